Background: an optimization exercise with open tools, aiming at small area. Do not read the settings as production practice. Where RTL was checked, it was by simulation tests only, not by an equivalence proof against the original. The runs stand in the order in which they began. Some may have run side by side, so a run need not build on the results above it, and the first need not be the original design. Not every run is shown, and edits may drop behaviour that the tests do not exercise. The RTL of runs 2, 4 and 5 was laid out without a check of its function. The flow treats the clock pin as an ideal source, which a real chip does not have.

`flow/design.v`:
```
`timescale 1ns / 1ps
module segDisplay(
	input wire [3:0] number,
	output wire [7:0] segment
    );
reg[7:0] segment_reg;
always @ (*) begin
	segment_reg[7] = 1'b1; 
	segment_reg[6] = (number[3] & number[2]) | 
						  (number[3] & number[1]) | 
						  (number[2] & number[1] & number[0]) |
						  (~number[3] & (~number[2]) & (~number[1]));
	segment_reg[5] = (number[3] & number[2]) | 
						  (number[1] & number[0]) |
						  (~number[2] & number[1]) |
						  (~number[3] & (~number[2]) & number[0]);
	segment_reg[4] = number[0] |
						 (number[3] & number[1]) |
						 (number[2] & ~number[1]);
	segment_reg[3] = (number[3] & number[2]) | 
						  (number[3] & number[1]) | 
						  (number[2] & number[1] & number[0]) |
						  (number[2] & (~number[1]) & (~number[0])) |
						  (~number[3] & (~number[2]) & (~number[1]) & number[0]);
	segment_reg[2] = (number[3] & number[2]) | 
						  (number[3] & number[1]) | 
						  (~number[2] & number[1] & ~number[0]);
	segment_reg[1] = (number[3] & number[2]) | 
						  (number[3] & number[1]) |
						  (number[2] & number[1] & ~number[0]) |
						  (number[2] & (~number[1]) & number[0]);
	segment_reg[0] = (number[3] & number[2]) | 
						  (number[3] & number[1]) |
						  (number[2] & (~number[1]) & ~number[0]) |
						  (~number[3] & (~number[2]) & (~number[1]) & number[0]);
end
assign segment = segment_reg;
endmodule
`timescale 1ns / 1ps
module segSignDisplay(
    input sign,
    output reg [7:0] segment
    );
	 always @(*) begin
		if(sign)  
		begin
			segment <= 8'b10111111;
		end
		else
		begin
			segment <= 8'b11111111;
		end
	 end
endmodule
`timescale 1ns / 1ps
module twoc_to_sm(
    input [10:0] T,
    output [10:0] SM,
	 output signbit
    );
	 reg [10:0] D;
	 reg sign;
	 always @(*)
	 begin
		D = T;
		if (D == 11'b10000000000)
			begin
				D = 11'b01111111111;
			end
		sign = D[10];
		if (sign)
		begin
			D = ~D + 1;
		end
	end
	assign SM = D;
	assign signbit = sign;
endmodule
`timescale 1ns / 1ps
module extract_digits(
    input [10:0] number,  
    output [3:0] digit_1,
    output [3:0] digit_2,
    output [3:0] digit_3
    );
	 reg [10:0] temp;
	 reg [3:0] digit_1_reg;
	 reg [3:0] digit_2_reg;
	 reg [3:0] digit_3_reg;
	 always @(*)
	 begin
		temp = number;
		digit_1_reg = temp % 10;
		temp = temp / 10;
		digit_2_reg = temp % 10;
		temp = temp / 10;
		digit_3_reg = temp % 10;
	 end
	 assign digit_1 = digit_1_reg;
	 assign digit_2 = digit_2_reg;
	 assign digit_3 = digit_3_reg;
endmodule
`timescale 1ns / 1ps
module display_number(
	 input clk,
	 input rst,
	 input en,  
    input [10:0] number,
    output reg [3:0] n_cnt,
    output reg [7:0] seg
    );
	 wire [10:0] sm_wire;
	 wire sign_wire;
	 wire [3:0] digit_1_wire, digit_2_wire, digit_3_wire;
	 wire [7:0] seg_sign, seg_digit1, seg_digit2, seg_digit3;
	 twoc_to_sm task1 (
		.T(number), 
		.SM(sm_wire),
		.signbit(sign_wire)
	);
	extract_digits task2(
		.number(sm_wire),
		.digit_1(digit_1_wire),
		.digit_2(digit_2_wire),
		.digit_3(digit_3_wire)
	);
	segDisplay digit_1(
		.number(digit_1_wire),
		.segment(seg_digit1)
		);
	segDisplay digit_2 (
		.number(digit_2_wire),
		.segment(seg_digit2)
		);
	segDisplay digit_3 (
		.number(digit_3_wire),
		.segment(seg_digit3)
		);
	segSignDisplay digit_sign (
		.sign(sign_wire),
		.segment(seg_sign)
	);
	reg [1:0] count;
	always @ (posedge clk) begin
		if (rst) begin
		  count <= 0;
		  n_cnt <= 4'b1111;
		  seg <= 8'b11111111;
		end
		else if (en) begin
		if (count == 0) begin  
		  n_cnt <= 4'b0111;
		  seg <= seg_sign;
		  count <= count + 1;
		end
		if (count == 1) begin
		  n_cnt <= 4'b1011;
		  seg <= seg_digit3;
		  count <= count + 1;
		end
		if (count == 2) begin
		  n_cnt <= 4'b1101;
		  seg <= seg_digit2;
		  count <= count + 1;
		end
		if (count == 3) begin
		  n_cnt <= 4'b1110;
		  seg <= seg_digit1;  
		  count <= count + 1;
		end
		end
	 end
endmodule
`timescale 1ns / 1ps
module choose_display(
	 input gameClk,
	 input rst,
    input status_btn,
    input [10:0] current_money_invested,
    input [10:0] current_balance,
    output reg [10:0] number_to_display
    );
	 always @(posedge gameClk)
	 begin
		if(rst)
		begin
			number_to_display <= 0;
		end
		else if(status_btn)
		begin
			number_to_display <= current_balance - current_money_invested;
		end
		else
		begin
			number_to_display <= current_balance;
		end
	 end
endmodule
`timescale 1ns / 1ps
module displayNum(
	num,
	array
    );
input wire [2:0]num;
output reg [63:0]array;
always @ (num)
	case(num)
		0:begin
				array = 64'b0000000001111110100000011000000110000001100000011000000101111110;
		  end
		1:begin
				array = 64'b0000000001111110000110000001100000011000000110110001111000011100;
			end
		2:begin
				array = 64'b0000000011111111000000010000000111111111100000001000000011111111;
			end
		3:begin
				array = 64'b0000000011111111100000001000000011111111100000001000000011111111;
			end
		4:begin
				array = 64'b0000000010000000100000001000000011111111100000011000000110000001;
			end
		5:begin
				array = 64'b0000000011111111100000001000000011111111000000010000000111111111;
			end
		6:begin
				array = 64'b0000000011111111100000011000000111111111000000010000000111111111;
			end
		7:begin
				array = 64'b0000000010000000100000001000000010000000100000001000000011111111;
			end
	endcase
endmodule
`timescale 1ns / 1ps
module calculate_result(
    input [2:0] card_1,
    input [2:0] card_2,
    input [2:0] card_3,
    output reg [2:0] multiplier
    );
	 always@(*)
	 begin
		multiplier = 0;
		if((card_1 == card_2) ||
			(card_2 == card_3) ||
			(card_3 == card_1))
		begin
			multiplier = 1;
		end
		if((card_1 == card_2) && (card_2 == card_3))
		begin
			multiplier = 2;
			if (card_1 == 3'b111)
			begin
				multiplier = 3;
			end
		end
	 end
endmodule
`timescale 1ns / 1ps
module random    (
	output [2:0] out             ,   
	input enable          ,   
	input clk             ,   
	input rst             ,   
	input tick            ,   
	input reset,             
	input [2:0] seed
);
reg [2:0] out_reg;
wire linear_feedback;
assign linear_feedback = !(out[2] ^ out[0] ^ seed[2] ^ seed[1] ^ seed[0]);
always @(posedge clk)
if (rst) begin
  out_reg <= 3'b0 ;
end else if (tick) begin
  if (reset) begin  
    out_reg <= 3'b0 ;
  end else if (enable) begin
    out_reg <= {out[2] ^ seed[1], out[1] ^ seed[0], out[0], linear_feedback};
  end
end
assign out = out_reg;
endmodule  
`timescale 1ns / 1ps
module generate_seed(
    input clk,
    input rst,
	 input [2:0] initial_seed,
	 input run_game,
    output [2:0] seed
    );
	 reg [2:0] counter;
	 reg [2:0] seed_reg;
	 always @(posedge clk)
	 begin
		if(rst)
		begin
			counter <= initial_seed;
			seed_reg <= initial_seed;
		end
		else
		begin
			counter <= counter + initial_seed;
			if(run_game == 1)
				seed_reg <= counter + initial_seed;
		end
	 end
	 assign seed = seed_reg;
endmodule
`timescale 1ns / 1ps
module balance_buttons(
	 input gameClk,
	 input rst,
	 input changeEn,  
	 input hold,
	 input compute,
    input cash_out_btn,  
    input add_btn,  
    input gamble_btn,  
	 input buffer_5,  
	 input buffer_10,  
	 input buffer_20,  
	 output [10:0] current_money_invested,  
    output [10:0] current_balance,  
	 output run_game,
	 output [2:0] digit_1,
	 output [2:0] digit_2,
	 output [2:0] digit_3
    );
	 reg [10:0] total_buffer;
	 reg [10:0] buffer_5_reg;
	 reg [10:0] buffer_10_reg;
	 reg [10:0] buffer_20_reg;
	 reg [10:0] money_invested_reg;
	 reg [10:0] balance_reg;
	 reg run_game_reg;
	 reg [2:0] multiplier_reg;
	 wire [2:0] out1;
	 wire [2:0] out2;
	 wire [2:0] out3;
	 wire [2:0] multiplier_wire;
	 wire [2:0] seed1_wire;
	 wire [2:0] seed2_wire;
	 wire [2:0] seed3_wire;
	 reg [10:0] money_invested_nxt;
	 reg [10:0] balance_nxt;
	 reg run_game_nxt;
	 always @(posedge gameClk)
	 if(rst)
	 begin
		total_buffer = 0;
		buffer_5_reg = 0;
		buffer_10_reg = 0;
		buffer_20_reg = 0;
		money_invested_reg <= 0;
		balance_reg <= 0;
		run_game_reg <= 0;
		multiplier_reg = 0;
	 end
	 else
	 begin
		money_invested_nxt = money_invested_reg;
		balance_nxt = balance_reg;
		run_game_nxt = run_game_reg;
		if(hold == 1)
		begin
			if(compute == 1)
			begin
				multiplier_reg = multiplier_wire;
				balance_nxt = balance_nxt + (total_buffer * multiplier_reg);
				total_buffer = 0;
				run_game_nxt = 0;
			end
		end
		else
		begin
			if(buffer_5)
				buffer_5_reg = 11'b0000000101;
			else
				buffer_5_reg = 0;
			if(buffer_10)
				buffer_10_reg = 11'b0000001010;
			else
				buffer_10_reg = 0;
			if(buffer_20)
				buffer_20_reg = 11'b0000010100;
			else
				buffer_20_reg = 0;
			total_buffer = buffer_5_reg + buffer_10_reg + buffer_20_reg;
			if(add_btn)
			begin
				money_invested_nxt = money_invested_nxt + total_buffer;
				if(money_invested_nxt > 11'b01111100111)
				begin
					money_invested_nxt = 11'b01111100111;
				end
				balance_nxt = balance_nxt + total_buffer;
				if(balance_nxt > 11'b01111100111)
				begin
					balance_nxt = 11'b01111100111;
				end
			end
			else if(gamble_btn)
			begin
				if(balance_nxt >= total_buffer) 
				begin
					balance_nxt = balance_nxt - total_buffer;
					run_game_nxt = 1;  
				end
			end
			if(cash_out_btn)
			begin
				money_invested_nxt = 0;
				balance_nxt = 0;
			end
		end
		money_invested_reg <= money_invested_nxt;
		balance_reg <= balance_nxt;
		run_game_reg <= run_game_nxt;
	end
	generate_seed gs1 (
		.clk(gameClk),
		.rst(rst),
		.initial_seed(3'b001),
		.run_game(run_game_reg),
		.seed(seed1_wire)
	);
	generate_seed gs2 (
		.clk(gameClk),
		.rst(rst),
		.initial_seed(3'b011),
		.run_game(run_game_reg),
		.seed(seed2_wire)
	);
	generate_seed gs3 (
		.clk(gameClk),
		.rst(rst),
		.initial_seed(3'b110),
		.run_game(run_game_reg),
		.seed(seed3_wire)
	);
	random digit_1_mod (
		.clk(gameClk),
		.rst(rst),
		.tick(changeEn),
		.seed(seed1_wire),
		.reset(cash_out_btn),
		.enable(run_game_reg),
		.out(out1)
	);
	random digit_2_mod (
		.clk(gameClk),
		.rst(rst),
		.tick(changeEn),
		.seed(seed2_wire),
		.reset(cash_out_btn),
		.enable(run_game_reg),
		.out(out2)
	);
	random digit_3_mod (
		.clk(gameClk),
		.rst(rst),
		.tick(changeEn),
		.seed(seed3_wire),
		.reset(cash_out_btn),
		.enable(run_game_reg),
		.out(out3)
	);
	 calculate_result calculate (
		.card_1(out1),
		.card_2(out2),
		.card_3(out3),
		.multiplier(multiplier_wire)
    );
	 assign current_money_invested = money_invested_reg;
	 assign current_balance = balance_reg;
	 assign run_game = run_game_reg;
	 assign digit_1 = out1;
	 assign digit_2 = out2;
	 assign digit_3 = out3;
endmodule
`timescale 1ns / 1ps
module counter(
    input clk,
    input rst,
    input en,
    input run_game,
    output compute,
	 output hold
    );
	 reg compute_reg;
	 reg [2:0] counter;
	 reg hold_reg;
	 always @(posedge clk)
	 if(rst)
	 begin
		compute_reg <= 0;
		counter <= 0;
		hold_reg <= 0;
	 end
	 else if(en)
	 begin
		if(run_game == 1)
		begin
			hold_reg <= 1;
			if(counter + 3'd1 == 3'b101)
			begin
				compute_reg <= 1;
				counter <= 0;
			end
			else
				counter <= counter + 1;
		end
		else
		begin
			compute_reg <= 0;
			counter <= 0;
			hold_reg <= 0;
		end
	 end
	 assign compute = compute_reg;
	 assign hold = hold_reg;
endmodule
`timescale 1ns / 1ps
module debouncer(
    input clk,
    input rst,
    input btn,
    output btnState
    );
		reg button_reg;
		localparam [15:0] DEB_COUNT = 16'd255;
		reg [15:0] count;
		always @ (posedge clk)
		begin
			if(rst)
			begin
				count <= 0;
				button_reg <= 0;
			end
			else if(btn > 0 || btn < 0)
			begin
				count <= count +1;
				if(count == DEB_COUNT)
				begin
					button_reg <= 1;
					count <= 0;
				end
			end
			else
			begin
				count <= 0;
				button_reg <= 0;
			end
		end
		assign btnState = button_reg;
endmodule
`timescale 1ns / 1ps
module edge_detect (input async_sig,
                    input clk,
                    input rst,
                    output reg rise,
                    output reg fall);
  reg [1:3] resync;
  always @(posedge clk)
  if (rst)
  begin
    rise <= 1'b0;
    fall <= 1'b0;
    resync <= 3'b000;
  end
  else
  begin
    rise <= resync[2] & !resync[3];
    fall <= resync[3] & !resync[2];
    resync <= {async_sig , resync[1:2]};
  end
endmodule
`timescale 1ns / 1ps
module clock(
	input wire clk,
	input wire rst,
	output wire hzSegClk,
	output wire gameClk,
	output wire clk1hz,
	output wire pix_en,
	output wire changeClk,
	output wire clk1hz_tick,	 
	output wire changeClk_tick,	 
	output wire hzSegClk_tick	 
    );
	localparam [31:0] TERM_1HZ    = 32'd5000;
	localparam [31:0] TERM_GAME   = 32'd500;
	localparam [31:0] TERM_CHANGE = 32'd100;
	localparam [31:0] TERM_SEG    = 32'd500;
	reg hzSegClkReg;
	reg gameClkReg;
	reg clk1hzReg;
	reg changeClkReg;
	reg [31:0] cnt_seg;
	reg [31:0] cnt_game;
	reg [31:0] cnt_1hz;
	reg [31:0] cnt_change;
	reg [1:0] q;
	always @ (posedge clk)
	begin
		if(rst)
		begin
			cnt_1hz <= 32'b0;
			clk1hzReg <= 1'b0;
		end
		else if(cnt_1hz == TERM_1HZ)
		begin
			cnt_1hz <= 32'b0;
			clk1hzReg <= ~clk1hz;
		end
		else
		begin
			cnt_1hz <= cnt_1hz + 32'b1;
			clk1hzReg <= clk1hz;
		end
	end
	always @ (posedge clk)
	begin
		if(rst)
		begin
			cnt_game <= 32'b0;
			gameClkReg <= 1'b0;
		end
		else if(cnt_game == TERM_GAME)
		begin
			cnt_game <= 32'b0;
			gameClkReg <= ~gameClk;
		end
		else
		begin
			cnt_game <= cnt_game + 32'b1;
			gameClkReg <= gameClk;
		end
	end
	always @ (posedge clk)
	begin
		if(rst)
		begin
			cnt_change <= 32'b0;
			changeClkReg <= 1'b0;
		end
		else if(cnt_change == TERM_CHANGE)
		begin
			cnt_change <= 32'b0;
			changeClkReg <= ~changeClk;
		end
		else
		begin
			cnt_change <= cnt_change + 32'b1;
			changeClkReg <= changeClk;
		end
	end
	always @ (posedge clk)
	begin
		if(rst)
		begin
			cnt_seg <= 32'b0;
			hzSegClkReg <= 1'b0;
		end
		else if(cnt_seg == TERM_SEG)
		begin
			cnt_seg <= 32'b0;
			hzSegClkReg <= ~hzSegClk;
		end
		else
		begin
			cnt_seg <= cnt_seg + 32'b1;
			hzSegClkReg <= hzSegClk;
		end
	end
	always @(posedge clk)
	begin
		if (rst == 1)
			q <= 0;
		else
			q <= q+1;
	end
	assign changeClk = changeClkReg;
	assign clk1hz = clk1hzReg;
	assign gameClk = gameClkReg;
	assign hzSegClk = hzSegClkReg;
	assign pix_en = ~q[1] & ~q[0];
	assign clk1hz_tick = (cnt_1hz == TERM_1HZ) & ~clk1hzReg & ~rst;
	assign changeClk_tick = (cnt_change == TERM_CHANGE) & ~changeClkReg & ~rst;
	assign hzSegClk_tick = (cnt_seg == TERM_SEG) & ~hzSegClkReg & ~rst;
endmodule
`timescale 1ns / 1ps
module vga640x480(
	input wire pix_en,		 
	input wire clk,			 
	input wire rst,			 
	input wire [63:0]array1,  
	input wire [63:0]array2,  
	input wire [63:0]array3,  
	output wire hsync,		 
	output wire vsync,		 
	output reg [2:0] red,	 
	output reg [2:0] green,  
	output reg [1:0] blue	 
	);
parameter hpixels = 800; 
parameter vlines = 521;  
parameter hpulse = 96; 	 
parameter vpulse = 2; 	 
parameter hbp = 144; 	 
parameter hfp = 784; 	 
parameter vbp = 31; 		 
parameter vfp = 511; 	 
reg [9:0] hc;
reg [9:0] vc;
always @(posedge clk)
begin
	if (rst == 1)
	begin
		hc <= 0;
		vc <= 0;
	end
	else if (pix_en == 1)
	begin
		if (hc < hpixels - 1)
			hc <= hc + 1;
		else
		begin
			hc <= 0;
			if (vc < vlines - 1)
				vc <= vc + 1;
			else
				vc <= 0;
		end
	end
end
assign hsync = (hc < hpulse) ? 0:1;
assign vsync = (vc < vpulse) ? 0:1;
always @(*)
begin
	if (vc >= vbp && vc < vfp)
	begin
		if (hc >= hbp && hc < (hbp+640) && vc >= vbp && vc < (vbp+160))
		begin
			red = 3'b111;
			green = 3'b111;
			blue = 2'b11;
		end
		else if (hc >= hbp && hc < (hbp+640) && vc >= (vbp+320) && vc < (vbp+480))
		begin
			red = 3'b111;
			green = 3'b111;
			blue = 2'b11;
		end
		else if (hc >= hbp && hc < (hbp+40) && vc >= (vbp+160) && vc < (vbp+320))
		begin
			red = 3'b111;
			green = 3'b111;
			blue = 2'b11;
		end
		else if (hc >= (hbp+40) && hc < (hbp+200) && vc >= (vbp+160) && vc < (vbp+320))
		begin
			if(array1[(hc - (hbp+40))/20 + 8*((vc - (vbp+160))/20)] == 1 && hc >= (hbp+50) && hc < (hbp+190) && vc >= (vbp+170) && vc < (vbp+310))
			begin
				red = 3'b000;
				green = 3'b000;
				blue = 2'b11;
			end
			else begin
				red = 3'b111;
				green = 3'b111;
				blue = 2'b00;
			end
		end
		else if (hc >= (hbp+200) && hc < (hbp+240) && vc >= (vbp+160) && vc < (vbp+320))
		begin
			red = 3'b111;
			green = 3'b111;
			blue = 2'b11;
		end
		else if (hc >= (hbp+240) && hc < (hbp+400) && vc >= (vbp+160) && vc < (vbp+320))
		begin
			if(array2[(hc - (hbp+240))/20 + 8*((vc - (vbp+160))/20)] == 1 && hc >= (hbp+250) && hc < (hbp+390) && vc >= (vbp+170) && vc < (vbp+310))
			begin
				red = 3'b000;
				green = 3'b000;
				blue = 2'b11;
			end
			else begin
				red = 3'b111;
				green = 3'b111;
				blue = 2'b00;
			end
		end
		else if (hc >= (hbp+400) && hc < (hbp+440) && vc >= (vbp+160) && vc < (vbp+320))
		begin
			red = 3'b111;
			green = 3'b111;
			blue = 2'b11;
		end
		else if (hc >= (hbp+440) && hc < (hbp+600) && vc >= (vbp+160) && vc < (vbp+320))
		begin
			if(array3[(hc - (hbp+440))/20 + 8*((vc - (vbp+160))/20)] == 1 && hc >= (hbp+450) && hc < (hbp+590) && vc >= (vbp+170) && vc < (vbp+310))
			begin
				red = 3'b000;
				green = 3'b000;
				blue = 2'b11;
			end
			else begin
				red = 3'b111;
				green = 3'b111;
				blue = 2'b00;
			end
		end
		else if (hc >= (hbp+600) && hc < (hbp+640) && vc >= (vbp+160) && vc < (vbp+320))
		begin
			red = 3'b111;
			green = 3'b111;
			blue = 2'b11;
		end
		else
		begin
			red = 0;
			green = 0;
			blue = 0;
		end
	end
	else
	begin
		red = 0;
		green = 0;
		blue = 0;
	end
end
endmodule
`timescale 1ns / 1ps
module controller(
    input clk,
    input rst,
    input cash_out_btn,
    input add_btn,
    input gamble_btn,
    input status_btn,
    input buffer_5,
    input buffer_10,
    input buffer_20,
	 output wire [3:0] n_cnt,
    output wire [7:0] seg,
	 output wire [2:0] red,	 
	 output wire [2:0] green, 
	 output wire [1:0] blue,	 
	 output wire hsync,		 
	 output wire vsync			 
    );
	 wire [10:0] current_money_wire;
	 wire [10:0] current_balance_wire;
	 wire [10:0] number_to_display_wire;
	 wire run_game_wire;
	 wire hzSegClk_wire;
	 wire gameClk_wire;
	 wire clk1hz_wire;
	 wire pix_en_wire;
	 wire changeClk_wire;
	 wire clk1hz_tick_wire;
	 wire changeClk_tick_wire;
	 wire hzSegClk_tick_wire;
	 wire reset_state_wire;
	 wire add_state_wire;
	 wire gamble_state_wire;
	 wire status_state_wire;
	 wire add_signal_on;
	 wire add_signal_off;
	 wire gamble_signal_on;
	 wire gamble_signal_off;
	 wire reset_signal_on;
	 wire reset_signal_off;
	 wire compute_wire;
	 wire hold_wire;
	 wire [2:0] out1_wire;
	 wire [2:0] out2_wire;
	 wire [2:0] out3_wire;
	 wire [63:0] array_1_wire;
	 wire [63:0] array_2_wire;
	 wire [63:0] array_3_wire;
	 debouncer add_deb(
		.clk(clk),
		.rst(rst),
		.btn(add_btn),
		.btnState(add_state_wire)
    );
	 debouncer gamble_deb(
		.clk(clk),
		.rst(rst),
		.btn(gamble_btn),
		.btnState(gamble_state_wire)
    );
	 debouncer status_deb(
		.clk(clk),
		.rst(rst),
		.btn(status_btn),
		.btnState(status_state_wire)
    );
    debouncer reset_deb(
		.clk(clk),
		.rst(rst),
		.btn(cash_out_btn),
		.btnState(reset_state_wire)
    );
    edge_detect ed_add(
        .async_sig(add_state_wire),
        .clk(clk),
        .rst(rst),
        .rise(add_signal_on),
        .fall(add_signal_off)
        );
	 edge_detect ed_gamble(
        .async_sig(gamble_state_wire),
        .clk(clk),
        .rst(rst),
        .rise(gamble_signal_on),
        .fall(gamble_signal_off)
        );
	 edge_detect ed_reset(
        .async_sig(reset_state_wire),
        .clk(clk),
        .rst(rst),
        .rise(reset_signal_on),
        .fall(reset_signal_off)
        );
	  clock m_clk(
		.clk(clk),
		.rst(rst),
		.clk1hz(clk1hz_wire),
		.hzSegClk(hzSegClk_wire),
		.gameClk(gameClk_wire),
		.pix_en(pix_en_wire),
		.changeClk(changeClk_wire),
		.clk1hz_tick(clk1hz_tick_wire),
		.changeClk_tick(changeClk_tick_wire),
		.hzSegClk_tick(hzSegClk_tick_wire)
		);
	 counter count (
		.clk(clk),
		.rst(rst),
		.en(clk1hz_tick_wire),
		.run_game(run_game_wire),
		.compute(compute_wire),
		.hold(hold_wire)
	 );
	 balance_buttons brain (
		.gameClk(clk),
		.rst(rst),
		.changeEn(changeClk_tick_wire),
		.hold(hold_wire),
		.compute(compute_wire),
		.cash_out_btn(reset_signal_on), 
		.add_btn(add_signal_on), 
		.gamble_btn(gamble_signal_on), 
		.buffer_5(buffer_5), 
		.buffer_10(buffer_10), 
		.buffer_20(buffer_20), 
		.current_money_invested(current_money_wire), 
		.current_balance(current_balance_wire), 
		.run_game(run_game_wire),
		.digit_1(out1_wire),
		.digit_2(out2_wire),
		.digit_3(out3_wire)
	 );
	 choose_display choose_disp (
		.gameClk(clk),
		.rst(rst),
		.status_btn(status_state_wire),
		.current_money_invested(current_money_wire),
		.current_balance(current_balance_wire),
		.number_to_display(number_to_display_wire)
	 );
	 display_number display (
		.clk(clk),
		.rst(rst),
		.en(hzSegClk_tick_wire),
		.number(number_to_display_wire), 
		.n_cnt(n_cnt), 
		.seg(seg)
	 );
	displayNum dnum1 (
		.num(out1_wire),
		.array(array_1_wire)
	);
	displayNum dnum2 (
		.num(out2_wire),
		.array(array_2_wire)
	);
	displayNum dnum3 (
		.num(out3_wire),
		.array(array_3_wire)
	);
	vga640x480 U3(
		.pix_en(pix_en_wire),
		.clk(clk),
		.rst(rst | reset_signal_on),
		.hsync(hsync),
		.vsync(vsync),
		.red(red),
		.green(green),
		.blue(blue),
		.array1(array_1_wire),
		.array2(array_2_wire),
		.array3(array_3_wire)
	);
endmodule
```
`flow/run.sh`:
```
#!/bin/bash
# synth_recipe.tcl (not shown) runs the flow's synth.tcl, then flattens the netlist and writes it again
# the make line also repeats each setting of config.mk as NAME=value (left out here)
make -C /OpenROAD-flow-scripts/flow DESIGN_CONFIG=/design/flow/config.mk WORK_HOME=/design/flow/orfs CLKGATE_MAP_FILE= SYNTH_SCRIPT=/design/flow/synth_recipe.tcl finish
```
`flow/config.mk`:
```
export PLATFORM = sky130hd
export DESIGN_NAME = controller
export DESIGN_NICKNAME = controller
export VERILOG_FILES = /design/flow/design.v
export SDC_FILE = /design/flow/constraint.sdc
export NUM_CORES = 4
export LEC_CHECK = 0
export CAP_MARGIN = 20
export CORE_MARGIN = 2
export CORE_UTILIZATION = 40
export SLEW_MARGIN = 20
```
`flow/constraint.sdc`:
```
create_clock -name core_clock -period 15.0 [get_ports {clk}]
set_input_delay 3.0000 -clock core_clock [delete_from_list [all_inputs] [get_ports {clk}]]
set_output_delay 3.0000 -clock core_clock [all_outputs]
set_load 0.01 [all_outputs]
```
==> results of run 1 <==
==> worst max-delay path by stage <==
stage,to,slack [ps],depth (start not counted)
after floorplan,green[1],4280,35
after global placement,blue[1],2560,34
after detailed placement,blue[0],2250,34
after CTS,blue[0],1620,36
after global routing,blue[0],1220,33
final,blue[0],1960,34
==> metal layers <==
layer,GRT usage (%),up-vias
met5,0,-
met4,5.55,0
met3,2.53,109
met2,31.6,537
met1,26.8,10300
li1,-,11000
==> worst max-delay path, delay by kind of cell, from the launching register on <==
family	cells	cell delay (ps)
compound gates	15	3820
simple gates	10	1910
fa+ha+maj	4	1370
xor+xnor	3	1050
buf+inv	1	650
flops	1	360
mux	1	310
==> Yosys cell counts, types with 19 or more instances <==
library cell and count:
o31ai_1 30, o22ai_1 19, buf_2 23, nand4_1 48, a211oi_1 43, or2_2 25
clkbuf_1 112, and2_1 33, or3_1 30, nand3_1 139, a21o_1 39, nor3_1 87
nor2_1 389, and3_1 58, xor2_1 140, nand2b_1 30, ha_1 123, o21ai_0 137
a21oi_1 157, inv_1 138, nor4_1 46, o211ai_1 26, xnor2_1 123, a22oi_1 19
nand2_1 269, dfxtp_1 329, mux2i_1 36, a31oi_1 43, nor2b_1 50
==> cell usage in the layout, fill, tap and decap left out, drive strengths merged, types with 30 or more instances in the layout <==
cell type,instances
o31ai,33
nand2b,30
a31oi,43
nor3,88
inv,142
o21ai,150
ha,123
nor2,390
nand3,140
nand4,48
nor2b,50
xnor2,123
xor2,140
a211oi,46
or3,31
a21o,40
a21oi,159
and2,36
dfxtp,329
clkbuf,54
nand2,269
and3,58
nor4,50
mux2i,36
==> logic make-up (layout without fill, tap and decap cells) <==
logic type,after synthesis,in the layout,synth area share (%)
other cells,1,5,0.0158
fa+ha+maj,139,139,7.69
compound gates,738,738,21.6
xor+xnor,263,263,9.68
buf+inv,304,257,5.06
flops,329,329,27.7
simple gates,1282,1282,26.4
mux,43,43,1.85
==> through the flow <==
step,hold slack (ps),utilization [%]
global placement,372,41.6
global route,411,43.9
floorplan,367,-
finish,380,43.9
detailed placement,376,41.7
CTS,385,43.9
==> layout make-up <==
class / count / area (um^2) / share of cell area (%)
clock inverters: 13 / 249 / 0.963
flip-flops and latches: 329 / 6590 / 25.5
well taps: 773 / 967 / 3.74
repair buffers: 44 / 400 / 1.55
clock buffers: 54 / 1070 / 4.14
inverters: 146 / 548 / 2.12
multi-input cells: 2470 / 16000 / 62.0
==> run summary, run 1 <==
Status = timing/DRC/antenna clean
Synth unique cells = 116
Min cycle time layout = 13040 ps
Synthesized cell area = 0.0238 mm^2
Skew final = 18.1 ps
Rel. slew slack = 20.6%
Pin count of the biggest net entering global routing = 71
Final period util = 86.9%
Post-CTS sizing = 0
Die X = 248 um
Final worst slack = 1960 ps
Mapped Avg Cell Area = 7.68 um^2
Final Hold Viols = 0
Total gr overflow = 0
Worst min-delay path class = reg2reg
CTS tree = done
Critical Path AT = 10040 ps
NumNets Final = 3174
Core Box Area = 0.0589 mm^2
Final Setup Violations = 0
Hold endpoint = ed_reset.rise
Vias after detailed routing = 21.9k
Clk Tree Root Cell = clkbuf_16
First-pass GRT wire length = 101000 um
R2R depth = 24
Max Transition Viols Final = 0
Worst r2r dst = display.seg[3]
Num CTS Buffers = 38
Post-synth EDFFs = 0
Cell count after synthesis = 3099
Layout Cells excl Fill = 3829
YS warnings = 16
Seq cells post-synth = 329
Via count of the first global-routing pass = 20.5k
Crit path largest cell delay = 650 ps
Metal-1 WL = 28900 um
Die area = 0.0615 mm^2
Setup bufs post-CTS = 0
RePlAce Congestion = 0.946
Register area share after synthesis = 27.7%
CP endpoint kind = output pin
Primary FF master, synth = dfxtp_1
Final ANT Viol Nets = 0
WP data required = 12000 ps
Clk pin slew, worst setup/hold paths = 60 ps
Synth-to-Final Area Change = 8.70%
Min-delay src = ed_reset.resync[3]
Crit-path max FO = 11
Worst hold path depth = 1
Avg WL per Cell = 15.9 um
CTS Sinks = 329
Final Instance Area = 0.0259 mm^2
DP Area = 0.0245 mm^2
H-tree levels = 2
Hpwl dp = 44400 um
Die Span Y = 248 um
DR pass1 iterations = 6
Iter 0 DRT Violations = 1620
Synth top area share = 27.7%
Critical path startpoint category = flop
Clock buffer depth = 3
Placed cells = 3762
Final WL = 60800 um
Critical path type = reg2out
Largest cells by area after synthesis = dfxtp_1 28%, ha_1 6.5%, nor2_1 6.1%
Worst reg2reg setup slack = 7380 ps
Maxcap violations = 0
Crit-path slowest cell = xnor2_1
RSZ-0062 raised after global routing = no
GR Util All Layers = 19.4%
Met3 WL = 3050 um
Largest regs = m_clk.cnt_1hz x32, m_clk.cnt_change x32, m_clk.cnt_seg x32
Async S/R FF share, synth = 0%
Hold-fix buffers, CTS = 0
Initial antenna violation count = 0
Residual DRC = 0
Slew @ Worst Pin = 1190 ps
Fmax = 76.7 MHz
Dpl ws = 2250 ps
Synth area leader = dfxtp_1
Top Metal Used = met4
Met2 WL = 27600 um
Final setup TNS = 0 ps
Initial core utilization = 40.4%
Worst skew pair latency = 550 ps
# rows = 89
Layout cells sized above 1 = 5.43%
Antenna cells = 0
# fillers = 5830
PortBufs = 29
Worst setup path start = U3.vc[0]
Vias per cell = 5.72
RR Startpoint = choose_disp.number_to_display[10]
I/O pins = 31
Power of run 1 is not shown: the default activity estimate is doubtful for this run.
==> inputs of run 2 (changes only) <==
==> flow/design.v (replaced) <==
`timescale 1ns / 1ps
module controller(
    input clk,
    input rst,
    input cash_out_btn,
    input add_btn,
    input gamble_btn,
    input status_btn,
    input buffer_5,
    input buffer_10,
    input buffer_20,
    output wire [3:0] n_cnt,
    output wire [7:0] seg,
    output wire [2:0] red,
    output wire [2:0] green,
    output wire [1:0] blue,
    output wire hsync,
    output wire vsync
    );
    reg [2:0]  q8;
    reg [6:0]  c101;
    reg [8:0]  c501;
    reg [12:0] c5001;
    wire c101_end  = c101[6] & c101[5] & c101[2];                           
    wire c501_end  = c501[8] & c501[7] & c501[6] & c501[5] & c501[4] & c501[2];  
    wire c5001_end = c5001[12] & c5001[9] & c5001[8] & c5001[7] & c5001[3];      
    always @(posedge clk) begin
        q8    <= rst ? 3'd0 : q8 + 3'd1;
        c101  <= (rst | c101_end)  ? 7'd0  : c101 + 7'd1;
        c501  <= (rst | c501_end)  ? 9'd0  : c501 + 9'd1;
        c5001 <= (rst | c5001_end) ? 13'd0 : c5001 + 13'd1;
    end
    wire pix_en      = (q8[1:0] == 2'd0);
    wire change_tick = c101_end  & ~q8[0];
    wire seg_tick    = c501_end  & ~q8[0];
    wire game_tick   = c5001_end & ~q8[0];
    wire add_b, gamble_b, cash_b, status_b;
    wire add_p, gamble_p, cash_p;
    sm_deb deb_add   (.clk(clk), .rst(rst), .btn(add_btn),      .b(add_b));
    sm_deb deb_gam   (.clk(clk), .rst(rst), .btn(gamble_btn),   .b(gamble_b));
    sm_deb deb_cash  (.clk(clk), .rst(rst), .btn(cash_out_btn), .b(cash_b));
    sm_deb deb_stat  (.clk(clk), .rst(rst), .btn(status_btn),   .b(status_b));
    sm_rise rise_add (.clk(clk), .rst(rst), .b(add_b),    .rise(add_p));
    sm_rise rise_gam (.clk(clk), .rst(rst), .b(gamble_b), .rise(gamble_p));
    sm_rise rise_cash(.clk(clk), .rst(rst), .b(cash_b),   .rise(cash_p));
    reg [2:0] g;
    reg run;
    always @(posedge clk)
        if (rst) g <= 3'd0;
        else if (game_tick) g <= run ? g + 3'd1 : 3'd0;
    wire hold    = |g;
    wire compute = g[2] & g[0];
    reg [2:0] s;
    reg [2:0] o1, o2, o3;
    wire [2:0] sd1 = s;
    wire [2:0] sd2 = s * 3'd3;
    wire [2:0] sd3 = s * 3'd6;
    always @(posedge clk)
        if (rst) s <= 3'd1;
        else if (run) s <= q8 + 3'd2;
    always @(posedge clk)
        if (rst) begin
            o1 <= 3'd0; o2 <= 3'd0; o3 <= 3'd0;
        end else if (change_tick) begin
            if (cash_p) begin
                o1 <= 3'd0; o2 <= 3'd0; o3 <= 3'd0;
            end else if (run) begin
                o1 <= {o1[1] ^ sd1[0], o1[0], ~(o1[2] ^ o1[0] ^ sd1[2] ^ sd1[1] ^ sd1[0])};
                o2 <= {o2[1] ^ sd2[0], o2[0], ~(o2[2] ^ o2[0] ^ sd2[2] ^ sd2[1] ^ sd2[0])};
                o3 <= {o3[1] ^ sd3[0], o3[0], ~(o3[2] ^ o3[0] ^ sd3[2] ^ sd3[1] ^ sd3[0])};
            end
        end
    wire e12 = (o1 == o2);
    wire e23 = (o2 == o3);
    wire e13 = (o1 == o3);
    wire [1:0] mult = (e12 & e23) ? ((&o1) ? 2'd3 : 2'd2) : ((e12 | e23 | e13) ? 2'd1 : 2'd0);
    reg [10:0] bal;
    reg [9:0]  inv;
    reg [2:0]  k;
    wire [2:0]  sw  = {buffer_20, buffer_10, buffer_5};
    wire [5:0]  tot = {1'b0, sw, 2'b00} + {3'b000, sw};
    wire [5:0]  ktot = {1'b0, k, 2'b00} + {3'b000, k};
    wire [10:0] win = ktot * mult;
    wire [10:0] bal_add = bal + {5'd0, tot};
    wire [10:0] inv_add = {1'b0, inv} + {5'd0, tot};
    wire        can_gamble = (bal >= {5'd0, tot});
    always @(posedge clk)
        if (rst) begin
            bal <= 11'd0; inv <= 10'd0; k <= 3'd0; run <= 1'b0;
        end else if (hold) begin
            if (compute) begin
                bal <= bal + win;
                k   <= 3'd0;
                run <= 1'b0;
            end
        end else begin
            k <= sw;
            if (cash_p) begin
                bal <= 11'd0;
                inv <= 10'd0;
            end else if (add_p) begin
                bal <= (bal_add > 11'd999) ? 11'd999 : bal_add;
                inv <= (inv_add > 11'd999) ? 10'd999 : inv_add[9:0];
            end else if (gamble_p & can_gamble) begin
                bal <= bal - {5'd0, tot};
            end
            if (~add_p & gamble_p & can_gamble) run <= 1'b1;
        end
    wire [10:0] num = status_b ? (bal - {1'b0, inv}) : bal;
    wire is_min = num[10] & (num[9:0] == 10'd0);
    wire sign   = num[10] & ~is_min;
    wire [9:0] mag = is_min ? 10'd1023 : (num[10] ? (~num[9:0] + 10'd1) : num[9:0]);
    reg [15:0] bcd;
    integer i;
    always @(*) begin
        bcd = 16'd0;
        for (i = 9; i >= 0; i = i - 1) begin
            if (bcd[3:0]  >= 4'd5) bcd[3:0]  = bcd[3:0]  + 4'd3;
            if (bcd[7:4]  >= 4'd5) bcd[7:4]  = bcd[7:4]  + 4'd3;
            if (bcd[11:8] >= 4'd5) bcd[11:8] = bcd[11:8] + 4'd3;
            bcd = {bcd[14:0], mag[i]};
        end
    end
    reg [1:0] cnt;
    reg [3:0] P, H;
    always @(posedge clk) begin
        case (cnt)
            2'd0: P <= {3'b101, ~sign};
            2'd1: P <= bcd[11:8];
            2'd2: P <= bcd[7:4];
            default: P <= bcd[3:0];
        endcase
        if (rst) begin
            cnt <= 2'd0;
            H <= 4'b1111;
        end else if (seg_tick) begin
            cnt <= cnt + 2'd1;
            H <= P;
        end
    end
    reg [6:0] sg;
    always @(*) begin
        case (H)
            4'd0: sg = 7'b1000000;
            4'd1: sg = 7'b1111001;
            4'd2: sg = 7'b0100100;
            4'd3: sg = 7'b0110000;
            4'd4: sg = 7'b0011001;
            4'd5: sg = 7'b0010010;
            4'd6: sg = 7'b0000010;
            4'd7: sg = 7'b1111000;
            4'd8: sg = 7'b0000000;
            4'd9: sg = 7'b0010000;
            4'd10: sg = 7'b0111111;
            default: sg = 7'b1111111;
        endcase
    end
    assign seg = {1'b1, sg};
    wire started = ~(H[3] & H[2]);
    assign n_cnt = ~started    ? 4'b1111 :
                   (cnt == 2'd1) ? 4'b0111 :
                   (cnt == 2'd2) ? 4'b1011 :
                   (cnt == 2'd3) ? 4'b1101 : 4'b1110;
    reg [3:0] hs;
    reg [4:0] hh;
    reg [1:0] hB;
    reg [3:0] vs;
    reg [5:0] vh;
    wire vrst     = rst | cash_p;
    wire hs_end   = hs[3] & hs[0];
    wire hh_end   = hh[4] & hh[1] & hh[0];
    wire vs_end   = vs[3] & vs[0];
    wire v_end    = vh[5] & vh[4] & vh[2];
    wire line_end = (hB == 2'd3) & (hh == 5'd1) & (hs == 4'd5);
    always @(posedge clk)
        if (vrst) begin
            hs <= 4'd6; hh <= 5'd1; hB <= 2'd3;
            vs <= 4'd0; vh <= 6'd49;
        end else if (pix_en) begin
            hs <= hs_end ? 4'd0 : hs + 4'd1;
            if (hs_end) begin
                hh <= hh_end ? 5'd0 : hh + 5'd1;
                if (hh_end) hB <= hB + 2'd1;
            end
            if (line_end) begin
                if (v_end) begin
                    vs <= 4'd0; vh <= 6'd0;
                end else begin
                    vs <= vs_end ? 4'd0 : vs + 4'd1;
                    if (vs_end) vh <= vh + 6'd1;
                end
            end
        end
    wire vact    = ~(vh[5] & vh[4]);
    wire midband = ~vh[5] & vh[4];
    wire black_h = (hB == 2'd3) & ~hh[4];
    wire box     = midband & ~hh[4] & ~(hB == 2'd3);
    wire drow    = (vh[3:0] != 4'd0) & (vh[3:0] != 4'd15);
    wire dcol    = (hh[3:0] != 4'd0) & (hh[3:0] != 4'd15);
    wire [2:0] reel = (hB == 2'd0) ? o1 : (hB == 2'd1) ? o2 : o3;
    reg [63:0] arr;
    always @(*)
        case (reel)
            3'd0: arr = 64'b0000000001111110100000011000000110000001100000011000000101111110;
            3'd1: arr = 64'b0000000001111110000110000001100000011000000110110001111000011100;
            3'd2: arr = 64'b0000000011111111000000010000000111111111100000001000000011111111;
            3'd3: arr = 64'b0000000011111111100000001000000011111111100000001000000011111111;
            3'd4: arr = 64'b0000000010000000100000001000000011111111100000011000000110000001;
            3'd5: arr = 64'b0000000011111111100000001000000011111111000000010000000111111111;
            3'd6: arr = 64'b0000000011111111100000011000000111111111000000010000000111111111;
            default: arr = 64'b0000000010000000100000001000000010000000100000001000000011111111;
        endcase
    wire pbit = arr[{vh[3:1], hh[3:1]}];
    wire dp   = box & drow & dcol & pbit;
    wire R    = vact & ~black_h & ~dp;
    wire B    = vact & ~black_h & (~box | dp);
    assign red   = {3{R}};
    assign green = {3{R}};
    assign blue  = {2{B}};
    assign hsync = ~((hB == 2'd3) & (((hh == 5'd1) & (hs >= 4'd6)) |
                                     ((hh >= 5'd2) & (hh <= 5'd10)) |
                                     ((hh == 5'd11) & (hs < 4'd2))));
    assign vsync = ~((vh == 6'd49) & (vs <= 4'd1));
endmodule
module sm_deb(
    input clk,
    input rst,
    input btn,
    output reg b
    );
    reg [7:0] cnt;
    always @(posedge clk)
        if (rst | ~btn) begin
            cnt <= 8'd0;
            b <= 1'b0;
        end else begin
            cnt <= cnt + 8'd1;
            if (&cnt) b <= 1'b1;
        end
endmodule
module sm_rise(
    input clk,
    input rst,
    input b,
    output reg rise
    );
    reg [2:0] r;
    always @(posedge clk)
        if (rst) begin
            r <= 3'd0;
            rise <= 1'b0;
        end else begin
            r <= {r[1:0], b};
            rise <= r[1] & ~r[2];
        end
endmodule
--- a/flow/config.mk
+++ b/flow/config.mk
@@ -7,2 +7,3 @@
 export LEC_CHECK = 0
+export ABC_AREA = 1
 export CAP_MARGIN = 20
==> run summary, run 2 <==
Pin count of the biggest net entering global routing = 59 (-17%)
I/O pins = 31 (unchanged)
XOR/XNOR Fraction of Synth Area = 4.66% (-5.0 points)
Commonest non-fill, non-tap cell in the layout = nand2_1
WP data required = 15310 ps (+3310 ps)
DP Area = 0.0119 mm^2 (-52%)
Cell count after synthesis = 1683 (-46%)
Hpwl dp = 19300 um (-57%)
Synth top area share = 28.0% (+0.34 points)
DR pass1 iterations = 5 (-1)
Top Metal Used = met4
Clk pin slew, worst setup/hold paths = 60 ps (about the same)
Die area = 0.0296 mm^2 (-52%)
Synth unique cells = 57 (-51%)
Placed cells = 2058 (-45%)
Crit path largest cell delay = 560 ps (-90 ps)
Num CTS Buffers = 17 (-55%)
Mux cell area share after synthesis = 0% (-1.8 points)
Skew final = 9.88 ps (-8.20 ps)
Setup bufs post-CTS = 0 (unchanged)
Synth area leader = dfxtp_1
Final WL = 25100 um (-59%)
Seq cells post-synth = 158 (-52%)
Biggest register = c5001
Worst setup path start = bal[1]
Clk Tree Root Cell = clkbuf_16
Crit-path slowest cell = fa_1
Footprint of the multi-input gates = 0.00688 mm^2 (-57%)
R2R depth = 60 (+150%)
Critical path startpoint category = flop
Min cycle time layout = 7800 ps (-5240 ps)
Clock buffer depth = 2 (-1)
RePlAce Congestion = 0.861 (-9.0%)
Rel. slew slack = 43.3% (+23 points)
Primary FF master, synth = dfxtp_1
CTS tree = done
PortBufs = 29 (unchanged)
Layout cells sized above 1 = 5.02% (-0.41 points)
GR Util All Layers = 17.8% (-1.6 points)
Mapped Avg Cell Area = 6.71 um^2 (-13%)
Total gr overflow = 0 (unchanged)
Initial core utilization = 40.6% (+0.24 points)
Maxcap violations = 0 (unchanged)
Max reg flops = 13
Via count of the first global-routing pass = 9835 (-52%)
Antenna cells = 0 (unchanged)
Post-synth EDFFs = 0 (unchanged)
Worst reg2reg setup slack = 7200 ps (-180 ps)
Final Setup Violations = 0 (unchanged)
Vias per cell = 4.94 (-14%)
Avg WL per Cell = 12.0 um (-25%)
Fin Hold WS = 389 ps (+8.27 ps)
Critical path type = reg2reg
Worst r2r dst = P[2]
Final Hold Viols = 0 (unchanged)
Met2 WL = 11700 um (-57%)
Async S/R FF share, synth = 0% (unchanged)
Worst Setup EP = P[2]
Register area share after synthesis = 28.0% (+0.34 points)
Iter 0 DRT Violations = 474 (-71%)
Most frequent cells after synthesis = 352 x nand2_1, 276 x inv_1, 191 x nor2_1
Largest regs = c5001 x13, bal x11, inv x10
Status = timing/DRC/antenna clean
Hold-fix buffers, CTS = 0 (unchanged)
First-pass GRT wire length = 43900 um (-57%)
Largest cells by area after synthesis = dfxtp_1 28%, nand2_1 12%, ha_1 11%
NumNets Final = 1817 (-43%)
Die Span Y = 172 um (-31%)
Vias after detailed routing = 10.3k (-53%)
RR Startpoint = bal[1]
Layout Cells excl Fill = 2090 (-45%)
# rows = 61 (-31%)
Most frequent cells in the layout = 352 x nand2_1, 276 x inv_1, 191 x nor2_1
Synth-to-Final Area Change = 10.8%
Most common cell in the synthesized netlist = nand2_1
Slew @ Worst Pin = 848 ps (-343 ps)
Final setup TNS = 0 ps (unchanged)
CTS Sinks = 158 (-52%)
Final period util = 52.0% (-35 points)
Synthesized cell area = 0.0113 mm^2 (-53%)
Simple-Gate Fraction of Synth Area = 29.7% (+3.3 points)
RSZ-0062 raised after global routing = no
Residual DRC = 0 (unchanged)
Final Instance Area = 0.0125 mm^2 (-52%)
Fmax = 128 MHz (+67%)
Worst min-delay path class = reg2reg
# fillers = 2932 (-50%)
H-tree levels = 4 (+2)
Initial antenna violation count = 0 (unchanged)
Die X = 172 um (-31%)
Crit-path max FO = 7 (-4)
Worst skew pair latency = 420 ps (-130 ps)
Post-CTS sizing = 0 (unchanged)
CP endpoint kind = flop
Critical Path AT = 8110 ps (-1930 ps)
Max Transition Viols Final = 0 (unchanged)
Post-synthesis adder-cell area fraction = 12.7% (+5.1 points)
Largest family of logic cells by synthesized area = simple AND/OR/NAND/NOR gates
Final ANT Viol Nets = 0 (unchanged)
YS warnings = 3 (-13)
Core Box Area = 0.0278 mm^2 (-53%)
Metal-1 WL = 12200 um (-58%)
Post-synthesis compound-gate area fraction = 13.7% (-7.9 points)
Met3 WL = 639 um (-79%)
Crit-path most repeated cell = nand2_1
FF/Latch Area = 0.00316 mm^2 (-52%)
run 2: changes by cell type after synthesis, sizes merged, moves of 57 or more:
| cell | before | now |
|---|---|---|
| xor2 | 140 | 36 |
| nor2 | 390 | 195 |
| clkbuf | 112 | 20 |
| inv | 141 | 279 |
| xnor2 | 123 | 24 |
| nor3 | 88 | 24 |
| o21ai | 150 | 79 |
| nand2 | 269 | 372 |
| and3 | 58 | 1 |
| dfxtp | 329 | 158 |
run 2: worst max-delay path, delay by kind of cell, from the launching register on:
| kind | cells | cell delay [ps] |
|---|---|---|
| DFF | 1 | 510 |
| adders and majority gates | 10 | 2200 |
| and+or+nand+nor | 36 | 3730 |
| buffers and inverters | 11 | 810 |
| AOI/OAI and AO/OA | 3 | 420 |
run 2: cells by family after synthesis:
group | count (synthesis)
AOI/OAI and AO/OA | 265
xor gates and xnor gates | 60
adders and majority gates | 109
buffers and inverters | 322
DFF | 158
other | 1
and+or+nand+nor | 768
run 2: cell type report:
type / instances / share of cell area, %
timing repair buffer: 32 / 2.46
clock inverter: 12 / 1.21
tap: 378 / 3.78
multi-input combinational: 1203 / 55.0
clock buffer: 20 / 3.65
sequential: 158 / 25.3
inverter: 287 / 8.65
run 2: how the worst min path moves through the flow:
| stage | start | endpoint | cells after the start | slack [ps] |
|---|---|---|---|---|
| 6_report | rise_add.r[2] | rise_add.rise | 1 | 390 |
| 5_1_grt | rise_cash.r[2] | rise_cash.rise | 1 | 400 |
| 4_1_cts | rise_add.r[2] | rise_add.rise | 1 | 390 |
| 3_5_place_dp | rise_add.r[2] | rise_add.rise | 1 | 380 |
| 3_3_place_gp | rise_add.r[2] | rise_add.rise | 1 | 380 |
| 2_1_floorplan | rise_add.r[2] | rise_add.rise | 1 | 370 |
run 2: per-stage QoR:
step           util [%]  setup WS, ps
6_report           45.0          7200
5_1_grt            45.0          6270
4_1_cts            45.0          7210
3_5_place_dp       42.8          7260
3_3_place_gp       42.8          7630
2_1_floorplan         -          8150
run 2: layer usage:
metal,vias to the layer above,GRT usage [%]
met4,0,5.92
met3,33,1.99
met2,150,30.9
met1,4685,23.0
met5,-,0
li1,5452,-
Power of run 2 is not shown: the default activity estimate is doubtful for this run.
==> inputs of run 3 (changes only) <==
--- a/flow/design.v
+++ b/flow/design.v
@@ -23,10 +23,10 @@
     reg [12:0] c5001;
-    wire c101_end  = c101[6] & c101[5] & c101[2];                           
-    wire c501_end  = c501[8] & c501[7] & c501[6] & c501[5] & c501[4] & c501[2];  
-    wire c5001_end = c5001[12] & c5001[9] & c5001[8] & c5001[7] & c5001[3];      
+    wire c101_end  = c101[6] & ~c101[3] & ~c101[2] & ~c101[1] & ~c101[0];
+    wire c501_end  = ~c501[8] & c501[7] & ~c501[6] & ~c501[5] & ~c501[4] & ~c501[3] & c501[2] & c501[1] & c501[0];
+    wire c5001_end = ~c5001[12] & c5001[11] & c5001[10] & ~c5001[9] & ~c5001[7] & c5001[4] & ~c5001[3] & ~c5001[2] & ~c5001[1] & ~c5001[0];
     always @(posedge clk) begin
         q8    <= rst ? 3'd0 : q8 + 3'd1;
-        c101  <= (rst | c101_end)  ? 7'd0  : c101 + 7'd1;
-        c501  <= (rst | c501_end)  ? 9'd0  : c501 + 9'd1;
-        c5001 <= (rst | c5001_end) ? 13'd0 : c5001 + 13'd1;
+        c101  <= (rst | c101_end)  ? 7'd0  : {c101[5:0],   ~(c101[6] ^ c101[3])};
+        c501  <= (rst | c501_end)  ? 9'd0  : {c501[7:0],   ~(c501[8] ^ c501[3])};
+        c5001 <= (rst | c5001_end) ? 13'd0 : {c5001[11:0], ~(c5001[12] ^ c5001[5])};
     end
@@ -80,8 +80,11 @@
     wire [2:0]  sw  = {buffer_20, buffer_10, buffer_5};
-    wire [5:0]  tot = {1'b0, sw, 2'b00} + {3'b000, sw};
-    wire [5:0]  ktot = {1'b0, k, 2'b00} + {3'b000, k};
-    wire [10:0] win = ktot * mult;
-    wire [10:0] bal_add = bal + {5'd0, tot};
-    wire [10:0] inv_add = {1'b0, inv} + {5'd0, tot};
-    wire        can_gamble = (bal >= {5'd0, tot});
+    wire [2:0]  z   = hold ? k : sw;
+    wire [5:0]  t5  = {1'b0, z, 2'b00} + {3'b000, z};
+    wire [1:0]  m   = hold ? mult : 2'd1;
+    wire [6:0]  Y   = ({7{m[0]}} & {1'b0, t5}) + ({7{m[1]}} & {t5, 1'b0});
+    wire        sub = ~hold & ~add_p;
+    wire [10:0] Yx  = sub ? ~{4'd0, Y} : {4'd0, Y};
+    wire [11:0] sum = {1'b0, bal} + {1'b0, Yx} + {11'd0, sub};
+    wire        ge  = sum[11];
+    wire [10:0] inv_add = {1'b0, inv} + {5'd0, t5};
     always @(posedge clk)
@@ -91,3 +94,3 @@
             if (compute) begin
-                bal <= bal + win;
+                bal <= sum[10:0];
                 k   <= 3'd0;
@@ -101,8 +104,8 @@
             end else if (add_p) begin
-                bal <= (bal_add > 11'd999) ? 11'd999 : bal_add;
+                bal <= (sum[10:0] > 11'd999) ? 11'd999 : sum[10:0];
                 inv <= (inv_add > 11'd999) ? 10'd999 : inv_add[9:0];
-            end else if (gamble_p & can_gamble) begin
-                bal <= bal - {5'd0, tot};
-            end
-            if (~add_p & gamble_p & can_gamble) run <= 1'b1;
+            end else if (gamble_p & ge) begin
+                bal <= sum[10:0];
+            end
+            if (~add_p & gamble_p & ge) run <= 1'b1;
         end
@@ -231,2 +234,3 @@
     reg [7:0] cnt;
+    wire fb = ~(cnt[7] ^ cnt[5] ^ cnt[4] ^ cnt[3]) ^ (&cnt[6:0]);
     always @(posedge clk)
@@ -236,4 +240,4 @@
         end else begin
-            cnt <= cnt + 8'd1;
-            if (&cnt) b <= 1'b1;
+            cnt <= {cnt[6:0], fb};
+            if (cnt == 8'b10000000) b <= 1'b1;
         end
==> flow/flow/run.sh (new file) <==
#!/bin/bash
# Layout flow: the standard synthesis, then the combinational logic between
# the (unchanged) registers is re-mapped with an area-oriented ABC script, then
# the standard layout (floorplan to finish) on that netlist.
set -euo pipefail
W=$PWD
R=$W/orfs/results/$FLOW_PLATFORM/controller/base
YOSYS=$(command -v yosys || echo "$FLOW_HOME/../tools/install/yosys/bin/yosys")

bash standard.sh synth > $W/log_1_standard_synth.log 2>&1
cp $R/1_2_yosys.v $W/std_1_2_yosys.v

# 2. re-map the logic between the registers
export RESYN_LIB=$FLOW_HOME/platforms/$FLOW_PLATFORM/lib/sky130_fd_sc_hd__tt_025C_1v80.lib
export RESYN_IN=$W/std_1_2_yosys.v
export RESYN_OUT=$W/resyn_1_2_yosys.v
export RESYN_ABC=$W/flow/resyn.abc
export RESYN_DONT_USE="$(sed -n '/DONT_USE_CELLS +=/,/^$/p' $FLOW_HOME/platforms/$FLOW_PLATFORM/config.mk | grep -o 'sky130_fd_sc_hd__[a-z0-9_]*' | tr '\n' ' ')"
$YOSYS -c $W/flow/resyn.tcl > $W/log_2_resyn.log 2>&1
cp $RESYN_OUT $R/1_2_yosys.v
rm -f $R/1_synth.odb $R/1_synth.sdc

# 3. standard layout from the new netlist
bash standard.sh > $W/log_3_standard_layout.log 2>&1
==> flow/flow/resyn.abc (new file) <==
strash; &get -n; &deepsyn -T 30; &dch -f; &nf -a; &put
==> flow/flow/resyn.tcl (new file) <==
# Re-map the combinational logic of the standard synthesis netlist.
# Registers stay as they are (same instances, names and cell types).
set lib $::env(RESYN_LIB)
set du {}
foreach c $::env(RESYN_DONT_USE) { lappend du -dont_use $c }
# 1. flatten the mapped cells into plain logic, keeping the flip-flops as cells
yosys read_liberty -ignore_miss_func -ignore_miss_data_latch $lib
yosys read_verilog $::env(RESYN_IN)
yosys hierarchy -top controller
yosys tee -o resyn_stat_before.txt stat -liberty $lib
yosys blackbox sky130_fd_sc_hd__df* sky130_fd_sc_hd__edf* sky130_fd_sc_hd__sdf* sky130_fd_sc_hd__dl*
yosys flatten
yosys opt_clean -purge
yosys select controller
yosys write_verilog -selected -noattr resyn_flat.v
yosys design -reset
# 2. map the logic again
yosys read_liberty -lib $lib
yosys read_verilog resyn_flat.v
yosys hierarchy -top controller
yosys techmap
yosys opt -purge
yosys abc -liberty $lib {*}$du -script $::env(RESYN_ABC)
yosys opt_clean -purge
yosys splitnets
yosys opt_clean -purge
yosys hilomap -singleton -hicell sky130_fd_sc_hd__conb_1 HI -locell sky130_fd_sc_hd__conb_1 LO
yosys insbuf -buf sky130_fd_sc_hd__buf_1 A X
yosys check -assert -mapped
yosys tee -o resyn_stat_after.txt stat -liberty $lib
yosys write_verilog -noattr -nohex -nodec $::env(RESYN_OUT)
==> flow/standard.sh (new file) <==
#!/bin/bash
# synth_recipe.tcl (not shown) runs the flow's synth.tcl, then flattens the netlist and writes it again
# the make line also repeats each setting of config.mk as NAME=value (left out here)
make -C /OpenROAD-flow-scripts/flow DESIGN_CONFIG=/design/flow/config.mk WORK_HOME=/design/flow/orfs CLKGATE_MAP_FILE= SYNTH_SCRIPT=/design/flow/synth_recipe.tcl "${@:-finish}"
removed: flow/run.sh
==> run summary, run 3 <==
Rel. slew slack = 46.4% (+3.1 points)
First-pass GRT wire length = 28800 um (-34%)
Layout cells sized above 1 = 3.68% (-1.3 points)
Initial antenna violation count = 0 (unchanged)
Die area = 0.0208 mm^2 (-30%)
Critical path type = reg2reg
DP Area = 0.00849 mm^2 (-29%)
Largest regs = c5001 x13, bal x11, inv x10
Critical path startpoint category = flop
Initial core utilization = 40.6% (about the same)
Layout Cells excl Fill = 1270 (-39%)
Maxcap violations = 0 (unchanged)
Core Box Area = 0.0194 mm^2 (-30%)
# fillers = 1953 (-33%)
# rows = 51 (-16%)
Min cycle time layout = 7820 ps (+22.6 ps)
I/O pins = 31 (unchanged)
Dpl ws = 7040 ps (-222 ps)
Final period util = 52.1% (+0.15 points)
CTS tree = done
Status = timing/DRC/antenna clean
PortBufs = 29 (unchanged)
Final ANT Viol Nets = 0 (unchanged)
Worst min-delay path class = reg2reg
Hold-fix buffers, CTS = 0 (unchanged)
RSZ-0062 raised after global routing = no
Avg WL per Cell = 13.2 um (+10%)
Clk Tree Root Cell = clkbuf_16
Crit-path max FO = 7 (unchanged)
DR pass1 iterations = 5 (unchanged)
Vias per cell = 5.28 (+6.9%)
Clk pin slew, worst setup/hold paths = 70 ps (about the same)
CTS Sinks = 158 (unchanged)
Via count of the first global-routing pass = 6261 (-36%)
YS warnings = 3 (unchanged)
Slew @ Worst Pin = 797 ps (-50.6 ps)
Fmax = 128 MHz (-0.29%)
Post-CTS sizing = 0 (unchanged)
Commonest non-fill, non-tap cell in the layout = dfxtp_1
Synthesized cell area = 0.00788 mm^2 (-30%)
Max reg flops = 13 (unchanged)
H-tree levels = 4 (unchanged)
NumNets Final = 1001 (-45%)
Skew final = 13.4 ps (+3.49 ps)
Most frequent cells in the layout = 158 x dfxtp_1, 98 x nand2_1, 88 x nor2_1
GR Util All Layers = 17.0% (-0.82 points)
Die Span Y = 144 um (-16%)
Final setup TNS = 0 ps (unchanged)
Cell count after synthesis = 953 (-43%)
Final Hold Viols = 0 (unchanged)
Setup bufs post-CTS = 0 (unchanged)
Num CTS Buffers = 17 (unchanged)
Synth-to-Final Area Change = 15.3%
Critical Path AT = 8130 ps (+20 ps)
Antenna cells = 0 (unchanged)
Worst skew pair latency = 420 ps (about the same)
Total gr overflow = 0 (unchanged)
Final Setup Violations = 0 (unchanged)
Biggest register = c5001
Mapped Avg Cell Area = 8.27 um^2 (+23%)
Pin count of the biggest net entering global routing = 57 (-3.4%)
Final worst slack = 7180 ps (-22.6 ps)
Final WL = 16800 um (-33%)
Hpwl dp = 12000 um (-38%)
Final Instance Area = 0.00909 mm^2 (-27%)
RePlAce Congestion = 0.867 (+0.71%)
Max Transition Viols Final = 0 (unchanged)
Clock buffer depth = 2 (unchanged)
Residual DRC = 0 (unchanged)
CP endpoint kind = flop
Die X = 144 um (-16%)
Vias after detailed routing = 6702 (-35%)
Placed cells = 1238 (-40%)
Iter 0 DRT Violations = 324 (-32%)
WP data required = 15310 ps (about the same)
run 3: final cells by class:
cell class              instances  area (um^2)  share of cell area, %
well taps                     265          332                   3.65
clock inverters                14          175                   1.93
multi-input cells             758         4590                   50.5
flip-flops and latches        158         3160                   34.8
inverters                      24         90.1                  0.991
clock buffers                  18          429                   4.72
repair buffers                 33          315                   3.47
run 3: worst paths after layout:
| kind | start | end | slack [ps] | cells after the start |
|---|---|---|---|---|
| worst max-delay path | bal[0] | P[2] | 7180 | 25 |
| worst min register to register | rise_add.r[2] | rise_add.rise | 380 | 1 |
| worst max register to register | bal[0] | P[2] | 7180 | 25 |
| worst min-delay path | rise_add.r[2] | rise_add.rise | 380 | 1 |
run 3: critical path, stage by stage, from the launching register on:
cell and delay, ps:
dfxtp_1 380, nand2b_1 190, o211ai_1 200, a31oi_1 150, maj3_1 410, o211ai_1 350
a21o_1 210, nand3_1 90, a31oi_1 300, a21oi_1 240, nor4b_1 660, a31oi_1 200
xnor2_1 490, a22oi_1 220, o21ai_0 450, xnor2_1 230, a211oi_1 420, nor2_1 180
o32ai_1 650, a21boi_0 230, o22ai_1 280, a21oi_1 170, o22a_1 200, o21ai_0 330
a2bb2oi_1 130, o32a_1 340
run 3: stage by stage:
step | utilization, % | hold WS (ps)
CTS | 46.9 | 382
finish | 46.9 | 380
global route | 46.9 | 407
detailed placement | 43.8 | 372
global placement | 43.8 | 373
floorplan | - | 367
run 3: per-layer routing:
metal	global-route usage [%]	share of wire, %
met5	0	0
met4	6.29	1.7
met3	3.31	3.0
met2	27.5	45
met1	22.6	50
Power of run 3 is not shown: the default activity estimate is doubtful for this run.
==> inputs of run 4 (changes only) <==
--- a/flow/design.v
+++ b/flow/design.v
@@ -130,3 +130,3 @@
         case (cnt)
-            2'd0: P <= {3'b101, ~sign};
+            2'd0: P <= {1'b1, sign, ~sign, 1'b0};
             2'd1: P <= bcd[11:8];
@@ -137,3 +137,3 @@
             cnt <= 2'd0;
-            H <= 4'b1111;
+            H <= 4'b1110;
         end else if (seg_tick) begin
@@ -143,21 +143,13 @@
     end
-    reg [6:0] sg;
-    always @(*) begin
-        case (H)
-            4'd0: sg = 7'b1000000;
-            4'd1: sg = 7'b1111001;
-            4'd2: sg = 7'b0100100;
-            4'd3: sg = 7'b0110000;
-            4'd4: sg = 7'b0011001;
-            4'd5: sg = 7'b0010010;
-            4'd6: sg = 7'b0000010;
-            4'd7: sg = 7'b1111000;
-            4'd8: sg = 7'b0000000;
-            4'd9: sg = 7'b0010000;
-            4'd10: sg = 7'b0111111;
-            default: sg = 7'b1111111;
-        endcase
-    end
+    wire [6:0] sg;
+    wire is_minus = H[3] & H[2] & ~H[1];
+    assign sg[6] = ((H[3] & H[2]) | (H[3] & H[1]) | (H[2] & H[1] & H[0]) | (~H[3] & ~H[2] & ~H[1])) & ~is_minus;
+    assign sg[5] = (H[3] & H[2]) | (H[1] & H[0]) | (~H[2] & H[1]) | (~H[3] & ~H[2] & H[0]);
+    assign sg[4] = H[0] | (H[3] & H[1]) | (H[2] & ~H[1]);
+    assign sg[3] = (H[3] & H[2]) | (H[3] & H[1]) | (H[2] & H[1] & H[0]) | (H[2] & ~H[1] & ~H[0]) | (~H[3] & ~H[2] & ~H[1] & H[0]);
+    assign sg[2] = (H[3] & H[2]) | (H[3] & H[1]) | (~H[2] & H[1] & ~H[0]);
+    assign sg[1] = (H[3] & H[2]) | (H[3] & H[1]) | (H[2] & H[1] & ~H[0]) | (H[2] & ~H[1] & H[0]);
+    assign sg[0] = (H[3] & H[2]) | (H[3] & H[1]) | (H[2] & ~H[1] & ~H[0]) | (~H[3] & ~H[2] & ~H[1] & H[0]);
     assign seg = {1'b1, sg};
-    wire started = ~(H[3] & H[2]);
+    wire started = ~(H[3] & H[2] & H[1]);
     assign n_cnt = ~started    ? 4'b1111 :
--- a/flow/flow/run.sh
+++ b/flow/flow/run.sh
@@ -23,2 +23,2 @@
 # 3. standard layout from the new netlist
-bash standard.sh > $W/log_3_standard_layout.log 2>&1
+bash standard.sh "CTS_ARGS=-sink_clustering_enable -repair_clock_nets -dont_use_dummy_load" "BUFFER_PORTS_ARGS=-buffer_cell sky130_fd_sc_hd__buf_1" finish > $W/log_3_standard_layout.log 2>&1
--- a/flow/config.mk
+++ b/flow/config.mk
@@ -7,3 +7,2 @@
 export LEC_CHECK = 0
-export ABC_AREA = 1
 export CAP_MARGIN = 20
==> run summary, run 4 <==
Final ANT Viol Nets = 0 (unchanged)
Setup bufs post-CTS = 0 (unchanged)
Slew @ Worst Pin = 1040 ps (+247 ps)
YS warnings = 3 (unchanged)
Critical Path AT = 7970 ps (-160 ps)
Most frequent cells in the layout = 151 x dfxtp_1, 92 x nor2_1, 81 x nand2_1
CTS Sinks = 151 (-4.4%)
DR pass1 iterations = 4 (-1)
Worst setup path start = inv[1]
Status = timing/DRC/antenna clean
Vias per cell = 5.39 (+2.2%)
Worst skew pair latency = 420 ps (about the same)
Iter 0 DRT Violations = 277 (-15%)
First-pass GRT wire length = 27000 um (-6.4%)
Cell count after synthesis = 933 (-2.1%)
CP endpoint kind = flop
Final Setup Violations = 0 (unchanged)
Worst reg2reg setup slack = 7320 ps (+140 ps)
NumNets Final = 976 (-2.5%)
WP data required = 15290 ps (-20 ps)
Worst r2r dst = P[1]
Clk pin slew, worst setup/hold paths = 50 ps (-20 ps)
I/O pins = 31 (unchanged)
Final WL = 15700 um (-6.7%)
# rows = 50 (-2.0%)
Core Box Area = 0.0188 mm^2 (-3.3%)
Commonest non-fill, non-tap cell in the layout = dfxtp_1
Pin count of the biggest net entering global routing = 47 (-18%)
Worst min-delay path class = reg2reg
Worst Setup EP = P[1]
Vias after detailed routing = 6466 (-3.5%)
Final setup TNS = 0 ps (unchanged)
RSZ-0062 raised after global routing = no
Total gr overflow = 0 (unchanged)
GR Util All Layers = 16.2% (-0.79 points)
Skew final = 20.2 ps (+6.83 ps)
Hold-fix buffers, CTS = 0 (unchanged)
Via count of the first global-routing pass = 5810 (-7.2%)
Largest regs = c5001 x13, bal x11, inv x10
Post-CTS sizing = 0 (unchanged)
Min cycle time layout = 7680 ps (-144 ps)
H-tree levels = 4 (unchanged)
Final Hold Viols = 0 (unchanged)
Layout Cells excl Fill = 1199 (-5.6%)
Initial core utilization = 41.0% (+0.34 points)
# fillers = 1880 (-3.7%)
Rel. slew slack = 29.5% (-17 points)
Crit-path max FO = 7 (unchanged)
Avg WL per Cell = 13.1 um (-1.2%)
Layout cells sized above 1 = 2.49% (-1.2 points)
Max Transition Viols Final = 0 (unchanged)
Critical path type = reg2reg
Residual DRC = 0 (unchanged)
Max reg flops = 13 (unchanged)
PortBufs = 29 (unchanged)
CTS tree = done
Clk Tree Root Cell = clkbuf_16
Fmax = 130 MHz (+1.9%)
Initial antenna violation count = 0 (unchanged)
Antenna cells = 0 (unchanged)
R2R depth = 26 (+4.0%)
Fin util = 45.2% (-1.6 points)
Die Span Y = 143 um (-1.2%)
RR Startpoint = inv[1]
RePlAce Congestion = 0.860 (-0.86%)
Synthesized cell area = 0.00769 mm^2 (-2.4%)
Biggest register = c5001
Mapped Avg Cell Area = 8.24 um^2 (-0.35%)
Critical path startpoint category = flop
Placed cells = 1182 (-4.5%)
Final period util = 51.2% (-0.96 points)
Num CTS Buffers = 17 (unchanged)
Die X = 143 um (-1.2%)
Hpwl dp = 11500 um (-4.0%)
Clock buffer depth = 2 (unchanged)
Die area = 0.0204 mm^2 (-2.4%)
Synth-to-Final Area Change = 10.4%
Maxcap violations = 0 (unchanged)
run 4: metrics by stage:
step | setup slack (ps) | area, um^2 | hold WS (ps)
2_1_floorplan | 8110 | 7690 | 367
3_3_place_gp | 7530 | 8060 | 374
3_5_place_dp | 7410 | 8060 | 372
4_1_cts | 7360 | 8490 | 390
5_1_grt | 6720 | 8490 | 403
6_report | 7320 | 8490 | 384
run 4: how the worst min path moves through the flow:
stage                    end  cells after the start          start  slack [ps]
2_1_floorplan  rise_add.rise                      1  rise_add.r[2]         370
3_3_place_gp   rise_add.rise                      1  rise_add.r[2]         370
3_5_place_dp   rise_add.rise                      1  rise_add.r[2]         370
4_1_cts        rise_gam.rise                      1  rise_gam.r[2]         390
5_1_grt        rise_add.rise                      1  rise_add.r[2]         400
6_report       rise_add.rise                      1  rise_add.r[2]         380
run 4: routing by layer:
| metal | global-route usage [%] | part of all wire [%] | vias to the layer above |
|---|---|---|---|
| met2 | 26.2 | 45 | 86 |
| met5 | 0 | 0 | - |
| met1 | 21.8 | 51 | 2993 |
| met3 | 3.42 | 3.6 | 13 |
| met4 | 4.90 | 1.2 | 0 |
| li1 | - | - | 3374 |
run 4: layout make-up:
class | count | area (um^2) | area share, %
Timing Repair Buffer | 35 | 155 | 1.83
Clock buffer | 17 | 425 | 5.01
Multi-Input combinational cell | 738 | 4500 | 53.0
Sequential cell | 151 | 3020 | 35.6
Inverter | 24 | 90.1 | 1.06
Tap cell | 234 | 293 | 3.45
run 4: worst max-delay path: stages, from the launching register on:
cell       delay [ps]
dfxtp_1           450
nor2b_1           210
a21oi_1            60
maj3_1            360
maj3_1            390
maj3_1            400
o211a_1           250
o311ai_0          490
nand3_1           210
o32a_1            400
a21boi_0          220
xor2_1            430
o211a_1           320
and2_0            280
o221ai_1          240
a221o_1           350
a21o_1            240
xnor2_1           160
a221o_1           350
a21oi_1           240
a2bb2oi_1         280
o21bai_1          190
xnor2_1           210
o22ai_1           310
a21o_1            180
nand2_1            50
a211o_1           270
Power of run 4 is not shown: the default activity estimate is doubtful for this run.
==> inputs of run 5 (changes only) <==
--- a/flow/flow/run.sh
+++ b/flow/flow/run.sh
@@ -23,2 +23,2 @@
 # 3. standard layout from the new netlist
-bash standard.sh "CTS_ARGS=-sink_clustering_enable -repair_clock_nets -dont_use_dummy_load" "BUFFER_PORTS_ARGS=-buffer_cell sky130_fd_sc_hd__buf_1" finish > $W/log_3_standard_layout.log 2>&1
+bash standard.sh "CTS_ARGS=-sink_clustering_enable -repair_clock_nets -dont_use_dummy_load -buf_list sky130_fd_sc_hd__clkbuf_8" "BUFFER_PORTS_ARGS=-buffer_cell sky130_fd_sc_hd__buf_1" finish > $W/log_3_standard_layout.log 2>&1
==> run summary, run 5 <==
Clk pin slew, worst setup/hold paths = 70 ps (+20 ps)
Pin count of the biggest net entering global routing = 47 (unchanged)
Maxcap violations = 0 (unchanged)
Crit-path most repeated cell = maj3_1
NumNets Final = 976 (unchanged)
Crit-path slowest cell = o311ai_0
YS warnings = 3 (unchanged)
Critical path type = reg2reg
Crit-path leading delay family = compound AO/OA/AOI/OAI gates
Max Transition Viols Final = 0 (unchanged)
Avg WL per Cell = 12.9 um (-1.0%)
Footprint of the multi-input gates = 0.00450 mm^2 (unchanged)
Post-CTS sizing = 0 (unchanged)
WP data required = 15310 ps (+20 ps)
Commonest non-fill, non-tap cell in the layout = dfxtp_1
Total gr overflow = 0 (unchanged)
Initial antenna violation count = 0 (unchanged)
Mapped Avg Cell Area = 8.24 um^2 (unchanged)
Worst min-delay path class = reg2reg
CTS tree = done
First-pass GRT wire length = 26800 um (-0.56%)
CTS Sinks = 151 (unchanged)
DR pass1 iterations = 5 (+1)
RePlAce Congestion = 0.860 (unchanged)
Via count of the first global-routing pass = 5772 (-0.65%)
Setup bufs post-CTS = 0 (unchanged)
Slew @ Worst Pin = 1050 ps (+8.43 ps)
Final ANT Viol Nets = 0 (unchanged)
Hpwl dp = 11500 um (unchanged)
# fillers = 1900 (+1.1%)
Fmax = 130 MHz (-0.45%)
Layout cells sized above 1 = 2.49% (unchanged)
Skew final = 29.3 ps (+9.14 ps)
Biggest register = c5001
Final WL = 15500 um (-1.0%)
# rows = 50 (unchanged)
Largest regs = c5001 x13, bal x11, inv x10
Final Setup Violations = 0 (unchanged)
Worst path bufs/invs = 0 (unchanged)
Die area = 0.0204 mm^2 (unchanged)
Min cycle time layout = 7710 ps (+34.7 ps)
Cell count after synthesis = 933 (unchanged)
Antenna cells = 0 (unchanged)
Fin Hold WS = 392 ps (+8.02 ps)
Crit path largest cell delay = 510 ps (+20 ps)
Die Span Y = 143 um (unchanged)
Synth-to-Final Area Change = 7.89%
CP endpoint kind = flop
Most frequent cells in the layout = 151 x dfxtp_1, 92 x nor2_1, 81 x nand2_1
Core Box Area = 0.0188 mm^2 (unchanged)
FF/Latch Area = 0.00302 mm^2 (unchanged)
Residual DRC = 0 (unchanged)
I/O pins = 31 (unchanged)
Initial core utilization = 41.0% (unchanged)
Critical path startpoint category = flop
Final setup TNS = 0 ps (unchanged)
Status = timing/DRC/antenna clean
RSZ-0062 raised after global routing = no
Final period util = 51.4% (+0.23 points)
Clock buffer depth = 2 (unchanged)
H-tree levels = 4 (unchanged)
Final Hold Viols = 0 (unchanged)
Vias after detailed routing = 6418 (-0.74%)
WP depth = 26 (unchanged)
R2R depth = 26 (unchanged)
Crit-path max FO = 7 (unchanged)
Die X = 143 um (unchanged)
Iter 0 DRT Violations = 298 (+7.6%)
Critical Path AT = 8020 ps (+50 ps)
GR Util All Layers = 16.2% (-0.042 points)
Max reg flops = 13 (unchanged)
Vias per cell = 5.35 (-0.74%)
Rel. slew slack = 28.9% (-0.57 points)
Synthesized cell area = 0.00769 mm^2 (unchanged)
Worst skew pair latency = 440 ps (+20 ps)
Hold-fix buffers, CTS = 0 (unchanged)
Num CTS Buffers = 17 (unchanged)
PortBufs = 29 (unchanged)
Worst hold path depth = 1 (unchanged)
Clk Tree Root Cell = clkbuf_8
-- run 5: layout make-up --
| class | count | share of cell area, % |
|---|---|---|
| inverters | 24 | 1.09 |
| well taps | 234 | 3.53 |
| flip-flops and latches | 151 | 36.4 |
| clock buffers | 17 | 2.82 |
| multi-input cells | 738 | 54.3 |
| repair buffers | 35 | 1.87 |
-- run 5: metrics by stage --
step	utilization [%]	cells	worst slack, ps	cell area (um^2)
finish	44.2	1199	7290	8300
floorplan	-	933	8110	7690
CTS	44.2	1199	7360	8300
global route	44.2	1199	6710	8300
global placement	43.0	1182	7530	8060
detailed placement	43.0	1182	7410	8060
-- run 5: path summary, 6_finish.rpt --
path,startpoint,to,slack (ps)
setup / recovery,inv[1],P[1],7290
hold / removal,rise_gam.r[2],rise_gam.rise,390
setup reg to reg,inv[1],P[1],7290
hold reg to reg,rise_gam.r[2],rise_gam.rise,390
-- run 5: layer usage --
layer / up-vias / global-route usage [%] / wire length [um]
met5: - / 0 / 0
met2: 89 / 25.9 / 6880
met1: 2948 / 21.8 / 7900
li1: 3368 / - / -
met3: 13 / 3.92 / 578
met4: 0 / 4.43 / 154
Power of run 5 is not shown: the default activity estimate is doubtful for this run.
==> inputs of run 6 (changes only) <==
--- a/flow/design.v
+++ b/flow/design.v
@@ -36,11 +36,8 @@
     wire game_tick   = c5001_end & ~q8[0];
-    wire add_b, gamble_b, cash_b, status_b;
+    wire status_b;
     wire add_p, gamble_p, cash_p;
-    sm_deb deb_add   (.clk(clk), .rst(rst), .btn(add_btn),      .b(add_b));
-    sm_deb deb_gam   (.clk(clk), .rst(rst), .btn(gamble_btn),   .b(gamble_b));
-    sm_deb deb_cash  (.clk(clk), .rst(rst), .btn(cash_out_btn), .b(cash_b));
-    sm_deb deb_stat  (.clk(clk), .rst(rst), .btn(status_btn),   .b(status_b));
-    sm_rise rise_add (.clk(clk), .rst(rst), .b(add_b),    .rise(add_p));
-    sm_rise rise_gam (.clk(clk), .rst(rst), .b(gamble_b), .rise(gamble_p));
-    sm_rise rise_cash(.clk(clk), .rst(rst), .b(cash_b),   .rise(cash_p));
+    sm_deb_rise deb_add (.clk(clk), .rst(rst), .btn(add_btn),      .rise(add_p));
+    sm_deb_rise deb_gam (.clk(clk), .rst(rst), .btn(gamble_btn),   .rise(gamble_p));
+    sm_deb_rise deb_cash(.clk(clk), .rst(rst), .btn(cash_out_btn), .rise(cash_p));
+    sm_deb      deb_stat(.clk(clk), .rst(rst), .btn(status_btn),   .b(status_b), .set());
     reg [2:0] g;
@@ -82,4 +79,5 @@
     wire [5:0]  t5  = {1'b0, z, 2'b00} + {3'b000, z};
-    wire [1:0]  m   = hold ? mult : 2'd1;
-    wire [6:0]  Y   = ({7{m[0]}} & {1'b0, t5}) + ({7{m[1]}} & {t5, 1'b0});
+    wire        dbl = hold & ~run;
+    wire        yen = ~hold | ~run | mult[0];
+    wire [6:0]  Y   = {7{yen}} & (dbl ? {t5, 1'b0} : {1'b0, t5});
     wire        sub = ~hold & ~add_p;
@@ -90,4 +88,7 @@
     always @(posedge clk)
-        if (rst) begin
-            bal <= 11'd0; inv <= 10'd0; k <= 3'd0; run <= 1'b0;
+        if (~hold) k <= sw;
+        else if (compute) k <= (run & mult[1]) ? k : 3'd0;
+    always @(posedge clk)
+        if (rst) begin
+            bal <= 11'd0; inv <= 10'd0; run <= 1'b0;
         end else if (hold) begin
@@ -95,3 +96,2 @@
                 bal <= sum[10:0];
-                k   <= 3'd0;
                 run <= 1'b0;
@@ -99,3 +99,2 @@
         end else begin
-            k <= sw;
             if (cash_p) begin
@@ -223,3 +222,4 @@
     input btn,
-    output reg b
+    output reg b,
+    output set
     );
@@ -227,2 +227,4 @@
     wire fb = ~(cnt[7] ^ cnt[5] ^ cnt[4] ^ cnt[3]) ^ (&cnt[6:0]);
+    wire top = (cnt == 8'b10000000);
+    assign set = btn & top & ~b;
     always @(posedge clk)
@@ -233,19 +235,21 @@
             cnt <= {cnt[6:0], fb};
-            if (cnt == 8'b10000000) b <= 1'b1;
+            if (top) b <= 1'b1;
         end
 endmodule
-module sm_rise(
+module sm_deb_rise(
     input clk,
     input rst,
-    input b,
+    input btn,
     output reg rise
     );
-    reg [2:0] r;
-    always @(posedge clk)
-        if (rst) begin
-            r <= 3'd0;
+    wire b, set;
+    reg [1:0] p;
+    sm_deb deb(.clk(clk), .rst(rst), .btn(btn), .b(b), .set(set));
+    always @(posedge clk)
+        if (rst) begin
+            p <= 2'd0;
             rise <= 1'b0;
         end else begin
-            r <= {r[1:0], b};
-            rise <= r[1] & ~r[2];
+            p <= set ? 2'd1 : p + {1'b0, |p};
+            rise <= &p;
         end
==> flow/flow/resyn.abc (replaced) <==
strash; &get -n; &deepsyn -T 60; &dch -f; &nf -a; &put
==> run summary, run 6 <==
Final Hold Viols = 0 (unchanged)
Hpwl dp = 11900 um (+3.0%)
Total gr overflow = 0 (unchanged)
First-pass GRT wire length = 27100 um (+1.3%)
Biggest register = c5001
Status = timing/DRC/antenna clean
Crit-path max FO = 9 (+2)
GR Util All Layers = 16.3% (+0.082 points)
Final period util = 55.5% (+4.1 points)
Min cycle time layout = 8330 ps (+614 ps)
Worst min-delay path class = reg2reg
NumNets Final = 976 (unchanged)
Skew final = 24.9 ps (-4.43 ps)
Die area = 0.0203 mm^2 (-0.40%)
Layout cells sized above 1 = 2.49% (unchanged)
Cell count after synthesis = 933 (unchanged)
Final setup TNS = 0 ps (unchanged)
CTS tree = done
Fin util = 44.0% (-0.18 points)
Worst setup path start = inv[0]
Worst hold path depth = 1 (unchanged)
CTS Sinks = 148 (-2.0%)
# rows = 50 (unchanged)
Worst reg2reg setup slack = 6670 ps (-610 ps)
I/O pins = 31 (unchanged)
DR pass1 iterations = 5 (unchanged)
Max reg flops = 13 (unchanged)
R2R depth = 26 (unchanged)
Dpl ws = 6820 ps (-584 ps)
Final Setup Violations = 0 (unchanged)
Vias per cell = 5.47 (+2.1%)
Die X = 142 um (-0.20%)
Max Transition Viols Final = 0 (unchanged)
Initial antenna violation count = 0 (unchanged)
Critical path type = reg2reg
Worst skew pair latency = 440 ps (about the same)
Critical path startpoint category = flop
H-tree levels = 4 (unchanged)
Antenna cells = 0 (unchanged)
Maxcap violations = 0 (unchanged)
Post-CTS sizing = 0 (unchanged)
Setup bufs post-CTS = 0 (unchanged)
Fmax = 120 MHz (-7.4%)
Avg WL per Cell = 13.4 um (+3.3%)
Pin count of the biggest net entering global routing = 39 (-17%)
Min-delay src = c101[4]
Residual DRC = 0 (unchanged)
Via count of the first global-routing pass = 5841 (+1.2%)
YS warnings = 3 (unchanged)
Final WL = 16000 um (+3.3%)
Fin Hold WS = 435 ps (+42.9 ps)
Iter 0 DRT Violations = 366 (+23%)
RSZ-0062 raised after global routing = no
Core Box Area = 0.0188 mm^2 (unchanged)
Synth-to-Final Area Change = 7.89% (about the same)
Initial core utilization = 40.8% (-0.17 points)
Mapped Avg Cell Area = 8.21 um^2 (-0.41%)
Clk Tree Root Cell = clkbuf_8
CP endpoint kind = flop
Rel. slew slack = 27.3% (-1.7 points)
RR Startpoint = inv[0]
Final ANT Viol Nets = 0 (unchanged)
Hold-fix buffers, CTS = 0 (unchanged)
Most frequent cells in the layout = 145 x dfxtp_1, 84 x nor2_1, 83 x nand2_1
Slew @ Worst Pin = 1080 ps (+26.7 ps)
Die Span Y = 142 um (-0.20%)
Synthesized cell area = 0.00766 mm^2 (-0.41%)
Critical Path AT = 8660 ps (+640 ps)
Vias after detailed routing = 6554 (+2.1%)
Clock buffer depth = 2 (unchanged)
Clk pin slew, worst setup/hold paths = 60 ps (about the same)
WP data required = 15330 ps (+20 ps)
RePlAce Congestion = 0.885 (+2.9%)
PortBufs = 29 (unchanged)
Num CTS Buffers = 17 (unchanged)
Final worst slack = 6670 ps (-614 ps)
Largest regs = c5001 x13, bal x11, inv x10
Commonest non-fill, non-tap cell in the layout = dfxtp_1
run 6: layout make-up:
class	instances	area (um^2)
timing repair buffer	35	153
inverter	27	101
clock buffer	17	234
tap	234	293
fill	1904	10500
multi-input combinational	738	4490
sequential	148	2990
run 6: per-stage QoR:
step	std cells	instance area (um^2)
after CTS	1198	8260
after global placement	1181	8030
after floorplan	933	7660
after detailed placement	1181	8030
final	1199	8260
after global routing	1199	8260
run 6: worst max-delay path: stages (launching register included):
cell       delay [ps]
dfxtp_1           350
nor2b_1           160
maj3_1            390
maj3_1            400
maj3_1            400
maj3_1            400
maj3_1            410
o211ai_1          280
a21oi_1           150
o31ai_1           480
a21oi_1           170
xnor2_1           520
or3_1             270
a31oi_1           160
xnor2_1           510
nand2_1           180
a2111oi_0         600
o21ai_0           340
o21a_1            270
o31ai_1           330
xnor2_1           200
a211oi_1          330
o21bai_1          100
a31oi_1           340
o21a_1            160
o32ai_1            80
a211oi_1          260
run 6: path summary, 6_finish.rpt:
path                                end
worst max register to register     P[2]
worst min register to register  c101[5]
worst min-delay path            c101[5]
worst max-delay path               P[2]
run 6: metal layers:
layer  part of all wire [%]  GRT usage [%]  vias up  routed length [um]
met4                   0.94           3.96        0                 151
met2                     43           24.8      115                6820
met5                      0              0        -                   0
met3                    3.7           3.77       13                 589
li1                       -              -     3418                   -
met1                     53           23.2     3008                8460
Power of run 6 is not shown: the default activity estimate is doubtful for this run.
==> inputs of run 7 (changes only) <==
--- a/flow/flow/run.sh
+++ b/flow/flow/run.sh
@@ -23,2 +23,2 @@
 # 3. standard layout from the new netlist
-bash standard.sh "CTS_ARGS=-sink_clustering_enable -repair_clock_nets -dont_use_dummy_load -buf_list sky130_fd_sc_hd__clkbuf_8" "BUFFER_PORTS_ARGS=-buffer_cell sky130_fd_sc_hd__buf_1" finish > $W/log_3_standard_layout.log 2>&1
+bash standard.sh "CTS_ARGS=-sink_clustering_enable -repair_clock_nets -dont_use_dummy_load -buf_list sky130_fd_sc_hd__clkbuf_8 -sink_clustering_size 25" "BUFFER_PORTS_ARGS=-buffer_cell sky130_fd_sc_hd__buf_1" finish > $W/log_3_standard_layout.log 2>&1
==> run summary, run 7 <==
Status = timing/DRC/antenna clean
Worst min-delay path class = reg2reg
Final setup TNS = 0 ps (unchanged)
I/O pins = 31 (unchanged)
H-tree levels = 4 (unchanged)
Metal-1 WL = 8460 um (unchanged)
Post-CTS sizing = 0 (unchanged)
Clk Tree Root Cell = clkbuf_8
Final WL = 16000 um (unchanged)
# fillers = 1904 (unchanged)
Vias after detailed routing = 6554 (unchanged)
Worst reg2reg setup slack = 6670 ps (about the same)
First-pass GRT wire length = 27100 um (unchanged)
Rel. slew slack = 27.3% (unchanged)
Pin count of the biggest net entering global routing = 39 (unchanged)
Worst path bufs/invs = 0 (unchanged)
Hold-fix buffers, CTS = 0 (unchanged)
Max reg flops = 13 (unchanged)
Final Hold Viols = 0 (unchanged)
Mapped Avg Cell Area = 8.21 um^2 (unchanged)
RSZ-0062 raised after global routing = no
Crit-path most repeated cell = maj3_1
# rows = 50 (unchanged)
Met2 WL = 6820 um (unchanged)
RePlAce Congestion = 0.885 (unchanged)
Skew final = 24.9 ps (unchanged)
Hold endpoint = c101[5]
Final Setup Violations = 0 (unchanged)
Fmax = 120 MHz (unchanged)
DR pass1 iterations = 5 (unchanged)
Avg WL per Cell = 13.4 um (unchanged)
Worst skew pair latency = 440 ps (about the same)
Clock buffer depth = 2 (unchanged)
R2R depth = 26 (unchanged)
Final period util = 55.5% (unchanged)
CTS tree = done
Layout cells sized above 1 = 2.49% (unchanged)
Die X = 142 um (unchanged)
Hpwl dp = 11900 um (unchanged)
Crit-path leading delay family = compound AO/OA/AOI/OAI gates
Fin util = 44.0% (unchanged)
Setup bufs post-CTS = 0 (unchanged)
Num CTS Buffers = 17 (unchanged)
Initial core utilization = 40.8% (unchanged)
NumNets Final = 976 (unchanged)
Final ANT Viol Nets = 0 (unchanged)
Worst r2r dst = P[2]
Die Span Y = 142 um (unchanged)
Total gr overflow = 0 (unchanged)
Iter 0 DRT Violations = 366 (unchanged)
Vias per cell = 5.47 (unchanged)
Min cycle time layout = 8330 ps (unchanged)
Cell count after synthesis = 933 (unchanged)
Maxcap violations = 0 (unchanged)
Commonest non-fill, non-tap cell in the layout = dfxtp_1
Synth-to-Final Area Change = 7.89% (unchanged)
CTS Sinks = 148 (unchanged)
PortBufs = 29 (unchanged)
Die area = 0.0203 mm^2 (unchanged)
GR Util All Layers = 16.3% (unchanged)
Core Box Area = 0.0188 mm^2 (unchanged)
Slew @ Worst Pin = 1080 ps (unchanged)
Via count of the first global-routing pass = 5841 (unchanged)
Crit-path slowest cell = a2111oi_0
Initial antenna violation count = 0 (unchanged)
Crit path largest cell delay = 600 ps (about the same)
Met3 WL = 589 um (unchanged)
Clk pin slew, worst setup/hold paths = 60 ps (about the same)
Antenna cells = 0 (unchanged)
Residual DRC = 0 (unchanged)
YS warnings = 3 (unchanged)
CP endpoint kind = flop
Min-delay src = c101[4]
RR Startpoint = inv[0]
Critical Path AT = 8660 ps (about the same)
Synthesized cell area = 0.00766 mm^2 (unchanged)
Crit-path max FO = 9 (unchanged)
Largest regs = c5001 x13, bal x11, inv x10
Most frequent cells in the layout = 145 x dfxtp_1, 84 x nor2_1, 83 x nand2_1
Critical path type = reg2reg
WP data required = 15330 ps (about the same)
Worst hold path depth = 1 (unchanged)
Top Metal Used = met4
Critical path startpoint category = flop
Biggest register = c5001
Max Transition Viols Final = 0 (unchanged)
run 7: final cells by class:
| type | count | area, um^2 | area share, % |
|---|---|---|---|
| tap | 234 | 293 | 3.54 |
| clock buffer | 17 | 234 | 2.83 |
| timing repair buffer | 35 | 153 | 1.85 |
| inverter | 27 | 101 | 1.23 |
| multi-input combinational | 738 | 4490 | 54.3 |
| sequential | 148 | 2990 | 36.2 |
run 7: metal layers:
layer	GRT usage [%]	up-vias
li1	-	3418
met1	23.2	3008
met2	24.8	115
met3	3.77	13
met4	3.96	0
met5	0	-
run 7: through the flow:
step / setup slack, ps / hold WS [ps] / cells / area, um^2
3_3_place_gp: 7100 / 412 / 1181 / 8030
4_1_cts: 6780 / 438 / 1198 / 8260
5_1_grt: 5800 / 465 / 1199 / 8260
3_5_place_dp: 6820 / 418 / 1181 / 8030
6_report: 6670 / 435 / 1199 / 8260
2_1_floorplan: 7650 / 407 / 933 / 7660
run 7: worst max-delay path by stage:
stage | startpoint | to | slack [ps] | depth (start not counted)
final | inv[0] | P[2] | 6670 | 26
after global routing | inv[0] | P[2] | 5800 | 26
after CTS | inv[0] | P[2] | 6780 | 26
after detailed placement | inv[0] | P[2] | 6820 | 26
after global placement | buffer_5 | bal[10] | 7100 | 21
after floorplan | buffer_10 | bal[10] | 7650 | 21
Power of run 7 is not shown: the default activity estimate is doubtful for this run.
==> inputs of run 8 (changes only) <==
--- a/flow/flow/run.sh
+++ b/flow/flow/run.sh
@@ -23,2 +23,2 @@
 # 3. standard layout from the new netlist
-bash standard.sh "CTS_ARGS=-sink_clustering_enable -repair_clock_nets -dont_use_dummy_load -buf_list sky130_fd_sc_hd__clkbuf_8 -sink_clustering_size 25" "BUFFER_PORTS_ARGS=-buffer_cell sky130_fd_sc_hd__buf_1" finish > $W/log_3_standard_layout.log 2>&1
+bash standard.sh "CTS_ARGS=-sink_clustering_enable -repair_clock_nets -dont_use_dummy_load -buf_list sky130_fd_sc_hd__clkbuf_8" "BUFFER_PORTS_ARGS=-buffer_cell sky130_fd_sc_hd__buf_1" finish > $W/log_3_standard_layout.log 2>&1
==> flow/flow/resyn.abc (replaced) <==
strash; &get -n; &deepsyn -T 60; &put; dch -f; amap; strash; dch -f; amap; topo
--- a/flow/config.mk
+++ b/flow/config.mk
@@ -9,3 +9,3 @@
 export CORE_MARGIN = 2
-export CORE_UTILIZATION = 40
+export CORE_UTILIZATION = 70
 export SLEW_MARGIN = 20
==> run summary, run 8 <==
Critical path type = reg2reg
PortBufs = 29 (unchanged)
I/O pins = 31 (unchanged)
Die area = 0.0114 mm^2 (-44%)
Maxcap violations = 0 (unchanged)
Most frequent cells in the layout = 202 x nor2_1, 161 x clkinv_1, 145 x dfxtp_1
DR pass1 iterations = 5 (unchanged)
Final ANT Viol Nets = 0 (unchanged)
Crit-path slowest cell = o21ai_0
Clock buffer depth = 2 (unchanged)
Crit path largest cell delay = 580 ps (-20 ps)
Critical Path AT = 9010 ps (+350 ps)
CTS Sinks = 148 (unchanged)
Core Box Area = 0.0103 mm^2 (-45%)
Min cycle time layout = 8640 ps (+312 ps)
Final setup TNS = 0 ps (unchanged)
Post-CTS sizing = 0 (unchanged)
Mapped Avg Cell Area = 6.97 um^2 (-15%)
R2R depth = 50 (+92%)
Worst hold path depth = 2 (+1)
Worst r2r dst = P[2]
Worst min-delay path class = reg2reg
Max reg flops = 13 (unchanged)
Clk pin slew, worst setup/hold paths = 80 ps (+20 ps)
Max Transition Viols Final = 0 (unchanged)
# rows = 37 (-26%)
GR Util All Layers = 29.6% (+13 points)
Crit-path max FO = 8 (-1)
Fin util = 76.4% (+32 points)
Via count of the first global-routing pass = 6342 (+8.6%)
Die X = 107 um (-25%)
Critical path startpoint category = flop
Vias after detailed routing = 7229 (+10%)
Final period util = 57.6% (+2.1 points)
Die Span Y = 107 um (-25%)
Hold endpoint = c5001[3]
Layout Cells excl Fill = 1226 (+2.3%)
Initial core utilization = 72.0% (+31 points)
Synthesized cell area = 0.00740 mm^2 (-3.4%)
Residual DRC = 0 (unchanged)
Final WL = 16400 um (+2.1%)
Cell count after synthesis = 1062 (+14%)
H-tree levels = 4 (unchanged)
Avg WL per Cell = 13.3 um (-0.13%)
Hpwl dp = 12300 um (+4.0%)
Slew @ Worst Pin = 890 ps (-190 ps)
Vias per cell = 5.90 (+7.9%)
RSZ-0062 raised after global routing = no
Largest regs = c5001 x13, bal x11, inv x10
YS warnings = 3 (unchanged)
Min-delay src = c5001[2]
Status = timing/DRC/antenna clean
Initial antenna violation count = 0 (unchanged)
Pin count of the biggest net entering global routing = 32 (-18%)
Worst skew pair latency = 460 ps (+20 ps)
Placed cells = 1209 (+2.4%)
Skew final = 27.1 ps (+2.19 ps)
Total gr overflow = 0 (unchanged)
NumNets Final = 1101 (+13%)
Setup bufs post-CTS = 0 (unchanged)
First-pass GRT wire length = 27700 um (+2.1%)
Synth-to-Final Area Change = 6.12%
Layout cells sized above 1 = 1.74% (-0.74 points)
Worst reg2reg setup slack = 6360 ps (-310 ps)
Final Setup Violations = 0 (unchanged)
CTS tree = done
WP data required = 15370 ps (+40 ps)
Biggest register = c5001
CP endpoint kind = flop
RR Startpoint = bal[1]
Hold-fix buffers, CTS = 0 (unchanged)
Num CTS Buffers = 17 (unchanged)
Fmax = 116 MHz (-3.6%)
Clk Tree Root Cell = clkbuf_8
Commonest non-fill, non-tap cell in the layout = nor2_1
Antenna cells = 0 (unchanged)
RePlAce Congestion = 0.922 (+4.1%)
Rel. slew slack = 40.7% (+13 points)
Final Hold Viols = 0 (unchanged)
Iter 0 DRT Violations = 549 (+50%)
[run 8: changes by cell type in the layout (fill, tap and decap cells not counted), moves of 12 or more]
| cell | delta |
|---|---|
| clkinv_1 | +134 |
| nor2_1 | +118 |
| xnor2_1 | -51 |
| and2_0 | -50 |
| o22ai_1 | +40 |
| o21ai_0 | +28 |
| nand2_1 | +24 |
| xor2_1 | -18 |
| nand2b_1 | -16 |
| a21o_1 | -15 |
| nor2b_1 | -12 |
[run 8: final cells by class]
| cell class | instances | area, um^2 |
|---|---|---|
| clock buffers | 17 | 234 |
| fillers | 836 | 2420 |
| inverters | 161 | 604 |
| multi-input cells | 733 | 3730 |
| flip-flops and latches | 148 | 2990 |
| well taps | 136 | 170 |
| repair buffers | 31 | 124 |
[run 8: stage by stage]
stage               hold slack, ps  instance area (um^2)  setup slack, ps
detailed placement             406                  7620             6550
global route                   428                  7860             4940
finish                         400                  7860             6360
CTS                            404                  7860             6500
floorplan                      397                  7400             7630
global placement               404                  7620             6870
[run 8: worst max-delay path: cells and delay by family, from the launching register on]
kind                   cells  cell delay (ps)
and+or+nand+nor           21             2540
AOI/OAI and AO/OA         24             4900
DFF                        1              340
buffers and inverters      5              800
[run 8: per-layer routing]
metal	up-vias	wire, um	track usage, %
li1	3735	-	-
met1	3275	7810	39.2
met2	190	7490	48.6
met3	29	817	6.14
met4	0	235	9.46
met5	-	0	0
[run 8: how the worst max path moves through the flow]
stage          startpoint  endpoint  slack (ps)  cells after the start
2_1_floorplan      bal[1]      P[2]        7630                     50
5_1_grt            bal[1]      P[2]        4940                     48
3_5_place_dp       bal[1]      P[2]        6550                     48
6_report           bal[1]      P[2]        6360                     50
4_1_cts            bal[1]      P[2]        6500                     48
3_3_place_gp       bal[1]      P[2]        6870                     50
Power of run 8 is not shown: the default activity estimate is doubtful for this run.
==> inputs of run 9 (changes only) <==
--- a/flow/design.v
+++ b/flow/design.v
@@ -42,9 +42,12 @@
     sm_deb      deb_stat(.clk(clk), .rst(rst), .btn(status_btn),   .b(status_b), .set());
-    reg [2:0] g;
-    reg run;
-    always @(posedge clk)
-        if (rst) g <= 3'd0;
-        else if (game_tick) g <= run ? g + 3'd1 : 3'd0;
-    wire hold    = |g;
-    wire compute = g[2] & g[0];
+    reg [2:0] e;
+    wire hold    = e[2] | e[1];
+    wire compute = e[2] & e[1];
+    wire run     = (e != 3'd0) & (e != 3'd7);
+    wire start;
+    always @(posedge clk)
+        if (rst) e <= 3'd0;
+        else if (e == 3'd6) e <= 3'd7;
+        else if (game_tick) e <= (e == 3'd7) ? 3'd0 : (e == 3'd0) ? {2'b00, start} : e + 3'd1;
+        else if ((e == 3'd0) & start) e <= 3'd1;
     reg [2:0] s;
@@ -87,2 +90,3 @@
     wire [10:0] inv_add = {1'b0, inv} + {5'd0, t5};
+    assign start = ~hold & ~add_p & gamble_p & ge;
     always @(posedge clk)
@@ -92,8 +96,5 @@
         if (rst) begin
-            bal <= 11'd0; inv <= 10'd0; run <= 1'b0;
+            bal <= 11'd0; inv <= 10'd0;
         end else if (hold) begin
-            if (compute) begin
-                bal <= sum[10:0];
-                run <= 1'b0;
-            end
+            if (compute) bal <= sum[10:0];
         end else begin
@@ -108,3 +109,2 @@
             end
-            if (~add_p & gamble_p & ge) run <= 1'b1;
         end
==> run summary, run 9 <==
Layout cells sized above 1 = 1.71% (-0.033 points)
Biggest register = c5001
Iter 0 DRT Violations = 471 (-14%)
Die area = 0.0114 mm^2 (-0.16%)
Crit-path max FO = 9 (+1)
Hold-fix buffers, CTS = 0 (unchanged)
R2R depth = 50 (unchanged)
Crit-path most repeated cell = nor2_1
# rows = 37 (unchanged)
Mapped Avg Cell Area = 6.82 um^2 (-2.1%)
YS warnings = 3 (unchanged)
Worst reg2reg setup slack = 5950 ps (-410 ps)
Final Instance Area = 0.00784 mm^2 (-0.16%)
Initial core utilization = 71.9% (-0.12 points)
Clk pin slew, worst setup/hold paths = 70 ps (about the same)
Num CTS Buffers = 17 (unchanged)
Cell count after synthesis = 1083 (+2.0%)
Worst r2r dst = P[1]
Synth-to-Final Area Change = 6.13% (about the same)
Vias per cell = 5.79 (-1.9%)
Skew final = 33.9 ps (+6.79 ps)
GR Util All Layers = 30.1% (+0.50 points)
Slew @ Worst Pin = 840 ps (-49.7 ps)
Crit path largest cell delay = 650 ps (+70 ps)
Worst min-delay path class = reg2reg
Final period util = 60.4% (+2.8 points)
Worst hold path depth = 2 (unchanged)
Vias after detailed routing = 7215 (-0.19%)
CP endpoint kind = flop
Metal-1 WL = 7640 um (-2.3%)
I/O pins = 31 (unchanged)
RePlAce Congestion = 0.952 (+3.3%)
First-pass GRT wire length = 28100 um (+1.5%)
Synthesized cell area = 0.00739 mm^2 (-0.17%)
Max Transition Viols Final = 0 (unchanged)
Via count of the first global-routing pass = 6418 (+1.2%)
Largest regs = c5001 x13, bal x11, inv x10
Initial antenna violation count = 0 (unchanged)
Pin count of the biggest net entering global routing = 33 (+3.1%)
CTS Sinks = 147 (-0.68%)
Final setup TNS = 0 ps (unchanged)
Final Setup Violations = 0 (unchanged)
PortBufs = 29 (unchanged)
Antenna cells = 0 (unchanged)
Rel. slew slack = 43.6% (+2.9 points)
Die Span Y = 107 um (about the same)
Most frequent cells in the layout = 242 x nor2_1, 158 x clkinv_1, 144 x dfxtp_1
Top Metal Used = met4
Critical Path AT = 9360 ps (+350 ps)
NumNets Final = 1122 (+1.9%)
Total gr overflow = 0 (unchanged)
Hpwl dp = 12100 um (-1.7%)
Fmax = 110 MHz (-4.6%)
Final Hold Viols = 0 (unchanged)
WP depth = 50 (unchanged)
Avg WL per Cell = 12.8 um (-3.8%)
Worst skew pair latency = 460 ps (about the same)
Status = timing/DRC/antenna clean
Met2 WL = 7220 um (-3.6%)
Setup bufs post-CTS = 0 (unchanged)
Crit-path slowest cell = o21ai_0
Final WL = 16000 um (-2.2%)
Final ANT Viol Nets = 0 (unchanged)
Die X = 107 um (about the same)
Post-CTS sizing = 0 (unchanged)
Critical path type = reg2reg
Crit-path leading delay family = compound AO/OA/AOI/OAI gates
Max reg flops = 13 (unchanged)
Residual DRC = 0 (unchanged)
DP Area = 0.00761 mm^2 (-0.16%)
Critical path startpoint category = flop
DR pass1 iterations = 7 (+2)
RSZ-0062 raised after global routing = no
H-tree levels = 4 (unchanged)
WP data required = 15310 ps (-60 ps)
Clk Tree Root Cell = clkbuf_8
Clock buffer depth = 2 (unchanged)
Worst path bufs/invs = 8 (+3)
Worst Setup EP = P[1]
Met3 WL = 907 um (+11%)
CTS tree = done
Maxcap violations = 0 (unchanged)
Commonest non-fill, non-tap cell in the layout = nor2_1
Min cycle time layout = 9050 ps (+414 ps)
Worst setup path start = inv[0]
RR Startpoint = inv[0]
Core Box Area = 0.0103 mm^2 (unchanged)
==> run 9: changes by cell type in the layout (fill, tap and decap cells not counted), sizes merged, moves of 5 or more <==
cell    delta
nor2b      -7
nor2      +40
and3       +6
o221ai     -7
o32ai      +5
==> run 9: worst reg2reg max path, delay by kind of cell, from the launching register on <==
kind            cells  cell delay (ps)
flops               1              380
compound gates     23             5240
simple gates       19             2110
buf+inv             8             1180
==> run 9: area by class of cell <==
cell class                      count  area (um^2)
Inverter                          158          593
Multi-Input combinational cell    758         3750
Fill cell                         839         2430
Tap cell                          136          170
Clock buffer                       17          234
Timing Repair Buffer               31          124
Sequential cell                   147         2970
==> run 9: per-layer routing <==
| metal | GRT usage (%) | vias to the layer above |
|---|---|---|
| li1 | - | 3765 |
| met1 | 41.2 | 3203 |
| met2 | 48.3 | 219 |
| met3 | 6.08 | 28 |
| met4 | 9.09 | 0 |
| met5 | 0 | - |
==> run 9: stage by stage <==
| stage | hold slack [ps] | setup slack (ps) | std cells | utilization (%) |
|---|---|---|---|---|
| finish | 418 | 5950 | 1247 | 76.3 |
| global route | 440 | 4620 | 1247 | 76.3 |
| CTS | 420 | 6120 | 1247 | 76.3 |
| detailed placement | 411 | 6130 | 1230 | 74.0 |
| global placement | 402 | 6290 | 1230 | 74.0 |
| floorplan | 397 | 7400 | 1083 | - |
==> run 9: worst min path at each step <==
stage / from / endpoint / slack, ps
finish: deb_gam.deb.cnt[1] / deb_gam.deb.cnt[2] / 420
global route: c501[4] / c501[5] / 440
CTS: c501[0] / c501[1] / 420
detailed placement: c501[0] / c501[1] / 410
global placement: c501[4] / c501[5] / 400
floorplan: c101[0] / c101[1] / 400
Power of run 9 is not shown: the default activity estimate is doubtful for this run.
==> inputs of run 10 (changes only) <==
--- a/flow/design.v
+++ b/flow/design.v
@@ -20,18 +20,21 @@
     reg [2:0]  q8;
+    reg [1:0]  c3;
     reg [6:0]  c101;
-    reg [8:0]  c501;
-    reg [12:0] c5001;
+    reg [7:0]  c167;
+    reg [10:0] c1667;
+    wire c3_end    = c3[1];
     wire c101_end  = c101[6] & ~c101[3] & ~c101[2] & ~c101[1] & ~c101[0];
-    wire c501_end  = ~c501[8] & c501[7] & ~c501[6] & ~c501[5] & ~c501[4] & ~c501[3] & c501[2] & c501[1] & c501[0];
-    wire c5001_end = ~c5001[12] & c5001[11] & c5001[10] & ~c5001[9] & ~c5001[7] & c5001[4] & ~c5001[3] & ~c5001[2] & ~c5001[1] & ~c5001[0];
+    wire c167_end  = c167[6] & c167[4] & ~c167[3] & c167[2] & c167[1] & c167[0];
+    wire c1667_end = c1667[9] & ~c1667[8] & c1667[7] & c1667[6] & ~c1667[5] & ~c1667[4] & c1667[3] & c1667[2] & c1667[1] & ~c1667[0];
     always @(posedge clk) begin
         q8    <= rst ? 3'd0 : q8 + 3'd1;
-        c101  <= (rst | c101_end)  ? 7'd0  : {c101[5:0],   ~(c101[6] ^ c101[3])};
-        c501  <= (rst | c501_end)  ? 9'd0  : {c501[7:0],   ~(c501[8] ^ c501[3])};
-        c5001 <= (rst | c5001_end) ? 13'd0 : {c5001[11:0], ~(c5001[12] ^ c5001[5])};
+        c3    <= (rst | c3_end)    ? 2'd0  : {c3[0], ~c3[0]};
+        c101  <= (rst | c101_end)  ? 7'd0  : {c101[5:0],  ~(c101[6] ^ c101[3])};
+        c167  <= (rst | c167_end)  ? 8'd0  : {c167[6:0],  ~(c167[7] ^ c167[4] ^ c167[2] ^ c167[0])};
+        c1667 <= (rst | c1667_end) ? 11'd0 : {c1667[9:0], ~(c1667[10] ^ c1667[1])};
     end
     wire pix_en      = (q8[1:0] == 2'd0);
-    wire change_tick = c101_end  & ~q8[0];
-    wire seg_tick    = c501_end  & ~q8[0];
-    wire game_tick   = c5001_end & ~q8[0];
+    wire change_tick = c101_end & ~q8[0];
+    wire seg_tick    = c167_end & c3_end & ~q8[0];
+    wire game_tick   = c1667_end & c3_end & ~q8[0];
     wire status_b;
@@ -52,10 +55,10 @@
         else if ((e == 3'd0) & start) e <= 3'd1;
-    reg [2:0] s;
+    reg [1:0] sh;
+    wire [2:0] sd1 = {sh, 1'b1};
+    wire [2:0] sd2 = sd1 * 3'd3;
+    wire [2:0] sd3 = sd1 * 3'd6;
     reg [2:0] o1, o2, o3;
-    wire [2:0] sd1 = s;
-    wire [2:0] sd2 = s * 3'd3;
-    wire [2:0] sd3 = s * 3'd6;
-    always @(posedge clk)
-        if (rst) s <= 3'd1;
-        else if (run) s <= q8 + 3'd2;
+    always @(posedge clk)
+        if (rst) sh <= 2'd0;
+        else if (run) sh <= q8[2:1] + 2'd1;
     always @(posedge clk)
==> flow/flow/run.sh (replaced) <==
#!/bin/bash
# Layout flow: the standard synthesis, then the combinational logic between
# the (unchanged) registers is re-mapped with an area-oriented ABC script (a few
# random seeds, keeping the smallest result), then the standard layout
# (floorplan to finish) on that netlist, with a smaller clock-tree buffer, no
# CTS dummy loads and the smallest buffer on the ports.
set -euo pipefail
W=$PWD
R=$W/orfs/results/$FLOW_PLATFORM/controller/base
YOSYS=$(command -v yosys || echo "$FLOW_HOME/../tools/install/yosys/bin/yosys")

bash standard.sh synth > $W/log_1_standard_synth.log 2>&1
cp $R/1_2_yosys.v $W/std_1_2_yosys.v

# 2. re-map the logic between the registers
export RESYN_LIB=$FLOW_HOME/platforms/$FLOW_PLATFORM/lib/sky130_fd_sc_hd__tt_025C_1v80.lib
export RESYN_IN=$W/std_1_2_yosys.v
export RESYN_DONT_USE="$(sed -n '/DONT_USE_CELLS +=/,/^$/p' $FLOW_HOME/platforms/$FLOW_PLATFORM/config.mk | grep -o 'sky130_fd_sc_hd__[a-z0-9_]*' | tr '\n' ' ')"
for S in 1 2 3 4; do
  mkdir -p $W/resyn_$S
  sed "s/@SEED@/$S/" $W/flow/resyn.abc > $W/resyn_$S/resyn.abc
  ( cd $W/resyn_$S && RESYN_ABC=$W/resyn_$S/resyn.abc RESYN_OUT=$W/resyn_$S/resyn_1_2_yosys.v \
      $YOSYS -c $W/flow/resyn.tcl > $W/log_2_resyn_$S.log 2>&1 ) &
done
wait
BEST=""; BESTA=""
for S in 1 2 3 4; do
  F=$W/resyn_$S/resyn_stat_after.txt
  [[ -f $F && -f $W/resyn_$S/resyn_1_2_yosys.v ]] || continue
  A=$(grep "Chip area" $F | tail -1 | awk '{print $NF}')
  echo "seed $S area $A" >> $W/log_2_resyn_pick.log
  if [[ -z $BEST ]] || awk "BEGIN{exit !($A < $BESTA)}"; then BEST=$S; BESTA=$A; fi
done
echo "picked seed $BEST area $BESTA" >> $W/log_2_resyn_pick.log
cp $W/resyn_$BEST/resyn_1_2_yosys.v $R/1_2_yosys.v
rm -f $R/1_synth.odb $R/1_synth.sdc

# 3. standard layout from the new netlist
bash standard.sh \
  "CTS_ARGS=-sink_clustering_enable -repair_clock_nets -dont_use_dummy_load -buf_list sky130_fd_sc_hd__clkbuf_8" \
  "BUFFER_PORTS_ARGS=-buffer_cell sky130_fd_sc_hd__buf_1" \
  finish > $W/log_3_standard_layout.log 2>&1
==> flow/flow/resyn.abc (replaced) <==
strash; &get -n; &deepsyn -S @SEED@ -T 60; &put; dch -f; amap; strash; dch -f; amap; topo
==> run summary, run 10 <==
Final period util = 55.6% (-4.7 points)
Final Setup Violations = 0 (unchanged)
Synth-to-Final Area Change = 6.41%
Worst skew pair latency = 440 ps (-20 ps)
Pin count of the biggest net entering global routing = 34 (+3.0%)
Footprint of the multi-input gates = 0.00363 mm^2 (-3.2%)
Fin Hold WS = 411 ps (-7.18 ps)
Status = timing/DRC/antenna clean
Skew final = 29.4 ps (-4.44 ps)
Cell count after synthesis = 1021 (-5.7%)
Clock buffer depth = 2 (unchanged)
Synthesized cell area = 0.00721 mm^2 (-2.5%)
NumNets Final = 1061 (-5.4%)
Fin util = 75.7% (-0.66 points)
Num CTS Buffers = 17 (unchanged)
Worst min-delay path class = reg2reg
Critical Path AT = 8650 ps (-710 ps)
Clk Tree Root Cell = clkbuf_8
Clk pin slew, worst setup/hold paths = 80 ps (about the same)
Vias after detailed routing = 6909 (-4.2%)
PortBufs = 29 (unchanged)
Final Hold Viols = 0 (unchanged)
Min cycle time layout = 8350 ps (-707 ps)
Crit-path most repeated cell = nor2_1
Rel. slew slack = 38.8% (-4.7 points)
Total gr overflow = 0 (unchanged)
RePlAce Congestion = 0.974 (+2.4%)
DR pass1 iterations = 5 (-2)
Hold-fix buffers, CTS = 0 (unchanged)
Most frequent cells in the layout = 205 x nor2_1, 153 x clkinv_1, 142 x dfxtp_1
Largest regs = bal x11, c1667 x11, inv x10
YS warnings = 3 (unchanged)
GR Util met2 = 48.5% (+0.21 points)
Via count of the first global-routing pass = 6278 (-2.2%)
Max Transition Viols Final = 0 (unchanged)
WP data required = 15310 ps (about the same)
H-tree levels = 4 (unchanged)
Die X = 105 um (-1.2%)
Setup bufs post-CTS = 0 (unchanged)
Fmax = 120 MHz (+8.5%)
Mapped Avg Cell Area = 7.06 um^2 (+3.5%)
CTS tree = done
Hpwl dp = 11400 um (-5.8%)
Final WL = 15500 um (-3.1%)
GR Util All Layers = 28.8% (-1.3 points)
Slew @ Worst Pin = 908 ps (+68.0 ps)
CTS Sinks = 145 (-1.4%)
# rows = 37 (unchanged)
Grt peak-use layer = met2
Initial antenna violation count = 0 (unchanged)
Die Span Y = 105 um (-1.2%)
Die area = 0.0111 mm^2 (-2.4%)
Initial core utilization = 71.1% (-0.80 points)
FF/Latch Area = 0.00293 mm^2 (-1.3%)
Post-CTS sizing = 0 (unchanged)
Crit path largest cell delay = 390 ps (-260 ps)
RSZ-0062 raised after global routing = no
Layout cells sized above 1 = 1.90% (+0.19 points)
Critical path startpoint category = flop
Antenna cells = 0 (unchanged)
I/O pins = 31 (unchanged)
M3 GR Usage = 5.94% (-0.14 points)
Final ANT Viol Nets = 0 (unchanged)
First-pass GRT wire length = 26700 um (-5.2%)
Iter 0 DRT Violations = 507 (+7.6%)
Avg WL per Cell = 13.1 um (+1.9%)
# fillers = 788 (-6.1%)
Final setup TNS = 0 ps (unchanged)
Commonest non-fill, non-tap cell in the layout = nor2_1
Crit-path max FO = 9 (unchanged)
GR Layer Usage met1 = 36.7% (-4.4 points)
Core Box Area = 0.0101 mm^2 (-1.4%)
Critical path type = reg2reg
CP endpoint kind = flop
Maxcap violations = 0 (unchanged)
Crit-path slowest cell = a21oi_1
Residual DRC = 0 (unchanged)
Vias per cell = 5.83 (+0.68%)
## run 10: cell types whose count changed in the layout (fill, tap and decap cells not counted), sizes merged, moves of 5 or more
cell and change:
nor2 -37, nand2 -20, and3 -13, o21ai -13
a21oi -11, nor2b +9, a22oi +5, clkinv -5
o32ai -5
## run 10: area by class of cell
class	instances	area share (%)
clock buffers	17	3.05
well taps	136	2.22
repair buffers	32	1.71
flip-flops and latches	145	38.2
multi-input cells	703	47.3
inverters	153	7.49
## run 10: through the flow
step	instance area (um^2)	setup slack [ps]	std cells
final	7670	6650	1186
after floorplan	7210	7110	1021
after detailed placement	7440	6820	1169
after CTS	7670	6840	1186
after global routing	7670	5460	1186
after global placement	7440	7170	1169
## run 10: layer usage
metal  wire length (um)  part of all wire [%]
met3                765                   4.9
met1               7200                    46
met4                290                   1.9
met5                  0                     0
met2               7260                    47
## run 10: worst paths after layout
check        startpoint     to  slack (ps)  cells past startpoint
min               c3[0]  c3[0]         410                      1
max reg2reg      bal[1]   P[2]        6650                     50
max              bal[1]   P[2]        6650                     50
min reg2reg       c3[0]  c3[0]         410                      1
## run 10: worst max-delay path, delay by kind of cell, from the launching register on
| kind | cells | cell delay [ps] |
|---|---|---|
| and+or+nand+nor | 20 | 2560 |
| xor gates and xnor gates | 1 | 170 |
| AOI/OAI and AO/OA | 21 | 3990 |
| buffers and inverters | 8 | 1150 |
| DFF | 1 | 380 |
Power of run 10 is not shown: the default activity estimate is doubtful for this run.
==> inputs of run 11 (changes only) <==
--- a/flow/flow/run.sh
+++ b/flow/flow/run.sh
@@ -18,18 +18,21 @@
 export RESYN_DONT_USE="$(sed -n '/DONT_USE_CELLS +=/,/^$/p' $FLOW_HOME/platforms/$FLOW_PLATFORM/config.mk | grep -o 'sky130_fd_sc_hd__[a-z0-9_]*' | tr '\n' ' ')"
-for S in 1 2 3 4; do
-  mkdir -p $W/resyn_$S
-  sed "s/@SEED@/$S/" $W/flow/resyn.abc > $W/resyn_$S/resyn.abc
-  ( cd $W/resyn_$S && RESYN_ABC=$W/resyn_$S/resyn.abc RESYN_OUT=$W/resyn_$S/resyn_1_2_yosys.v \
-      $YOSYS -c $W/flow/resyn.tcl > $W/log_2_resyn_$S.log 2>&1 ) &
+# six runs: two ABC recipes, three random seeds each; keep the smallest
+RUNS="a1 a2 a3 b1 b2 b3"
+for RS in $RUNS; do
+  K=${RS:0:1}; S=${RS:1}
+  mkdir -p $W/resyn_$RS
+  sed "s/@SEED@/$S/" $W/flow/resyn_$K.abc > $W/resyn_$RS/resyn.abc
+  ( cd $W/resyn_$RS && RESYN_ABC=$W/resyn_$RS/resyn.abc RESYN_OUT=$W/resyn_$RS/resyn_1_2_yosys.v \
+      timeout 1200 $YOSYS -c $W/flow/resyn.tcl > $W/log_2_resyn_$RS.log 2>&1 ) &
 done
-wait
+wait || true
 BEST=""; BESTA=""
-for S in 1 2 3 4; do
-  F=$W/resyn_$S/resyn_stat_after.txt
-  [[ -f $F && -f $W/resyn_$S/resyn_1_2_yosys.v ]] || continue
+for RS in $RUNS; do
+  F=$W/resyn_$RS/resyn_stat_after.txt
+  [[ -f $F && -f $W/resyn_$RS/resyn_1_2_yosys.v ]] || continue
   A=$(grep "Chip area" $F | tail -1 | awk '{print $NF}')
-  echo "seed $S area $A" >> $W/log_2_resyn_pick.log
-  if [[ -z $BEST ]] || awk "BEGIN{exit !($A < $BESTA)}"; then BEST=$S; BESTA=$A; fi
+  echo "run $RS area $A" >> $W/log_2_resyn_pick.log
+  if [[ -z $BEST ]] || awk "BEGIN{exit !($A < $BESTA)}"; then BEST=$RS; BESTA=$A; fi
 done
-echo "picked seed $BEST area $BESTA" >> $W/log_2_resyn_pick.log
+echo "picked run $BEST area $BESTA" >> $W/log_2_resyn_pick.log
 cp $W/resyn_$BEST/resyn_1_2_yosys.v $R/1_2_yosys.v
==> flow/flow/resyn_a.abc (new file) <==
strash; &get -n; &deepsyn -S @SEED@ -T 60; &put; strash; dch -f; amap -F 4 -A 16; strash; dch -f; amap -F 4 -A 16; strash; dch -f; amap -F 4 -A 16; topo
==> flow/flow/resyn_b.abc (new file) <==
strash; &get -n; &deepsyn -S @SEED@ -T 60; &put; strash; dch -f; amap -F 2 -A 8; strash; dch -f; amap -F 2 -A 8; strash; dch -f; amap -F 2 -A 8; strash; dch -f; amap -F 2 -A 8; topo
removed: flow/flow/resyn.abc
==> run summary, run 11 <==
Status = timing/DRC/antenna clean
Critical path startpoint category = flop
First-pass GRT wire length = 27800 um (+4.2%)
# rows = 36 (-2.7%)
I/O pins = 31 (unchanged)
Total gr overflow = 0 (unchanged)
Rel. slew slack = 33.4% (-5.4 points)
Num CTS Buffers = 17 (unchanged)
Residual DRC = 0 (unchanged)
Final setup TNS = 0 ps (unchanged)
Crit path largest cell delay = 830 ps (+440 ps)
Crit-path slowest cell = a211oi_1
Mapped Avg Cell Area = 7.04 um^2 (-0.22%)
Antenna cells = 0 (unchanged)
Final Hold Viols = 0 (unchanged)
CTS Sinks = 145 (unchanged)
Initial core utilization = 72.7% (+1.6 points)
H-tree levels = 4 (unchanged)
Worst skew pair latency = 450 ps (about the same)
Commonest non-fill, non-tap cell in the layout = nor2_1
Die area = 0.0110 mm^2 (-0.87%)
Cell count after synthesis = 1014 (-0.69%)
Vias after detailed routing = 6939 (+0.43%)
RR Startpoint = bal[0]
Largest regs = bal x11, c1667 x11, inv x10
GR Util All Layers = 30.3% (+1.5 points)
Worst min-delay path class = reg2reg
Clk pin slew, worst setup/hold paths = 70 ps (about the same)
Final period util = 58.0% (+2.4 points)
RSZ-0062 raised after global routing = no
Post-CTS sizing = 0 (unchanged)
Min-delay src = c1667[4]
Crit-path most repeated cell = nor2_1
GR Layer Usage met1 = 37.2% (+0.43 points)
Grt peak-use layer = met2
DR pass1 iterations = 5 (unchanged)
Critical path type = reg2reg
Setup bufs post-CTS = 0 (unchanged)
Via count of the first global-routing pass = 6532 (+4.0%)
M3 GR Usage = 6.49% (+0.55 points)
Iter 0 DRT Violations = 549 (+8.3%)
Critical Path AT = 9030 ps (+380 ps)
Die Span Y = 105 um (-0.44%)
Worst setup path start = bal[0]
Final WL = 15800 um (+1.7%)
Initial antenna violation count = 0 (unchanged)
Crit-path max FO = 9 (unchanged)
CTS tree = done
Layout cells sized above 1 = 1.73% (-0.18 points)
Hold-fix buffers, CTS = 0 (unchanged)
Max Transition Viols Final = 0 (unchanged)
Clk Tree Root Cell = clkbuf_8
Maxcap violations = 0 (unchanged)
Min cycle time layout = 8710 ps (+361 ps)
Die X = 105 um (-0.44%)
PortBufs = 29 (unchanged)
RePlAce Congestion = 0.998 (+2.5%)
Core Box Area = 0.00982 mm^2 (-3.1%)
Skew final = 29.2 ps (-0.281 ps)
WP data required = 15320 ps (about the same)
Fmax = 115 MHz (-4.1%)
Pin count of the biggest net entering global routing = 33 (-2.9%)
CP endpoint kind = flop
Slew @ Worst Pin = 993 ps (+85.0 ps)
Avg WL per Cell = 13.4 um (+2.8%)
Final ANT Viol Nets = 0 (unchanged)
Hpwl dp = 11600 um (+1.8%)
Synth-to-Final Area Change = 6.18%
YS warnings = 3 (unchanged)
Clock buffer depth = 2 (unchanged)
NumNets Final = 1052 (-0.85%)
Synthesized cell area = 0.00714 mm^2 (-0.90%)
Vias per cell = 5.91 (+1.5%)
GR Util met2 = 50.9% (+2.4 points)
Most frequent cells in the layout = 205 x nor2_1, 152 x clkinv_1, 142 x dfxtp_1
Final Setup Violations = 0 (unchanged)
-- run 11: final timing paths --
check,end,cells after the start,slack [ps]
worst min register to register,c1667[5],2,420
worst max register to register,P[2],47,6290
worst min-delay path,c1667[5],2,420
worst max-delay path,P[2],47,6290
-- run 11: worst max-delay path, delay by kind of cell (launching register included) --
| kind | cells | cell delay (ps) |
|---|---|---|
| flip-flops | 1 | 410 |
| AND/OR/NAND/NOR | 19 | 2650 |
| buffers and inverters | 4 | 560 |
| AO/OA/AOI/OAI | 24 | 4930 |
-- run 11: metal layers --
metal | routed length (um) | vias to the layer above
met3 | 726 | 46
met5 | 0 | -
met2 | 7430 | 192
li1 | - | 3590
met4 | 450 | 0
met1 | 7180 | 3111
-- run 11: cell type report --
| type | instances | area (um^2) |
|---|---|---|
| flip-flops and latches | 145 | 2930 |
| well taps | 133 | 166 |
| multi-input cells | 697 | 3560 |
| inverters | 152 | 571 |
| fillers | 785 | 2230 |
| repair buffers | 30 | 116 |
| clock buffers | 17 | 234 |
-- run 11: through the flow --
step	setup WS (ps)	area (um^2)	hold slack [ps]	util, %	instances
4_1_cts	6560	7580	421	77.2	1174
2_1_floorplan	7730	7140	383	-	1014
6_report	6290	7580	419	77.2	1174
3_3_place_gp	7020	7350	395	74.9	1157
5_1_grt	4980	7580	442	77.2	1174
3_5_place_dp	6590	7350	401	74.9	1157
Power of run 11 is not shown: the default activity estimate is doubtful for this run.
==> inputs of run 12 (changes only) <==
--- a/flow/design.v
+++ b/flow/design.v
@@ -194,3 +194,3 @@
     wire box     = midband & ~hh[4] & ~(hB == 2'd3);
-    wire drow    = (vh[3:0] != 4'd0) & (vh[3:0] != 4'd15);
+    wire drow    = (vh[3:0] != 4'd0);    
     wire dcol    = (hh[3:0] != 4'd0) & (hh[3:0] != 4'd15);
--- a/flow/flow/run.sh
+++ b/flow/flow/run.sh
@@ -18,12 +18,15 @@
 export RESYN_DONT_USE="$(sed -n '/DONT_USE_CELLS +=/,/^$/p' $FLOW_HOME/platforms/$FLOW_PLATFORM/config.mk | grep -o 'sky130_fd_sc_hd__[a-z0-9_]*' | tr '\n' ' ')"
-# six runs: two ABC recipes, three random seeds each; keep the smallest
-RUNS="a1 a2 a3 b1 b2 b3"
-for RS in $RUNS; do
-  K=${RS:0:1}; S=${RS:1}
-  mkdir -p $W/resyn_$RS
-  sed "s/@SEED@/$S/" $W/flow/resyn_$K.abc > $W/resyn_$RS/resyn.abc
-  ( cd $W/resyn_$RS && RESYN_ABC=$W/resyn_$RS/resyn.abc RESYN_OUT=$W/resyn_$RS/resyn_1_2_yosys.v \
-      timeout 1200 $YOSYS -c $W/flow/resyn.tcl > $W/log_2_resyn_$RS.log 2>&1 ) &
+# twelve runs in two waves of six: three ABC recipes, several random seeds;
+# keep the smallest result
+RUNS="a1 a2 a3 b1 b2 b3 a4 a5 b4 c1 c2 c3"
+for WAVE in "a1 a2 a3 b1 b2 b3" "a4 a5 b4 c1 c2 c3"; do
+  for RS in $WAVE; do
+    K=${RS:0:1}; S=${RS:1}
+    mkdir -p $W/resyn_$RS
+    sed "s/@SEED@/$S/" $W/flow/resyn_$K.abc > $W/resyn_$RS/resyn.abc
+    ( cd $W/resyn_$RS && RESYN_ABC=$W/resyn_$RS/resyn.abc RESYN_OUT=$W/resyn_$RS/resyn_1_2_yosys.v \
+        timeout 1200 $YOSYS -c $W/flow/resyn.tcl > $W/log_2_resyn_$RS.log 2>&1 ) &
+  done
+  wait || true
 done
-wait || true
 BEST=""; BESTA=""
==> flow/flow/resyn_c.abc (new file) <==
strash; &get -n; &deepsyn -S @SEED@ -T 60; &put; dch -f; amap; strash; dch -f; amap; strash; dch -f; amap -F 2 -A 8; topo
==> run summary, run 12 <==
Initial antenna violation count = 0 (unchanged)
Slew @ Worst Pin = 944 ps (-49.2 ps)
GR Util All Layers = 28.7% (-1.6 points)
Critical Path AT = 9190 ps (+160 ps)
Vias per cell = 5.90 (-0.15%)
Crit path largest cell delay = 770 ps (-60 ps)
Maxcap violations = 0 (unchanged)
Setup bufs post-CTS = 0 (unchanged)
Worst r2r dst = P[2]
Antenna cells = 0 (unchanged)
Worst min-delay path class = reg2reg
Post-CTS sizing = 0 (unchanged)
RR Startpoint = inv[1]
Commonest non-fill, non-tap cell in the layout = nor2_1
CTS Sinks = 145 (unchanged)
Die Span Y = 105 um (about the same)
Pin count of the biggest net entering global routing = 35 (+6.1%)
YS warnings = 3 (unchanged)
PortBufs = 29 (unchanged)
CP endpoint kind = flop
Clock buffer depth = 2 (unchanged)
# fillers = 800 (+1.9%)
Residual DRC = 0 (unchanged)
Max Transition Viols Final = 0 (unchanged)
Final ANT Viol Nets = 0 (unchanged)
Synthesized cell area = 0.00714 mm^2 (about the same)
Total gr overflow = 0 (unchanged)
Footprint of the multi-input gates = 0.00361 mm^2 (+1.4%)
Min cycle time layout = 8870 ps (+166 ps)
Hpwl dp = 11500 um (-1.2%)
First-pass GRT wire length = 26300 um (-5.4%)
Hold-fix buffers, CTS = 0 (unchanged)
CTS tree = done
Most frequent cells in the layout = 187 x nor2_1, 142 x dfxtp_1, 138 x clkinv_1
R2R depth = 43 (-8.5%)
NumNets Final = 1047 (-0.48%)
Critical path type = reg2reg
Final Hold Viols = 0 (unchanged)
Status = timing/DRC/antenna clean
Vias after detailed routing = 6899 (-0.58%)
Critical path startpoint category = flop
Min-delay src = c3[0]
Mapped Avg Cell Area = 7.09 um^2 (+0.66%)
Core Box Area = 0.00982 mm^2 (unchanged)
Clk pin slew, worst setup/hold paths = 70 ps (about the same)
Crit-path slowest cell = a2111oi_0
RSZ-0062 raised after global routing = no
FF/Latch Area = 0.00293 mm^2 (unchanged)
Rel. slew slack = 36.4% (+3.0 points)
Fmax = 113 MHz (-1.9%)
Worst hold path depth = 1 (-1)
Final Setup Violations = 0 (unchanged)
I/O pins = 31 (unchanged)
Clk Tree Root Cell = clkbuf_8
Final setup TNS = 0 ps (unchanged)
Crit-path leading delay family = compound AO/OA/AOI/OAI gates
Final period util = 59.1% (+1.1 points)
H-tree levels = 4 (unchanged)
WP data required = 15320 ps (about the same)
Worst path bufs/invs = 4 (unchanged)
Initial core utilization = 72.7% (about the same)
Die area = 0.0110 mm^2 (about the same)
Num CTS Buffers = 17 (unchanged)
Skew final = 28.9 ps (-0.235 ps)
Worst skew pair latency = 440 ps (about the same)
Worst reg2reg setup slack = 6130 ps (-170 ps)
Layout cells sized above 1 = 1.93% (+0.20 points)
# rows = 36 (unchanged)
Largest regs = bal x11, c1667 x11, inv x10
Die X = 105 um (about the same)
Iter 0 DRT Violations = 571 (+4.0%)
Final WL = 15400 um (-2.4%)
RePlAce Congestion = 0.922 (-7.6%)
Synth-to-Final Area Change = 6.40%
DR pass1 iterations = 5 (unchanged)
Hold endpoint = c3[0]
Via count of the first global-routing pass = 6115 (-6.4%)
Crit-path max FO = 9 (unchanged)
Cell count after synthesis = 1007 (-0.69%)
Avg WL per Cell = 13.2 um (-1.9%)
==> run 12: area by class of cell <==
class | instances | share of cell area [%]
Multi-Input combinational cell | 704 | 47.6
Inverter | 138 | 6.82
Tap cell | 133 | 2.19
Timing Repair Buffer | 32 | 1.73
Sequential cell | 145 | 38.6
Clock buffer | 17 | 3.08
==> run 12: stage by stage <==
step	utilization [%]	cells	cell area (um^2)	setup WS [ps]	hold WS (ps)
6_report	77.4	1169	7600	6130	413
5_1_grt	77.4	1169	7600	4880	428
4_1_cts	77.4	1169	7600	6260	415
3_5_place_dp	75.0	1152	7360	6310	403
3_3_place_gp	75.0	1152	7360	6640	398
2_1_floorplan	-	1007	7140	7430	383
==> run 12: per-layer routing <==
layer | GRT usage (%) | wire length (um) | share of wire, % | vias up
met4 | 9.05 | 236 | 1.5 | 0
met3 | 6.18 | 778 | 5.0 | 32
met2 | 48.0 | 7300 | 47 | 201
li1 | - | - | - | 3582
met5 | 0 | 0 | 0 | -
met1 | 37.0 | 7090 | 46 | 3084
==> run 12: worst max path at each step <==
stage | startpoint | end | slack (ps) | cells after the start
2_1_floorplan | inv[1] | P[2] | 7430 | 43
3_3_place_gp | inv[1] | P[2] | 6640 | 43
3_5_place_dp | inv[1] | P[2] | 6310 | 43
4_1_cts | inv[1] | P[2] | 6260 | 43
5_1_grt | bal[1] | P[2] | 4880 | 42
6_report | inv[1] | P[2] | 6130 | 43
Power of run 12 is not shown: the default activity estimate is doubtful for this run.
==> inputs of run 13 (changes only) <==
--- a/flow/config.mk
+++ b/flow/config.mk
@@ -7,5 +7,5 @@
 export LEC_CHECK = 0
-export CAP_MARGIN = 20
+export CAP_MARGIN = 0
 export CORE_MARGIN = 2
 export CORE_UTILIZATION = 70
-export SLEW_MARGIN = 20
+export SLEW_MARGIN = 0
==> run summary, run 13 <==
Total gr overflow = 0 (unchanged)
Die area = 0.0111 mm^2 (+0.64%)
Post-CTS sizing = 0 (unchanged)
Commonest non-fill, non-tap cell in the layout = nor2_1
Num CTS Buffers = 17 (unchanged)
Mapped Avg Cell Area = 7.15 um^2 (+0.77%)
R2R depth = 45 (+4.7%)
RR Startpoint = inv[0]
Clk pin slew, worst setup/hold paths = 70 ps (about the same)
CP endpoint kind = flop
Iter 0 DRT Violations = 505 (-12%)
Core Box Area = 0.00986 mm^2 (+0.46%)
CTS tree = done
Hpwl dp = 11900 um (+3.9%)
Largest regs = bal x11, c1667 x11, inv x10
Fmax = 120 MHz (+6.3%)
Max Transition Viols Final = 0 (unchanged)
Hold-fix buffers, CTS = 0 (unchanged)
Die X = 105 um (+0.32%)
Status = timing/DRC/antenna clean
Skew final = 20.2 ps (-8.70 ps)
Final Hold Viols = 0 (unchanged)
Vias after detailed routing = 7073 (+2.5%)
Pin count of the biggest net entering global routing = 31 (-11%)
NumNets Final = 1045 (-0.19%)
GR Util All Layers = 29.7% (+0.98 points)
WP data required = 15330 ps (about the same)
Initial antenna violation count = 0 (unchanged)
Worst reg2reg setup slack = 6650 ps (+520 ps)
Critical path startpoint category = flop
Residual DRC = 0 (unchanged)
Slew @ Worst Pin = 871 ps (-73.4 ps)
Worst min-delay path class = reg2reg
RePlAce Congestion = 0.982 (+6.5%)
Clk Tree Root Cell = clkbuf_8
Min cycle time layout = 8350 ps (-525 ps)
Crit-path max FO = 8 (-1)
Vias per cell = 6.06 (+2.7%)
Worst r2r dst = P[2]
Cell count after synthesis = 1006 (-0.099%)
DR pass1 iterations = 5 (unchanged)
Rel. slew slack = 41.3% (+4.9 points)
Worst Setup EP = P[2]
Initial core utilization = 72.9% (+0.15 points)
Avg WL per Cell = 13.9 um (+5.6%)
Clock buffer depth = 2 (unchanged)
Crit path largest cell delay = 660 ps (-110 ps)
H-tree levels = 4 (unchanged)
Critical Path AT = 8670 ps (-520 ps)
Most frequent cells in the layout = 186 x nor2_1, 147 x clkinv_1, 142 x dfxtp_1
Synth-to-Final Area Change = 6.25%
Final Instance Area = 0.00764 mm^2 (+0.53%)
DP Area = 0.00740 mm^2 (+0.54%)
I/O pins = 31 (unchanged)
Final ANT Viol Nets = 0 (unchanged)
Layout cells sized above 1 = 1.84% (-0.093 points)
Critical path type = reg2reg
# rows = 36 (unchanged)
Final setup TNS = 0 ps (unchanged)
RSZ-0062 raised after global routing = no
First-pass GRT wire length = 27200 um (+3.5%)
Via count of the first global-routing pass = 6270 (+2.5%)
CTS Sinks = 145 (unchanged)
Final period util = 55.6% (-3.5 points)
PortBufs = 29 (unchanged)
Final Setup Violations = 0 (unchanged)
Antenna cells = 0 (unchanged)
YS warnings = 3 (unchanged)
Worst setup path start = inv[0]
Crit-path slowest cell = o21ai_0
Synthesized cell area = 0.00719 mm^2 (+0.67%)
Die Span Y = 105 um (+0.32%)
Maxcap violations = 0 (unchanged)
Layout Cells excl Fill = 1167 (-0.17%)
Worst skew pair latency = 440 ps (about the same)
Setup bufs post-CTS = 0 (unchanged)
Crit-path most repeated cell = o21ai_0
Final WL = 16200 um (+5.4%)
Placed cells = 1150 (-0.17%)
-- run 13: final cells by class --
type / instances / area (um^2)
well taps: 133 / 166
clock buffers: 17 / 234
fillers: 765 / 2230
inverters: 147 / 552
flip-flops and latches: 145 / 2930
repair buffers: 31 / 124
multi-input cells: 694 / 3630
-- run 13: per-stage QoR --
step	setup slack, ps	hold slack [ps]	utilization (%)
after floorplan	7940	383	-
after global placement	6990	399	75.1
after detailed placement	6930	409	75.1
after CTS	6930	422	77.4
after global routing	5590	443	77.4
final	6650	421	77.4
-- run 13: routing by layer --
layer  track usage, %  wire (um)  vias to the layer above
li1                 -          -                     3614
met1             36.9       7300                     3217
met2             51.7       7870                      215
met3             4.82        786                       27
met4             11.0        276                        0
met5                0          0                        -
-- run 13: worst min-delay path by stage --
| stage | from | end | slack, ps | depth (start not counted) |
|---|---|---|---|---|
| finish | c101[3] | c101[4] | 420 | 2 |
| global route | c1667[0] | c1667[1] | 440 | 2 |
| CTS | c101[3] | c101[4] | 420 | 2 |
| detailed placement | c3[0] | c3[0] | 410 | 1 |
| global placement | c3[0] | c3[0] | 400 | 1 |
| floorplan | c3[0] | c3[0] | 380 | 1 |
-- run 13: worst max-delay path, delay by kind of cell (launching register included) --
family                 cells  cell delay, ps
buffers and inverters      7            1310
flip-flops                 1             380
AND/OR/NAND/NOR           13            1810
AO/OA/AOI/OAI             25            4750
Power of run 13 is not shown: the default activity estimate is doubtful for this run.
==> inputs of run 14 (changes only) <==
--- a/flow/flow/run.sh
+++ b/flow/flow/run.sh
@@ -5,3 +5,4 @@
 # (floorplan to finish) on that netlist, with a smaller clock-tree buffer, no
-# CTS dummy loads and the smallest buffer on the ports.
+# CTS dummy loads and the smallest buffer on the ports; after CTS, clock
+# buffers are downsized where the clock-pin slew allows.
 set -euo pipefail
@@ -44,3 +45,4 @@
 # 3. standard layout from the new netlist
-bash standard.sh \
+CLKDOWN_LIMIT=0.100 bash standard.sh \
+  "POST_CTS_TCL=$W/flow/clkdown.tcl" \
   "CTS_ARGS=-sink_clustering_enable -repair_clock_nets -dont_use_dummy_load -buf_list sky130_fd_sc_hd__clkbuf_8" \
==> flow/flow/clkdown.tcl (new file) <==
# POST_CTS hook: replace clock-tree buffers sky130_fd_sc_hd__clkbuf_8 by the
# smaller clkbuf_4 where the estimated slew at every pin they drive stays
# at or below CLKDOWN_LIMIT (ns). Smaller cells stay legal in place.
proc clkdown_worst_slew { inst } {
  set worst 0
  foreach opin [get_pins -of_objects [get_cells $inst] -filter "direction == output"] {
    set net [get_nets -of_objects $opin]
    foreach p [get_pins -of_objects $net -filter "direction == input"] {
      set s [get_property $p slew_max]
      if {$s > $worst} { set worst $s }
    }
  }
  return $worst
}
set clkdown_limit 0.100
if {[info exists ::env(CLKDOWN_LIMIT)]} { set clkdown_limit $::env(CLKDOWN_LIMIT) }
estimate_parasitics -placement
set clkdown_n 0
foreach inst [get_cells clkbuf_*] {
  if {[get_property $inst ref_name] ne "sky130_fd_sc_hd__clkbuf_8"} { continue }
  replace_cell $inst sky130_fd_sc_hd__clkbuf_4
  estimate_parasitics -placement
  set s [clkdown_worst_slew $inst]
  if {$s > $clkdown_limit} {
    replace_cell $inst sky130_fd_sc_hd__clkbuf_8
    estimate_parasitics -placement
    puts "clkdown: kept [get_name $inst] (slew $s)"
  } else {
    incr clkdown_n
    puts "clkdown: downsized [get_name $inst] (slew $s)"
  }
}
puts "clkdown: downsized $clkdown_n buffers"
check_placement -verbose
--- a/flow/config.mk
+++ b/flow/config.mk
@@ -7,5 +7,5 @@
 export LEC_CHECK = 0
-export CAP_MARGIN = 0
+export CAP_MARGIN = 20
 export CORE_MARGIN = 2
 export CORE_UTILIZATION = 70
-export SLEW_MARGIN = 0
+export SLEW_MARGIN = 20
==> run summary, run 14 <==
Synthesized cell area = 0.00714 mm^2 (-0.66%)
NumNets Final = 1047 (+0.19%)
Worst min-delay path class = reg2reg
Vias per cell = 5.91 (-2.5%)
Critical path type = reg2reg
Total gr overflow = 0 (unchanged)
# rows = 36 (unchanged)
Die area = 0.0110 mm^2 (-0.64%)
GR Util All Layers = 28.7% (-1.0 points)
CTS Sinks = 145 (unchanged)
Vias after detailed routing = 6906 (-2.4%)
Core Box Area = 0.00982 mm^2 (-0.46%)
Final Setup Violations = 0 (unchanged)
Status = timing/DRC/antenna clean
WP data required = 15280 ps (-50 ps)
YS warnings = 3 (unchanged)
Maxcap violations = 0 (unchanged)
PortBufs = 29 (unchanged)
Final Hold Viols = 0 (unchanged)
Crit-path slowest cell = o21ai_0
RSZ-0062 raised after global routing = no
Clk pin slew, worst setup/hold paths = 80 ps (about the same)
Critical path startpoint category = flop
Most frequent cells in the layout = 187 x nor2_1, 142 x dfxtp_1, 138 x clkinv_1
Critical Path AT = 9250 ps (+580 ps)
Layout cells sized above 1 = 1.93% (+0.093 points)
Max Transition Viols Final = 0 (unchanged)
Worst reg2reg setup slack = 6040 ps (-610 ps)
Mapped Avg Cell Area = 7.09 um^2 (-0.76%)
Final period util = 59.7% (+4.1 points)
RePlAce Congestion = 0.922 (-6.1%)
Worst skew pair latency = 430 ps (about the same)
Final setup TNS = 0 ps (unchanged)
CP endpoint kind = flop
Slew @ Worst Pin = 960 ps (+89.7 ps)
Die Span Y = 105 um (-0.32%)
Worst path bufs/invs = 4 (-3)
Final WL = 15400 um (-5.4%)
Min cycle time layout = 8960 ps (+614 ps)
Synth-to-Final Area Change = 5.69%
Commonest non-fill, non-tap cell in the layout = nor2_1
Min-delay src = c3[0]
Residual DRC = 0 (unchanged)
Skew final = 29.7 ps (+9.45 ps)
Crit-path leading delay family = compound AO/OA/AOI/OAI gates
I/O pins = 31 (unchanged)
Crit-path max FO = 9 (+1)
Final ANT Viol Nets = 0 (unchanged)
Die X = 105 um (-0.32%)
Crit path largest cell delay = 770 ps (+110 ps)
Cell count after synthesis = 1007 (+0.099%)
DR pass1 iterations = 7 (+2)
First-pass GRT wire length = 26300 um (-3.4%)
Rel. slew slack = 35.3% (-6.0 points)
Initial core utilization = 72.7% (-0.15 points)
Avg WL per Cell = 13.1 um (-5.6%)
RR Startpoint = inv[1]
Antenna cells = 0 (unchanged)
Via count of the first global-routing pass = 6114 (-2.5%)
Worst setup path start = inv[1]
Fmax = 112 MHz (-6.9%)
Hpwl dp = 11500 um (-3.8%)
Fin Hold WS = 412 ps (-8.37 ps)
Pin count of the biggest net entering global routing = 35 (+13%)
Iter 0 DRT Violations = 487 (-3.6%)
Initial antenna violation count = 0 (unchanged)
Largest regs = bal x11, c1667 x11, inv x10
CTS tree = done
-- run 14: final timing paths --
kind,cells after the start,to
setup / recovery,43,P[2]
hold reg to reg,1,c3[0]
hold / removal,1,c3[0]
setup reg to reg,43,P[2]
-- run 14: area by class of cell --
type                            instances  area (um^2)
Multi-Input combinational cell        704         3610
Clock buffer                           17          184
Inverter                              138          518
Timing Repair Buffer                   32          131
Fill cell                             807         2270
Tap cell                              133          166
Sequential cell                       145         2930
-- run 14: layer usage --
metal | global-route usage [%] | vias up | share of wire, %
li1 | - | 3580 | -
met1 | 37.0 | 3086 | 46
met2 | 48.0 | 216 | 47
met3 | 6.18 | 24 | 5.3
met4 | 9.05 | 0 | 1.5
met5 | 0 | - | 0
-- run 14: per-stage QoR --
stage | util, % | area [um^2] | std cells | setup slack (ps)
global route | 76.9 | 7550 | 1169 | 4850
finish | 76.9 | 7550 | 1169 | 6040
global placement | 75.0 | 7360 | 1152 | 6640
floorplan | - | 7140 | 1007 | 7430
detailed placement | 75.0 | 7360 | 1152 | 6310
-- run 14: worst register-to-register path: cells and delay by family, from the launching register on --
kind / cells / cell delay, ps
buffers and inverters: 4 / 710
AND/OR/NAND/NOR: 16 / 2210
flip-flops: 1 / 320
AO/OA/AOI/OAI: 23 / 5600
Power of run 14 is not shown: the default activity estimate is doubtful for this run.
==> inputs of run 15 (changes only) <==
--- a/flow/flow/run.sh
+++ b/flow/flow/run.sh
@@ -19,6 +19,6 @@
 export RESYN_DONT_USE="$(sed -n '/DONT_USE_CELLS +=/,/^$/p' $FLOW_HOME/platforms/$FLOW_PLATFORM/config.mk | grep -o 'sky130_fd_sc_hd__[a-z0-9_]*' | tr '\n' ' ')"
-# twelve runs in two waves of six: three ABC recipes, several random seeds;
+# eighteen runs in three waves of six: three ABC recipes, several random seeds;
 # keep the smallest result
-RUNS="a1 a2 a3 b1 b2 b3 a4 a5 b4 c1 c2 c3"
-for WAVE in "a1 a2 a3 b1 b2 b3" "a4 a5 b4 c1 c2 c3"; do
+RUNS="a1 a2 a3 b1 b2 b3 a4 a5 b4 c1 c2 c3 a6 a7 b5 b6 b7 c4"
+for WAVE in "a1 a2 a3 b1 b2 b3" "a4 a5 b4 c1 c2 c3" "a6 a7 b5 b6 b7 c4"; do
   for RS in $WAVE; do
@@ -45,3 +45,3 @@
 # 3. standard layout from the new netlist
-CLKDOWN_LIMIT=0.100 bash standard.sh \
+CLKDOWN_LIMIT=0.105 bash standard.sh \
   "POST_CTS_TCL=$W/flow/clkdown.tcl" \
==> run summary, run 15 <==
Critical path startpoint category = flop
Die area = 0.0110 mm^2 (unchanged)
Die Span Y = 105 um (unchanged)
Core Box Area = 0.00982 mm^2 (unchanged)
Critical path type = reg2reg
Largest regs = bal x11, c1667 x11, inv x10
Hpwl dp = 11500 um (unchanged)
Avg WL per Cell = 13.2 um (about the same)
Status = timing/DRC/antenna clean
Final ANT Viol Nets = 0 (unchanged)
Worst setup path start = inv[1]
Crit-path leading delay family = compound AO/OA/AOI/OAI gates
Initial antenna violation count = 0 (unchanged)
Placed cells = 1152 (unchanged)
RR Startpoint = inv[1]
Cell count after synthesis = 1007 (unchanged)
Slew @ Worst Pin = 978 ps (+17.8 ps)
Vias after detailed routing = 6882 (-0.35%)
# fillers = 811 (+0.50%)
Antenna cells = 0 (unchanged)
Worst min-delay path class = reg2reg
Crit-path slowest cell = o21ai_0
Vias per cell = 5.89 (-0.35%)
Rel. slew slack = 34.1% (-1.2 points)
Worst reg2reg setup slack = 6060 ps (+30 ps)
Iter 0 DRT Violations = 487 (unchanged)
Critical Path AT = 9250 ps (about the same)
Die X = 105 um (unchanged)
Clk pin slew, worst setup/hold paths = 100 ps (+20 ps)
Final period util = 59.6% (-0.17 points)
I/O pins = 31 (unchanged)
Most frequent cells in the layout = 187 x nor2_1, 142 x dfxtp_1, 138 x clkinv_1
Final Setup Violations = 0 (unchanged)
NumNets Final = 1047 (unchanged)
Maxcap violations = 0 (unchanged)
Worst skew pair latency = 430 ps (about the same)
Final setup TNS = 0 ps (unchanged)
R2R depth = 43 (unchanged)
CP endpoint kind = flop
WP depth = 43 (unchanged)
Crit path largest cell delay = 780 ps (about the same)
Min cycle time layout = 8940 ps (-25.3 ps)
RePlAce Congestion = 0.922 (unchanged)
Final Hold Viols = 0 (unchanged)
CTS Sinks = 145 (unchanged)
Total gr overflow = 0 (unchanged)
Via count of the first global-routing pass = 6113 (-0.016%)
YS warnings = 3 (unchanged)
Skew final = 35.4 ps (+5.68 ps)
Residual DRC = 0 (unchanged)
# rows = 36 (unchanged)
PortBufs = 29 (unchanged)
Pin count of the biggest net entering global routing = 35 (unchanged)
Worst path bufs/invs = 4 (unchanged)
Worst Setup EP = P[2]
Initial core utilization = 72.7% (unchanged)
Layout Cells excl Fill = 1169 (unchanged)
RSZ-0062 raised after global routing = no
Fmax = 112 MHz (+0.28%)
Crit-path max FO = 9 (unchanged)
Max Transition Viols Final = 0 (unchanged)
DR pass1 iterations = 6 (-1)
Commonest non-fill, non-tap cell in the layout = nor2_1
Final WL = 15400 um (about the same)
Synthesized cell area = 0.00714 mm^2 (unchanged)
Worst r2r dst = P[2]
WP data required = 15320 ps (+40 ps)
Synth-to-Final Area Change = 5.52%
Layout cells sized above 1 = 1.93% (unchanged)
CTS tree = done
First-pass GRT wire length = 26300 um (unchanged)
GR Util All Layers = 28.6% (about the same)
Mapped Avg Cell Area = 7.09 um^2 (unchanged)
-- run 15: cell types whose count changed in the layout (fill, tap and decap cells not counted) --
cell,previous run,this run
clkbuf_4,8,10
clkbuf_8,9,7
-- run 15: worst min-delay path by stage --
stage / start / cells past startpoint / slack [ps] / to
after global placement: c3[0] / 1 / 400 / c3[0]
after global routing: c3[0] / 1 / 430 / c3[0]
after detailed placement: c3[0] / 1 / 400 / c3[0]
after floorplan: c3[0] / 1 / 380 / c3[0]
final: c3[0] / 1 / 410 / c3[0]
-- run 15: per-stage QoR --
step / hold WS [ps] / utilization, % / worst slack [ps] / cell area (um^2)
final: 412 / 76.7 / 6060 / 7530
after global routing: 428 / 76.7 / 4890 / 7530
after detailed placement: 403 / 75.0 / 6310 / 7360
after global placement: 398 / 75.0 / 6640 / 7360
after floorplan: 383 / - / 7430 / 7140
-- run 15: routing by layer --
layer	GRT usage [%]	vias to the layer above	share of wire, %
met5	0	-	0
met4	9.05	0	1.5
met3	6.18	24	4.9
met2	48.0	188	47
met1	36.9	3091	46
li1	-	3579	-
-- run 15: layout make-up --
type	count	area [um^2]	share of cell area, %
Sequential cell	145	2930	38.9
Inverter	138	518	6.87
Tap cell	133	166	2.21
Multi-Input combinational cell	704	3610	48.0
Clock buffer	17	171	2.27
Timing Repair Buffer	32	131	1.74
-- run 15: worst reg2reg max path, delay by kind of cell (launching register included) --
kind,cells,cell delay [ps]
buf+inv,4,720
flops,1,320
simple gates,16,2190
compound gates,23,5620
Power of run 15 is not shown: the default activity estimate is doubtful for this run.

-- re-timing with driven ports --
The results above use ideal ports. As a check the final layouts listed here were re-extracted and re-timed, cells and wires unchanged.
Step 1 assumes that a clkbuf_16 drives the clock port and a buf_2 every other input.
Step 2, shift: input delay + t, output delay - t, t = (earliest + latest rising clock arrival at the registers) / 2. This alone moves slack from input paths to output paths.
Three values: ideal, step 1, step 2; two values: the first two.
| run | t (ns) | slack for setup (ns) | worst setup path at the end | latest minus earliest clock arrival (ns) | worst slew at a driven data input, ns |
|---|---|---|---|---|---|
| run 1 | 0.601 | 1.964 / 1.907 / 2.508 | register to output | 0.018 / 0.019 | 0.04 |
| run 2 | 0.462 | 7.201 / 7.201 / 7.201 | register to register | 0.011 / 0.012 | 0.04 |
| run 3 | 0.459 | 7.178 / 7.178 / 6.933 | input to register | 0.017 / 0.017 | 0.04 |
| run 4 | 0.456 | 7.322 / 7.322 / 7.322 | register to register | 0.027 / 0.028 | 0.04 |
| run 5 | 0.468 | 7.287 / 7.287 / 7.287 | register to register | 0.039 / 0.039 | 0.05 |
| run 6 | 0.467 | 6.673 / 6.673 / 6.673 | register to register | 0.029 / 0.029 | 0.03 |
| run 7 | 0.467 | 6.673 / 6.673 / 6.673 | register to register | 0.029 / 0.029 | 0.03 |
| run 8 | 0.480 | 6.361 / 6.361 / 6.361 | register to register | 0.028 / 0.027 | 0.03 |
| run 9 | 0.476 | 5.947 / 5.947 / 5.947 | register to register | 0.035 / 0.035 | 0.03 |
| run 10 | 0.467 | 6.655 / 6.655 / 6.655 | register to register | 0.030 / 0.030 | 0.04 |
| run 11 | 0.470 | 6.294 / 6.294 / 6.294 | register to register | 0.030 / 0.029 | 0.05 |
| run 12 | 0.464 | 6.128 / 6.128 / 6.128 | register to register | 0.029 / 0.029 | 0.04 |
| run 13 | 0.466 | 6.653 / 6.653 / 6.653 | register to register | 0.024 / 0.024 | 0.04 |
| run 14 | 0.451 | 6.039 / 6.039 / 6.039 | register to register | 0.030 / 0.030 | 0.04 |
| run 15 | 0.448 | 6.064 / 6.064 / 6.064 | register to register | 0.035 / 0.036 | 0.04 |
After both steps setup and hold are still met in every run listed. The setup slack of run 3, which loses most, moves by 0.000 ns with the drivers and by -0.245 ns with both steps.
